From an optimization exercise on the open Yosys and OpenROAD flow, aimed at small area, a short achievable clock period and few clock cycles per item; shortcuts taken in it are not production practice. Where RTL was checked, it was by simulation tests only, not by an equivalence proof against the original. Order is by start time. A run may have started before the one above it ended, and the first run may already hold edits. Not every run is shown, and edits may drop behaviour that the tests do not exercise. Only the layout flow was run in runs 1 to 4; the RTL was not checked for function there.

===== flow/design.v =====
`timescale 1ns / 1ps
module PE_seq_flat #(
    parameter VECTOR_LENGTH = 16,
    parameter W = 8,
    parameter ACC_WIDTH = W+7
)(
    input clk,
    input reset,
    input start,
    input signed [W*VECTOR_LENGTH-1:0] in_vector_flat,
    input signed [W*VECTOR_LENGTH-1:0] weight_row_flat,
    input signed [W-1:0] bias,
    output reg signed [ACC_WIDTH-1:0] result,
    output reg done
);
    reg [$clog2(VECTOR_LENGTH)-1:0] index;
    reg signed [ACC_WIDTH-1:0] acc;
    reg signed [ACC_WIDTH-1:0] in_val;
    reg signed [ACC_WIDTH-1:0] w_val;
    function automatic signed [ACC_WIDTH-1:0] sign_extend;
        input signed [W-1:0] value;
        begin
            sign_extend = {{(ACC_WIDTH-W){value[W-1]}}, value};
        end
    endfunction
    always @(posedge clk) begin
    if (reset) begin
        index <= 0;
        acc <= 0;
        result <= 0;
        done <= 0;
    end else if (start) begin
        index <= 0;
        acc <= 0;
        done <= 0;
    end else if (!done) begin
        in_val = sign_extend(in_vector_flat[index*W +: W]);
        w_val = sign_extend(weight_row_flat[index*W +: W]);
        if (index == VECTOR_LENGTH-1) begin
            result <= (acc + in_val*w_val) + bias;
            done <= 1;
            acc <= acc+in_val*w_val;
        end else begin
            acc <= acc + in_val * w_val;
            index <= index + 1;
        end
    end
end
endmodule
`timescale 1ns / 1ps
module fc_layer1_flattened #(
    parameter IN_SIZE  = 16,
    parameter OUT_SIZE = 8,
    parameter W = 8,
    parameter ACC_WIDTH = W+7
)(
    input clk,
    input reset,
    input start,
    input signed [W*IN_SIZE-1:0] in_vector_flat,
    input signed [W*(OUT_SIZE*IN_SIZE)-1:0] weights_flat,
    input signed [W*OUT_SIZE-1:0] biases_flat,
    output reg signed [W*OUT_SIZE-1:0] out_vector_flat,
    output reg done
);
    localparam MAX_POS = (2 ** (W-1)) - 1;
    wire signed [W-1:0] biases [0:OUT_SIZE-1];
    genvar i;
    generate
        for (i = 0; i < OUT_SIZE; i = i + 1) begin : UNPACK_BIASES
            assign biases[i] = biases_flat[i*W +: W];
        end
    endgenerate
    wire signed [W*IN_SIZE-1:0] weight_rows [0:OUT_SIZE-1];
    genvar n;
    generate
        for (n = 0; n < OUT_SIZE; n = n + 1) begin : UNPACK_WEIGHTS
            assign weight_rows[n] = weights_flat[n*IN_SIZE*W +: IN_SIZE*W];
        end
    endgenerate
    wire signed [ACC_WIDTH-1:0] pe_result [0:OUT_SIZE-1];
    wire [OUT_SIZE-1:0] pe_done;
    genvar p;
    generate
        for (p = 0; p < OUT_SIZE; p = p + 1) begin : PE_INSTANCES
            PE_seq_flat #(IN_SIZE, W, ACC_WIDTH) pe_inst (
                .clk(clk),
                .reset(reset),
                .start(start),
                .in_vector_flat(in_vector_flat),
                .weight_row_flat(weight_rows[p]),
                .bias(biases[p]),
                .result(pe_result[p]),
                .done(pe_done[p])
            );
        end
    endgenerate
    integer j;
    always @(posedge clk) begin
    if (reset) begin
        out_vector_flat <= 0;
        done <= 0;
    end else if (start) begin
        done <= 0;
    end else if (&pe_done) begin
        for (j = 0; j < OUT_SIZE; j = j + 1) begin
            if ($signed(pe_result[j]) > 0) begin
                if (pe_result[j] > MAX_POS)
                    out_vector_flat[j*W +: W] <= MAX_POS;
                else
                    out_vector_flat[j*W +: W] <= pe_result[j][W-1:0];
            end else begin
                out_vector_flat[j*W +: W] <= 0;
            end
        end
        done <= 1;
    end
end
endmodule

===== flow/run.sh =====
#!/bin/bash
# synth_recipe.tcl (not shown) runs the flow's synth.tcl, then flattens the netlist and writes it again
# the make line also repeats each setting of config.mk as NAME=value (left out here)
make -C /OpenROAD-flow-scripts/flow DESIGN_CONFIG=/design/flow/config.mk WORK_HOME=/design/flow/orfs CLKGATE_MAP_FILE= SYNTH_SCRIPT=/design/flow/synth_recipe.tcl finish

===== flow/config.mk =====
export PLATFORM = sky130hd
export DESIGN_NAME = fc_layer1_flattened
export DESIGN_NICKNAME = fc_layer1_flattened
export VERILOG_FILES = /design/flow/design.v
export SDC_FILE = /design/flow/constraint.sdc
export NUM_CORES = 4
export LEC_CHECK = 0
export CAP_MARGIN = 20
export CORE_AREA = 5 5 445 445
export DIE_AREA = 0 0 450 450
export PLACE_DENSITY = 0.6
export SLEW_MARGIN = 20

===== flow/constraint.sdc =====
create_clock -name core_clock -period 10.0 [get_ports {clk}]
set_input_delay 2.0000 -clock core_clock [delete_from_list [all_inputs] [get_ports {clk}]]
set_output_delay 2.0000 -clock core_clock [all_outputs]
set_load 0.01 [all_outputs]

==> flow_summary.json, run 1 <==
{
  "outcome": "finished clean",
  "chipHeight_um": 450,
  "ff2ff_path_depth": 27,
  "setup_viol": 0,
  "seq_area_mm2": 0.00699,
  "tightest_slew_ns": 1.02,
  "reg2reg_from": "PE_INSTANCES[3].pe_inst.index[0]",
  "cts_max_path_buffers": 3,
  "syn_inst": 5050,
  "track_usage_pct": 23.3,
  "critPathBufInv": 4,
  "hpwl_um": 207000,
  "grt_pass1_wl_um": 345000,
  "min_period_ns": 9.06,
  "drc": 0,
  "timing_worst_setup_path_type": "input port to register",
  "path_clk_slew_ns": 0.05,
  "port_buffers": 1283,
  "slew_headroom_pct": 31.9,
  "numCtsBuffers": 49,
  "vias": 45927,
  "hold_viol_final": 0,
  "highest_layer": "met5",
  "grt_antenna_before_repair": 63,
  "pre_cts_ws_ns": 0.329,
  "synth_top_area_cell": "mux4_2",
  "gp_congestion": 0.948,
  "grt_max_degree": 79,
  "clock_sinks": 345,
  "rrSetupSlack_ns": 1.67,
  "multi_input_area_mm2": 0.0435,
  "grt_overflow_total": 0,
  "async_flop_share_pct": 0,
  "fp.dieW_um": 450,
  "start_util_pct": 27.8,
  "cp-startpoint": "in_vector_flat[87]",
  "yosysTopAreaCellShare_pct": 26.0,
  "rsz0062_at_grt": "false",
  "wl_um": 243000,
  "ctsRootBufferMaster": "clkbuf_16",
  "path_common_cell": "fa_1",
  "grt_pass1_vias": 48222,
  "final_cell_area_mm2": 0.0712,
  "utilization_pct": 37.0,
  "ant_nets": 0,
  "wl_met3_um": 15300,
  "clk_latency_ns": 0.64,
  "drive_above_1_share_pct": 13.8,
  "synth_cell_types": 65,
  "cts_setup_buffers": 0,
  "fin_ws_ns": 0.939,
  "post_cts_resized": 0,
  "syn-cell-area_mm2": 0.0535,
  "synth_edf_count": 0,
  "wl_met1_um": 91400,
  "crit_path_end_kind": "register",
  "hp-class": "register to register",
  "max_cap_violations": 0,
  "maxSlewViolCount": 0,
  "fin_worst_skew_ns": 0.0392,
  "required_ns": 10.45,
  "nets": 8374,
  "dieArea_mm2": 0.203,
  "ys_ff_latch": 345,
  "cp_max_fo": 8,
  "finalCritPeriodShare_pct": 90.6,
  "crit_path_end": "PE_INSTANCES[3].pe_inst.result[14]",
  "area_delta_synth_final_pct": 33.1,
  "drt_iter0_drc": 3419,
  "hold_buffers": 0,
  "met2_length_um": 127000,
  "cp.depth": 27,
  "fillers": 18889,
  "design.portCount": 1284,
  "slowest_delay_ns": 0.68,
  "yosys_warnings": 2,
  "coreArea_mm2": 0.193,
  "routedWlPerCell_um": 27.6,
  "crit_arrival_ns": 9.51,
  "tritoncts": "built",
  "fp-row-count": 161,
  "synth-seq-area-share_pct": 12.9,
  "hold_path_depth": 2,
  "syn_avg_cell_area_um2": 10.6,
  "crit_family": "adder cells",
  "synthFlopType": "dfxtp_1",
  "htree_levels": 2,
  "startpoint_type": "input port",
  "finalSetupTns_ns": 0,
  "drt_first_pass_iters": 5,
  "fmax_mhz": 110,
  "crit-reg2reg-capture": "PE_INSTANCES[3].pe_inst.result[14]",
  "crit_path_top_delay_cell": "mux4_2",
  "via_per_inst": 5.20,
  "place_area_mm2": 0.0693,
  "netlist_top_cells_area": "mux4_2 (26%), fa_1 (20%), dfxtp_1 (13%)"
}
-- worst min-delay path by stage --
stage / from / end / slack (ns)
after CTS: out_vector_flat[60] / out_vector_flat[60] / 0.45
final: out_vector_flat[60] / out_vector_flat[60] / 0.45
after global routing: PE_INSTANCES[5].pe_inst.result[11] / PE_INSTANCES[5].pe_inst.result[11] / 0.46
after global placement: PE_INSTANCES[3].pe_inst.result[8] / PE_INSTANCES[3].pe_inst.result[8] / 0.44
after detailed placement: PE_INSTANCES[7].pe_inst.result[8] / PE_INSTANCES[7].pe_inst.result[8] / 0.44
after floorplan: PE_INSTANCES[0].pe_inst.result[9] / PE_INSTANCES[0].pe_inst.result[9] / 0.43
-- synthesized netlist by cell type (8+ instances only) --
library cell and instances:
a211o_1 10, a211oi_1 26, a21o_1 41, a21oi_1 256, a31oi_1 22, and2_1 254
and3_1 8, buf_1 77, buf_2 10, buf_6 10, clkbuf_1 142, dfxtp_1 345
fa_1 536, ha_1 399, inv_1 555, inv_2 8, mux2i_1 118, mux4_1 12
mux4_2 617, nand2_1 436, nand2b_1 13, nand3_1 30, nand4_1 11, nor2_1 429
nor2b_1 47, nor3_1 85, nor4_1 15, o211ai_1 8, o21a_1 22, o21ai_0 47
o21ai_1 17, o21bai_1 27, o41ai_1 8, or2_1 12, or2_2 8, or3_1 19
xnor2_1 223, xor2_1 61
-- stage by stage --
stage	hold slack [ns]	std cells
after floorplan	0.432	5050
after global placement	0.438	8695
after detailed placement	0.443	8695
after CTS	0.451	8786
after global routing	0.462	8818
final	0.449	8830
-- layer usage --
layer	GRT usage [%]	up-vias
li1	-	20241
met1	27.2	23512
met2	42.6	1796
met3	4.67	366
met4	8.01	12
met5	0	-
-- layout by cell type, fill, tap and decap left out, types with 15 or more instances in the layout --
master              n
or3_1              18
inv_1             555
xnor2_1           223
xor2_1             61
buf_4              67
o21ai_1            17
nor3_1             83
diode_2            44
dfxtp_4            16
nand3_1            30
ha_1              399
o21bai_1           27
nor4_1             15
a211oi_1           26
mux2i_1           118
and2_1            254
nor2b_1            47
o21a_1             22
dfxtp_1           314
mux4_2            617
o21ai_0            47
clkdlybuf4s50_1  1281
a31oi_1            22
nand2_1           436
clkbuf_16          51
a21o_1             41
a21oi_1           256
nor2_1            428
dfxtp_2            15
fa_1              536
-- state kept, by name, summed over array words and instances (netlist names) --
register and count:
PE_INSTANCES.pe_inst.index 32, PE_INSTANCES.pe_inst.done 8, PE_INSTANCES.pe_inst.acc 120, PE_INSTANCES.pe_inst.result 120
out_vector_flat 64, done 1
-- kinds of logic (layout without fill, tap and decap cells) --
| logic type | count (synthesis) | in the layout | share of synthesized area [%] |
|---|---|---|---|
| AO/OA/AOI/OAI | 539 | 539 | 6.22 |
| multiplexers | 754 | 754 | 28.9 |
| adder cells (fa/ha/maj) | 935 | 935 | 29.4 |
| buffers and inverters | 803 | 2013 | 5.81 |
| flip-flops | 345 | 345 | 12.9 |
| AND/OR/NAND/NOR | 1388 | 1388 | 12.0 |
| XOR/XNOR | 286 | 286 | 4.73 |
| other | 0 | 44 | 0 |
-- worst min-delay path: stages, from the launching register on --
cell and delay [ns]:
dfxtp_1 0.30, nand2_1 0.05, a21oi_1 0.05
-- area by class of cell --
| cell class | count | share of cell area [%] |
|---|---|---|
| well taps | 2526 | 4.44 |
| clock inverters | 27 | 0.515 |
| flip-flops and latches | 345 | 9.81 |
| inverters | 563 | 2.97 |
| multi-input cells | 3902 | 61.1 |
| diodes | 44 | 0.155 |
| clock buffers | 64 | 2.04 |
| repair buffers | 1359 | 19.0 |
Power of run 1 is not shown: the default activity estimate is doubtful for this run.
==> run 2, diff against run 1 <==
==> flow/design.v (replaced) <==
`timescale 1ns / 1ps
module PE_seq_flat (
    input clk,
    input en,                       
    input fb_en,                    
    input last,                     
    input [127:0] weight_row_flat,
    input [31:0] b_one,      
    input [31:0] b_two,
    input [31:0] b_neg,
    input [7:0] bias,
    input [14:0] negk,
    output [7:0] result
);
    reg [14:0] acc_s, acc_c;
    wire [7:0] w0 = weight_row_flat[7:0];
    wire [7:0] w1 = weight_row_flat[15:8];
    wire [7:0] w2 = weight_row_flat[23:16];
    wire [7:0] w3 = weight_row_flat[31:24];
    wire [7:0] w4 = weight_row_flat[39:32];
    wire [7:0] w5 = weight_row_flat[47:40];
    wire [7:0] w6 = weight_row_flat[55:48];
    wire [7:0] w7 = weight_row_flat[63:56];
    wire [7:0] w8 = weight_row_flat[71:64];
    wire [7:0] w9 = weight_row_flat[79:72];
    wire [7:0] w10 = weight_row_flat[87:80];
    wire [7:0] w11 = weight_row_flat[95:88];
    wire [7:0] w12 = weight_row_flat[103:96];
    wire [7:0] w13 = weight_row_flat[111:104];
    wire [7:0] w14 = weight_row_flat[119:112];
    wire [7:0] w15 = weight_row_flat[127:120];
    wire [8:0] pp0_0 = ({9{b_one[0]}} & {w0[7], w0} | {9{b_two[0]}} & {w0, 1'b0}) ^ {9{b_neg[0]}};
    wire [8:0] pp0_1 = ({9{b_one[1]}} & {w1[7], w1} | {9{b_two[1]}} & {w1, 1'b0}) ^ {9{b_neg[1]}};
    wire [8:0] pp0_2 = ({9{b_one[2]}} & {w2[7], w2} | {9{b_two[2]}} & {w2, 1'b0}) ^ {9{b_neg[2]}};
    wire [8:0] pp0_3 = ({9{b_one[3]}} & {w3[7], w3} | {9{b_two[3]}} & {w3, 1'b0}) ^ {9{b_neg[3]}};
    wire [8:0] pp0_4 = ({9{b_one[4]}} & {w4[7], w4} | {9{b_two[4]}} & {w4, 1'b0}) ^ {9{b_neg[4]}};
    wire [8:0] pp0_5 = ({9{b_one[5]}} & {w5[7], w5} | {9{b_two[5]}} & {w5, 1'b0}) ^ {9{b_neg[5]}};
    wire [8:0] pp0_6 = ({9{b_one[6]}} & {w6[7], w6} | {9{b_two[6]}} & {w6, 1'b0}) ^ {9{b_neg[6]}};
    wire [8:0] pp0_7 = ({9{b_one[7]}} & {w7[7], w7} | {9{b_two[7]}} & {w7, 1'b0}) ^ {9{b_neg[7]}};
    wire [8:0] pp0_8 = ({9{b_one[8]}} & {w8[7], w8} | {9{b_two[8]}} & {w8, 1'b0}) ^ {9{b_neg[8]}};
    wire [8:0] pp0_9 = ({9{b_one[9]}} & {w9[7], w9} | {9{b_two[9]}} & {w9, 1'b0}) ^ {9{b_neg[9]}};
    wire [8:0] pp0_10 = ({9{b_one[10]}} & {w10[7], w10} | {9{b_two[10]}} & {w10, 1'b0}) ^ {9{b_neg[10]}};
    wire [8:0] pp0_11 = ({9{b_one[11]}} & {w11[7], w11} | {9{b_two[11]}} & {w11, 1'b0}) ^ {9{b_neg[11]}};
    wire [8:0] pp0_12 = ({9{b_one[12]}} & {w12[7], w12} | {9{b_two[12]}} & {w12, 1'b0}) ^ {9{b_neg[12]}};
    wire [8:0] pp0_13 = ({9{b_one[13]}} & {w13[7], w13} | {9{b_two[13]}} & {w13, 1'b0}) ^ {9{b_neg[13]}};
    wire [8:0] pp0_14 = ({9{b_one[14]}} & {w14[7], w14} | {9{b_two[14]}} & {w14, 1'b0}) ^ {9{b_neg[14]}};
    wire [8:0] pp0_15 = ({9{b_one[15]}} & {w15[7], w15} | {9{b_two[15]}} & {w15, 1'b0}) ^ {9{b_neg[15]}};
    wire [8:0] pp1_0 = ({9{b_one[16]}} & {w0[7], w0} | {9{b_two[16]}} & {w0, 1'b0}) ^ {9{b_neg[16]}};
    wire [8:0] pp1_1 = ({9{b_one[17]}} & {w1[7], w1} | {9{b_two[17]}} & {w1, 1'b0}) ^ {9{b_neg[17]}};
    wire [8:0] pp1_2 = ({9{b_one[18]}} & {w2[7], w2} | {9{b_two[18]}} & {w2, 1'b0}) ^ {9{b_neg[18]}};
    wire [8:0] pp1_3 = ({9{b_one[19]}} & {w3[7], w3} | {9{b_two[19]}} & {w3, 1'b0}) ^ {9{b_neg[19]}};
    wire [8:0] pp1_4 = ({9{b_one[20]}} & {w4[7], w4} | {9{b_two[20]}} & {w4, 1'b0}) ^ {9{b_neg[20]}};
    wire [8:0] pp1_5 = ({9{b_one[21]}} & {w5[7], w5} | {9{b_two[21]}} & {w5, 1'b0}) ^ {9{b_neg[21]}};
    wire [8:0] pp1_6 = ({9{b_one[22]}} & {w6[7], w6} | {9{b_two[22]}} & {w6, 1'b0}) ^ {9{b_neg[22]}};
    wire [8:0] pp1_7 = ({9{b_one[23]}} & {w7[7], w7} | {9{b_two[23]}} & {w7, 1'b0}) ^ {9{b_neg[23]}};
    wire [8:0] pp1_8 = ({9{b_one[24]}} & {w8[7], w8} | {9{b_two[24]}} & {w8, 1'b0}) ^ {9{b_neg[24]}};
    wire [8:0] pp1_9 = ({9{b_one[25]}} & {w9[7], w9} | {9{b_two[25]}} & {w9, 1'b0}) ^ {9{b_neg[25]}};
    wire [8:0] pp1_10 = ({9{b_one[26]}} & {w10[7], w10} | {9{b_two[26]}} & {w10, 1'b0}) ^ {9{b_neg[26]}};
    wire [8:0] pp1_11 = ({9{b_one[27]}} & {w11[7], w11} | {9{b_two[27]}} & {w11, 1'b0}) ^ {9{b_neg[27]}};
    wire [8:0] pp1_12 = ({9{b_one[28]}} & {w12[7], w12} | {9{b_two[28]}} & {w12, 1'b0}) ^ {9{b_neg[28]}};
    wire [8:0] pp1_13 = ({9{b_one[29]}} & {w13[7], w13} | {9{b_two[29]}} & {w13, 1'b0}) ^ {9{b_neg[29]}};
    wire [8:0] pp1_14 = ({9{b_one[30]}} & {w14[7], w14} | {9{b_two[30]}} & {w14, 1'b0}) ^ {9{b_neg[30]}};
    wire [8:0] pp1_15 = ({9{b_one[31]}} & {w15[7], w15} | {9{b_two[31]}} & {w15, 1'b0}) ^ {9{b_neg[31]}};
    wire [7:0] bg = {~bias[7] & last, bias[6:0] & {7{last}}};
    wire [10:0] fbs = acc_s[10:0] & {11{fb_en}};
    wire [10:0] fbc = acc_c[10:0] & {11{fb_en}};
    wire fs0 = negk[0] ^ bg[0] ^ pp0_0[0];
    wire fc0 = (negk[0] & bg[0]) | (negk[0] & pp0_0[0]) | (bg[0] & pp0_0[0]);
    wire fs1 = pp0_10[0] ^ pp0_11[0] ^ pp0_12[0];
    wire fc1 = (pp0_10[0] & pp0_11[0]) | (pp0_10[0] & pp0_12[0]) | (pp0_11[0] & pp0_12[0]);
    wire fs2 = pp0_13[0] ^ pp0_14[0] ^ pp0_15[0];
    wire fc2 = (pp0_13[0] & pp0_14[0]) | (pp0_13[0] & pp0_15[0]) | (pp0_14[0] & pp0_15[0]);
    wire fs3 = pp0_1[0] ^ pp0_2[0] ^ pp0_3[0];
    wire fc3 = (pp0_1[0] & pp0_2[0]) | (pp0_1[0] & pp0_3[0]) | (pp0_2[0] & pp0_3[0]);
    wire fs4 = pp0_4[0] ^ pp0_5[0] ^ pp0_6[0];
    wire fc4 = (pp0_4[0] & pp0_5[0]) | (pp0_4[0] & pp0_6[0]) | (pp0_5[0] & pp0_6[0]);
    wire fs5 = pp0_7[0] ^ pp0_8[0] ^ pp0_9[0];
    wire fc5 = (pp0_7[0] & pp0_8[0]) | (pp0_7[0] & pp0_9[0]) | (pp0_8[0] & pp0_9[0]);
    wire fs6 = fs0 ^ fs1 ^ fs2;
    wire fc6 = (fs0 & fs1) | (fs0 & fs2) | (fs1 & fs2);
    wire fs7 = fs3 ^ fs4 ^ fs5;
    wire fc7 = (fs3 & fs4) | (fs3 & fs5) | (fs4 & fs5);
    wire fs8 = negk[1] ^ bg[1] ^ pp0_0[1];
    wire fc8 = (negk[1] & bg[1]) | (negk[1] & pp0_0[1]) | (bg[1] & pp0_0[1]);
    wire fs9 = pp0_10[1] ^ pp0_11[1] ^ pp0_12[1];
    wire fc9 = (pp0_10[1] & pp0_11[1]) | (pp0_10[1] & pp0_12[1]) | (pp0_11[1] & pp0_12[1]);
    wire fs10 = pp0_13[1] ^ pp0_14[1] ^ pp0_15[1];
    wire fc10 = (pp0_13[1] & pp0_14[1]) | (pp0_13[1] & pp0_15[1]) | (pp0_14[1] & pp0_15[1]);
    wire fs11 = pp0_1[1] ^ pp0_2[1] ^ pp0_3[1];
    wire fc11 = (pp0_1[1] & pp0_2[1]) | (pp0_1[1] & pp0_3[1]) | (pp0_2[1] & pp0_3[1]);
    wire fs12 = pp0_4[1] ^ pp0_5[1] ^ pp0_6[1];
    wire fc12 = (pp0_4[1] & pp0_5[1]) | (pp0_4[1] & pp0_6[1]) | (pp0_5[1] & pp0_6[1]);
    wire fs13 = pp0_7[1] ^ pp0_8[1] ^ pp0_9[1];
    wire fc13 = (pp0_7[1] & pp0_8[1]) | (pp0_7[1] & pp0_9[1]) | (pp0_8[1] & pp0_9[1]);
    wire fs14 = fc0 ^ fc1 ^ fc2;
    wire fc14 = (fc0 & fc1) | (fc0 & fc2) | (fc1 & fc2);
    wire fs15 = fc3 ^ fc4 ^ fc5;
    wire fc15 = (fc3 & fc4) | (fc3 & fc5) | (fc4 & fc5);
    wire fs16 = fs10 ^ fs11 ^ fs12;
    wire fc16 = (fs10 & fs11) | (fs10 & fs12) | (fs11 & fs12);
    wire fs17 = fs13 ^ fs8 ^ fs9;
    wire fc17 = (fs13 & fs8) | (fs13 & fs9) | (fs8 & fs9);
    wire fs18 = fs14 ^ fs15 ^ fc6;
    wire fc18 = (fs14 & fs15) | (fs14 & fc6) | (fs15 & fc6);
    wire fs19 = fc7 ^ fs16 ^ fs17;
    wire fc19 = (fc7 & fs16) | (fc7 & fs17) | (fs16 & fs17);
    wire fs20 = negk[2] ^ bg[2] ^ pp0_0[2];
    wire fc20 = (negk[2] & bg[2]) | (negk[2] & pp0_0[2]) | (bg[2] & pp0_0[2]);
    wire fs21 = pp0_10[2] ^ pp0_11[2] ^ pp0_12[2];
    wire fc21 = (pp0_10[2] & pp0_11[2]) | (pp0_10[2] & pp0_12[2]) | (pp0_11[2] & pp0_12[2]);
    wire fs22 = pp0_13[2] ^ pp0_14[2] ^ pp0_15[2];
    wire fc22 = (pp0_13[2] & pp0_14[2]) | (pp0_13[2] & pp0_15[2]) | (pp0_14[2] & pp0_15[2]);
    wire fs23 = pp0_1[2] ^ pp0_2[2] ^ pp0_3[2];
    wire fc23 = (pp0_1[2] & pp0_2[2]) | (pp0_1[2] & pp0_3[2]) | (pp0_2[2] & pp0_3[2]);
    wire fs24 = pp0_4[2] ^ pp0_5[2] ^ pp0_6[2];
    wire fc24 = (pp0_4[2] & pp0_5[2]) | (pp0_4[2] & pp0_6[2]) | (pp0_5[2] & pp0_6[2]);
    wire fs25 = pp0_7[2] ^ pp0_8[2] ^ pp0_9[2];
    wire fc25 = (pp0_7[2] & pp0_8[2]) | (pp0_7[2] & pp0_9[2]) | (pp0_8[2] & pp0_9[2]);
    wire fs26 = pp1_0[0] ^ pp1_10[0] ^ pp1_11[0];
    wire fc26 = (pp1_0[0] & pp1_10[0]) | (pp1_0[0] & pp1_11[0]) | (pp1_10[0] & pp1_11[0]);
    wire fs27 = pp1_12[0] ^ pp1_13[0] ^ pp1_14[0];
    wire fc27 = (pp1_12[0] & pp1_13[0]) | (pp1_12[0] & pp1_14[0]) | (pp1_13[0] & pp1_14[0]);
    wire fs28 = pp1_15[0] ^ pp1_1[0] ^ pp1_2[0];
    wire fc28 = (pp1_15[0] & pp1_1[0]) | (pp1_15[0] & pp1_2[0]) | (pp1_1[0] & pp1_2[0]);
    wire fs29 = pp1_3[0] ^ pp1_4[0] ^ pp1_5[0];
    wire fc29 = (pp1_3[0] & pp1_4[0]) | (pp1_3[0] & pp1_5[0]) | (pp1_4[0] & pp1_5[0]);
    wire fs30 = pp1_6[0] ^ pp1_7[0] ^ pp1_8[0];
    wire fc30 = (pp1_6[0] & pp1_7[0]) | (pp1_6[0] & pp1_8[0]) | (pp1_7[0] & pp1_8[0]);
    wire fs31 = pp1_9[0] ^ fc10 ^ fc11;
    wire fc31 = (pp1_9[0] & fc10) | (pp1_9[0] & fc11) | (fc10 & fc11);
    wire fs32 = fc12 ^ fc13 ^ fc8;
    wire fc32 = (fc12 & fc13) | (fc12 & fc8) | (fc13 & fc8);
    wire fs33 = fc9 ^ fs20 ^ fs21;
    wire fc33 = (fc9 & fs20) | (fc9 & fs21) | (fs20 & fs21);
    wire fs34 = fs22 ^ fs23 ^ fs24;
    wire fc34 = (fs22 & fs23) | (fs22 & fs24) | (fs23 & fs24);
    wire fs35 = fs25 ^ fs26 ^ fs27;
    wire fc35 = (fs25 & fs26) | (fs25 & fs27) | (fs26 & fs27);
    wire fs36 = fs28 ^ fs29 ^ fs30;
    wire fc36 = (fs28 & fs29) | (fs28 & fs30) | (fs29 & fs30);
    wire fs37 = fc14 ^ fc15 ^ fs31;
    wire fc37 = (fc14 & fc15) | (fc14 & fs31) | (fc15 & fs31);
    wire fs38 = fs32 ^ fc16 ^ fc17;
    wire fc38 = (fs32 & fc16) | (fs32 & fc17) | (fc16 & fc17);
    wire fs39 = fs33 ^ fs34 ^ fs35;
    wire fc39 = (fs33 & fs34) | (fs33 & fs35) | (fs34 & fs35);
    wire fs40 = fs36 ^ fc18 ^ fs37;
    wire fc40 = (fs36 & fc18) | (fs36 & fs37) | (fc18 & fs37);
    wire fs41 = fc19 ^ fs38 ^ fs39;
    wire fc41 = (fc19 & fs38) | (fc19 & fs39) | (fs38 & fs39);
    wire fs42 = negk[3] ^ bg[3] ^ pp0_0[3];
    wire fc42 = (negk[3] & bg[3]) | (negk[3] & pp0_0[3]) | (bg[3] & pp0_0[3]);
    wire fs43 = pp0_10[3] ^ pp0_11[3] ^ pp0_12[3];
    wire fc43 = (pp0_10[3] & pp0_11[3]) | (pp0_10[3] & pp0_12[3]) | (pp0_11[3] & pp0_12[3]);
    wire fs44 = pp0_13[3] ^ pp0_14[3] ^ pp0_15[3];
    wire fc44 = (pp0_13[3] & pp0_14[3]) | (pp0_13[3] & pp0_15[3]) | (pp0_14[3] & pp0_15[3]);
    wire fs45 = pp0_1[3] ^ pp0_2[3] ^ pp0_3[3];
    wire fc45 = (pp0_1[3] & pp0_2[3]) | (pp0_1[3] & pp0_3[3]) | (pp0_2[3] & pp0_3[3]);
    wire fs46 = pp0_4[3] ^ pp0_5[3] ^ pp0_6[3];
    wire fc46 = (pp0_4[3] & pp0_5[3]) | (pp0_4[3] & pp0_6[3]) | (pp0_5[3] & pp0_6[3]);
    wire fs47 = pp0_7[3] ^ pp0_8[3] ^ pp0_9[3];
    wire fc47 = (pp0_7[3] & pp0_8[3]) | (pp0_7[3] & pp0_9[3]) | (pp0_8[3] & pp0_9[3]);
    wire fs48 = pp1_0[1] ^ pp1_10[1] ^ pp1_11[1];
    wire fc48 = (pp1_0[1] & pp1_10[1]) | (pp1_0[1] & pp1_11[1]) | (pp1_10[1] & pp1_11[1]);
    wire fs49 = pp1_12[1] ^ pp1_13[1] ^ pp1_14[1];
    wire fc49 = (pp1_12[1] & pp1_13[1]) | (pp1_12[1] & pp1_14[1]) | (pp1_13[1] & pp1_14[1]);
    wire fs50 = pp1_15[1] ^ pp1_1[1] ^ pp1_2[1];
    wire fc50 = (pp1_15[1] & pp1_1[1]) | (pp1_15[1] & pp1_2[1]) | (pp1_1[1] & pp1_2[1]);
    wire fs51 = pp1_3[1] ^ pp1_4[1] ^ pp1_5[1];
    wire fc51 = (pp1_3[1] & pp1_4[1]) | (pp1_3[1] & pp1_5[1]) | (pp1_4[1] & pp1_5[1]);
    wire fs52 = pp1_6[1] ^ pp1_7[1] ^ pp1_8[1];
    wire fc52 = (pp1_6[1] & pp1_7[1]) | (pp1_6[1] & pp1_8[1]) | (pp1_7[1] & pp1_8[1]);
    wire fs53 = pp1_9[1] ^ fc20 ^ fc21;
    wire fc53 = (pp1_9[1] & fc20) | (pp1_9[1] & fc21) | (fc20 & fc21);
    wire fs54 = fc22 ^ fc23 ^ fc24;
    wire fc54 = (fc22 & fc23) | (fc22 & fc24) | (fc23 & fc24);
    wire fs55 = fc25 ^ fc26 ^ fc27;
    wire fc55 = (fc25 & fc26) | (fc25 & fc27) | (fc26 & fc27);
    wire fs56 = fc28 ^ fc29 ^ fc30;
    wire fc56 = (fc28 & fc29) | (fc28 & fc30) | (fc29 & fc30);
    wire fs57 = fs42 ^ fs43 ^ fs44;
    wire fc57 = (fs42 & fs43) | (fs42 & fs44) | (fs43 & fs44);
    wire fs58 = fs45 ^ fs46 ^ fs47;
    wire fc58 = (fs45 & fs46) | (fs45 & fs47) | (fs46 & fs47);
    wire fs59 = fs48 ^ fs49 ^ fs50;
    wire fc59 = (fs48 & fs49) | (fs48 & fs50) | (fs49 & fs50);
    wire fs60 = fs51 ^ fs52 ^ fc31;
    wire fc60 = (fs51 & fs52) | (fs51 & fc31) | (fs52 & fc31);
    wire fs61 = fc32 ^ fs53 ^ fs54;
    wire fc61 = (fc32 & fs53) | (fc32 & fs54) | (fs53 & fs54);
    wire fs62 = fs55 ^ fs56 ^ fc33;
    wire fc62 = (fs55 & fs56) | (fs55 & fc33) | (fs56 & fc33);
    wire fs63 = fc34 ^ fc35 ^ fc36;
    wire fc63 = (fc34 & fc35) | (fc34 & fc36) | (fc35 & fc36);
    wire fs64 = fs57 ^ fs58 ^ fs59;
    wire fc64 = (fs57 & fs58) | (fs57 & fs59) | (fs58 & fs59);
    wire fs65 = fc37 ^ fs60 ^ fc38;
    wire fc65 = (fc37 & fs60) | (fc37 & fc38) | (fs60 & fc38);
    wire fs66 = fs61 ^ fc39 ^ fs62;
    wire fc66 = (fs61 & fc39) | (fs61 & fs62) | (fc39 & fs62);
    wire fs67 = fs63 ^ fs64 ^ fc40;
    wire fc67 = (fs63 & fs64) | (fs63 & fc40) | (fs64 & fc40);
    wire fs68 = fs65 ^ fc41 ^ fs66;
    wire fc68 = (fs65 & fc41) | (fs65 & fs66) | (fc41 & fs66);
    wire fs69 = negk[4] ^ fbc[0] ^ fbs[0];
    wire fc69 = (negk[4] & fbc[0]) | (negk[4] & fbs[0]) | (fbc[0] & fbs[0]);
    wire fs70 = fs69 ^ bg[4] ^ pp0_0[4];
    wire fc70 = (fs69 & bg[4]) | (fs69 & pp0_0[4]) | (bg[4] & pp0_0[4]);
    wire fs71 = pp0_10[4] ^ pp0_11[4] ^ pp0_12[4];
    wire fc71 = (pp0_10[4] & pp0_11[4]) | (pp0_10[4] & pp0_12[4]) | (pp0_11[4] & pp0_12[4]);
    wire fs72 = pp0_13[4] ^ pp0_14[4] ^ pp0_15[4];
    wire fc72 = (pp0_13[4] & pp0_14[4]) | (pp0_13[4] & pp0_15[4]) | (pp0_14[4] & pp0_15[4]);
    wire fs73 = pp0_1[4] ^ pp0_2[4] ^ pp0_3[4];
    wire fc73 = (pp0_1[4] & pp0_2[4]) | (pp0_1[4] & pp0_3[4]) | (pp0_2[4] & pp0_3[4]);
    wire fs74 = pp0_4[4] ^ pp0_5[4] ^ pp0_6[4];
    wire fc74 = (pp0_4[4] & pp0_5[4]) | (pp0_4[4] & pp0_6[4]) | (pp0_5[4] & pp0_6[4]);
    wire fs75 = pp0_7[4] ^ pp0_8[4] ^ pp0_9[4];
    wire fc75 = (pp0_7[4] & pp0_8[4]) | (pp0_7[4] & pp0_9[4]) | (pp0_8[4] & pp0_9[4]);
    wire fs76 = pp1_0[2] ^ pp1_10[2] ^ pp1_11[2];
    wire fc76 = (pp1_0[2] & pp1_10[2]) | (pp1_0[2] & pp1_11[2]) | (pp1_10[2] & pp1_11[2]);
    wire fs77 = pp1_12[2] ^ pp1_13[2] ^ pp1_14[2];
    wire fc77 = (pp1_12[2] & pp1_13[2]) | (pp1_12[2] & pp1_14[2]) | (pp1_13[2] & pp1_14[2]);
    wire fs78 = pp1_15[2] ^ pp1_1[2] ^ pp1_2[2];
    wire fc78 = (pp1_15[2] & pp1_1[2]) | (pp1_15[2] & pp1_2[2]) | (pp1_1[2] & pp1_2[2]);
    wire fs79 = pp1_3[2] ^ pp1_4[2] ^ pp1_5[2];
    wire fc79 = (pp1_3[2] & pp1_4[2]) | (pp1_3[2] & pp1_5[2]) | (pp1_4[2] & pp1_5[2]);
    wire fs80 = pp1_6[2] ^ pp1_7[2] ^ pp1_8[2];
    wire fc80 = (pp1_6[2] & pp1_7[2]) | (pp1_6[2] & pp1_8[2]) | (pp1_7[2] & pp1_8[2]);
    wire fs81 = pp1_9[2] ^ fc42 ^ fc43;
    wire fc81 = (pp1_9[2] & fc42) | (pp1_9[2] & fc43) | (fc42 & fc43);
    wire fs82 = fc44 ^ fc45 ^ fc46;
    wire fc82 = (fc44 & fc45) | (fc44 & fc46) | (fc45 & fc46);
    wire fs83 = fc47 ^ fc48 ^ fc49;
    wire fc83 = (fc47 & fc48) | (fc47 & fc49) | (fc48 & fc49);
    wire fs84 = fc50 ^ fc51 ^ fc52;
    wire fc84 = (fc50 & fc51) | (fc50 & fc52) | (fc51 & fc52);
    wire fs85 = fs70 ^ fs71 ^ fs72;
    wire fc85 = (fs70 & fs71) | (fs70 & fs72) | (fs71 & fs72);
    wire fs86 = fs73 ^ fs74 ^ fs75;
    wire fc86 = (fs73 & fs74) | (fs73 & fs75) | (fs74 & fs75);
    wire fs87 = fs76 ^ fs77 ^ fs78;
    wire fc87 = (fs76 & fs77) | (fs76 & fs78) | (fs77 & fs78);
    wire fs88 = fs79 ^ fs80 ^ fc53;
    wire fc88 = (fs79 & fs80) | (fs79 & fc53) | (fs80 & fc53);
    wire fs89 = fc54 ^ fc55 ^ fc56;
    wire fc89 = (fc54 & fc55) | (fc54 & fc56) | (fc55 & fc56);
    wire fs90 = fs81 ^ fs82 ^ fs83;
    wire fc90 = (fs81 & fs82) | (fs81 & fs83) | (fs82 & fs83);
    wire fs91 = fs84 ^ fc57 ^ fc58;
    wire fc91 = (fs84 & fc57) | (fs84 & fc58) | (fc57 & fc58);
    wire fs92 = fc59 ^ fs85 ^ fs86;
    wire fc92 = (fc59 & fs85) | (fc59 & fs86) | (fs85 & fs86);
    wire fs93 = fs87 ^ fc60 ^ fc61;
    wire fc93 = (fs87 & fc60) | (fs87 & fc61) | (fc60 & fc61);
    wire fs94 = fs88 ^ fs89 ^ fc62;
    wire fc94 = (fs88 & fs89) | (fs88 & fc62) | (fs89 & fc62);
    wire fs95 = fc63 ^ fs90 ^ fc64;
    wire fc95 = (fc63 & fs90) | (fc63 & fc64) | (fs90 & fc64);
    wire fs96 = fs91 ^ fs92 ^ fc65;
    wire fc96 = (fs91 & fs92) | (fs91 & fc65) | (fs92 & fc65);
    wire fs97 = fs93 ^ fc66 ^ fs94;
    wire fc97 = (fs93 & fc66) | (fs93 & fs94) | (fc66 & fs94);
    wire fs98 = fs95 ^ fc67 ^ fs96;
    wire fc98 = (fs95 & fc67) | (fs95 & fs96) | (fc67 & fs96);
    wire fs99 = fc68 ^ fs97 ^ fs98;
    wire fc99 = (fc68 & fs97) | (fc68 & fs98) | (fs97 & fs98);
    wire fs100 = negk[5] ^ fbc[1] ^ fbs[1];
    wire fc100 = (negk[5] & fbc[1]) | (negk[5] & fbs[1]) | (fbc[1] & fbs[1]);
    wire fs101 = fc69 ^ fs100 ^ bg[5];
    wire fc101 = (fc69 & fs100) | (fc69 & bg[5]) | (fs100 & bg[5]);
    wire fs102 = fs101 ^ pp0_0[5] ^ pp0_10[5];
    wire fc102 = (fs101 & pp0_0[5]) | (fs101 & pp0_10[5]) | (pp0_0[5] & pp0_10[5]);
    wire fs103 = pp0_11[5] ^ pp0_12[5] ^ pp0_13[5];
    wire fc103 = (pp0_11[5] & pp0_12[5]) | (pp0_11[5] & pp0_13[5]) | (pp0_12[5] & pp0_13[5]);
    wire fs104 = pp0_14[5] ^ pp0_15[5] ^ pp0_1[5];
    wire fc104 = (pp0_14[5] & pp0_15[5]) | (pp0_14[5] & pp0_1[5]) | (pp0_15[5] & pp0_1[5]);
    wire fs105 = pp0_2[5] ^ pp0_3[5] ^ pp0_4[5];
    wire fc105 = (pp0_2[5] & pp0_3[5]) | (pp0_2[5] & pp0_4[5]) | (pp0_3[5] & pp0_4[5]);
    wire fs106 = pp0_5[5] ^ pp0_6[5] ^ pp0_7[5];
    wire fc106 = (pp0_5[5] & pp0_6[5]) | (pp0_5[5] & pp0_7[5]) | (pp0_6[5] & pp0_7[5]);
    wire fs107 = pp0_8[5] ^ pp0_9[5] ^ pp1_0[3];
    wire fc107 = (pp0_8[5] & pp0_9[5]) | (pp0_8[5] & pp1_0[3]) | (pp0_9[5] & pp1_0[3]);
    wire fs108 = pp1_10[3] ^ pp1_11[3] ^ pp1_12[3];
    wire fc108 = (pp1_10[3] & pp1_11[3]) | (pp1_10[3] & pp1_12[3]) | (pp1_11[3] & pp1_12[3]);
    wire fs109 = pp1_13[3] ^ pp1_14[3] ^ pp1_15[3];
    wire fc109 = (pp1_13[3] & pp1_14[3]) | (pp1_13[3] & pp1_15[3]) | (pp1_14[3] & pp1_15[3]);
    wire fs110 = pp1_1[3] ^ pp1_2[3] ^ pp1_3[3];
    wire fc110 = (pp1_1[3] & pp1_2[3]) | (pp1_1[3] & pp1_3[3]) | (pp1_2[3] & pp1_3[3]);
    wire fs111 = pp1_4[3] ^ pp1_5[3] ^ pp1_6[3];
    wire fc111 = (pp1_4[3] & pp1_5[3]) | (pp1_4[3] & pp1_6[3]) | (pp1_5[3] & pp1_6[3]);
    wire fs112 = pp1_7[3] ^ pp1_8[3] ^ pp1_9[3];
    wire fc112 = (pp1_7[3] & pp1_8[3]) | (pp1_7[3] & pp1_9[3]) | (pp1_8[3] & pp1_9[3]);
    wire fs113 = fc70 ^ fc71 ^ fc72;
    wire fc113 = (fc70 & fc71) | (fc70 & fc72) | (fc71 & fc72);
    wire fs114 = fc73 ^ fc74 ^ fc75;
    wire fc114 = (fc73 & fc74) | (fc73 & fc75) | (fc74 & fc75);
    wire fs115 = fc76 ^ fc77 ^ fc78;
    wire fc115 = (fc76 & fc77) | (fc76 & fc78) | (fc77 & fc78);
    wire fs116 = fc79 ^ fc80 ^ fs102;
    wire fc116 = (fc79 & fc80) | (fc79 & fs102) | (fc80 & fs102);
    wire fs117 = fs103 ^ fs104 ^ fs105;
    wire fc117 = (fs103 & fs104) | (fs103 & fs105) | (fs104 & fs105);
    wire fs118 = fs106 ^ fs107 ^ fs108;
    wire fc118 = (fs106 & fs107) | (fs106 & fs108) | (fs107 & fs108);
    wire fs119 = fs109 ^ fs110 ^ fs111;
    wire fc119 = (fs109 & fs110) | (fs109 & fs111) | (fs110 & fs111);
    wire fs120 = fs112 ^ fc81 ^ fc82;
    wire fc120 = (fs112 & fc81) | (fs112 & fc82) | (fc81 & fc82);
    wire fs121 = fc83 ^ fc84 ^ fs113;
    wire fc121 = (fc83 & fc84) | (fc83 & fs113) | (fc84 & fs113);
    wire fs122 = fs114 ^ fs115 ^ fc85;
    wire fc122 = (fs114 & fs115) | (fs114 & fc85) | (fs115 & fc85);
    wire fs123 = fc86 ^ fc87 ^ fs116;
    wire fc123 = (fc86 & fc87) | (fc86 & fs116) | (fc87 & fs116);
    wire fs124 = fs117 ^ fs118 ^ fs119;
    wire fc124 = (fs117 & fs118) | (fs117 & fs119) | (fs118 & fs119);
    wire fs125 = fc88 ^ fc89 ^ fc90;
    wire fc125 = (fc88 & fc89) | (fc88 & fc90) | (fc89 & fc90);
    wire fs126 = fs120 ^ fc91 ^ fs121;
    wire fc126 = (fs120 & fc91) | (fs120 & fs121) | (fc91 & fs121);
    wire fs127 = fc92 ^ fs122 ^ fs123;
    wire fc127 = (fc92 & fs122) | (fc92 & fs123) | (fs122 & fs123);
    wire fs128 = fs124 ^ fc93 ^ fc94;
    wire fc128 = (fs124 & fc93) | (fs124 & fc94) | (fc93 & fc94);
    wire fs129 = fs125 ^ fc95 ^ fs126;
    wire fc129 = (fs125 & fc95) | (fs125 & fs126) | (fc95 & fs126);
    wire fs130 = fs127 ^ fc96 ^ fc97;
    wire fc130 = (fs127 & fc96) | (fs127 & fc97) | (fc96 & fc97);
    wire fs131 = fs128 ^ fs129 ^ fc98;
    wire fc131 = (fs128 & fs129) | (fs128 & fc98) | (fs129 & fc98);
    wire fs132 = fs130 ^ fc99 ^ fs131;
    wire fc132 = (fs130 & fc99) | (fs130 & fs131) | (fc99 & fs131);
    wire fs133 = negk[6] ^ fbc[2] ^ fbs[2];
    wire fc133 = (negk[6] & fbc[2]) | (negk[6] & fbs[2]) | (fbc[2] & fbs[2]);
    wire fs134 = fc100 ^ fs133 ^ bg[6];
    wire fc134 = (fc100 & fs133) | (fc100 & bg[6]) | (fs133 & bg[6]);
    wire fs135 = fc101 ^ fs134 ^ pp0_0[6];
    wire fc135 = (fc101 & fs134) | (fc101 & pp0_0[6]) | (fs134 & pp0_0[6]);
    wire fs136 = pp0_10[6] ^ pp0_11[6] ^ pp0_12[6];
    wire fc136 = (pp0_10[6] & pp0_11[6]) | (pp0_10[6] & pp0_12[6]) | (pp0_11[6] & pp0_12[6]);
    wire fs137 = pp0_13[6] ^ pp0_14[6] ^ pp0_15[6];
    wire fc137 = (pp0_13[6] & pp0_14[6]) | (pp0_13[6] & pp0_15[6]) | (pp0_14[6] & pp0_15[6]);
    wire fs138 = pp0_1[6] ^ pp0_2[6] ^ pp0_3[6];
    wire fc138 = (pp0_1[6] & pp0_2[6]) | (pp0_1[6] & pp0_3[6]) | (pp0_2[6] & pp0_3[6]);
    wire fs139 = pp0_4[6] ^ pp0_5[6] ^ pp0_6[6];
    wire fc139 = (pp0_4[6] & pp0_5[6]) | (pp0_4[6] & pp0_6[6]) | (pp0_5[6] & pp0_6[6]);
    wire fs140 = pp0_7[6] ^ pp0_8[6] ^ pp0_9[6];
    wire fc140 = (pp0_7[6] & pp0_8[6]) | (pp0_7[6] & pp0_9[6]) | (pp0_8[6] & pp0_9[6]);
    wire fs141 = pp1_0[4] ^ pp1_10[4] ^ pp1_11[4];
    wire fc141 = (pp1_0[4] & pp1_10[4]) | (pp1_0[4] & pp1_11[4]) | (pp1_10[4] & pp1_11[4]);
    wire fs142 = pp1_12[4] ^ pp1_13[4] ^ pp1_14[4];
    wire fc142 = (pp1_12[4] & pp1_13[4]) | (pp1_12[4] & pp1_14[4]) | (pp1_13[4] & pp1_14[4]);
    wire fs143 = pp1_15[4] ^ pp1_1[4] ^ pp1_2[4];
    wire fc143 = (pp1_15[4] & pp1_1[4]) | (pp1_15[4] & pp1_2[4]) | (pp1_1[4] & pp1_2[4]);
    wire fs144 = pp1_3[4] ^ pp1_4[4] ^ pp1_5[4];
    wire fc144 = (pp1_3[4] & pp1_4[4]) | (pp1_3[4] & pp1_5[4]) | (pp1_4[4] & pp1_5[4]);
    wire fs145 = pp1_6[4] ^ pp1_7[4] ^ pp1_8[4];
    wire fc145 = (pp1_6[4] & pp1_7[4]) | (pp1_6[4] & pp1_8[4]) | (pp1_7[4] & pp1_8[4]);
    wire fs146 = pp1_9[4] ^ fc102 ^ fc103;
    wire fc146 = (pp1_9[4] & fc102) | (pp1_9[4] & fc103) | (fc102 & fc103);
    wire fs147 = fc104 ^ fc105 ^ fc106;
    wire fc147 = (fc104 & fc105) | (fc104 & fc106) | (fc105 & fc106);
    wire fs148 = fc107 ^ fc108 ^ fc109;
    wire fc148 = (fc107 & fc108) | (fc107 & fc109) | (fc108 & fc109);
    wire fs149 = fc110 ^ fc111 ^ fc112;
    wire fc149 = (fc110 & fc111) | (fc110 & fc112) | (fc111 & fc112);
    wire fs150 = fs135 ^ fs136 ^ fs137;
    wire fc150 = (fs135 & fs136) | (fs135 & fs137) | (fs136 & fs137);
    wire fs151 = fs138 ^ fs139 ^ fs140;
    wire fc151 = (fs138 & fs139) | (fs138 & fs140) | (fs139 & fs140);
    wire fs152 = fs141 ^ fs142 ^ fs143;
    wire fc152 = (fs141 & fs142) | (fs141 & fs143) | (fs142 & fs143);
    wire fs153 = fs144 ^ fs145 ^ fc113;
    wire fc153 = (fs144 & fs145) | (fs144 & fc113) | (fs145 & fc113);
    wire fs154 = fc114 ^ fc115 ^ fs146;
    wire fc154 = (fc114 & fc115) | (fc114 & fs146) | (fc115 & fs146);
    wire fs155 = fs147 ^ fs148 ^ fs149;
    wire fc155 = (fs147 & fs148) | (fs147 & fs149) | (fs148 & fs149);
    wire fs156 = fc116 ^ fc117 ^ fc118;
    wire fc156 = (fc116 & fc117) | (fc116 & fc118) | (fc117 & fc118);
    wire fs157 = fc119 ^ fs150 ^ fs151;
    wire fc157 = (fc119 & fs150) | (fc119 & fs151) | (fs150 & fs151);
    wire fs158 = fs152 ^ fc120 ^ fc121;
    wire fc158 = (fs152 & fc120) | (fs152 & fc121) | (fc120 & fc121);
    wire fs159 = fs153 ^ fc122 ^ fs154;
    wire fc159 = (fs153 & fc122) | (fs153 & fs154) | (fc122 & fs154);
    wire fs160 = fs155 ^ fc123 ^ fc124;
    wire fc160 = (fs155 & fc123) | (fs155 & fc124) | (fc123 & fc124);
    wire fs161 = fs156 ^ fs157 ^ fc125;
    wire fc161 = (fs156 & fs157) | (fs156 & fc125) | (fs157 & fc125);
    wire fs162 = fc126 ^ fs158 ^ fs159;
    wire fc162 = (fc126 & fs158) | (fc126 & fs159) | (fs158 & fs159);
    wire fs163 = fc127 ^ fs160 ^ fc128;
    wire fc163 = (fc127 & fs160) | (fc127 & fc128) | (fs160 & fc128);
    wire fs164 = fs161 ^ fc129 ^ fs162;
    wire fc164 = (fs161 & fc129) | (fs161 & fs162) | (fc129 & fs162);
    wire fs165 = fc130 ^ fs163 ^ fs164;
    wire fc165 = (fc130 & fs163) | (fc130 & fs164) | (fs163 & fs164);
    wire fs166 = fc131 ^ fs165 ^ fc132;
    wire fc166 = (fc131 & fs165) | (fc131 & fc132) | (fs165 & fc132);
    wire fs167 = negk[7] ^ fbc[3] ^ fbs[3];
    wire fc167 = (negk[7] & fbc[3]) | (negk[7] & fbs[3]) | (fbc[3] & fbs[3]);
    wire fs168 = fc133 ^ fs167 ^ bg[7];
    wire fc168 = (fc133 & fs167) | (fc133 & bg[7]) | (fs167 & bg[7]);
    wire fs169 = fc134 ^ fs168 ^ pp0_0[7];
    wire fc169 = (fc134 & fs168) | (fc134 & pp0_0[7]) | (fs168 & pp0_0[7]);
    wire fs170 = pp0_10[7] ^ pp0_11[7] ^ pp0_12[7];
    wire fc170 = (pp0_10[7] & pp0_11[7]) | (pp0_10[7] & pp0_12[7]) | (pp0_11[7] & pp0_12[7]);
    wire fs171 = pp0_13[7] ^ pp0_14[7] ^ pp0_15[7];
    wire fc171 = (pp0_13[7] & pp0_14[7]) | (pp0_13[7] & pp0_15[7]) | (pp0_14[7] & pp0_15[7]);
    wire fs172 = pp0_1[7] ^ pp0_2[7] ^ pp0_3[7];
    wire fc172 = (pp0_1[7] & pp0_2[7]) | (pp0_1[7] & pp0_3[7]) | (pp0_2[7] & pp0_3[7]);
    wire fs173 = pp0_4[7] ^ pp0_5[7] ^ pp0_6[7];
    wire fc173 = (pp0_4[7] & pp0_5[7]) | (pp0_4[7] & pp0_6[7]) | (pp0_5[7] & pp0_6[7]);
    wire fs174 = pp0_7[7] ^ pp0_8[7] ^ pp0_9[7];
    wire fc174 = (pp0_7[7] & pp0_8[7]) | (pp0_7[7] & pp0_9[7]) | (pp0_8[7] & pp0_9[7]);
    wire fs175 = pp1_0[5] ^ pp1_10[5] ^ pp1_11[5];
    wire fc175 = (pp1_0[5] & pp1_10[5]) | (pp1_0[5] & pp1_11[5]) | (pp1_10[5] & pp1_11[5]);
    wire fs176 = pp1_12[5] ^ pp1_13[5] ^ pp1_14[5];
    wire fc176 = (pp1_12[5] & pp1_13[5]) | (pp1_12[5] & pp1_14[5]) | (pp1_13[5] & pp1_14[5]);
    wire fs177 = pp1_15[5] ^ pp1_1[5] ^ pp1_2[5];
    wire fc177 = (pp1_15[5] & pp1_1[5]) | (pp1_15[5] & pp1_2[5]) | (pp1_1[5] & pp1_2[5]);
    wire fs178 = pp1_3[5] ^ pp1_4[5] ^ pp1_5[5];
    wire fc178 = (pp1_3[5] & pp1_4[5]) | (pp1_3[5] & pp1_5[5]) | (pp1_4[5] & pp1_5[5]);
    wire fs179 = pp1_6[5] ^ pp1_7[5] ^ pp1_8[5];
    wire fc179 = (pp1_6[5] & pp1_7[5]) | (pp1_6[5] & pp1_8[5]) | (pp1_7[5] & pp1_8[5]);
    wire fs180 = pp1_9[5] ^ fc135 ^ fc136;
    wire fc180 = (pp1_9[5] & fc135) | (pp1_9[5] & fc136) | (fc135 & fc136);
    wire fs181 = fc137 ^ fc138 ^ fc139;
    wire fc181 = (fc137 & fc138) | (fc137 & fc139) | (fc138 & fc139);
    wire fs182 = fc140 ^ fc141 ^ fc142;
    wire fc182 = (fc140 & fc141) | (fc140 & fc142) | (fc141 & fc142);
    wire fs183 = fc143 ^ fc144 ^ fc145;
    wire fc183 = (fc143 & fc144) | (fc143 & fc145) | (fc144 & fc145);
    wire fs184 = fs169 ^ fs170 ^ fs171;
    wire fc184 = (fs169 & fs170) | (fs169 & fs171) | (fs170 & fs171);
    wire fs185 = fs172 ^ fs173 ^ fs174;
    wire fc185 = (fs172 & fs173) | (fs172 & fs174) | (fs173 & fs174);
    wire fs186 = fs175 ^ fs176 ^ fs177;
    wire fc186 = (fs175 & fs176) | (fs175 & fs177) | (fs176 & fs177);
    wire fs187 = fs178 ^ fs179 ^ fc146;
    wire fc187 = (fs178 & fs179) | (fs178 & fc146) | (fs179 & fc146);
    wire fs188 = fc147 ^ fc148 ^ fc149;
    wire fc188 = (fc147 & fc148) | (fc147 & fc149) | (fc148 & fc149);
    wire fs189 = fs180 ^ fs181 ^ fs182;
    wire fc189 = (fs180 & fs181) | (fs180 & fs182) | (fs181 & fs182);
    wire fs190 = fs183 ^ fc150 ^ fc151;
    wire fc190 = (fs183 & fc150) | (fs183 & fc151) | (fc150 & fc151);
    wire fs191 = fc152 ^ fs184 ^ fs185;
    wire fc191 = (fc152 & fs184) | (fc152 & fs185) | (fs184 & fs185);
    wire fs192 = fs186 ^ fc153 ^ fc154;
    wire fc192 = (fs186 & fc153) | (fs186 & fc154) | (fc153 & fc154);
    wire fs193 = fc155 ^ fs187 ^ fs188;
    wire fc193 = (fc155 & fs187) | (fc155 & fs188) | (fs187 & fs188);
    wire fs194 = fc156 ^ fs189 ^ fc157;
    wire fc194 = (fc156 & fs189) | (fc156 & fc157) | (fs189 & fc157);
    wire fs195 = fs190 ^ fs191 ^ fc158;
    wire fc195 = (fs190 & fs191) | (fs190 & fc158) | (fs191 & fc158);
    wire fs196 = fc159 ^ fs192 ^ fs193;
    wire fc196 = (fc159 & fs192) | (fc159 & fs193) | (fs192 & fs193);
    wire fs197 = fc160 ^ fs194 ^ fc161;
    wire fc197 = (fc160 & fs194) | (fc160 & fc161) | (fs194 & fc161);
    wire fs198 = fs195 ^ fc162 ^ fs196;
    wire fc198 = (fs195 & fc162) | (fs195 & fs196) | (fc162 & fs196);
    wire fs199 = fc163 ^ fs197 ^ fc164;
    wire fc199 = (fc163 & fs197) | (fc163 & fc164) | (fs197 & fc164);
    wire fs200 = fs198 ^ fc165 ^ fs199;
    wire fc200 = (fs198 & fc165) | (fs198 & fs199) | (fc165 & fs199);
    wire fs201 = negk[8] ^ fbc[4] ^ fbs[4];
    wire fc201 = (negk[8] & fbc[4]) | (negk[8] & fbs[4]) | (fbc[4] & fbs[4]);
    wire fs202 = fc167 ^ fs201 ^ fc168;
    wire fc202 = (fc167 & fs201) | (fc167 & fc168) | (fs201 & fc168);
    wire fs203 = fs202 ^ pp1_0[6] ^ pp1_10[6];
    wire fc203 = (fs202 & pp1_0[6]) | (fs202 & pp1_10[6]) | (pp1_0[6] & pp1_10[6]);
    wire fs204 = pp1_11[6] ^ pp1_12[6] ^ pp1_13[6];
    wire fc204 = (pp1_11[6] & pp1_12[6]) | (pp1_11[6] & pp1_13[6]) | (pp1_12[6] & pp1_13[6]);
    wire fs205 = pp1_14[6] ^ pp1_15[6] ^ pp1_1[6];
    wire fc205 = (pp1_14[6] & pp1_15[6]) | (pp1_14[6] & pp1_1[6]) | (pp1_15[6] & pp1_1[6]);
    wire fs206 = pp1_2[6] ^ pp1_3[6] ^ pp1_4[6];
    wire fc206 = (pp1_2[6] & pp1_3[6]) | (pp1_2[6] & pp1_4[6]) | (pp1_3[6] & pp1_4[6]);
    wire fs207 = pp1_5[6] ^ pp1_6[6] ^ pp1_7[6];
    wire fc207 = (pp1_5[6] & pp1_6[6]) | (pp1_5[6] & pp1_7[6]) | (pp1_6[6] & pp1_7[6]);
    wire fs208 = pp1_8[6] ^ pp1_9[6] ^ ~pp0_0[8];
    wire fc208 = (pp1_8[6] & pp1_9[6]) | (pp1_8[6] & ~pp0_0[8]) | (pp1_9[6] & ~pp0_0[8]);
    wire fs209 = ~pp0_10[8] ^ ~pp0_11[8] ^ ~pp0_12[8];
    wire fc209 = (~pp0_10[8] & ~pp0_11[8]) | (~pp0_10[8] & ~pp0_12[8]) | (~pp0_11[8] & ~pp0_12[8]);
    wire fs210 = ~pp0_13[8] ^ ~pp0_14[8] ^ ~pp0_15[8];
    wire fc210 = (~pp0_13[8] & ~pp0_14[8]) | (~pp0_13[8] & ~pp0_15[8]) | (~pp0_14[8] & ~pp0_15[8]);
    wire fs211 = ~pp0_1[8] ^ ~pp0_2[8] ^ ~pp0_3[8];
    wire fc211 = (~pp0_1[8] & ~pp0_2[8]) | (~pp0_1[8] & ~pp0_3[8]) | (~pp0_2[8] & ~pp0_3[8]);
    wire fs212 = ~pp0_4[8] ^ ~pp0_5[8] ^ ~pp0_6[8];
    wire fc212 = (~pp0_4[8] & ~pp0_5[8]) | (~pp0_4[8] & ~pp0_6[8]) | (~pp0_5[8] & ~pp0_6[8]);
    wire fs213 = ~pp0_7[8] ^ ~pp0_8[8] ^ ~pp0_9[8];
    wire fc213 = (~pp0_7[8] & ~pp0_8[8]) | (~pp0_7[8] & ~pp0_9[8]) | (~pp0_8[8] & ~pp0_9[8]);
    wire fs214 = fc169 ^ fc170 ^ fc171;
    wire fc214 = (fc169 & fc170) | (fc169 & fc171) | (fc170 & fc171);
    wire fs215 = fc172 ^ fc173 ^ fc174;
    wire fc215 = (fc172 & fc173) | (fc172 & fc174) | (fc173 & fc174);
    wire fs216 = fc175 ^ fc176 ^ fc177;
    wire fc216 = (fc175 & fc176) | (fc175 & fc177) | (fc176 & fc177);
    wire fs217 = fc178 ^ fc179 ^ fs203;
    wire fc217 = (fc178 & fc179) | (fc178 & fs203) | (fc179 & fs203);
    wire fs218 = fs204 ^ fs205 ^ fs206;
    wire fc218 = (fs204 & fs205) | (fs204 & fs206) | (fs205 & fs206);
    wire fs219 = fs207 ^ fs208 ^ fs209;
    wire fc219 = (fs207 & fs208) | (fs207 & fs209) | (fs208 & fs209);
    wire fs220 = fs210 ^ fs211 ^ fs212;
    wire fc220 = (fs210 & fs211) | (fs210 & fs212) | (fs211 & fs212);
    wire fs221 = fs213 ^ fc180 ^ fc181;
    wire fc221 = (fs213 & fc180) | (fs213 & fc181) | (fc180 & fc181);
    wire fs222 = fc182 ^ fc183 ^ fs214;
    wire fc222 = (fc182 & fc183) | (fc182 & fs214) | (fc183 & fs214);
    wire fs223 = fs215 ^ fs216 ^ fc184;
    wire fc223 = (fs215 & fs216) | (fs215 & fc184) | (fs216 & fc184);
    wire fs224 = fc185 ^ fc186 ^ fs217;
    wire fc224 = (fc185 & fc186) | (fc185 & fs217) | (fc186 & fs217);
    wire fs225 = fs218 ^ fs219 ^ fs220;
    wire fc225 = (fs218 & fs219) | (fs218 & fs220) | (fs219 & fs220);
    wire fs226 = fc187 ^ fc188 ^ fc189;
    wire fc226 = (fc187 & fc188) | (fc187 & fc189) | (fc188 & fc189);
    wire fs227 = fs221 ^ fc190 ^ fs222;
    wire fc227 = (fs221 & fc190) | (fs221 & fs222) | (fc190 & fs222);
    wire fs228 = fc191 ^ fs223 ^ fs224;
    wire fc228 = (fc191 & fs223) | (fc191 & fs224) | (fs223 & fs224);
    wire fs229 = fs225 ^ fc192 ^ fc193;
    wire fc229 = (fs225 & fc192) | (fs225 & fc193) | (fc192 & fc193);
    wire fs230 = fs226 ^ fc194 ^ fs227;
    wire fc230 = (fs226 & fc194) | (fs226 & fs227) | (fc194 & fs227);
    wire fs231 = fs228 ^ fc195 ^ fc196;
    wire fc231 = (fs228 & fc195) | (fs228 & fc196) | (fc195 & fc196);
    wire fs232 = fs229 ^ fs230 ^ fc197;
    wire fc232 = (fs229 & fs230) | (fs229 & fc197) | (fs230 & fc197);
    wire fs233 = fc198 ^ fs231 ^ fs232;
    wire fc233 = (fc198 & fs231) | (fc198 & fs232) | (fs231 & fs232);
    wire fs234 = fc199 ^ fs233 ^ fc200;
    wire fc234 = (fc199 & fs233) | (fc199 & fc200) | (fs233 & fc200);
    wire fs235 = negk[9] ^ fbc[5] ^ fbs[5];
    wire fc235 = (negk[9] & fbc[5]) | (negk[9] & fbs[5]) | (fbc[5] & fbs[5]);
    wire fs236 = fc201 ^ fs235 ^ fc202;
    wire fc236 = (fc201 & fs235) | (fc201 & fc202) | (fs235 & fc202);
    wire fs237 = fs236 ^ pp1_0[7] ^ pp1_10[7];
    wire fc237 = (fs236 & pp1_0[7]) | (fs236 & pp1_10[7]) | (pp1_0[7] & pp1_10[7]);
    wire fs238 = pp1_11[7] ^ pp1_12[7] ^ pp1_13[7];
    wire fc238 = (pp1_11[7] & pp1_12[7]) | (pp1_11[7] & pp1_13[7]) | (pp1_12[7] & pp1_13[7]);
    wire fs239 = pp1_14[7] ^ pp1_15[7] ^ pp1_1[7];
    wire fc239 = (pp1_14[7] & pp1_15[7]) | (pp1_14[7] & pp1_1[7]) | (pp1_15[7] & pp1_1[7]);
    wire fs240 = pp1_2[7] ^ pp1_3[7] ^ pp1_4[7];
    wire fc240 = (pp1_2[7] & pp1_3[7]) | (pp1_2[7] & pp1_4[7]) | (pp1_3[7] & pp1_4[7]);
    wire fs241 = pp1_5[7] ^ pp1_6[7] ^ pp1_7[7];
    wire fc241 = (pp1_5[7] & pp1_6[7]) | (pp1_5[7] & pp1_7[7]) | (pp1_6[7] & pp1_7[7]);
    wire fs242 = pp1_8[7] ^ pp1_9[7] ^ fc203;
    wire fc242 = (pp1_8[7] & pp1_9[7]) | (pp1_8[7] & fc203) | (pp1_9[7] & fc203);
    wire fs243 = fc204 ^ fc205 ^ fc206;
    wire fc243 = (fc204 & fc205) | (fc204 & fc206) | (fc205 & fc206);
    wire fs244 = fc207 ^ fs237 ^ fs238;
    wire fc244 = (fc207 & fs237) | (fc207 & fs238) | (fs237 & fs238);
    wire fs245 = fs239 ^ fs240 ^ fs241;
    wire fc245 = (fs239 & fs240) | (fs239 & fs241) | (fs240 & fs241);
    wire fs246 = fc208 ^ fc209 ^ fc210;
    wire fc246 = (fc208 & fc209) | (fc208 & fc210) | (fc209 & fc210);
    wire fs247 = fc211 ^ fc212 ^ fc213;
    wire fc247 = (fc211 & fc212) | (fc211 & fc213) | (fc212 & fc213);
    wire fs248 = fc214 ^ fc215 ^ fc216;
    wire fc248 = (fc214 & fc215) | (fc214 & fc216) | (fc215 & fc216);
    wire fs249 = fs242 ^ fs243 ^ fc217;
    wire fc249 = (fs242 & fs243) | (fs242 & fc217) | (fs243 & fc217);
    wire fs250 = fc218 ^ fs244 ^ fs245;
    wire fc250 = (fc218 & fs244) | (fc218 & fs245) | (fs244 & fs245);
    wire fs251 = fc219 ^ fc220 ^ fs246;
    wire fc251 = (fc219 & fc220) | (fc219 & fs246) | (fc220 & fs246);
    wire fs252 = fs247 ^ fc221 ^ fc222;
    wire fc252 = (fs247 & fc221) | (fs247 & fc222) | (fc221 & fc222);
    wire fs253 = fs248 ^ fc223 ^ fc224;
    wire fc253 = (fs248 & fc223) | (fs248 & fc224) | (fc223 & fc224);
    wire fs254 = fs249 ^ fs250 ^ fc225;
    wire fc254 = (fs249 & fs250) | (fs249 & fc225) | (fs250 & fc225);
    wire fs255 = fs251 ^ fc226 ^ fc227;
    wire fc255 = (fs251 & fc226) | (fs251 & fc227) | (fc226 & fc227);
    wire fs256 = fs252 ^ fc228 ^ fs253;
    wire fc256 = (fs252 & fc228) | (fs252 & fs253) | (fc228 & fs253);
    wire fs257 = fs254 ^ fc229 ^ fc230;
    wire fc257 = (fs254 & fc229) | (fs254 & fc230) | (fc229 & fc230);
    wire fs258 = fs255 ^ fs256 ^ fc231;
    wire fc258 = (fs255 & fs256) | (fs255 & fc231) | (fs256 & fc231);
    wire fs259 = fs257 ^ fc232 ^ fs258;
    wire fc259 = (fs257 & fc232) | (fs257 & fs258) | (fc232 & fs258);
    wire fs260 = fc233 ^ fs259 ^ fc234;
    wire fc260 = (fc233 & fs259) | (fc233 & fc234) | (fs259 & fc234);
    wire fs261 = negk[10] ^ fbc[6] ^ fbs[6];
    wire fc261 = (negk[10] & fbc[6]) | (negk[10] & fbs[6]) | (fbc[6] & fbs[6]);
    wire fs262 = fc235 ^ fs261 ^ fc236;
    wire fc262 = (fc235 & fs261) | (fc235 & fc236) | (fs261 & fc236);
    wire fs263 = ~pp1_0[8] ^ ~pp1_10[8] ^ ~pp1_11[8];
    wire fc263 = (~pp1_0[8] & ~pp1_10[8]) | (~pp1_0[8] & ~pp1_11[8]) | (~pp1_10[8] & ~pp1_11[8]);
    wire fs264 = ~pp1_12[8] ^ ~pp1_13[8] ^ ~pp1_14[8];
    wire fc264 = (~pp1_12[8] & ~pp1_13[8]) | (~pp1_12[8] & ~pp1_14[8]) | (~pp1_13[8] & ~pp1_14[8]);
    wire fs265 = ~pp1_15[8] ^ ~pp1_1[8] ^ ~pp1_2[8];
    wire fc265 = (~pp1_15[8] & ~pp1_1[8]) | (~pp1_15[8] & ~pp1_2[8]) | (~pp1_1[8] & ~pp1_2[8]);
    wire fs266 = ~pp1_3[8] ^ ~pp1_4[8] ^ ~pp1_5[8];
    wire fc266 = (~pp1_3[8] & ~pp1_4[8]) | (~pp1_3[8] & ~pp1_5[8]) | (~pp1_4[8] & ~pp1_5[8]);
    wire fs267 = ~pp1_6[8] ^ ~pp1_7[8] ^ ~pp1_8[8];
    wire fc267 = (~pp1_6[8] & ~pp1_7[8]) | (~pp1_6[8] & ~pp1_8[8]) | (~pp1_7[8] & ~pp1_8[8]);
    wire fs268 = ~pp1_9[8] ^ fs262 ^ fc237;
    wire fc268 = (~pp1_9[8] & fs262) | (~pp1_9[8] & fc237) | (fs262 & fc237);
    wire fs269 = fc238 ^ fc239 ^ fc240;
    wire fc269 = (fc238 & fc239) | (fc238 & fc240) | (fc239 & fc240);
    wire fs270 = fc241 ^ fs263 ^ fs264;
    wire fc270 = (fc241 & fs263) | (fc241 & fs264) | (fs263 & fs264);
    wire fs271 = fs265 ^ fs266 ^ fs267;
    wire fc271 = (fs265 & fs266) | (fs265 & fs267) | (fs266 & fs267);
    wire fs272 = fc242 ^ fc243 ^ fs268;
    wire fc272 = (fc242 & fc243) | (fc242 & fs268) | (fc243 & fs268);
    wire fs273 = fs269 ^ fc244 ^ fc245;
    wire fc273 = (fs269 & fc244) | (fs269 & fc245) | (fc244 & fc245);
    wire fs274 = fc246 ^ fc247 ^ fs270;
    wire fc274 = (fc246 & fc247) | (fc246 & fs270) | (fc247 & fs270);
    wire fs275 = fs271 ^ fc248 ^ fc249;
    wire fc275 = (fs271 & fc248) | (fs271 & fc249) | (fc248 & fc249);
    wire fs276 = fs272 ^ fc250 ^ fs273;
    wire fc276 = (fs272 & fc250) | (fs272 & fs273) | (fc250 & fs273);
    wire fs277 = fc251 ^ fs274 ^ fc252;
    wire fc277 = (fc251 & fs274) | (fc251 & fc252) | (fs274 & fc252);
    wire fs278 = fc253 ^ fs275 ^ fs276;
    wire fc278 = (fc253 & fs275) | (fc253 & fs276) | (fs275 & fs276);
    wire fs279 = fc254 ^ fc255 ^ fs277;
    wire fc279 = (fc254 & fc255) | (fc254 & fs277) | (fc255 & fs277);
    wire fs280 = fc256 ^ fs278 ^ fc257;
    wire fc280 = (fc256 & fs278) | (fc256 & fc257) | (fs278 & fc257);
    wire fs281 = fs279 ^ fc258 ^ fs280;
    wire fc281 = (fs279 & fc258) | (fs279 & fs280) | (fc258 & fs280);
    wire fs282 = fc259 ^ fs281 ^ fc260;
    wire fc282 = (fc259 & fs281) | (fc259 & fc260) | (fs281 & fc260);
    wire fs283 = negk[11] ^ fbc[7] ^ fbs[7];
    wire fc283 = (negk[11] & fbc[7]) | (negk[11] & fbs[7]) | (fbc[7] & fbs[7]);
    wire fs284 = fc261 ^ fs283 ^ fc262;
    wire fc284 = (fc261 & fs283) | (fc261 & fc262) | (fs283 & fc262);
    wire fs285 = fc263 ^ fc264 ^ fc265;
    wire fc285 = (fc263 & fc264) | (fc263 & fc265) | (fc264 & fc265);
    wire fs286 = fc266 ^ fc267 ^ fs284;
    wire fc286 = (fc266 & fc267) | (fc266 & fs284) | (fc267 & fs284);
    wire fs287 = fc268 ^ fc269 ^ fc270;
    wire fc287 = (fc268 & fc269) | (fc268 & fc270) | (fc269 & fc270);
    wire fs288 = fc271 ^ fs285 ^ fs286;
    wire fc288 = (fc271 & fs285) | (fc271 & fs286) | (fs285 & fs286);
    wire fs289 = fc272 ^ fc273 ^ fc274;
    wire fc289 = (fc272 & fc273) | (fc272 & fc274) | (fc273 & fc274);
    wire fs290 = fs287 ^ fs288 ^ fc275;
    wire fc290 = (fs287 & fs288) | (fs287 & fc275) | (fs288 & fc275);
    wire fs291 = fc276 ^ fs289 ^ fc277;
    wire fc291 = (fc276 & fs289) | (fc276 & fc277) | (fs289 & fc277);
    wire fs292 = fs290 ^ fc278 ^ fc279;
    wire fc292 = (fs290 & fc278) | (fs290 & fc279) | (fc278 & fc279);
    wire fs293 = fs291 ^ fc280 ^ fs292;
    wire fc293 = (fs291 & fc280) | (fs291 & fs292) | (fc280 & fs292);
    wire fs294 = fc281 ^ fs293 ^ fc282;
    wire fc294 = (fc281 & fs293) | (fc281 & fc282) | (fs293 & fc282);
    wire fs295 = negk[12] ^ fbc[8] ^ fbs[8];
    wire fc295 = (negk[12] & fbc[8]) | (negk[12] & fbs[8]) | (fbc[8] & fbs[8]);
    wire fs296 = fc283 ^ fs295 ^ fc284;
    wire fc296 = (fc283 & fs295) | (fc283 & fc284) | (fs295 & fc284);
    wire fs297 = fc285 ^ fc286 ^ fs296;
    wire fc297 = (fc285 & fc286) | (fc285 & fs296) | (fc286 & fs296);
    wire fs298 = fc287 ^ fc288 ^ fs297;
    wire fc298 = (fc287 & fc288) | (fc287 & fs297) | (fc288 & fs297);
    wire fs299 = fc289 ^ fs298 ^ fc290;
    wire fc299 = (fc289 & fs298) | (fc289 & fc290) | (fs298 & fc290);
    wire fs300 = fc291 ^ fs299 ^ fc292;
    wire fc300 = (fc291 & fs299) | (fc291 & fc292) | (fs299 & fc292);
    wire fs301 = fc293 ^ fs300 ^ fc294;
    wire fc301 = (fc293 & fs300) | (fc293 & fc294) | (fs300 & fc294);
    wire fs302 = negk[13] ^ fbc[9] ^ fbs[9];
    wire fc302 = (negk[13] & fbc[9]) | (negk[13] & fbs[9]) | (fbc[9] & fbs[9]);
    wire fs303 = fc295 ^ fs302 ^ fc296;
    wire fc303 = (fc295 & fs302) | (fc295 & fc296) | (fs302 & fc296);
    wire fs304 = fc297 ^ fs303 ^ fc298;
    wire fc304 = (fc297 & fs303) | (fc297 & fc298) | (fs303 & fc298);
    wire fs305 = fs304 ^ fc299 ^ fc300;
    wire fc305 = (fs304 & fc299) | (fs304 & fc300) | (fc299 & fc300);
    wire fs306 = negk[14] ^ fbc[10] ^ fbs[10];
    wire fc306 = (negk[14] & fbc[10]) | (negk[14] & fbs[10]) | (fbc[10] & fbs[10]);
    wire fs307 = fc302 ^ fs306 ^ fc303;
    wire fc307 = (fc302 & fs306) | (fc302 & fc303) | (fs306 & fc303);
    wire fs308 = fs307 ^ fc304 ^ fc305;
    wire fc308 = (fs307 & fc304) | (fs307 & fc305) | (fc304 & fc305);
    wire [14:0] ts = {fs308, fs305, fs301, fs294, fs282, fs260, fs234, fs200, fs166, fs132, fs99, fs67, fs40, fs18, fs6};
    wire [14:0] tc = {1'b0, fc301, 1'b0, 1'b0, 1'b0, 1'b0, 1'b0, fc166, 1'b0, 1'b0, 1'b0, fs68, fs41, fs19, fs7};
    always @(posedge clk) begin
        if (en) begin
            acc_s <= ts;
            acc_c <= tc;
        end
    end
    wire [14:0] r = acc_s + acc_c;
    assign result = r[14] ? 8'd0 : (|r[13:7]) ? 8'd127 : {1'b0, r[6:0]};
endmodule
`timescale 1ns / 1ps
module fc_layer1_flattened #(
    parameter IN_SIZE  = 16,
    parameter OUT_SIZE = 8,
    parameter W = 8,
    parameter ACC_WIDTH = W+7
)(
    input clk,
    input reset,
    input start,
    input signed [W*IN_SIZE-1:0] in_vector_flat,
    input signed [W*(OUT_SIZE*IN_SIZE)-1:0] weights_flat,
    input signed [W*OUT_SIZE-1:0] biases_flat,
    output reg signed [W*OUT_SIZE-1:0] out_vector_flat,
    output reg done
);
    reg [0:0] cnt;      
    reg run;                
    reg [14:0] negk;        
    wire first = (cnt == 0);
    wire lastc = (cnt == 1);
    wire en = start | run;
    wire [0:0] cnt_n = reset ? 1'd0 : start ? (first ? 1'd1 : 1'd0) :
                        (run ? (lastc ? 1'd0 : cnt + 1'd1) : cnt);
    wire [31:0] b_one, b_two, b_neg;
    wire [15:0] nsum [0:3];
    genvar gi;
    generate
        for (gi = 0; gi < 16; gi = gi + 1) begin : ENC
            wire [7:0] x = in_vector_flat[gi*8 +: 8];
            wire [8:0] xe = {x, 1'b0};
            wire [2:0] t0 = (cnt == 1'd0) ? xe[6:4] : xe[2:0];
            assign b_one[0+gi] = t0[1] ^ t0[0];
            assign b_two[0+gi] = (t0[2] & ~t0[1] & ~t0[0]) | (~t0[2] & t0[1] & t0[0]);
            assign b_neg[0+gi] = t0[2];
            wire [2:0] t1 = (cnt == 1'd0) ? xe[8:6] : xe[4:2];
            assign b_one[16+gi] = t1[1] ^ t1[0];
            assign b_two[16+gi] = (t1[2] & ~t1[1] & ~t1[0]) | (~t1[2] & t1[1] & t1[0]);
            assign b_neg[16+gi] = t1[2];
            assign nsum[0][gi] = x[1];
            assign nsum[1][gi] = x[3];
            assign nsum[2][gi] = x[5];
            assign nsum[3][gi] = x[7];
        end
    endgenerate
    function automatic [14:0] popw;
        input [15:0] v;
        integer q;
        begin
            popw = 15'd0;
            for (q = 0; q < 16; q = q + 1) popw = popw + {14'd0, v[q]};
        end
    endfunction
    wire [14:0] negk_x = popw(nsum[0]) + (popw(nsum[1]) << 2) + (popw(nsum[2]) << 4) +
                         (popw(nsum[3]) << 6) + 15'd12160;
    always @(posedge clk) begin
        if (reset) begin
            run <= 1'b0;
            done <= 1'b0;
        end else if (start) begin
            run <= 1'b1;
            done <= 1'b0;
        end else if (run) begin
            if (lastc) begin
                run <= 1'b0;
                done <= 1'b1;
            end
        end
        cnt <= cnt_n;
        negk <= (cnt_n == 1'd1) ? negk_x : 15'd0;
    end
    wire [7:0] res [0:7];
    genvar gn;
    generate
        for (gn = 0; gn < 8; gn = gn + 1) begin : PE_INSTANCES
            PE_seq_flat pe_inst (
                .clk(clk),
                .en(en),
                .fb_en(~first),
                .last(lastc),
                .weight_row_flat(weights_flat[gn*128 +: 128]),
                .b_one(b_one),
                .b_two(b_two),
                .b_neg(b_neg),
                .bias(biases_flat[gn*8 +: 8]),
                .negk(negk),
                .result(res[gn])
            );
        end
    endgenerate
    integer j;
    always @(*) begin
        for (j = 0; j < 8; j = j + 1)
            out_vector_flat[j*8 +: 8] = res[j];
    end
endmodule
==> run 2 against run 1 <==
- the flow now stops in global routing
- area after synthesis rose by 130%
- synthesized cell count rose to 2.9 times the previous value
==> flow_summary.json, run 2 <==
{
  "async_flop_share_pct": 0,
  "htree_levels": 4,
  "grt_overflow_total": 2,
  "yosys_warnings": 2,
  "yosysTopAreaCellShare_pct": 40.6,
  "synth_top_area_cell": "fa_1",
  "design.portCount": 1284,
  "numCtsBuffers": 17,
  "gp_congestion": 1.48,
  "ys_ff_latch": 186,
  "syn-cell-area_mm2": 0.121,
  "synthXorXnorAreaFrac_pct": 10.4,
  "grt_pass1_vias": 143202,
  "hold_buffers": 0,
  "port_buffers": 1275,
  "synthFlopType": "edfxtp_1",
  "ctsRootBufferMaster": "clkbuf_16",
  "syn_avg_cell_area_um2": 8.23,
  "synth-simple-area-share_pct": 11.3,
  "grt_pass1_wl_um": 1060000,
  "tool.error": "[ERROR GRT-0116] Global routing finished with congestion. Check the congestion regions in the DRC Viewer.",
  "synth.most_common_cell": "inv_1",
  "cts_max_path_buffers": 2,
  "fp-row-count": 161,
  "grt_max_degree": 63,
  "outcome": "aborted with a tool error",
  "syn_inst": 14742,
  "synth_edf_count": 168,
  "start_util_pct": 63.0,
  "pre_cts_ws_ns": -0.946,
  "place_inst": 19636,
  "synth_adder_area_share_pct": 42.0,
  "synth-compound-area-share_pct": 19.1,
  "chipHeight_um": 450,
  "netlist_top_cells_area": "fa_1 (41%), a22oi_1 (8.7%), inv_1 (8.1%)",
  "muxShareOfSynthArea_pct": 0.640,
  "fp.dieW_um": 450,
  "synth-seq-area-share_pct": 4.46,
  "synth_top_family_by_area": "adder cells",
  "synth_cell_types": 78,
  "haltStage": "global routing",
  "synth_common_cells": "inv_1 (2,626), fa_1 (2,460), nand2_1 (1,600), a22oi_1 (1,410), nor2_1 (1,288)",
  "hpwl_um": 661000,
  "track_usage_pct": 75.8,
  "clock_sinks": 186
}
-- run 2: cell types whose count changed after synthesis, moves of 751 or more --
cell | previous run | this run
a22oi_1 | 4 | 1410
fa_1 | 536 | 2460
o21ai_0 | 47 | 798
inv_1 | 555 | 2626
nor2_1 | 429 | 1288
nand2_1 | 436 | 1600
-- run 2: through the flow --
step / hold WS [ns] / area (µm²)
floorplan: 0.508 / 121000
global placement: 0.486 / 151000
detailed placement: 0.511 / 151000
CTS: 0.531 / 152000
-- run 2: cells by family after synthesis --
group           after synthesis
xor+xnor                   1425
other cells                   1
mux                          52
fa+ha+maj                  2597
buf+inv                    3627
compound gates             3465
simple gates               3389
flops                       186
-- run 2: timing repair --
item                       in CTS
resized for setup              26
setup endpoints to repair       7
pin swaps                       3
buffers inserted                4
-- run 2: worst max path at each step --
stage / start / slack (ns) / endpoint
after global placement: in_vector_flat[121] / -0.88 / PE_INSTANCES[3].pe_inst.acc_s[12]
after CTS: in_vector_flat[3] / 0.001 / PE_INSTANCES[6].pe_inst.acc_s[12]
after floorplan: in_vector_flat[105] / 0.32 / PE_INSTANCES[1].pe_inst.acc_s[12]
after detailed placement: in_vector_flat[121] / -0.95 / PE_INSTANCES[3].pe_inst.acc_s[12]
-- run 2: layer usage --
layer,GRT usage [%],overflow
met4,68.3,0
met1,77.2,0
met3,67.1,0
met2,86.5,2
met5,55.7,0
==> run 3, diff against run 2 <==
==> flow/design.v (replaced) <==
`timescale 1ns / 1ps
module PE_seq_flat (
    input clk,
    input en,                       
    input fb_en,                    
    input last,                     
    input [127:0] weight_row_flat,
    input [15:0] b_one,      
    input [15:0] b_two,
    input [15:0] b_neg,
    input [7:0] bias,
    input [14:0] negk,
    output [7:0] result
);
    reg [14:0] acc_s, acc_c;
    wire [7:0] w0 = weight_row_flat[7:0];
    wire [7:0] w1 = weight_row_flat[15:8];
    wire [7:0] w2 = weight_row_flat[23:16];
    wire [7:0] w3 = weight_row_flat[31:24];
    wire [7:0] w4 = weight_row_flat[39:32];
    wire [7:0] w5 = weight_row_flat[47:40];
    wire [7:0] w6 = weight_row_flat[55:48];
    wire [7:0] w7 = weight_row_flat[63:56];
    wire [7:0] w8 = weight_row_flat[71:64];
    wire [7:0] w9 = weight_row_flat[79:72];
    wire [7:0] w10 = weight_row_flat[87:80];
    wire [7:0] w11 = weight_row_flat[95:88];
    wire [7:0] w12 = weight_row_flat[103:96];
    wire [7:0] w13 = weight_row_flat[111:104];
    wire [7:0] w14 = weight_row_flat[119:112];
    wire [7:0] w15 = weight_row_flat[127:120];
    wire [8:0] pp0_0 = ({9{b_one[0]}} & {w0[7], w0} | {9{b_two[0]}} & {w0, 1'b0}) ^ {9{b_neg[0]}};
    wire [8:0] pp0_1 = ({9{b_one[1]}} & {w1[7], w1} | {9{b_two[1]}} & {w1, 1'b0}) ^ {9{b_neg[1]}};
    wire [8:0] pp0_2 = ({9{b_one[2]}} & {w2[7], w2} | {9{b_two[2]}} & {w2, 1'b0}) ^ {9{b_neg[2]}};
    wire [8:0] pp0_3 = ({9{b_one[3]}} & {w3[7], w3} | {9{b_two[3]}} & {w3, 1'b0}) ^ {9{b_neg[3]}};
    wire [8:0] pp0_4 = ({9{b_one[4]}} & {w4[7], w4} | {9{b_two[4]}} & {w4, 1'b0}) ^ {9{b_neg[4]}};
    wire [8:0] pp0_5 = ({9{b_one[5]}} & {w5[7], w5} | {9{b_two[5]}} & {w5, 1'b0}) ^ {9{b_neg[5]}};
    wire [8:0] pp0_6 = ({9{b_one[6]}} & {w6[7], w6} | {9{b_two[6]}} & {w6, 1'b0}) ^ {9{b_neg[6]}};
    wire [8:0] pp0_7 = ({9{b_one[7]}} & {w7[7], w7} | {9{b_two[7]}} & {w7, 1'b0}) ^ {9{b_neg[7]}};
    wire [8:0] pp0_8 = ({9{b_one[8]}} & {w8[7], w8} | {9{b_two[8]}} & {w8, 1'b0}) ^ {9{b_neg[8]}};
    wire [8:0] pp0_9 = ({9{b_one[9]}} & {w9[7], w9} | {9{b_two[9]}} & {w9, 1'b0}) ^ {9{b_neg[9]}};
    wire [8:0] pp0_10 = ({9{b_one[10]}} & {w10[7], w10} | {9{b_two[10]}} & {w10, 1'b0}) ^ {9{b_neg[10]}};
    wire [8:0] pp0_11 = ({9{b_one[11]}} & {w11[7], w11} | {9{b_two[11]}} & {w11, 1'b0}) ^ {9{b_neg[11]}};
    wire [8:0] pp0_12 = ({9{b_one[12]}} & {w12[7], w12} | {9{b_two[12]}} & {w12, 1'b0}) ^ {9{b_neg[12]}};
    wire [8:0] pp0_13 = ({9{b_one[13]}} & {w13[7], w13} | {9{b_two[13]}} & {w13, 1'b0}) ^ {9{b_neg[13]}};
    wire [8:0] pp0_14 = ({9{b_one[14]}} & {w14[7], w14} | {9{b_two[14]}} & {w14, 1'b0}) ^ {9{b_neg[14]}};
    wire [8:0] pp0_15 = ({9{b_one[15]}} & {w15[7], w15} | {9{b_two[15]}} & {w15, 1'b0}) ^ {9{b_neg[15]}};
    wire [7:0] bg = {~bias[7] & last, bias[6:0] & {7{last}}};
    wire [12:0] fbs = acc_s[12:0] & {13{fb_en}};
    wire [12:0] fbc = acc_c[12:0] & {13{fb_en}};
    wire fs0 = negk[0] ^ bg[0] ^ pp0_0[0];
    wire fc0 = (negk[0] & bg[0]) | (negk[0] & pp0_0[0]) | (bg[0] & pp0_0[0]);
    wire fs1 = pp0_10[0] ^ pp0_11[0] ^ pp0_12[0];
    wire fc1 = (pp0_10[0] & pp0_11[0]) | (pp0_10[0] & pp0_12[0]) | (pp0_11[0] & pp0_12[0]);
    wire fs2 = pp0_13[0] ^ pp0_14[0] ^ pp0_15[0];
    wire fc2 = (pp0_13[0] & pp0_14[0]) | (pp0_13[0] & pp0_15[0]) | (pp0_14[0] & pp0_15[0]);
    wire fs3 = pp0_1[0] ^ pp0_2[0] ^ pp0_3[0];
    wire fc3 = (pp0_1[0] & pp0_2[0]) | (pp0_1[0] & pp0_3[0]) | (pp0_2[0] & pp0_3[0]);
    wire fs4 = pp0_4[0] ^ pp0_5[0] ^ pp0_6[0];
    wire fc4 = (pp0_4[0] & pp0_5[0]) | (pp0_4[0] & pp0_6[0]) | (pp0_5[0] & pp0_6[0]);
    wire fs5 = pp0_7[0] ^ pp0_8[0] ^ pp0_9[0];
    wire fc5 = (pp0_7[0] & pp0_8[0]) | (pp0_7[0] & pp0_9[0]) | (pp0_8[0] & pp0_9[0]);
    wire fs6 = fs0 ^ fs1 ^ fs2;
    wire fc6 = (fs0 & fs1) | (fs0 & fs2) | (fs1 & fs2);
    wire fs7 = fs3 ^ fs4 ^ fs5;
    wire fc7 = (fs3 & fs4) | (fs3 & fs5) | (fs4 & fs5);
    wire fs8 = negk[1] ^ bg[1] ^ pp0_0[1];
    wire fc8 = (negk[1] & bg[1]) | (negk[1] & pp0_0[1]) | (bg[1] & pp0_0[1]);
    wire fs9 = pp0_10[1] ^ pp0_11[1] ^ pp0_12[1];
    wire fc9 = (pp0_10[1] & pp0_11[1]) | (pp0_10[1] & pp0_12[1]) | (pp0_11[1] & pp0_12[1]);
    wire fs10 = pp0_13[1] ^ pp0_14[1] ^ pp0_15[1];
    wire fc10 = (pp0_13[1] & pp0_14[1]) | (pp0_13[1] & pp0_15[1]) | (pp0_14[1] & pp0_15[1]);
    wire fs11 = pp0_1[1] ^ pp0_2[1] ^ pp0_3[1];
    wire fc11 = (pp0_1[1] & pp0_2[1]) | (pp0_1[1] & pp0_3[1]) | (pp0_2[1] & pp0_3[1]);
    wire fs12 = pp0_4[1] ^ pp0_5[1] ^ pp0_6[1];
    wire fc12 = (pp0_4[1] & pp0_5[1]) | (pp0_4[1] & pp0_6[1]) | (pp0_5[1] & pp0_6[1]);
    wire fs13 = pp0_7[1] ^ pp0_8[1] ^ pp0_9[1];
    wire fc13 = (pp0_7[1] & pp0_8[1]) | (pp0_7[1] & pp0_9[1]) | (pp0_8[1] & pp0_9[1]);
    wire fs14 = fc0 ^ fc1 ^ fc2;
    wire fc14 = (fc0 & fc1) | (fc0 & fc2) | (fc1 & fc2);
    wire fs15 = fc3 ^ fc4 ^ fc5;
    wire fc15 = (fc3 & fc4) | (fc3 & fc5) | (fc4 & fc5);
    wire fs16 = fs10 ^ fs11 ^ fs12;
    wire fc16 = (fs10 & fs11) | (fs10 & fs12) | (fs11 & fs12);
    wire fs17 = fs13 ^ fs8 ^ fs9;
    wire fc17 = (fs13 & fs8) | (fs13 & fs9) | (fs8 & fs9);
    wire fs18 = fs14 ^ fs15 ^ fc6;
    wire fc18 = (fs14 & fs15) | (fs14 & fc6) | (fs15 & fc6);
    wire fs19 = fc7 ^ fs16 ^ fs17;
    wire fc19 = (fc7 & fs16) | (fc7 & fs17) | (fs16 & fs17);
    wire fs20 = negk[2] ^ fbc[0] ^ fbs[0];
    wire fc20 = (negk[2] & fbc[0]) | (negk[2] & fbs[0]) | (fbc[0] & fbs[0]);
    wire fs21 = fs20 ^ bg[2] ^ pp0_0[2];
    wire fc21 = (fs20 & bg[2]) | (fs20 & pp0_0[2]) | (bg[2] & pp0_0[2]);
    wire fs22 = pp0_10[2] ^ pp0_11[2] ^ pp0_12[2];
    wire fc22 = (pp0_10[2] & pp0_11[2]) | (pp0_10[2] & pp0_12[2]) | (pp0_11[2] & pp0_12[2]);
    wire fs23 = pp0_13[2] ^ pp0_14[2] ^ pp0_15[2];
    wire fc23 = (pp0_13[2] & pp0_14[2]) | (pp0_13[2] & pp0_15[2]) | (pp0_14[2] & pp0_15[2]);
    wire fs24 = pp0_1[2] ^ pp0_2[2] ^ pp0_3[2];
    wire fc24 = (pp0_1[2] & pp0_2[2]) | (pp0_1[2] & pp0_3[2]) | (pp0_2[2] & pp0_3[2]);
    wire fs25 = pp0_4[2] ^ pp0_5[2] ^ pp0_6[2];
    wire fc25 = (pp0_4[2] & pp0_5[2]) | (pp0_4[2] & pp0_6[2]) | (pp0_5[2] & pp0_6[2]);
    wire fs26 = pp0_7[2] ^ pp0_8[2] ^ pp0_9[2];
    wire fc26 = (pp0_7[2] & pp0_8[2]) | (pp0_7[2] & pp0_9[2]) | (pp0_8[2] & pp0_9[2]);
    wire fs27 = fc10 ^ fc11 ^ fc12;
    wire fc27 = (fc10 & fc11) | (fc10 & fc12) | (fc11 & fc12);
    wire fs28 = fc13 ^ fc8 ^ fc9;
    wire fc28 = (fc13 & fc8) | (fc13 & fc9) | (fc8 & fc9);
    wire fs29 = fs21 ^ fs22 ^ fs23;
    wire fc29 = (fs21 & fs22) | (fs21 & fs23) | (fs22 & fs23);
    wire fs30 = fs24 ^ fs25 ^ fs26;
    wire fc30 = (fs24 & fs25) | (fs24 & fs26) | (fs25 & fs26);
    wire fs31 = fc14 ^ fc15 ^ fs27;
    wire fc31 = (fc14 & fc15) | (fc14 & fs27) | (fc15 & fs27);
    wire fs32 = fs28 ^ fc16 ^ fc17;
    wire fc32 = (fs28 & fc16) | (fs28 & fc17) | (fc16 & fc17);
    wire fs33 = fs29 ^ fs30 ^ fc18;
    wire fc33 = (fs29 & fs30) | (fs29 & fc18) | (fs30 & fc18);
    wire fs34 = fs31 ^ fc19 ^ fs32;
    wire fc34 = (fs31 & fc19) | (fs31 & fs32) | (fc19 & fs32);
    wire fs35 = negk[3] ^ fbc[1] ^ fbs[1];
    wire fc35 = (negk[3] & fbc[1]) | (negk[3] & fbs[1]) | (fbc[1] & fbs[1]);
    wire fs36 = fc20 ^ fs35 ^ bg[3];
    wire fc36 = (fc20 & fs35) | (fc20 & bg[3]) | (fs35 & bg[3]);
    wire fs37 = fs36 ^ pp0_0[3] ^ pp0_10[3];
    wire fc37 = (fs36 & pp0_0[3]) | (fs36 & pp0_10[3]) | (pp0_0[3] & pp0_10[3]);
    wire fs38 = pp0_11[3] ^ pp0_12[3] ^ pp0_13[3];
    wire fc38 = (pp0_11[3] & pp0_12[3]) | (pp0_11[3] & pp0_13[3]) | (pp0_12[3] & pp0_13[3]);
    wire fs39 = pp0_14[3] ^ pp0_15[3] ^ pp0_1[3];
    wire fc39 = (pp0_14[3] & pp0_15[3]) | (pp0_14[3] & pp0_1[3]) | (pp0_15[3] & pp0_1[3]);
    wire fs40 = pp0_2[3] ^ pp0_3[3] ^ pp0_4[3];
    wire fc40 = (pp0_2[3] & pp0_3[3]) | (pp0_2[3] & pp0_4[3]) | (pp0_3[3] & pp0_4[3]);
    wire fs41 = pp0_5[3] ^ pp0_6[3] ^ pp0_7[3];
    wire fc41 = (pp0_5[3] & pp0_6[3]) | (pp0_5[3] & pp0_7[3]) | (pp0_6[3] & pp0_7[3]);
    wire fs42 = pp0_8[3] ^ pp0_9[3] ^ fc21;
    wire fc42 = (pp0_8[3] & pp0_9[3]) | (pp0_8[3] & fc21) | (pp0_9[3] & fc21);
    wire fs43 = fc22 ^ fc23 ^ fc24;
    wire fc43 = (fc22 & fc23) | (fc22 & fc24) | (fc23 & fc24);
    wire fs44 = fc25 ^ fc26 ^ fs37;
    wire fc44 = (fc25 & fc26) | (fc25 & fs37) | (fc26 & fs37);
    wire fs45 = fs38 ^ fs39 ^ fs40;
    wire fc45 = (fs38 & fs39) | (fs38 & fs40) | (fs39 & fs40);
    wire fs46 = fs41 ^ fc27 ^ fc28;
    wire fc46 = (fs41 & fc27) | (fs41 & fc28) | (fc27 & fc28);
    wire fs47 = fs42 ^ fs43 ^ fc29;
    wire fc47 = (fs42 & fs43) | (fs42 & fc29) | (fs43 & fc29);
    wire fs48 = fc30 ^ fs44 ^ fs45;
    wire fc48 = (fc30 & fs44) | (fc30 & fs45) | (fs44 & fs45);
    wire fs49 = fc31 ^ fs46 ^ fc32;
    wire fc49 = (fc31 & fs46) | (fc31 & fc32) | (fs46 & fc32);
    wire fs50 = fs47 ^ fs48 ^ fc33;
    wire fc50 = (fs47 & fs48) | (fs47 & fc33) | (fs48 & fc33);
    wire fs51 = fc34 ^ fs49 ^ fs50;
    wire fc51 = (fc34 & fs49) | (fc34 & fs50) | (fs49 & fs50);
    wire fs52 = negk[4] ^ fbc[2] ^ fbs[2];
    wire fc52 = (negk[4] & fbc[2]) | (negk[4] & fbs[2]) | (fbc[2] & fbs[2]);
    wire fs53 = fc35 ^ fs52 ^ bg[4];
    wire fc53 = (fc35 & fs52) | (fc35 & bg[4]) | (fs52 & bg[4]);
    wire fs54 = fc36 ^ fs53 ^ pp0_0[4];
    wire fc54 = (fc36 & fs53) | (fc36 & pp0_0[4]) | (fs53 & pp0_0[4]);
    wire fs55 = pp0_10[4] ^ pp0_11[4] ^ pp0_12[4];
    wire fc55 = (pp0_10[4] & pp0_11[4]) | (pp0_10[4] & pp0_12[4]) | (pp0_11[4] & pp0_12[4]);
    wire fs56 = pp0_13[4] ^ pp0_14[4] ^ pp0_15[4];
    wire fc56 = (pp0_13[4] & pp0_14[4]) | (pp0_13[4] & pp0_15[4]) | (pp0_14[4] & pp0_15[4]);
    wire fs57 = pp0_1[4] ^ pp0_2[4] ^ pp0_3[4];
    wire fc57 = (pp0_1[4] & pp0_2[4]) | (pp0_1[4] & pp0_3[4]) | (pp0_2[4] & pp0_3[4]);
    wire fs58 = pp0_4[4] ^ pp0_5[4] ^ pp0_6[4];
    wire fc58 = (pp0_4[4] & pp0_5[4]) | (pp0_4[4] & pp0_6[4]) | (pp0_5[4] & pp0_6[4]);
    wire fs59 = pp0_7[4] ^ pp0_8[4] ^ pp0_9[4];
    wire fc59 = (pp0_7[4] & pp0_8[4]) | (pp0_7[4] & pp0_9[4]) | (pp0_8[4] & pp0_9[4]);
    wire fs60 = fc37 ^ fc38 ^ fc39;
    wire fc60 = (fc37 & fc38) | (fc37 & fc39) | (fc38 & fc39);
    wire fs61 = fc40 ^ fc41 ^ fs54;
    wire fc61 = (fc40 & fc41) | (fc40 & fs54) | (fc41 & fs54);
    wire fs62 = fs55 ^ fs56 ^ fs57;
    wire fc62 = (fs55 & fs56) | (fs55 & fs57) | (fs56 & fs57);
    wire fs63 = fs58 ^ fs59 ^ fc42;
    wire fc63 = (fs58 & fs59) | (fs58 & fc42) | (fs59 & fc42);
    wire fs64 = fc43 ^ fs60 ^ fc44;
    wire fc64 = (fc43 & fs60) | (fc43 & fc44) | (fs60 & fc44);
    wire fs65 = fc45 ^ fs61 ^ fs62;
    wire fc65 = (fc45 & fs61) | (fc45 & fs62) | (fs61 & fs62);
    wire fs66 = fc46 ^ fs63 ^ fc47;
    wire fc66 = (fc46 & fs63) | (fc46 & fc47) | (fs63 & fc47);
    wire fs67 = fc48 ^ fs64 ^ fs65;
    wire fc67 = (fc48 & fs64) | (fc48 & fs65) | (fs64 & fs65);
    wire fs68 = fc49 ^ fs66 ^ fs67;
    wire fc68 = (fc49 & fs66) | (fc49 & fs67) | (fs66 & fs67);
    wire fs69 = fc50 ^ fs68 ^ fc51;
    wire fc69 = (fc50 & fs68) | (fc50 & fc51) | (fs68 & fc51);
    wire fs70 = negk[5] ^ fbc[3] ^ fbs[3];
    wire fc70 = (negk[5] & fbc[3]) | (negk[5] & fbs[3]) | (fbc[3] & fbs[3]);
    wire fs71 = fc52 ^ fs70 ^ bg[5];
    wire fc71 = (fc52 & fs70) | (fc52 & bg[5]) | (fs70 & bg[5]);
    wire fs72 = fc53 ^ fs71 ^ pp0_0[5];
    wire fc72 = (fc53 & fs71) | (fc53 & pp0_0[5]) | (fs71 & pp0_0[5]);
    wire fs73 = pp0_10[5] ^ pp0_11[5] ^ pp0_12[5];
    wire fc73 = (pp0_10[5] & pp0_11[5]) | (pp0_10[5] & pp0_12[5]) | (pp0_11[5] & pp0_12[5]);
    wire fs74 = pp0_13[5] ^ pp0_14[5] ^ pp0_15[5];
    wire fc74 = (pp0_13[5] & pp0_14[5]) | (pp0_13[5] & pp0_15[5]) | (pp0_14[5] & pp0_15[5]);
    wire fs75 = pp0_1[5] ^ pp0_2[5] ^ pp0_3[5];
    wire fc75 = (pp0_1[5] & pp0_2[5]) | (pp0_1[5] & pp0_3[5]) | (pp0_2[5] & pp0_3[5]);
    wire fs76 = pp0_4[5] ^ pp0_5[5] ^ pp0_6[5];
    wire fc76 = (pp0_4[5] & pp0_5[5]) | (pp0_4[5] & pp0_6[5]) | (pp0_5[5] & pp0_6[5]);
    wire fs77 = pp0_7[5] ^ pp0_8[5] ^ pp0_9[5];
    wire fc77 = (pp0_7[5] & pp0_8[5]) | (pp0_7[5] & pp0_9[5]) | (pp0_8[5] & pp0_9[5]);
    wire fs78 = fc54 ^ fc55 ^ fc56;
    wire fc78 = (fc54 & fc55) | (fc54 & fc56) | (fc55 & fc56);
    wire fs79 = fc57 ^ fc58 ^ fc59;
    wire fc79 = (fc57 & fc58) | (fc57 & fc59) | (fc58 & fc59);
    wire fs80 = fs72 ^ fs73 ^ fs74;
    wire fc80 = (fs72 & fs73) | (fs72 & fs74) | (fs73 & fs74);
    wire fs81 = fs75 ^ fs76 ^ fs77;
    wire fc81 = (fs75 & fs76) | (fs75 & fs77) | (fs76 & fs77);
    wire fs82 = fc60 ^ fs78 ^ fs79;
    wire fc82 = (fc60 & fs78) | (fc60 & fs79) | (fs78 & fs79);
    wire fs83 = fc61 ^ fc62 ^ fs80;
    wire fc83 = (fc61 & fc62) | (fc61 & fs80) | (fc62 & fs80);
    wire fs84 = fs81 ^ fc63 ^ fc64;
    wire fc84 = (fs81 & fc63) | (fs81 & fc64) | (fc63 & fc64);
    wire fs85 = fs82 ^ fc65 ^ fs83;
    wire fc85 = (fs82 & fc65) | (fs82 & fs83) | (fc65 & fs83);
    wire fs86 = fc66 ^ fs84 ^ fc67;
    wire fc86 = (fc66 & fs84) | (fc66 & fc67) | (fs84 & fc67);
    wire fs87 = fs85 ^ fc68 ^ fs86;
    wire fc87 = (fs85 & fc68) | (fs85 & fs86) | (fc68 & fs86);
    wire fs88 = negk[6] ^ fbc[4] ^ fbs[4];
    wire fc88 = (negk[6] & fbc[4]) | (negk[6] & fbs[4]) | (fbc[4] & fbs[4]);
    wire fs89 = fc70 ^ fs88 ^ bg[6];
    wire fc89 = (fc70 & fs88) | (fc70 & bg[6]) | (fs88 & bg[6]);
    wire fs90 = fc71 ^ fs89 ^ pp0_0[6];
    wire fc90 = (fc71 & fs89) | (fc71 & pp0_0[6]) | (fs89 & pp0_0[6]);
    wire fs91 = pp0_10[6] ^ pp0_11[6] ^ pp0_12[6];
    wire fc91 = (pp0_10[6] & pp0_11[6]) | (pp0_10[6] & pp0_12[6]) | (pp0_11[6] & pp0_12[6]);
    wire fs92 = pp0_13[6] ^ pp0_14[6] ^ pp0_15[6];
    wire fc92 = (pp0_13[6] & pp0_14[6]) | (pp0_13[6] & pp0_15[6]) | (pp0_14[6] & pp0_15[6]);
    wire fs93 = pp0_1[6] ^ pp0_2[6] ^ pp0_3[6];
    wire fc93 = (pp0_1[6] & pp0_2[6]) | (pp0_1[6] & pp0_3[6]) | (pp0_2[6] & pp0_3[6]);
    wire fs94 = pp0_4[6] ^ pp0_5[6] ^ pp0_6[6];
    wire fc94 = (pp0_4[6] & pp0_5[6]) | (pp0_4[6] & pp0_6[6]) | (pp0_5[6] & pp0_6[6]);
    wire fs95 = pp0_7[6] ^ pp0_8[6] ^ pp0_9[6];
    wire fc95 = (pp0_7[6] & pp0_8[6]) | (pp0_7[6] & pp0_9[6]) | (pp0_8[6] & pp0_9[6]);
    wire fs96 = fc72 ^ fc73 ^ fc74;
    wire fc96 = (fc72 & fc73) | (fc72 & fc74) | (fc73 & fc74);
    wire fs97 = fc75 ^ fc76 ^ fc77;
    wire fc97 = (fc75 & fc76) | (fc75 & fc77) | (fc76 & fc77);
    wire fs98 = fs90 ^ fs91 ^ fs92;
    wire fc98 = (fs90 & fs91) | (fs90 & fs92) | (fs91 & fs92);
    wire fs99 = fs93 ^ fs94 ^ fs95;
    wire fc99 = (fs93 & fs94) | (fs93 & fs95) | (fs94 & fs95);
    wire fs100 = fc78 ^ fc79 ^ fs96;
    wire fc100 = (fc78 & fc79) | (fc78 & fs96) | (fc79 & fs96);
    wire fs101 = fs97 ^ fc80 ^ fc81;
    wire fc101 = (fs97 & fc80) | (fs97 & fc81) | (fc80 & fc81);
    wire fs102 = fs98 ^ fs99 ^ fc82;
    wire fc102 = (fs98 & fs99) | (fs98 & fc82) | (fs99 & fc82);
    wire fs103 = fs100 ^ fc83 ^ fs101;
    wire fc103 = (fs100 & fc83) | (fs100 & fs101) | (fc83 & fs101);
    wire fs104 = fc84 ^ fs102 ^ fc85;
    wire fc104 = (fc84 & fs102) | (fc84 & fc85) | (fs102 & fc85);
    wire fs105 = fs103 ^ fc86 ^ fs104;
    wire fc105 = (fs103 & fc86) | (fs103 & fs104) | (fc86 & fs104);
    wire fs106 = negk[7] ^ fbc[5] ^ fbs[5];
    wire fc106 = (negk[7] & fbc[5]) | (negk[7] & fbs[5]) | (fbc[5] & fbs[5]);
    wire fs107 = fc88 ^ fs106 ^ bg[7];
    wire fc107 = (fc88 & fs106) | (fc88 & bg[7]) | (fs106 & bg[7]);
    wire fs108 = fc89 ^ fs107 ^ pp0_0[7];
    wire fc108 = (fc89 & fs107) | (fc89 & pp0_0[7]) | (fs107 & pp0_0[7]);
    wire fs109 = pp0_10[7] ^ pp0_11[7] ^ pp0_12[7];
    wire fc109 = (pp0_10[7] & pp0_11[7]) | (pp0_10[7] & pp0_12[7]) | (pp0_11[7] & pp0_12[7]);
    wire fs110 = pp0_13[7] ^ pp0_14[7] ^ pp0_15[7];
    wire fc110 = (pp0_13[7] & pp0_14[7]) | (pp0_13[7] & pp0_15[7]) | (pp0_14[7] & pp0_15[7]);
    wire fs111 = pp0_1[7] ^ pp0_2[7] ^ pp0_3[7];
    wire fc111 = (pp0_1[7] & pp0_2[7]) | (pp0_1[7] & pp0_3[7]) | (pp0_2[7] & pp0_3[7]);
    wire fs112 = pp0_4[7] ^ pp0_5[7] ^ pp0_6[7];
    wire fc112 = (pp0_4[7] & pp0_5[7]) | (pp0_4[7] & pp0_6[7]) | (pp0_5[7] & pp0_6[7]);
    wire fs113 = pp0_7[7] ^ pp0_8[7] ^ pp0_9[7];
    wire fc113 = (pp0_7[7] & pp0_8[7]) | (pp0_7[7] & pp0_9[7]) | (pp0_8[7] & pp0_9[7]);
    wire fs114 = fc90 ^ fc91 ^ fc92;
    wire fc114 = (fc90 & fc91) | (fc90 & fc92) | (fc91 & fc92);
    wire fs115 = fc93 ^ fc94 ^ fc95;
    wire fc115 = (fc93 & fc94) | (fc93 & fc95) | (fc94 & fc95);
    wire fs116 = fs108 ^ fs109 ^ fs110;
    wire fc116 = (fs108 & fs109) | (fs108 & fs110) | (fs109 & fs110);
    wire fs117 = fs111 ^ fs112 ^ fs113;
    wire fc117 = (fs111 & fs112) | (fs111 & fs113) | (fs112 & fs113);
    wire fs118 = fc96 ^ fc97 ^ fs114;
    wire fc118 = (fc96 & fc97) | (fc96 & fs114) | (fc97 & fs114);
    wire fs119 = fs115 ^ fc98 ^ fc99;
    wire fc119 = (fs115 & fc98) | (fs115 & fc99) | (fc98 & fc99);
    wire fs120 = fs116 ^ fs117 ^ fc100;
    wire fc120 = (fs116 & fs117) | (fs116 & fc100) | (fs117 & fc100);
    wire fs121 = fc101 ^ fs118 ^ fs119;
    wire fc121 = (fc101 & fs118) | (fc101 & fs119) | (fs118 & fs119);
    wire fs122 = fc102 ^ fs120 ^ fc103;
    wire fc122 = (fc102 & fs120) | (fc102 & fc103) | (fs120 & fc103);
    wire fs123 = fs121 ^ fc104 ^ fs122;
    wire fc123 = (fs121 & fc104) | (fs121 & fs122) | (fc104 & fs122);
    wire fs124 = negk[8] ^ fbc[6] ^ fbs[6];
    wire fc124 = (negk[8] & fbc[6]) | (negk[8] & fbs[6]) | (fbc[6] & fbs[6]);
    wire fs125 = fc106 ^ fs124 ^ fc107;
    wire fc125 = (fc106 & fs124) | (fc106 & fc107) | (fs124 & fc107);
    wire fs126 = fs125 ^ ~pp0_0[8] ^ ~pp0_10[8];
    wire fc126 = (fs125 & ~pp0_0[8]) | (fs125 & ~pp0_10[8]) | (~pp0_0[8] & ~pp0_10[8]);
    wire fs127 = ~pp0_11[8] ^ ~pp0_12[8] ^ ~pp0_13[8];
    wire fc127 = (~pp0_11[8] & ~pp0_12[8]) | (~pp0_11[8] & ~pp0_13[8]) | (~pp0_12[8] & ~pp0_13[8]);
    wire fs128 = ~pp0_14[8] ^ ~pp0_15[8] ^ ~pp0_1[8];
    wire fc128 = (~pp0_14[8] & ~pp0_15[8]) | (~pp0_14[8] & ~pp0_1[8]) | (~pp0_15[8] & ~pp0_1[8]);
    wire fs129 = ~pp0_2[8] ^ ~pp0_3[8] ^ ~pp0_4[8];
    wire fc129 = (~pp0_2[8] & ~pp0_3[8]) | (~pp0_2[8] & ~pp0_4[8]) | (~pp0_3[8] & ~pp0_4[8]);
    wire fs130 = ~pp0_5[8] ^ ~pp0_6[8] ^ ~pp0_7[8];
    wire fc130 = (~pp0_5[8] & ~pp0_6[8]) | (~pp0_5[8] & ~pp0_7[8]) | (~pp0_6[8] & ~pp0_7[8]);
    wire fs131 = ~pp0_8[8] ^ ~pp0_9[8] ^ fc108;
    wire fc131 = (~pp0_8[8] & ~pp0_9[8]) | (~pp0_8[8] & fc108) | (~pp0_9[8] & fc108);
    wire fs132 = fc109 ^ fc110 ^ fc111;
    wire fc132 = (fc109 & fc110) | (fc109 & fc111) | (fc110 & fc111);
    wire fs133 = fc112 ^ fc113 ^ fs126;
    wire fc133 = (fc112 & fc113) | (fc112 & fs126) | (fc113 & fs126);
    wire fs134 = fs127 ^ fs128 ^ fs129;
    wire fc134 = (fs127 & fs128) | (fs127 & fs129) | (fs128 & fs129);
    wire fs135 = fs130 ^ fc114 ^ fc115;
    wire fc135 = (fs130 & fc114) | (fs130 & fc115) | (fc114 & fc115);
    wire fs136 = fs131 ^ fs132 ^ fc116;
    wire fc136 = (fs131 & fs132) | (fs131 & fc116) | (fs132 & fc116);
    wire fs137 = fc117 ^ fs133 ^ fs134;
    wire fc137 = (fc117 & fs133) | (fc117 & fs134) | (fs133 & fs134);
    wire fs138 = fc118 ^ fs135 ^ fc119;
    wire fc138 = (fc118 & fs135) | (fc118 & fc119) | (fs135 & fc119);
    wire fs139 = fs136 ^ fs137 ^ fc120;
    wire fc139 = (fs136 & fs137) | (fs136 & fc120) | (fs137 & fc120);
    wire fs140 = fc121 ^ fs138 ^ fs139;
    wire fc140 = (fc121 & fs138) | (fc121 & fs139) | (fs138 & fs139);
    wire fs141 = fc122 ^ fs140 ^ fc123;
    wire fc141 = (fc122 & fs140) | (fc122 & fc123) | (fs140 & fc123);
    wire fs142 = negk[9] ^ fbc[7] ^ fbs[7];
    wire fc142 = (negk[9] & fbc[7]) | (negk[9] & fbs[7]) | (fbc[7] & fbs[7]);
    wire fs143 = fc124 ^ fs142 ^ fc125;
    wire fc143 = (fc124 & fs142) | (fc124 & fc125) | (fs142 & fc125);
    wire fs144 = fs143 ^ fc126 ^ fc127;
    wire fc144 = (fs143 & fc126) | (fs143 & fc127) | (fc126 & fc127);
    wire fs145 = fc128 ^ fc129 ^ fc130;
    wire fc145 = (fc128 & fc129) | (fc128 & fc130) | (fc129 & fc130);
    wire fs146 = fc131 ^ fc132 ^ fc133;
    wire fc146 = (fc131 & fc132) | (fc131 & fc133) | (fc132 & fc133);
    wire fs147 = fc134 ^ fs144 ^ fs145;
    wire fc147 = (fc134 & fs144) | (fc134 & fs145) | (fs144 & fs145);
    wire fs148 = fc135 ^ fc136 ^ fc137;
    wire fc148 = (fc135 & fc136) | (fc135 & fc137) | (fc136 & fc137);
    wire fs149 = fs146 ^ fs147 ^ fc138;
    wire fc149 = (fs146 & fs147) | (fs146 & fc138) | (fs147 & fc138);
    wire fs150 = fs148 ^ fc139 ^ fs149;
    wire fc150 = (fs148 & fc139) | (fs148 & fs149) | (fc139 & fs149);
    wire fs151 = fc140 ^ fs150 ^ fc141;
    wire fc151 = (fc140 & fs150) | (fc140 & fc141) | (fs150 & fc141);
    wire fs152 = negk[10] ^ fbc[8] ^ fbs[8];
    wire fc152 = (negk[10] & fbc[8]) | (negk[10] & fbs[8]) | (fbc[8] & fbs[8]);
    wire fs153 = fc142 ^ fs152 ^ fc143;
    wire fc153 = (fc142 & fs152) | (fc142 & fc143) | (fs152 & fc143);
    wire fs154 = fs153 ^ fc144 ^ fc145;
    wire fc154 = (fs153 & fc144) | (fs153 & fc145) | (fc144 & fc145);
    wire fs155 = fc146 ^ fc147 ^ fs154;
    wire fc155 = (fc146 & fc147) | (fc146 & fs154) | (fc147 & fs154);
    wire fs156 = fc148 ^ fs155 ^ fc149;
    wire fc156 = (fc148 & fs155) | (fc148 & fc149) | (fs155 & fc149);
    wire fs157 = fc150 ^ fs156 ^ fc151;
    wire fc157 = (fc150 & fs156) | (fc150 & fc151) | (fs156 & fc151);
    wire fs158 = negk[11] ^ fbc[9] ^ fbs[9];
    wire fc158 = (negk[11] & fbc[9]) | (negk[11] & fbs[9]) | (fbc[9] & fbs[9]);
    wire fs159 = fc152 ^ fs158 ^ fc153;
    wire fc159 = (fc152 & fs158) | (fc152 & fc153) | (fs158 & fc153);
    wire fs160 = fs159 ^ fc154 ^ fc155;
    wire fc160 = (fs159 & fc154) | (fs159 & fc155) | (fc154 & fc155);
    wire fs161 = fs160 ^ fc156 ^ fc157;
    wire fc161 = (fs160 & fc156) | (fs160 & fc157) | (fc156 & fc157);
    wire fs162 = negk[12] ^ fbc[10] ^ fbs[10];
    wire fc162 = (negk[12] & fbc[10]) | (negk[12] & fbs[10]) | (fbc[10] & fbs[10]);
    wire fs163 = fc158 ^ fs162 ^ fc159;
    wire fc163 = (fc158 & fs162) | (fc158 & fc159) | (fs162 & fc159);
    wire fs164 = fs163 ^ fc160 ^ fc161;
    wire fc164 = (fs163 & fc160) | (fs163 & fc161) | (fc160 & fc161);
    wire fs165 = negk[13] ^ fbc[11] ^ fbs[11];
    wire fc165 = (negk[13] & fbc[11]) | (negk[13] & fbs[11]) | (fbc[11] & fbs[11]);
    wire fs166 = fc162 ^ fs165 ^ fc163;
    wire fc166 = (fc162 & fs165) | (fc162 & fc163) | (fs165 & fc163);
    wire fs167 = negk[14] ^ fbc[12] ^ fbs[12];
    wire fc167 = (negk[14] & fbc[12]) | (negk[14] & fbs[12]) | (fbc[12] & fbs[12]);
    wire fs168 = fc165 ^ fs167 ^ fc166;
    wire fc168 = (fc165 & fs167) | (fc165 & fc166) | (fs167 & fc166);
    wire [14:0] ts = {fs168, fs166, fs164, fs161, fs157, fs151, fs141, fc105, fc87, fs87, fs69, fs51, fs33, fs18, fs6};
    wire [14:0] tc = {1'b0, fc164, 1'b0, 1'b0, 1'b0, 1'b0, 1'b0, fs123, fs105, fc69, 1'b0, 1'b0, fs34, fs19, fs7};
    always @(posedge clk) begin
        if (en) begin
            acc_s <= ts;
            acc_c <= tc;
        end
    end
    wire [14:0] r = acc_s + acc_c;
    assign result = r[14] ? 8'd0 : (|r[13:7]) ? 8'd127 : {1'b0, r[6:0]};
endmodule
`timescale 1ns / 1ps
module fc_layer1_flattened #(
    parameter IN_SIZE  = 16,
    parameter OUT_SIZE = 8,
    parameter W = 8,
    parameter ACC_WIDTH = W+7
)(
    input clk,
    input reset,
    input start,
    input signed [W*IN_SIZE-1:0] in_vector_flat,
    input signed [W*(OUT_SIZE*IN_SIZE)-1:0] weights_flat,
    input signed [W*OUT_SIZE-1:0] biases_flat,
    output reg signed [W*OUT_SIZE-1:0] out_vector_flat,
    output reg done
);
    reg [1:0] cnt;      
    reg run;                
    reg [14:0] negk;        
    wire first = (cnt == 0);
    wire lastc = (cnt == 3);
    wire en = start | run;
    wire [1:0] cnt_n = reset ? 2'd0 : start ? (first ? 2'd1 : 2'd0) :
                        (run ? (lastc ? 2'd0 : cnt + 2'd1) : cnt);
    wire [15:0] b_one, b_two, b_neg;
    wire [15:0] nsum [0:3];
    genvar gi;
    generate
        for (gi = 0; gi < 16; gi = gi + 1) begin : ENC
            wire [7:0] x = in_vector_flat[gi*8 +: 8];
            wire [8:0] xe = {x, 1'b0};
            wire [2:0] t0 = (cnt == 2'd0) ? xe[8:6] : (cnt == 2'd1) ? xe[6:4] : (cnt == 2'd2) ? xe[4:2] : xe[2:0];
            assign b_one[0+gi] = t0[1] ^ t0[0];
            assign b_two[0+gi] = (t0[2] & ~t0[1] & ~t0[0]) | (~t0[2] & t0[1] & t0[0]);
            assign b_neg[0+gi] = t0[2];
            assign nsum[0][gi] = x[1];
            assign nsum[1][gi] = x[3];
            assign nsum[2][gi] = x[5];
            assign nsum[3][gi] = x[7];
        end
    endgenerate
    function automatic [14:0] popw;
        input [15:0] v;
        integer q;
        begin
            popw = 15'd0;
            for (q = 0; q < 16; q = q + 1) popw = popw + {14'd0, v[q]};
        end
    endfunction
    wire [14:0] negk_x = popw(nsum[0]) + (popw(nsum[1]) << 2) + (popw(nsum[2]) << 4) +
                         (popw(nsum[3]) << 6) + 15'd12160;
    always @(posedge clk) begin
        if (reset) begin
            run <= 1'b0;
            done <= 1'b0;
        end else if (start) begin
            run <= 1'b1;
            done <= 1'b0;
        end else if (run) begin
            if (lastc) begin
                run <= 1'b0;
                done <= 1'b1;
            end
        end
        cnt <= cnt_n;
        negk <= (cnt_n == 2'd3) ? negk_x : 15'd0;
    end
    wire [7:0] res [0:7];
    genvar gn;
    generate
        for (gn = 0; gn < 8; gn = gn + 1) begin : PE_INSTANCES
            PE_seq_flat pe_inst (
                .clk(clk),
                .en(en),
                .fb_en(~first),
                .last(lastc),
                .weight_row_flat(weights_flat[gn*128 +: 128]),
                .b_one(b_one),
                .b_two(b_two),
                .b_neg(b_neg),
                .bias(biases_flat[gn*8 +: 8]),
                .negk(negk),
                .result(res[gn])
            );
        end
    endgenerate
    integer j;
    always @(*) begin
        for (j = 0; j < 8; j = j + 1)
            out_vector_flat[j*8 +: 8] = res[j];
    end
endmodule
==> run 3 against run 2 <==
- the run now finishes clean
- synthesized cell count fell by 39%
- area after synthesis fell by 37%
==> flow_summary.json, run 3 <==
{
  "outcome": "finished clean",
  "fmax_mhz": 102,
  "startpoint_type": "input port",
  "rrSetupSlack_ns": 0.54,
  "final_cell_mix": "inv_1 (1,536), fa_1 (1,340), clkdlybuf4s50_1 (1,275), nor2_1 (675), nand2_1 (656)",
  "syn-cell-area_mm2": 0.0760,
  "finalCritPeriodShare_pct": 97.8,
  "maxSlewViolCount": 0,
  "cp-startpoint": "in_vector_flat[52]",
  "hold_viol_final": 0,
  "syn_inst": 9042,
  "slowest_delay_ns": 0.77,
  "drive_above_1_share_pct": 9.11,
  "crit_family": "adder cells",
  "synth_top_area_cell": "fa_1",
  "synth_edf_count": 176,
  "critPathBufInv": 9,
  "hpwl_um": 490000,
  "fp-row-count": 161,
  "grt_antenna_before_repair": 114,
  "pre_cts_ws_ns": -0.227,
  "timing_worst_setup_path_type": "input port to register",
  "crit-reg2reg-capture": "PE_INSTANCES[3].pe_inst.acc_s[12]",
  "start_util_pct": 39.5,
  "clock_sinks": 195,
  "crit_arrival_ns": 10.09,
  "path_common_cell": "fa_1",
  "crit_path_top_delay_cell": "a211oi_4",
  "top_register": "PE_INSTANCES.pe_inst.acc_s",
  "rsz0062_at_grt": "false",
  "largest_register_ffs": 120,
  "final_common_cell": "inv_1",
  "required_ns": 10.31,
  "yosys_warnings": 2,
  "vias": 86130,
  "setup_viol": 0,
  "grt_pass1_wl_um": 726000,
  "finalSetupTns_ns": 0,
  "async_flop_share_pct": 0,
  "path_clk_slew_ns": 0.10,
  "grt_overflow_total": 0,
  "synthFlopType": "edfxtp_1",
  "hp-class": "register to register",
  "whs_ns": 0.520,
  "met3_usage_pct": 21.3,
  "crit_path_end_kind": "register",
  "coreArea_mm2": 0.193,
  "netlist_top_cells_area": "fa_1 (35%), inv_1 (7.6%), edfxtp_1 (7.0%)",
  "hp-start": "done",
  "yosysTopAreaCellShare_pct": 35.3,
  "design.portCount": 1284,
  "grt_busiest_layer": "met2",
  "clk_latency_ns": 0.57,
  "grt_pass1_vias": 80748,
  "synth.most_common_cell": "inv_1",
  "gp_congestion": 1.15,
  "min_period_ns": 9.78,
  "chipHeight_um": 450,
  "via_per_inst": 6.63,
  "numCtsBuffers": 17,
  "port_buffers": 1275,
  "max_cap_violations": 0,
  "ant_nets": 0,
  "use_met2_pct": 73.7,
  "synth-seq-area-share_pct": 7.46,
  "ff2ff_path_depth": 27,
  "reg2reg_from": "cnt[0]",
  "cp_max_fo": 22,
  "drt_first_pass_iters": 10,
  "synth_common_cells": "inv_1 (1,539), fa_1 (1,340), nor2_1 (675), nand2_1 (657), or3_1 (618)",
  "fin_worst_skew_ns": 0.0287,
  "drt_iter0_drc": 14870,
  "dieArea_mm2": 0.203,
  "hold_buffers": 0,
  "tritoncts": "built",
  "grt_max_degree": 121,
  "htree_levels": 4,
  "tightest_slew_ns": 1.14,
  "cts_max_path_buffers": 2,
  "syn_avg_cell_area_um2": 8.40,
  "drc": 0,
  "fillers": 18320,
  "post_cts_resized": 0,
  "hold_path_depth": 2,
  "nets": 13081,
  "reg.largest.list": "PE_INSTANCES.pe_inst.acc_s x120, PE_INSTANCES.pe_inst.acc_c x56, negk x15",
  "ys_ff_latch": 195,
  "use_met1_pct": 62.1,
  "synth_cell_types": 95,
  "ctsRootBufferMaster": "clkbuf_16",
  "wl_um": 558000,
  "utilization_pct": 50.6,
  "area_delta_synth_final_pct": 28.2,
  "track_usage_pct": 53.1,
  "fp.dieW_um": 450,
  "fin_ws_ns": 0.219,
  "cts_setup_buffers": 0,
  "whs_endpoint": "done",
  "routedWlPerCell_um": 42.9,
  "slew_headroom_pct": 24.1
}
## run 3: cell types whose count changed after synthesis, moves of 370 or more
cell,change
o311ai_0,+543
a221o_1,+370
fa_1,-1120
nor2_1,-613
inv_1,-1087
a21oi_1,-416
xnor2_1,-769
or3_1,+615
xor2_1,-417
a22oi_1,-1402
nand2_1,-943
## run 3: cells by family after synthesis
group	share of synthesized area, %
simple gates	15.9
buf+inv	12.1
compound gates	22.9
fa+ha+maj	37.8
xor+xnor	2.58
flops	7.46
mux	1.38
other cells	0.00494
## run 3: worst reg2reg max path, cell delays in order (launching register included)
cell	delay, ns
dfxtp_1	0.51
inv_1	0.17
ha_4	0.30
inv_6	0.57
o211ai_1	0.37
a211oi_4	0.77
buf_12	0.26
or3_1	0.13
o311ai_0	0.11
a221oi_1	0.55
buf_4	0.23
fa_1	0.16
inv_1	0.08
fa_1	0.66
fa_1	0.53
fa_1	0.46
fa_1	0.55
inv_1	0.06
fa_1	0.54
inv_1	0.06
fa_1	0.42
inv_1	0.11
fa_1	0.19
inv_1	0.06
fa_1	0.45
fa_1	0.43
inv_1	0.09
fa_1	0.40
## run 3: cell type report
cell class | count | area (µm²) | share of cell area (%)
multi-input cells | 6581 | 61500 | 63.1
repair buffers | 2038 | 20500 | 21.0
diodes | 84 | 210 | 0.216
well taps | 2526 | 3160 | 3.24
clock inverters | 15 | 221 | 0.227
clock buffers | 17 | 425 | 0.437
flip-flops and latches | 195 | 5670 | 5.83
inverters | 1540 | 5790 | 5.94
## run 3: worst max-delay path by stage
stage,end,cells after the start,slack (ns)
2_1_floorplan,PE_INSTANCES[0].pe_inst.acc_s[12],24,1.29
3_3_place_gp,PE_INSTANCES[4].pe_inst.acc_s[12],27,-0.23
3_5_place_dp,PE_INSTANCES[3].pe_inst.acc_s[12],28,-0.23
4_1_cts,PE_INSTANCES[4].pe_inst.acc_s[12],27,0.40
5_1_grt,PE_INSTANCES[3].pe_inst.acc_s[12],28,0.003
6_report,PE_INSTANCES[3].pe_inst.acc_s[12],26,0.22
## run 3: routing by layer
metal / part of all wire, % / vias up
met5: 0.10 / -
met4: 12 / 56
met3: 14 / 1979
met2: 39 / 7694
met1: 34 / 42215
li1: - / 34186
## run 3: stage by stage
stage	cells	cell area (µm²)
finish	12996	97400
global route	12962	97300
CTS	12911	97200
detailed placement	12879	96500
global placement	12878	96500
floorplan	9049	76000
Power of run 3 is left out: the tool's default activity adds up to more than one toggle a clock period on the data nets, which glitch-free logic cannot reach.
==> run 4, diff against run 3 <==
==> flow/design.v (replaced) <==
`timescale 1ns / 1ps
module PE_seq_flat (
    input clk,
    input en,                       
    input [127:0] weight_row_flat,
    input [63:0] b_one,      
    input [63:0] b_two,      
    input [63:0] b_neg,      
    input [7:0] bias,
    input [14:0] neg_s,
    input [14:0] neg_c,
    output [7:0] result
);
    reg [14:0] acc_s, acc_c;
    wire [7:0] w0 = weight_row_flat[7:0];
    wire [7:0] w1 = weight_row_flat[15:8];
    wire [7:0] w2 = weight_row_flat[23:16];
    wire [7:0] w3 = weight_row_flat[31:24];
    wire [7:0] w4 = weight_row_flat[39:32];
    wire [7:0] w5 = weight_row_flat[47:40];
    wire [7:0] w6 = weight_row_flat[55:48];
    wire [7:0] w7 = weight_row_flat[63:56];
    wire [7:0] w8 = weight_row_flat[71:64];
    wire [7:0] w9 = weight_row_flat[79:72];
    wire [7:0] w10 = weight_row_flat[87:80];
    wire [7:0] w11 = weight_row_flat[95:88];
    wire [7:0] w12 = weight_row_flat[103:96];
    wire [7:0] w13 = weight_row_flat[111:104];
    wire [7:0] w14 = weight_row_flat[119:112];
    wire [7:0] w15 = weight_row_flat[127:120];
    wire [8:0] pp0_0 = ({9{b_one[0]}} & {w0[7], w0} | {9{b_two[0]}} & {w0, 1'b0}) ^ {9{b_neg[0]}};
    wire [8:0] pp0_1 = ({9{b_one[1]}} & {w1[7], w1} | {9{b_two[1]}} & {w1, 1'b0}) ^ {9{b_neg[1]}};
    wire [8:0] pp0_2 = ({9{b_one[2]}} & {w2[7], w2} | {9{b_two[2]}} & {w2, 1'b0}) ^ {9{b_neg[2]}};
    wire [8:0] pp0_3 = ({9{b_one[3]}} & {w3[7], w3} | {9{b_two[3]}} & {w3, 1'b0}) ^ {9{b_neg[3]}};
    wire [8:0] pp0_4 = ({9{b_one[4]}} & {w4[7], w4} | {9{b_two[4]}} & {w4, 1'b0}) ^ {9{b_neg[4]}};
    wire [8:0] pp0_5 = ({9{b_one[5]}} & {w5[7], w5} | {9{b_two[5]}} & {w5, 1'b0}) ^ {9{b_neg[5]}};
    wire [8:0] pp0_6 = ({9{b_one[6]}} & {w6[7], w6} | {9{b_two[6]}} & {w6, 1'b0}) ^ {9{b_neg[6]}};
    wire [8:0] pp0_7 = ({9{b_one[7]}} & {w7[7], w7} | {9{b_two[7]}} & {w7, 1'b0}) ^ {9{b_neg[7]}};
    wire [8:0] pp0_8 = ({9{b_one[8]}} & {w8[7], w8} | {9{b_two[8]}} & {w8, 1'b0}) ^ {9{b_neg[8]}};
    wire [8:0] pp0_9 = ({9{b_one[9]}} & {w9[7], w9} | {9{b_two[9]}} & {w9, 1'b0}) ^ {9{b_neg[9]}};
    wire [8:0] pp0_10 = ({9{b_one[10]}} & {w10[7], w10} | {9{b_two[10]}} & {w10, 1'b0}) ^ {9{b_neg[10]}};
    wire [8:0] pp0_11 = ({9{b_one[11]}} & {w11[7], w11} | {9{b_two[11]}} & {w11, 1'b0}) ^ {9{b_neg[11]}};
    wire [8:0] pp0_12 = ({9{b_one[12]}} & {w12[7], w12} | {9{b_two[12]}} & {w12, 1'b0}) ^ {9{b_neg[12]}};
    wire [8:0] pp0_13 = ({9{b_one[13]}} & {w13[7], w13} | {9{b_two[13]}} & {w13, 1'b0}) ^ {9{b_neg[13]}};
    wire [8:0] pp0_14 = ({9{b_one[14]}} & {w14[7], w14} | {9{b_two[14]}} & {w14, 1'b0}) ^ {9{b_neg[14]}};
    wire [8:0] pp0_15 = ({9{b_one[15]}} & {w15[7], w15} | {9{b_two[15]}} & {w15, 1'b0}) ^ {9{b_neg[15]}};
    wire [8:0] pp1_0 = ({9{b_one[16]}} & {w0[7], w0} | {9{b_two[16]}} & {w0, 1'b0}) ^ {9{b_neg[16]}};
    wire [8:0] pp1_1 = ({9{b_one[17]}} & {w1[7], w1} | {9{b_two[17]}} & {w1, 1'b0}) ^ {9{b_neg[17]}};
    wire [8:0] pp1_2 = ({9{b_one[18]}} & {w2[7], w2} | {9{b_two[18]}} & {w2, 1'b0}) ^ {9{b_neg[18]}};
    wire [8:0] pp1_3 = ({9{b_one[19]}} & {w3[7], w3} | {9{b_two[19]}} & {w3, 1'b0}) ^ {9{b_neg[19]}};
    wire [8:0] pp1_4 = ({9{b_one[20]}} & {w4[7], w4} | {9{b_two[20]}} & {w4, 1'b0}) ^ {9{b_neg[20]}};
    wire [8:0] pp1_5 = ({9{b_one[21]}} & {w5[7], w5} | {9{b_two[21]}} & {w5, 1'b0}) ^ {9{b_neg[21]}};
    wire [8:0] pp1_6 = ({9{b_one[22]}} & {w6[7], w6} | {9{b_two[22]}} & {w6, 1'b0}) ^ {9{b_neg[22]}};
    wire [8:0] pp1_7 = ({9{b_one[23]}} & {w7[7], w7} | {9{b_two[23]}} & {w7, 1'b0}) ^ {9{b_neg[23]}};
    wire [8:0] pp1_8 = ({9{b_one[24]}} & {w8[7], w8} | {9{b_two[24]}} & {w8, 1'b0}) ^ {9{b_neg[24]}};
    wire [8:0] pp1_9 = ({9{b_one[25]}} & {w9[7], w9} | {9{b_two[25]}} & {w9, 1'b0}) ^ {9{b_neg[25]}};
    wire [8:0] pp1_10 = ({9{b_one[26]}} & {w10[7], w10} | {9{b_two[26]}} & {w10, 1'b0}) ^ {9{b_neg[26]}};
    wire [8:0] pp1_11 = ({9{b_one[27]}} & {w11[7], w11} | {9{b_two[27]}} & {w11, 1'b0}) ^ {9{b_neg[27]}};
    wire [8:0] pp1_12 = ({9{b_one[28]}} & {w12[7], w12} | {9{b_two[28]}} & {w12, 1'b0}) ^ {9{b_neg[28]}};
    wire [8:0] pp1_13 = ({9{b_one[29]}} & {w13[7], w13} | {9{b_two[29]}} & {w13, 1'b0}) ^ {9{b_neg[29]}};
    wire [8:0] pp1_14 = ({9{b_one[30]}} & {w14[7], w14} | {9{b_two[30]}} & {w14, 1'b0}) ^ {9{b_neg[30]}};
    wire [8:0] pp1_15 = ({9{b_one[31]}} & {w15[7], w15} | {9{b_two[31]}} & {w15, 1'b0}) ^ {9{b_neg[31]}};
    wire [8:0] pp2_0 = ({9{b_one[32]}} & {w0[7], w0} | {9{b_two[32]}} & {w0, 1'b0}) ^ {9{b_neg[32]}};
    wire [8:0] pp2_1 = ({9{b_one[33]}} & {w1[7], w1} | {9{b_two[33]}} & {w1, 1'b0}) ^ {9{b_neg[33]}};
    wire [8:0] pp2_2 = ({9{b_one[34]}} & {w2[7], w2} | {9{b_two[34]}} & {w2, 1'b0}) ^ {9{b_neg[34]}};
    wire [8:0] pp2_3 = ({9{b_one[35]}} & {w3[7], w3} | {9{b_two[35]}} & {w3, 1'b0}) ^ {9{b_neg[35]}};
    wire [8:0] pp2_4 = ({9{b_one[36]}} & {w4[7], w4} | {9{b_two[36]}} & {w4, 1'b0}) ^ {9{b_neg[36]}};
    wire [8:0] pp2_5 = ({9{b_one[37]}} & {w5[7], w5} | {9{b_two[37]}} & {w5, 1'b0}) ^ {9{b_neg[37]}};
    wire [8:0] pp2_6 = ({9{b_one[38]}} & {w6[7], w6} | {9{b_two[38]}} & {w6, 1'b0}) ^ {9{b_neg[38]}};
    wire [8:0] pp2_7 = ({9{b_one[39]}} & {w7[7], w7} | {9{b_two[39]}} & {w7, 1'b0}) ^ {9{b_neg[39]}};
    wire [8:0] pp2_8 = ({9{b_one[40]}} & {w8[7], w8} | {9{b_two[40]}} & {w8, 1'b0}) ^ {9{b_neg[40]}};
    wire [8:0] pp2_9 = ({9{b_one[41]}} & {w9[7], w9} | {9{b_two[41]}} & {w9, 1'b0}) ^ {9{b_neg[41]}};
    wire [8:0] pp2_10 = ({9{b_one[42]}} & {w10[7], w10} | {9{b_two[42]}} & {w10, 1'b0}) ^ {9{b_neg[42]}};
    wire [8:0] pp2_11 = ({9{b_one[43]}} & {w11[7], w11} | {9{b_two[43]}} & {w11, 1'b0}) ^ {9{b_neg[43]}};
    wire [8:0] pp2_12 = ({9{b_one[44]}} & {w12[7], w12} | {9{b_two[44]}} & {w12, 1'b0}) ^ {9{b_neg[44]}};
    wire [8:0] pp2_13 = ({9{b_one[45]}} & {w13[7], w13} | {9{b_two[45]}} & {w13, 1'b0}) ^ {9{b_neg[45]}};
    wire [8:0] pp2_14 = ({9{b_one[46]}} & {w14[7], w14} | {9{b_two[46]}} & {w14, 1'b0}) ^ {9{b_neg[46]}};
    wire [8:0] pp2_15 = ({9{b_one[47]}} & {w15[7], w15} | {9{b_two[47]}} & {w15, 1'b0}) ^ {9{b_neg[47]}};
    wire [8:0] pp3_0 = ({9{b_one[48]}} & {w0[7], w0} | {9{b_two[48]}} & {w0, 1'b0}) ^ {9{b_neg[48]}};
    wire [8:0] pp3_1 = ({9{b_one[49]}} & {w1[7], w1} | {9{b_two[49]}} & {w1, 1'b0}) ^ {9{b_neg[49]}};
    wire [8:0] pp3_2 = ({9{b_one[50]}} & {w2[7], w2} | {9{b_two[50]}} & {w2, 1'b0}) ^ {9{b_neg[50]}};
    wire [8:0] pp3_3 = ({9{b_one[51]}} & {w3[7], w3} | {9{b_two[51]}} & {w3, 1'b0}) ^ {9{b_neg[51]}};
    wire [8:0] pp3_4 = ({9{b_one[52]}} & {w4[7], w4} | {9{b_two[52]}} & {w4, 1'b0}) ^ {9{b_neg[52]}};
    wire [8:0] pp3_5 = ({9{b_one[53]}} & {w5[7], w5} | {9{b_two[53]}} & {w5, 1'b0}) ^ {9{b_neg[53]}};
    wire [8:0] pp3_6 = ({9{b_one[54]}} & {w6[7], w6} | {9{b_two[54]}} & {w6, 1'b0}) ^ {9{b_neg[54]}};
    wire [8:0] pp3_7 = ({9{b_one[55]}} & {w7[7], w7} | {9{b_two[55]}} & {w7, 1'b0}) ^ {9{b_neg[55]}};
    wire [8:0] pp3_8 = ({9{b_one[56]}} & {w8[7], w8} | {9{b_two[56]}} & {w8, 1'b0}) ^ {9{b_neg[56]}};
    wire [8:0] pp3_9 = ({9{b_one[57]}} & {w9[7], w9} | {9{b_two[57]}} & {w9, 1'b0}) ^ {9{b_neg[57]}};
    wire [8:0] pp3_10 = ({9{b_one[58]}} & {w10[7], w10} | {9{b_two[58]}} & {w10, 1'b0}) ^ {9{b_neg[58]}};
    wire [8:0] pp3_11 = ({9{b_one[59]}} & {w11[7], w11} | {9{b_two[59]}} & {w11, 1'b0}) ^ {9{b_neg[59]}};
    wire [8:0] pp3_12 = ({9{b_one[60]}} & {w12[7], w12} | {9{b_two[60]}} & {w12, 1'b0}) ^ {9{b_neg[60]}};
    wire [8:0] pp3_13 = ({9{b_one[61]}} & {w13[7], w13} | {9{b_two[61]}} & {w13, 1'b0}) ^ {9{b_neg[61]}};
    wire [8:0] pp3_14 = ({9{b_one[62]}} & {w14[7], w14} | {9{b_two[62]}} & {w14, 1'b0}) ^ {9{b_neg[62]}};
    wire [8:0] pp3_15 = ({9{b_one[63]}} & {w15[7], w15} | {9{b_two[63]}} & {w15, 1'b0}) ^ {9{b_neg[63]}};
    wire fs0, fc0;
    fa3 u_f0 (.a(bias[0]), .b(pp0_0[0]), .c(pp0_10[0]), .s(fs0), .co(fc0));
    wire fs1, fc1;
    fa3 u_f1 (.a(pp0_11[0]), .b(pp0_12[0]), .c(pp0_13[0]), .s(fs1), .co(fc1));
    wire fs2, fc2;
    fa3 u_f2 (.a(pp0_14[0]), .b(pp0_15[0]), .c(pp0_1[0]), .s(fs2), .co(fc2));
    wire fs3, fc3;
    fa3 u_f3 (.a(pp0_2[0]), .b(pp0_3[0]), .c(pp0_4[0]), .s(fs3), .co(fc3));
    wire fs4, fc4;
    fa3 u_f4 (.a(pp0_5[0]), .b(pp0_6[0]), .c(pp0_7[0]), .s(fs4), .co(fc4));
    wire fs5, fc5;
    fa3 u_f5 (.a(pp0_8[0]), .b(pp0_9[0]), .c(fs0), .s(fs5), .co(fc5));
    wire fs6, fc6;
    fa3 u_f6 (.a(fs1), .b(fs2), .c(fs3), .s(fs6), .co(fc6));
    wire fs7, fc7;
    fa3 u_f7 (.a(fs4), .b(fs5), .c(fs6), .s(fs7), .co(fc7));
    wire fs8, fc8;
    fa3 u_f8 (.a(fs7), .b(neg_c[0]), .c(neg_s[0]), .s(fs8), .co(fc8));
    wire fs9, fc9;
    fa3 u_f9 (.a(bias[1]), .b(pp0_0[1]), .c(pp0_10[1]), .s(fs9), .co(fc9));
    wire fs10, fc10;
    fa3 u_f10 (.a(pp0_11[1]), .b(pp0_12[1]), .c(pp0_13[1]), .s(fs10), .co(fc10));
    wire fs11, fc11;
    fa3 u_f11 (.a(pp0_14[1]), .b(pp0_15[1]), .c(pp0_1[1]), .s(fs11), .co(fc11));
    wire fs12, fc12;
    fa3 u_f12 (.a(pp0_2[1]), .b(pp0_3[1]), .c(pp0_4[1]), .s(fs12), .co(fc12));
    wire fs13, fc13;
    fa3 u_f13 (.a(pp0_5[1]), .b(pp0_6[1]), .c(pp0_7[1]), .s(fs13), .co(fc13));
    wire fs14, fc14;
    fa3 u_f14 (.a(pp0_8[1]), .b(pp0_9[1]), .c(fc0), .s(fs14), .co(fc14));
    wire fs15, fc15;
    fa3 u_f15 (.a(fc1), .b(fc2), .c(fc3), .s(fs15), .co(fc15));
    wire fs16, fc16;
    fa3 u_f16 (.a(fc4), .b(fs10), .c(fs11), .s(fs16), .co(fc16));
    wire fs17, fc17;
    fa3 u_f17 (.a(fs12), .b(fs13), .c(fs9), .s(fs17), .co(fc17));
    wire fs18, fc18;
    fa3 u_f18 (.a(fc5), .b(fc6), .c(fs14), .s(fs18), .co(fc18));
    wire fs19, fc19;
    fa3 u_f19 (.a(fs15), .b(fs16), .c(fs17), .s(fs19), .co(fc19));
    wire fs20, fc20;
    fa3 u_f20 (.a(fc7), .b(fs18), .c(fs19), .s(fs20), .co(fc20));
    wire fs21, fc21;
    fa3 u_f21 (.a(neg_c[1]), .b(neg_s[1]), .c(fs20), .s(fs21), .co(fc21));
    wire fs22, fc22;
    fa3 u_f22 (.a(bias[2]), .b(pp0_0[2]), .c(pp0_10[2]), .s(fs22), .co(fc22));
    wire fs23, fc23;
    fa3 u_f23 (.a(pp0_11[2]), .b(pp0_12[2]), .c(pp0_13[2]), .s(fs23), .co(fc23));
    wire fs24, fc24;
    fa3 u_f24 (.a(pp0_14[2]), .b(pp0_15[2]), .c(pp0_1[2]), .s(fs24), .co(fc24));
    wire fs25, fc25;
    fa3 u_f25 (.a(pp0_2[2]), .b(pp0_3[2]), .c(pp0_4[2]), .s(fs25), .co(fc25));
    wire fs26, fc26;
    fa3 u_f26 (.a(pp0_5[2]), .b(pp0_6[2]), .c(pp0_7[2]), .s(fs26), .co(fc26));
    wire fs27, fc27;
    fa3 u_f27 (.a(pp0_8[2]), .b(pp0_9[2]), .c(pp1_0[0]), .s(fs27), .co(fc27));
    wire fs28, fc28;
    fa3 u_f28 (.a(pp1_10[0]), .b(pp1_11[0]), .c(pp1_12[0]), .s(fs28), .co(fc28));
    wire fs29, fc29;
    fa3 u_f29 (.a(pp1_13[0]), .b(pp1_14[0]), .c(pp1_15[0]), .s(fs29), .co(fc29));
    wire fs30, fc30;
    fa3 u_f30 (.a(pp1_1[0]), .b(pp1_2[0]), .c(pp1_3[0]), .s(fs30), .co(fc30));
    wire fs31, fc31;
    fa3 u_f31 (.a(pp1_4[0]), .b(pp1_5[0]), .c(pp1_6[0]), .s(fs31), .co(fc31));
    wire fs32, fc32;
    fa3 u_f32 (.a(pp1_7[0]), .b(pp1_8[0]), .c(pp1_9[0]), .s(fs32), .co(fc32));
    wire fs33, fc33;
    fa3 u_f33 (.a(fc10), .b(fc11), .c(fc12), .s(fs33), .co(fc33));
    wire fs34, fc34;
    fa3 u_f34 (.a(fc13), .b(fc9), .c(fs22), .s(fs34), .co(fc34));
    wire fs35, fc35;
    fa3 u_f35 (.a(fs23), .b(fs24), .c(fs25), .s(fs35), .co(fc35));
    wire fs36, fc36;
    fa3 u_f36 (.a(fs26), .b(fs27), .c(fs28), .s(fs36), .co(fc36));
    wire fs37, fc37;
    fa3 u_f37 (.a(fs29), .b(fs30), .c(fs31), .s(fs37), .co(fc37));
    wire fs38, fc38;
    fa3 u_f38 (.a(fs32), .b(fc14), .c(fc15), .s(fs38), .co(fc38));
    wire fs39, fc39;
    fa3 u_f39 (.a(fc16), .b(fc17), .c(fs33), .s(fs39), .co(fc39));
    wire fs40, fc40;
    fa3 u_f40 (.a(fs34), .b(fs35), .c(fs36), .s(fs40), .co(fc40));
    wire fs41, fc41;
    fa3 u_f41 (.a(fs37), .b(fc18), .c(fs38), .s(fs41), .co(fc41));
    wire fs42, fc42;
    fa3 u_f42 (.a(fc19), .b(fs39), .c(fs40), .s(fs42), .co(fc42));
    wire fs43, fc43;
    fa3 u_f43 (.a(fs41), .b(fc20), .c(neg_c[2]), .s(fs43), .co(fc43));
    wire fs44, fc44;
    fa3 u_f44 (.a(neg_s[2]), .b(fs42), .c(fc21), .s(fs44), .co(fc44));
    wire fs45, fc45;
    fa3 u_f45 (.a(bias[3]), .b(pp0_0[3]), .c(pp0_10[3]), .s(fs45), .co(fc45));
    wire fs46, fc46;
    fa3 u_f46 (.a(pp0_11[3]), .b(pp0_12[3]), .c(pp0_13[3]), .s(fs46), .co(fc46));
    wire fs47, fc47;
    fa3 u_f47 (.a(pp0_14[3]), .b(pp0_15[3]), .c(pp0_1[3]), .s(fs47), .co(fc47));
    wire fs48, fc48;
    fa3 u_f48 (.a(pp0_2[3]), .b(pp0_3[3]), .c(pp0_4[3]), .s(fs48), .co(fc48));
    wire fs49, fc49;
    fa3 u_f49 (.a(pp0_5[3]), .b(pp0_6[3]), .c(pp0_7[3]), .s(fs49), .co(fc49));
    wire fs50, fc50;
    fa3 u_f50 (.a(pp0_8[3]), .b(pp0_9[3]), .c(pp1_0[1]), .s(fs50), .co(fc50));
    wire fs51, fc51;
    fa3 u_f51 (.a(pp1_10[1]), .b(pp1_11[1]), .c(pp1_12[1]), .s(fs51), .co(fc51));
    wire fs52, fc52;
    fa3 u_f52 (.a(pp1_13[1]), .b(pp1_14[1]), .c(pp1_15[1]), .s(fs52), .co(fc52));
    wire fs53, fc53;
    fa3 u_f53 (.a(pp1_1[1]), .b(pp1_2[1]), .c(pp1_3[1]), .s(fs53), .co(fc53));
    wire fs54, fc54;
    fa3 u_f54 (.a(pp1_4[1]), .b(pp1_5[1]), .c(pp1_6[1]), .s(fs54), .co(fc54));
    wire fs55, fc55;
    fa3 u_f55 (.a(pp1_7[1]), .b(pp1_8[1]), .c(pp1_9[1]), .s(fs55), .co(fc55));
    wire fs56, fc56;
    fa3 u_f56 (.a(fc22), .b(fc23), .c(fc24), .s(fs56), .co(fc56));
    wire fs57, fc57;
    fa3 u_f57 (.a(fc25), .b(fc26), .c(fc27), .s(fs57), .co(fc57));
    wire fs58, fc58;
    fa3 u_f58 (.a(fc28), .b(fc29), .c(fc30), .s(fs58), .co(fc58));
    wire fs59, fc59;
    fa3 u_f59 (.a(fc31), .b(fc32), .c(fs45), .s(fs59), .co(fc59));
    wire fs60, fc60;
    fa3 u_f60 (.a(fs46), .b(fs47), .c(fs48), .s(fs60), .co(fc60));
    wire fs61, fc61;
    fa3 u_f61 (.a(fs49), .b(fs50), .c(fs51), .s(fs61), .co(fc61));
    wire fs62, fc62;
    fa3 u_f62 (.a(fs52), .b(fs53), .c(fs54), .s(fs62), .co(fc62));
    wire fs63, fc63;
    fa3 u_f63 (.a(fs55), .b(fc33), .c(fc34), .s(fs63), .co(fc63));
    wire fs64, fc64;
    fa3 u_f64 (.a(fc35), .b(fc36), .c(fc37), .s(fs64), .co(fc64));
    wire fs65, fc65;
    fa3 u_f65 (.a(fs56), .b(fs57), .c(fs58), .s(fs65), .co(fc65));
    wire fs66, fc66;
    fa3 u_f66 (.a(fs59), .b(fs60), .c(fs61), .s(fs66), .co(fc66));
    wire fs67, fc67;
    fa3 u_f67 (.a(fs62), .b(fc38), .c(fc39), .s(fs67), .co(fc67));
    wire fs68, fc68;
    fa3 u_f68 (.a(fc40), .b(fs63), .c(fs64), .s(fs68), .co(fc68));
    wire fs69, fc69;
    fa3 u_f69 (.a(fs65), .b(fs66), .c(fc41), .s(fs69), .co(fc69));
    wire fs70, fc70;
    fa3 u_f70 (.a(fs67), .b(fc42), .c(fs68), .s(fs70), .co(fc70));
    wire fs71, fc71;
    fa3 u_f71 (.a(neg_c[3]), .b(neg_s[3]), .c(fs69), .s(fs71), .co(fc71));
    wire fs72, fc72;
    fa3 u_f72 (.a(fc43), .b(fs70), .c(fs71), .s(fs72), .co(fc72));
    wire fs73, fc73;
    fa3 u_f73 (.a(bias[4]), .b(pp0_0[4]), .c(pp0_10[4]), .s(fs73), .co(fc73));
    wire fs74, fc74;
    fa3 u_f74 (.a(pp0_11[4]), .b(pp0_12[4]), .c(pp0_13[4]), .s(fs74), .co(fc74));
    wire fs75, fc75;
    fa3 u_f75 (.a(pp0_14[4]), .b(pp0_15[4]), .c(pp0_1[4]), .s(fs75), .co(fc75));
    wire fs76, fc76;
    fa3 u_f76 (.a(pp0_2[4]), .b(pp0_3[4]), .c(pp0_4[4]), .s(fs76), .co(fc76));
    wire fs77, fc77;
    fa3 u_f77 (.a(pp0_5[4]), .b(pp0_6[4]), .c(pp0_7[4]), .s(fs77), .co(fc77));
    wire fs78, fc78;
    fa3 u_f78 (.a(pp0_8[4]), .b(pp0_9[4]), .c(pp1_0[2]), .s(fs78), .co(fc78));
    wire fs79, fc79;
    fa3 u_f79 (.a(pp1_10[2]), .b(pp1_11[2]), .c(pp1_12[2]), .s(fs79), .co(fc79));
    wire fs80, fc80;
    fa3 u_f80 (.a(pp1_13[2]), .b(pp1_14[2]), .c(pp1_15[2]), .s(fs80), .co(fc80));
    wire fs81, fc81;
    fa3 u_f81 (.a(pp1_1[2]), .b(pp1_2[2]), .c(pp1_3[2]), .s(fs81), .co(fc81));
    wire fs82, fc82;
    fa3 u_f82 (.a(pp1_4[2]), .b(pp1_5[2]), .c(pp1_6[2]), .s(fs82), .co(fc82));
    wire fs83, fc83;
    fa3 u_f83 (.a(pp1_7[2]), .b(pp1_8[2]), .c(pp1_9[2]), .s(fs83), .co(fc83));
    wire fs84, fc84;
    fa3 u_f84 (.a(pp2_0[0]), .b(pp2_10[0]), .c(pp2_11[0]), .s(fs84), .co(fc84));
    wire fs85, fc85;
    fa3 u_f85 (.a(pp2_12[0]), .b(pp2_13[0]), .c(pp2_14[0]), .s(fs85), .co(fc85));
    wire fs86, fc86;
    fa3 u_f86 (.a(pp2_15[0]), .b(pp2_1[0]), .c(pp2_2[0]), .s(fs86), .co(fc86));
    wire fs87, fc87;
    fa3 u_f87 (.a(pp2_3[0]), .b(pp2_4[0]), .c(pp2_5[0]), .s(fs87), .co(fc87));
    wire fs88, fc88;
    fa3 u_f88 (.a(pp2_6[0]), .b(pp2_7[0]), .c(pp2_8[0]), .s(fs88), .co(fc88));
    wire fs89, fc89;
    fa3 u_f89 (.a(pp2_9[0]), .b(fc45), .c(fc46), .s(fs89), .co(fc89));
    wire fs90, fc90;
    fa3 u_f90 (.a(fc47), .b(fc48), .c(fc49), .s(fs90), .co(fc90));
    wire fs91, fc91;
    fa3 u_f91 (.a(fc50), .b(fc51), .c(fc52), .s(fs91), .co(fc91));
    wire fs92, fc92;
    fa3 u_f92 (.a(fc53), .b(fc54), .c(fc55), .s(fs92), .co(fc92));
    wire fs93, fc93;
    fa3 u_f93 (.a(fs73), .b(fs74), .c(fs75), .s(fs93), .co(fc93));
    wire fs94, fc94;
    fa3 u_f94 (.a(fs76), .b(fs77), .c(fs78), .s(fs94), .co(fc94));
    wire fs95, fc95;
    fa3 u_f95 (.a(fs79), .b(fs80), .c(fs81), .s(fs95), .co(fc95));
    wire fs96, fc96;
    fa3 u_f96 (.a(fs82), .b(fs83), .c(fs84), .s(fs96), .co(fc96));
    wire fs97, fc97;
    fa3 u_f97 (.a(fs85), .b(fs86), .c(fs87), .s(fs97), .co(fc97));
    wire fs98, fc98;
    fa3 u_f98 (.a(fs88), .b(fc56), .c(fc57), .s(fs98), .co(fc98));
    wire fs99, fc99;
    fa3 u_f99 (.a(fc58), .b(fc59), .c(fc60), .s(fs99), .co(fc99));
    wire fs100, fc100;
    fa3 u_f100 (.a(fc61), .b(fc62), .c(fs89), .s(fs100), .co(fc100));
    wire fs101, fc101;
    fa3 u_f101 (.a(fs90), .b(fs91), .c(fs92), .s(fs101), .co(fc101));
    wire fs102, fc102;
    fa3 u_f102 (.a(fs93), .b(fs94), .c(fs95), .s(fs102), .co(fc102));
    wire fs103, fc103;
    fa3 u_f103 (.a(fs96), .b(fs97), .c(fc63), .s(fs103), .co(fc103));
    wire fs104, fc104;
    fa3 u_f104 (.a(fc64), .b(fc65), .c(fs98), .s(fs104), .co(fc104));
    wire fs105, fc105;
    fa3 u_f105 (.a(fc66), .b(fs100), .c(fs101), .s(fs105), .co(fc105));
    wire fs106, fc106;
    fa3 u_f106 (.a(fs99), .b(fs102), .c(fc67), .s(fs106), .co(fc106));
    wire fs107, fc107;
    fa3 u_f107 (.a(fc68), .b(fs103), .c(fs104), .s(fs107), .co(fc107));
    wire fs108, fc108;
    fa3 u_f108 (.a(fs105), .b(neg_c[4]), .c(neg_s[4]), .s(fs108), .co(fc108));
    wire fs109, fc109;
    fa3 u_f109 (.a(fc69), .b(fs106), .c(fc70), .s(fs109), .co(fc109));
    wire fs110, fc110;
    fa3 u_f110 (.a(fs107), .b(fs108), .c(fc71), .s(fs110), .co(fc110));
    wire fs111, fc111;
    fa3 u_f111 (.a(fs109), .b(fc72), .c(fs110), .s(fs111), .co(fc111));
    wire fs112, fc112;
    fa3 u_f112 (.a(bias[5]), .b(pp0_0[5]), .c(pp0_10[5]), .s(fs112), .co(fc112));
    wire fs113, fc113;
    fa3 u_f113 (.a(pp0_11[5]), .b(pp0_12[5]), .c(pp0_13[5]), .s(fs113), .co(fc113));
    wire fs114, fc114;
    fa3 u_f114 (.a(pp0_14[5]), .b(pp0_15[5]), .c(pp0_1[5]), .s(fs114), .co(fc114));
    wire fs115, fc115;
    fa3 u_f115 (.a(pp0_2[5]), .b(pp0_3[5]), .c(pp0_4[5]), .s(fs115), .co(fc115));
    wire fs116, fc116;
    fa3 u_f116 (.a(pp0_5[5]), .b(pp0_6[5]), .c(pp0_7[5]), .s(fs116), .co(fc116));
    wire fs117, fc117;
    fa3 u_f117 (.a(pp0_8[5]), .b(pp0_9[5]), .c(pp1_0[3]), .s(fs117), .co(fc117));
    wire fs118, fc118;
    fa3 u_f118 (.a(pp1_10[3]), .b(pp1_11[3]), .c(pp1_12[3]), .s(fs118), .co(fc118));
    wire fs119, fc119;
    fa3 u_f119 (.a(pp1_13[3]), .b(pp1_14[3]), .c(pp1_15[3]), .s(fs119), .co(fc119));
    wire fs120, fc120;
    fa3 u_f120 (.a(pp1_1[3]), .b(pp1_2[3]), .c(pp1_3[3]), .s(fs120), .co(fc120));
    wire fs121, fc121;
    fa3 u_f121 (.a(pp1_4[3]), .b(pp1_5[3]), .c(pp1_6[3]), .s(fs121), .co(fc121));
    wire fs122, fc122;
    fa3 u_f122 (.a(pp1_7[3]), .b(pp1_8[3]), .c(pp1_9[3]), .s(fs122), .co(fc122));
    wire fs123, fc123;
    fa3 u_f123 (.a(pp2_0[1]), .b(pp2_10[1]), .c(pp2_11[1]), .s(fs123), .co(fc123));
    wire fs124, fc124;
    fa3 u_f124 (.a(pp2_12[1]), .b(pp2_13[1]), .c(pp2_14[1]), .s(fs124), .co(fc124));
    wire fs125, fc125;
    fa3 u_f125 (.a(pp2_15[1]), .b(pp2_1[1]), .c(pp2_2[1]), .s(fs125), .co(fc125));
    wire fs126, fc126;
    fa3 u_f126 (.a(pp2_3[1]), .b(pp2_4[1]), .c(pp2_5[1]), .s(fs126), .co(fc126));
    wire fs127, fc127;
    fa3 u_f127 (.a(pp2_6[1]), .b(pp2_7[1]), .c(pp2_8[1]), .s(fs127), .co(fc127));
    wire fs128, fc128;
    fa3 u_f128 (.a(pp2_9[1]), .b(fc73), .c(fc74), .s(fs128), .co(fc128));
    wire fs129, fc129;
    fa3 u_f129 (.a(fc75), .b(fc76), .c(fc77), .s(fs129), .co(fc129));
    wire fs130, fc130;
    fa3 u_f130 (.a(fc78), .b(fc79), .c(fc80), .s(fs130), .co(fc130));
    wire fs131, fc131;
    fa3 u_f131 (.a(fc81), .b(fc82), .c(fc83), .s(fs131), .co(fc131));
    wire fs132, fc132;
    fa3 u_f132 (.a(fc84), .b(fc85), .c(fc86), .s(fs132), .co(fc132));
    wire fs133, fc133;
    fa3 u_f133 (.a(fc87), .b(fc88), .c(fs112), .s(fs133), .co(fc133));
    wire fs134, fc134;
    fa3 u_f134 (.a(fs113), .b(fs114), .c(fs115), .s(fs134), .co(fc134));
    wire fs135, fc135;
    fa3 u_f135 (.a(fs116), .b(fs117), .c(fs118), .s(fs135), .co(fc135));
    wire fs136, fc136;
    fa3 u_f136 (.a(fs119), .b(fs120), .c(fs121), .s(fs136), .co(fc136));
    wire fs137, fc137;
    fa3 u_f137 (.a(fs122), .b(fs123), .c(fs124), .s(fs137), .co(fc137));
    wire fs138, fc138;
    fa3 u_f138 (.a(fs125), .b(fs126), .c(fs127), .s(fs138), .co(fc138));
    wire fs139, fc139;
    fa3 u_f139 (.a(fc89), .b(fc90), .c(fc91), .s(fs139), .co(fc139));
    wire fs140, fc140;
    fa3 u_f140 (.a(fc92), .b(fc93), .c(fc94), .s(fs140), .co(fc140));
    wire fs141, fc141;
    fa3 u_f141 (.a(fc95), .b(fc96), .c(fc97), .s(fs141), .co(fc141));
    wire fs142, fc142;
    fa3 u_f142 (.a(fs128), .b(fs129), .c(fs130), .s(fs142), .co(fc142));
    wire fs143, fc143;
    fa3 u_f143 (.a(fs131), .b(fs132), .c(fs133), .s(fs143), .co(fc143));
    wire fs144, fc144;
    fa3 u_f144 (.a(fs134), .b(fs135), .c(fs136), .s(fs144), .co(fc144));
    wire fs145, fc145;
    fa3 u_f145 (.a(fs137), .b(fs138), .c(fc98), .s(fs145), .co(fc145));
    wire fs146, fc146;
    fa3 u_f146 (.a(fc100), .b(fc101), .c(fc99), .s(fs146), .co(fc146));
    wire fs147, fc147;
    fa3 u_f147 (.a(fs139), .b(fc102), .c(fs140), .s(fs147), .co(fc147));
    wire fs148, fc148;
    fa3 u_f148 (.a(fs141), .b(fs142), .c(fs143), .s(fs148), .co(fc148));
    wire fs149, fc149;
    fa3 u_f149 (.a(fs144), .b(fc103), .c(fc104), .s(fs149), .co(fc149));
    wire fs150, fc150;
    fa3 u_f150 (.a(fs145), .b(fc105), .c(fs146), .s(fs150), .co(fc150));
    wire fs151, fc151;
    fa3 u_f151 (.a(fs147), .b(neg_c[5]), .c(neg_s[5]), .s(fs151), .co(fc151));
    wire fs152, fc152;
    fa3 u_f152 (.a(fs148), .b(fc106), .c(fc107), .s(fs152), .co(fc152));
    wire fs153, fc153;
    fa3 u_f153 (.a(fs149), .b(fc108), .c(fs150), .s(fs153), .co(fc153));
    wire fs154, fc154;
    fa3 u_f154 (.a(fs151), .b(fc109), .c(fs152), .s(fs154), .co(fc154));
    wire fs155, fc155;
    fa3 u_f155 (.a(fs153), .b(fc110), .c(fs154), .s(fs155), .co(fc155));
    wire fs156, fc156;
    fa3 u_f156 (.a(bias[6]), .b(pp0_0[6]), .c(pp0_10[6]), .s(fs156), .co(fc156));
    wire fs157, fc157;
    fa3 u_f157 (.a(pp0_11[6]), .b(pp0_12[6]), .c(pp0_13[6]), .s(fs157), .co(fc157));
    wire fs158, fc158;
    fa3 u_f158 (.a(pp0_14[6]), .b(pp0_15[6]), .c(pp0_1[6]), .s(fs158), .co(fc158));
    wire fs159, fc159;
    fa3 u_f159 (.a(pp0_2[6]), .b(pp0_3[6]), .c(pp0_4[6]), .s(fs159), .co(fc159));
    wire fs160, fc160;
    fa3 u_f160 (.a(pp0_5[6]), .b(pp0_6[6]), .c(pp0_7[6]), .s(fs160), .co(fc160));
    wire fs161, fc161;
    fa3 u_f161 (.a(pp0_8[6]), .b(pp0_9[6]), .c(pp1_0[4]), .s(fs161), .co(fc161));
    wire fs162, fc162;
    fa3 u_f162 (.a(pp1_10[4]), .b(pp1_11[4]), .c(pp1_12[4]), .s(fs162), .co(fc162));
    wire fs163, fc163;
    fa3 u_f163 (.a(pp1_13[4]), .b(pp1_14[4]), .c(pp1_15[4]), .s(fs163), .co(fc163));
    wire fs164, fc164;
    fa3 u_f164 (.a(pp1_1[4]), .b(pp1_2[4]), .c(pp1_3[4]), .s(fs164), .co(fc164));
    wire fs165, fc165;
    fa3 u_f165 (.a(pp1_4[4]), .b(pp1_5[4]), .c(pp1_6[4]), .s(fs165), .co(fc165));
    wire fs166, fc166;
    fa3 u_f166 (.a(pp1_7[4]), .b(pp1_8[4]), .c(pp1_9[4]), .s(fs166), .co(fc166));
    wire fs167, fc167;
    fa3 u_f167 (.a(pp2_0[2]), .b(pp2_10[2]), .c(pp2_11[2]), .s(fs167), .co(fc167));
    wire fs168, fc168;
    fa3 u_f168 (.a(pp2_12[2]), .b(pp2_13[2]), .c(pp2_14[2]), .s(fs168), .co(fc168));
    wire fs169, fc169;
    fa3 u_f169 (.a(pp2_15[2]), .b(pp2_1[2]), .c(pp2_2[2]), .s(fs169), .co(fc169));
    wire fs170, fc170;
    fa3 u_f170 (.a(pp2_3[2]), .b(pp2_4[2]), .c(pp2_5[2]), .s(fs170), .co(fc170));
    wire fs171, fc171;
    fa3 u_f171 (.a(pp2_6[2]), .b(pp2_7[2]), .c(pp2_8[2]), .s(fs171), .co(fc171));
    wire fs172, fc172;
    fa3 u_f172 (.a(pp2_9[2]), .b(pp3_0[0]), .c(pp3_10[0]), .s(fs172), .co(fc172));
    wire fs173, fc173;
    fa3 u_f173 (.a(pp3_11[0]), .b(pp3_12[0]), .c(pp3_13[0]), .s(fs173), .co(fc173));
    wire fs174, fc174;
    fa3 u_f174 (.a(pp3_14[0]), .b(pp3_15[0]), .c(pp3_1[0]), .s(fs174), .co(fc174));
    wire fs175, fc175;
    fa3 u_f175 (.a(pp3_2[0]), .b(pp3_3[0]), .c(pp3_4[0]), .s(fs175), .co(fc175));
    wire fs176, fc176;
    fa3 u_f176 (.a(pp3_5[0]), .b(pp3_6[0]), .c(pp3_7[0]), .s(fs176), .co(fc176));
    wire fs177, fc177;
    fa3 u_f177 (.a(pp3_8[0]), .b(pp3_9[0]), .c(fc112), .s(fs177), .co(fc177));
    wire fs178, fc178;
    fa3 u_f178 (.a(fc113), .b(fc114), .c(fc115), .s(fs178), .co(fc178));
    wire fs179, fc179;
    fa3 u_f179 (.a(fc116), .b(fc117), .c(fc118), .s(fs179), .co(fc179));
    wire fs180, fc180;
    fa3 u_f180 (.a(fc119), .b(fc120), .c(fc121), .s(fs180), .co(fc180));
    wire fs181, fc181;
    fa3 u_f181 (.a(fc122), .b(fc123), .c(fc124), .s(fs181), .co(fc181));
    wire fs182, fc182;
    fa3 u_f182 (.a(fc125), .b(fc126), .c(fc127), .s(fs182), .co(fc182));
    wire fs183, fc183;
    fa3 u_f183 (.a(fs156), .b(fs157), .c(fs158), .s(fs183), .co(fc183));
    wire fs184, fc184;
    fa3 u_f184 (.a(fs159), .b(fs160), .c(fs161), .s(fs184), .co(fc184));
    wire fs185, fc185;
    fa3 u_f185 (.a(fs162), .b(fs163), .c(fs164), .s(fs185), .co(fc185));
    wire fs186, fc186;
    fa3 u_f186 (.a(fs165), .b(fs166), .c(fs167), .s(fs186), .co(fc186));
    wire fs187, fc187;
    fa3 u_f187 (.a(fs168), .b(fs169), .c(fs170), .s(fs187), .co(fc187));
    wire fs188, fc188;
    fa3 u_f188 (.a(fs171), .b(fs172), .c(fs173), .s(fs188), .co(fc188));
    wire fs189, fc189;
    fa3 u_f189 (.a(fs174), .b(fs175), .c(fs176), .s(fs189), .co(fc189));
    wire fs190, fc190;
    fa3 u_f190 (.a(fc128), .b(fc129), .c(fc130), .s(fs190), .co(fc190));
    wire fs191, fc191;
    fa3 u_f191 (.a(fc131), .b(fc132), .c(fc133), .s(fs191), .co(fc191));
    wire fs192, fc192;
    fa3 u_f192 (.a(fc134), .b(fc135), .c(fc136), .s(fs192), .co(fc192));
    wire fs193, fc193;
    fa3 u_f193 (.a(fc137), .b(fc138), .c(fs177), .s(fs193), .co(fc193));
    wire fs194, fc194;
    fa3 u_f194 (.a(fs178), .b(fs179), .c(fs180), .s(fs194), .co(fc194));
    wire fs195, fc195;
    fa3 u_f195 (.a(fs181), .b(fs182), .c(fs183), .s(fs195), .co(fc195));
    wire fs196, fc196;
    fa3 u_f196 (.a(fs184), .b(fs185), .c(fs186), .s(fs196), .co(fc196));
    wire fs197, fc197;
    fa3 u_f197 (.a(fs187), .b(fs188), .c(fs189), .s(fs197), .co(fc197));
    wire fs198, fc198;
    fa3 u_f198 (.a(fc139), .b(fc140), .c(fc141), .s(fs198), .co(fc198));
    wire fs199, fc199;
    fa3 u_f199 (.a(fc142), .b(fs190), .c(fc143), .s(fs199), .co(fc199));
    wire fs200, fc200;
    fa3 u_f200 (.a(fc144), .b(fs191), .c(fs192), .s(fs200), .co(fc200));
    wire fs201, fc201;
    fa3 u_f201 (.a(fs193), .b(fs194), .c(fs195), .s(fs201), .co(fc201));
    wire fs202, fc202;
    fa3 u_f202 (.a(fs196), .b(fs197), .c(fc145), .s(fs202), .co(fc202));
    wire fs203, fc203;
    fa3 u_f203 (.a(fc146), .b(fc147), .c(fs198), .s(fs203), .co(fc203));
    wire fs204, fc204;
    fa3 u_f204 (.a(fc148), .b(fs199), .c(fs200), .s(fs204), .co(fc204));
    wire fs205, fc205;
    fa3 u_f205 (.a(neg_c[6]), .b(neg_s[6]), .c(fs201), .s(fs205), .co(fc205));
    wire fs206, fc206;
    fa3 u_f206 (.a(fc149), .b(fs202), .c(fc150), .s(fs206), .co(fc206));
    wire fs207, fc207;
    fa3 u_f207 (.a(fc151), .b(fs203), .c(fs204), .s(fs207), .co(fc207));
    wire fs208, fc208;
    fa3 u_f208 (.a(fs205), .b(fc152), .c(fc153), .s(fs208), .co(fc208));
    wire fs209, fc209;
    fa3 u_f209 (.a(fs206), .b(fs207), .c(fc154), .s(fs209), .co(fc209));
    wire fs210, fc210;
    fa3 u_f210 (.a(fs208), .b(fc155), .c(fs209), .s(fs210), .co(fc210));
    wire fs211, fc211;
    fa3 u_f211 (.a(~bias[7]), .b(pp0_0[7]), .c(pp0_10[7]), .s(fs211), .co(fc211));
    wire fs212, fc212;
    fa3 u_f212 (.a(pp0_11[7]), .b(pp0_12[7]), .c(pp0_13[7]), .s(fs212), .co(fc212));
    wire fs213, fc213;
    fa3 u_f213 (.a(pp0_14[7]), .b(pp0_15[7]), .c(pp0_1[7]), .s(fs213), .co(fc213));
    wire fs214, fc214;
    fa3 u_f214 (.a(pp0_2[7]), .b(pp0_3[7]), .c(pp0_4[7]), .s(fs214), .co(fc214));
    wire fs215, fc215;
    fa3 u_f215 (.a(pp0_5[7]), .b(pp0_6[7]), .c(pp0_7[7]), .s(fs215), .co(fc215));
    wire fs216, fc216;
    fa3 u_f216 (.a(pp0_8[7]), .b(pp0_9[7]), .c(pp1_0[5]), .s(fs216), .co(fc216));
    wire fs217, fc217;
    fa3 u_f217 (.a(pp1_10[5]), .b(pp1_11[5]), .c(pp1_12[5]), .s(fs217), .co(fc217));
    wire fs218, fc218;
    fa3 u_f218 (.a(pp1_13[5]), .b(pp1_14[5]), .c(pp1_15[5]), .s(fs218), .co(fc218));
    wire fs219, fc219;
    fa3 u_f219 (.a(pp1_1[5]), .b(pp1_2[5]), .c(pp1_3[5]), .s(fs219), .co(fc219));
    wire fs220, fc220;
    fa3 u_f220 (.a(pp1_4[5]), .b(pp1_5[5]), .c(pp1_6[5]), .s(fs220), .co(fc220));
    wire fs221, fc221;
    fa3 u_f221 (.a(pp1_7[5]), .b(pp1_8[5]), .c(pp1_9[5]), .s(fs221), .co(fc221));
    wire fs222, fc222;
    fa3 u_f222 (.a(pp2_0[3]), .b(pp2_10[3]), .c(pp2_11[3]), .s(fs222), .co(fc222));
    wire fs223, fc223;
    fa3 u_f223 (.a(pp2_12[3]), .b(pp2_13[3]), .c(pp2_14[3]), .s(fs223), .co(fc223));
    wire fs224, fc224;
    fa3 u_f224 (.a(pp2_15[3]), .b(pp2_1[3]), .c(pp2_2[3]), .s(fs224), .co(fc224));
    wire fs225, fc225;
    fa3 u_f225 (.a(pp2_3[3]), .b(pp2_4[3]), .c(pp2_5[3]), .s(fs225), .co(fc225));
    wire fs226, fc226;
    fa3 u_f226 (.a(pp2_6[3]), .b(pp2_7[3]), .c(pp2_8[3]), .s(fs226), .co(fc226));
    wire fs227, fc227;
    fa3 u_f227 (.a(pp2_9[3]), .b(pp3_0[1]), .c(pp3_10[1]), .s(fs227), .co(fc227));
    wire fs228, fc228;
    fa3 u_f228 (.a(pp3_11[1]), .b(pp3_12[1]), .c(pp3_13[1]), .s(fs228), .co(fc228));
    wire fs229, fc229;
    fa3 u_f229 (.a(pp3_14[1]), .b(pp3_15[1]), .c(pp3_1[1]), .s(fs229), .co(fc229));
    wire fs230, fc230;
    fa3 u_f230 (.a(pp3_2[1]), .b(pp3_3[1]), .c(pp3_4[1]), .s(fs230), .co(fc230));
    wire fs231, fc231;
    fa3 u_f231 (.a(pp3_5[1]), .b(pp3_6[1]), .c(pp3_7[1]), .s(fs231), .co(fc231));
    wire fs232, fc232;
    fa3 u_f232 (.a(pp3_8[1]), .b(pp3_9[1]), .c(fc156), .s(fs232), .co(fc232));
    wire fs233, fc233;
    fa3 u_f233 (.a(fc157), .b(fc158), .c(fc159), .s(fs233), .co(fc233));
    wire fs234, fc234;
    fa3 u_f234 (.a(fc160), .b(fc161), .c(fc162), .s(fs234), .co(fc234));
    wire fs235, fc235;
    fa3 u_f235 (.a(fc163), .b(fc164), .c(fc165), .s(fs235), .co(fc235));
    wire fs236, fc236;
    fa3 u_f236 (.a(fc166), .b(fc167), .c(fc168), .s(fs236), .co(fc236));
    wire fs237, fc237;
    fa3 u_f237 (.a(fc169), .b(fc170), .c(fc171), .s(fs237), .co(fc237));
    wire fs238, fc238;
    fa3 u_f238 (.a(fc172), .b(fc173), .c(fc174), .s(fs238), .co(fc238));
    wire fs239, fc239;
    fa3 u_f239 (.a(fc175), .b(fc176), .c(fs211), .s(fs239), .co(fc239));
    wire fs240, fc240;
    fa3 u_f240 (.a(fs212), .b(fs213), .c(fs214), .s(fs240), .co(fc240));
    wire fs241, fc241;
    fa3 u_f241 (.a(fs215), .b(fs216), .c(fs217), .s(fs241), .co(fc241));
    wire fs242, fc242;
    fa3 u_f242 (.a(fs218), .b(fs219), .c(fs220), .s(fs242), .co(fc242));
    wire fs243, fc243;
    fa3 u_f243 (.a(fs221), .b(fs222), .c(fs223), .s(fs243), .co(fc243));
    wire fs244, fc244;
    fa3 u_f244 (.a(fs224), .b(fs225), .c(fs226), .s(fs244), .co(fc244));
    wire fs245, fc245;
    fa3 u_f245 (.a(fs227), .b(fs228), .c(fs229), .s(fs245), .co(fc245));
    wire fs246, fc246;
    fa3 u_f246 (.a(fs230), .b(fs231), .c(fc177), .s(fs246), .co(fc246));
    wire fs247, fc247;
    fa3 u_f247 (.a(fc178), .b(fc179), .c(fc180), .s(fs247), .co(fc247));
    wire fs248, fc248;
    fa3 u_f248 (.a(fc181), .b(fc182), .c(fc183), .s(fs248), .co(fc248));
    wire fs249, fc249;
    fa3 u_f249 (.a(fc184), .b(fc185), .c(fc186), .s(fs249), .co(fc249));
    wire fs250, fc250;
    fa3 u_f250 (.a(fc187), .b(fc188), .c(fc189), .s(fs250), .co(fc250));
    wire fs251, fc251;
    fa3 u_f251 (.a(fs232), .b(fs233), .c(fs234), .s(fs251), .co(fc251));
    wire fs252, fc252;
    fa3 u_f252 (.a(fs235), .b(fs236), .c(fs237), .s(fs252), .co(fc252));
    wire fs253, fc253;
    fa3 u_f253 (.a(fs238), .b(fs239), .c(fs240), .s(fs253), .co(fc253));
    wire fs254, fc254;
    fa3 u_f254 (.a(fs241), .b(fs242), .c(fs243), .s(fs254), .co(fc254));
    wire fs255, fc255;
    fa3 u_f255 (.a(fs244), .b(fs245), .c(fc190), .s(fs255), .co(fc255));
    wire fs256, fc256;
    fa3 u_f256 (.a(fc191), .b(fc192), .c(fc193), .s(fs256), .co(fc256));
    wire fs257, fc257;
    fa3 u_f257 (.a(fc194), .b(fs246), .c(fs247), .s(fs257), .co(fc257));
    wire fs258, fc258;
    fa3 u_f258 (.a(fc195), .b(fc196), .c(fc197), .s(fs258), .co(fc258));
    wire fs259, fc259;
    fa3 u_f259 (.a(fs248), .b(fs249), .c(fs250), .s(fs259), .co(fc259));
    wire fs260, fc260;
    fa3 u_f260 (.a(fs251), .b(fs252), .c(fs253), .s(fs260), .co(fc260));
    wire fs261, fc261;
    fa3 u_f261 (.a(fs254), .b(fc198), .c(fs255), .s(fs261), .co(fc261));
    wire fs262, fc262;
    fa3 u_f262 (.a(fc199), .b(fc200), .c(fs256), .s(fs262), .co(fc262));
    wire fs263, fc263;
    fa3 u_f263 (.a(fs257), .b(fc201), .c(fs258), .s(fs263), .co(fc263));
    wire fs264, fc264;
    fa3 u_f264 (.a(fs259), .b(neg_c[7]), .c(neg_s[7]), .s(fs264), .co(fc264));
    wire fs265, fc265;
    fa3 u_f265 (.a(fs260), .b(fc202), .c(fc203), .s(fs265), .co(fc265));
    wire fs266, fc266;
    fa3 u_f266 (.a(fs261), .b(fc204), .c(fs262), .s(fs266), .co(fc266));
    wire fs267, fc267;
    fa3 u_f267 (.a(fc205), .b(fs263), .c(fs264), .s(fs267), .co(fc267));
    wire fs268, fc268;
    fa3 u_f268 (.a(fc206), .b(fs265), .c(fc207), .s(fs268), .co(fc268));
    wire fs269, fc269;
    fa3 u_f269 (.a(fs266), .b(fs267), .c(fc208), .s(fs269), .co(fc269));
    wire fs270, fc270;
    fa3 u_f270 (.a(fs268), .b(fc209), .c(fs269), .s(fs270), .co(fc270));
    wire fs271, fc271;
    fa3 u_f271 (.a(pp1_0[6]), .b(pp1_10[6]), .c(pp1_11[6]), .s(fs271), .co(fc271));
    wire fs272, fc272;
    fa3 u_f272 (.a(pp1_12[6]), .b(pp1_13[6]), .c(pp1_14[6]), .s(fs272), .co(fc272));
    wire fs273, fc273;
    fa3 u_f273 (.a(pp1_15[6]), .b(pp1_1[6]), .c(pp1_2[6]), .s(fs273), .co(fc273));
    wire fs274, fc274;
    fa3 u_f274 (.a(pp1_3[6]), .b(pp1_4[6]), .c(pp1_5[6]), .s(fs274), .co(fc274));
    wire fs275, fc275;
    fa3 u_f275 (.a(pp1_6[6]), .b(pp1_7[6]), .c(pp1_8[6]), .s(fs275), .co(fc275));
    wire fs276, fc276;
    fa3 u_f276 (.a(pp1_9[6]), .b(pp2_0[4]), .c(pp2_10[4]), .s(fs276), .co(fc276));
    wire fs277, fc277;
    fa3 u_f277 (.a(pp2_11[4]), .b(pp2_12[4]), .c(pp2_13[4]), .s(fs277), .co(fc277));
    wire fs278, fc278;
    fa3 u_f278 (.a(pp2_14[4]), .b(pp2_15[4]), .c(pp2_1[4]), .s(fs278), .co(fc278));
    wire fs279, fc279;
    fa3 u_f279 (.a(pp2_2[4]), .b(pp2_3[4]), .c(pp2_4[4]), .s(fs279), .co(fc279));
    wire fs280, fc280;
    fa3 u_f280 (.a(pp2_5[4]), .b(pp2_6[4]), .c(pp2_7[4]), .s(fs280), .co(fc280));
    wire fs281, fc281;
    fa3 u_f281 (.a(pp2_8[4]), .b(pp2_9[4]), .c(pp3_0[2]), .s(fs281), .co(fc281));
    wire fs282, fc282;
    fa3 u_f282 (.a(pp3_10[2]), .b(pp3_11[2]), .c(pp3_12[2]), .s(fs282), .co(fc282));
    wire fs283, fc283;
    fa3 u_f283 (.a(pp3_13[2]), .b(pp3_14[2]), .c(pp3_15[2]), .s(fs283), .co(fc283));
    wire fs284, fc284;
    fa3 u_f284 (.a(pp3_1[2]), .b(pp3_2[2]), .c(pp3_3[2]), .s(fs284), .co(fc284));
    wire fs285, fc285;
    fa3 u_f285 (.a(pp3_4[2]), .b(pp3_5[2]), .c(pp3_6[2]), .s(fs285), .co(fc285));
    wire fs286, fc286;
    fa3 u_f286 (.a(pp3_7[2]), .b(pp3_8[2]), .c(pp3_9[2]), .s(fs286), .co(fc286));
    wire fs287, fc287;
    fa3 u_f287 (.a(~pp0_0[8]), .b(~pp0_10[8]), .c(~pp0_11[8]), .s(fs287), .co(fc287));
    wire fs288, fc288;
    fa3 u_f288 (.a(~pp0_12[8]), .b(~pp0_13[8]), .c(~pp0_14[8]), .s(fs288), .co(fc288));
    wire fs289, fc289;
    fa3 u_f289 (.a(~pp0_15[8]), .b(~pp0_1[8]), .c(~pp0_2[8]), .s(fs289), .co(fc289));
    wire fs290, fc290;
    fa3 u_f290 (.a(~pp0_3[8]), .b(~pp0_4[8]), .c(~pp0_5[8]), .s(fs290), .co(fc290));
    wire fs291, fc291;
    fa3 u_f291 (.a(~pp0_6[8]), .b(~pp0_7[8]), .c(~pp0_8[8]), .s(fs291), .co(fc291));
    wire fs292, fc292;
    fa3 u_f292 (.a(~pp0_9[8]), .b(fc211), .c(fc212), .s(fs292), .co(fc292));
    wire fs293, fc293;
    fa3 u_f293 (.a(fc213), .b(fc214), .c(fc215), .s(fs293), .co(fc293));
    wire fs294, fc294;
    fa3 u_f294 (.a(fc216), .b(fc217), .c(fc218), .s(fs294), .co(fc294));
    wire fs295, fc295;
    fa3 u_f295 (.a(fc219), .b(fc220), .c(fc221), .s(fs295), .co(fc295));
    wire fs296, fc296;
    fa3 u_f296 (.a(fc222), .b(fc223), .c(fc224), .s(fs296), .co(fc296));
    wire fs297, fc297;
    fa3 u_f297 (.a(fc225), .b(fc226), .c(fc227), .s(fs297), .co(fc297));
    wire fs298, fc298;
    fa3 u_f298 (.a(fc228), .b(fc229), .c(fc230), .s(fs298), .co(fc298));
    wire fs299, fc299;
    fa3 u_f299 (.a(fc231), .b(fs271), .c(fs272), .s(fs299), .co(fc299));
    wire fs300, fc300;
    fa3 u_f300 (.a(fs273), .b(fs274), .c(fs275), .s(fs300), .co(fc300));
    wire fs301, fc301;
    fa3 u_f301 (.a(fs276), .b(fs277), .c(fs278), .s(fs301), .co(fc301));
    wire fs302, fc302;
    fa3 u_f302 (.a(fs279), .b(fs280), .c(fs281), .s(fs302), .co(fc302));
    wire fs303, fc303;
    fa3 u_f303 (.a(fs282), .b(fs283), .c(fs284), .s(fs303), .co(fc303));
    wire fs304, fc304;
    fa3 u_f304 (.a(fs285), .b(fs286), .c(fs287), .s(fs304), .co(fc304));
    wire fs305, fc305;
    fa3 u_f305 (.a(fs288), .b(fs289), .c(fs290), .s(fs305), .co(fc305));
    wire fs306, fc306;
    fa3 u_f306 (.a(fs291), .b(fc232), .c(fc233), .s(fs306), .co(fc306));
    wire fs307, fc307;
    fa3 u_f307 (.a(fc234), .b(fc235), .c(fc236), .s(fs307), .co(fc307));
    wire fs308, fc308;
    fa3 u_f308 (.a(fc237), .b(fc238), .c(fc239), .s(fs308), .co(fc308));
    wire fs309, fc309;
    fa3 u_f309 (.a(fc240), .b(fc241), .c(fc242), .s(fs309), .co(fc309));
    wire fs310, fc310;
    fa3 u_f310 (.a(fc243), .b(fc244), .c(fc245), .s(fs310), .co(fc310));
    wire fs311, fc311;
    fa3 u_f311 (.a(fs292), .b(fs293), .c(fs294), .s(fs311), .co(fc311));
    wire fs312, fc312;
    fa3 u_f312 (.a(fs295), .b(fs296), .c(fs297), .s(fs312), .co(fc312));
    wire fs313, fc313;
    fa3 u_f313 (.a(fs298), .b(fs299), .c(fs300), .s(fs313), .co(fc313));
    wire fs314, fc314;
    fa3 u_f314 (.a(fs301), .b(fs302), .c(fs303), .s(fs314), .co(fc314));
    wire fs315, fc315;
    fa3 u_f315 (.a(fs304), .b(fs305), .c(fc246), .s(fs315), .co(fc315));
    wire fs316, fc316;
    fa3 u_f316 (.a(fc247), .b(fc248), .c(fc249), .s(fs316), .co(fc316));
    wire fs317, fc317;
    fa3 u_f317 (.a(fc250), .b(fc251), .c(fc252), .s(fs317), .co(fc317));
    wire fs318, fc318;
    fa3 u_f318 (.a(fs306), .b(fs307), .c(fc253), .s(fs318), .co(fc318));
    wire fs319, fc319;
    fa3 u_f319 (.a(fc254), .b(fs308), .c(fs309), .s(fs319), .co(fc319));
    wire fs320, fc320;
    fa3 u_f320 (.a(fs310), .b(fs311), .c(fs312), .s(fs320), .co(fc320));
    wire fs321, fc321;
    fa3 u_f321 (.a(fs313), .b(fs314), .c(fc255), .s(fs321), .co(fc321));
    wire fs322, fc322;
    fa3 u_f322 (.a(fc256), .b(fc257), .c(fs315), .s(fs322), .co(fc322));
    wire fs323, fc323;
    fa3 u_f323 (.a(fc258), .b(fc259), .c(fs316), .s(fs323), .co(fc323));
    wire fs324, fc324;
    fa3 u_f324 (.a(fs317), .b(fc260), .c(fs318), .s(fs324), .co(fc324));
    wire fs325, fc325;
    fa3 u_f325 (.a(fs319), .b(fs320), .c(neg_c[8]), .s(fs325), .co(fc325));
    wire fs326, fc326;
    fa3 u_f326 (.a(neg_s[8]), .b(fc261), .c(fs321), .s(fs326), .co(fc326));
    wire fs327, fc327;
    fa3 u_f327 (.a(fc262), .b(fs322), .c(fc263), .s(fs327), .co(fc327));
    wire fs328, fc328;
    fa3 u_f328 (.a(fc264), .b(fs323), .c(fs324), .s(fs328), .co(fc328));
    wire fs329, fc329;
    fa3 u_f329 (.a(fs325), .b(fc265), .c(fs326), .s(fs329), .co(fc329));
    wire fs330, fc330;
    fa3 u_f330 (.a(fc266), .b(fc267), .c(fs327), .s(fs330), .co(fc330));
    wire fs331, fc331;
    fa3 u_f331 (.a(fs328), .b(fs329), .c(fc268), .s(fs331), .co(fc331));
    wire fs332, fc332;
    fa3 u_f332 (.a(fs330), .b(fc269), .c(fs331), .s(fs332), .co(fc332));
    wire fs333, fc333;
    fa3 u_f333 (.a(pp1_0[7]), .b(pp1_10[7]), .c(pp1_11[7]), .s(fs333), .co(fc333));
    wire fs334, fc334;
    fa3 u_f334 (.a(pp1_12[7]), .b(pp1_13[7]), .c(pp1_14[7]), .s(fs334), .co(fc334));
    wire fs335, fc335;
    fa3 u_f335 (.a(pp1_15[7]), .b(pp1_1[7]), .c(pp1_2[7]), .s(fs335), .co(fc335));
    wire fs336, fc336;
    fa3 u_f336 (.a(pp1_3[7]), .b(pp1_4[7]), .c(pp1_5[7]), .s(fs336), .co(fc336));
    wire fs337, fc337;
    fa3 u_f337 (.a(pp1_6[7]), .b(pp1_7[7]), .c(pp1_8[7]), .s(fs337), .co(fc337));
    wire fs338, fc338;
    fa3 u_f338 (.a(pp1_9[7]), .b(pp2_0[5]), .c(pp2_10[5]), .s(fs338), .co(fc338));
    wire fs339, fc339;
    fa3 u_f339 (.a(pp2_11[5]), .b(pp2_12[5]), .c(pp2_13[5]), .s(fs339), .co(fc339));
    wire fs340, fc340;
    fa3 u_f340 (.a(pp2_14[5]), .b(pp2_15[5]), .c(pp2_1[5]), .s(fs340), .co(fc340));
    wire fs341, fc341;
    fa3 u_f341 (.a(pp2_2[5]), .b(pp2_3[5]), .c(pp2_4[5]), .s(fs341), .co(fc341));
    wire fs342, fc342;
    fa3 u_f342 (.a(pp2_5[5]), .b(pp2_6[5]), .c(pp2_7[5]), .s(fs342), .co(fc342));
    wire fs343, fc343;
    fa3 u_f343 (.a(pp2_8[5]), .b(pp2_9[5]), .c(pp3_0[3]), .s(fs343), .co(fc343));
    wire fs344, fc344;
    fa3 u_f344 (.a(pp3_10[3]), .b(pp3_11[3]), .c(pp3_12[3]), .s(fs344), .co(fc344));
    wire fs345, fc345;
    fa3 u_f345 (.a(pp3_13[3]), .b(pp3_14[3]), .c(pp3_15[3]), .s(fs345), .co(fc345));
    wire fs346, fc346;
    fa3 u_f346 (.a(pp3_1[3]), .b(pp3_2[3]), .c(pp3_3[3]), .s(fs346), .co(fc346));
    wire fs347, fc347;
    fa3 u_f347 (.a(pp3_4[3]), .b(pp3_5[3]), .c(pp3_6[3]), .s(fs347), .co(fc347));
    wire fs348, fc348;
    fa3 u_f348 (.a(pp3_7[3]), .b(pp3_8[3]), .c(pp3_9[3]), .s(fs348), .co(fc348));
    wire fs349, fc349;
    fa3 u_f349 (.a(fc271), .b(fc272), .c(fc273), .s(fs349), .co(fc349));
    wire fs350, fc350;
    fa3 u_f350 (.a(fc274), .b(fc275), .c(fc276), .s(fs350), .co(fc350));
    wire fs351, fc351;
    fa3 u_f351 (.a(fc277), .b(fc278), .c(fc279), .s(fs351), .co(fc351));
    wire fs352, fc352;
    fa3 u_f352 (.a(fc280), .b(fc281), .c(fc282), .s(fs352), .co(fc352));
    wire fs353, fc353;
    fa3 u_f353 (.a(fc283), .b(fc284), .c(fc285), .s(fs353), .co(fc353));
    wire fs354, fc354;
    fa3 u_f354 (.a(fc286), .b(fc287), .c(fc288), .s(fs354), .co(fc354));
    wire fs355, fc355;
    fa3 u_f355 (.a(fc289), .b(fc290), .c(fc291), .s(fs355), .co(fc355));
    wire fs356, fc356;
    fa3 u_f356 (.a(fs333), .b(fs334), .c(fs335), .s(fs356), .co(fc356));
    wire fs357, fc357;
    fa3 u_f357 (.a(fs336), .b(fs337), .c(fs338), .s(fs357), .co(fc357));
    wire fs358, fc358;
    fa3 u_f358 (.a(fs339), .b(fs340), .c(fs341), .s(fs358), .co(fc358));
    wire fs359, fc359;
    fa3 u_f359 (.a(fs342), .b(fs343), .c(fs344), .s(fs359), .co(fc359));
    wire fs360, fc360;
    fa3 u_f360 (.a(fs345), .b(fs346), .c(fs347), .s(fs360), .co(fc360));
    wire fs361, fc361;
    fa3 u_f361 (.a(fs348), .b(fc292), .c(fc293), .s(fs361), .co(fc361));
    wire fs362, fc362;
    fa3 u_f362 (.a(fc294), .b(fc295), .c(fc296), .s(fs362), .co(fc362));
    wire fs363, fc363;
    fa3 u_f363 (.a(fc297), .b(fc298), .c(fc299), .s(fs363), .co(fc363));
    wire fs364, fc364;
    fa3 u_f364 (.a(fc300), .b(fc301), .c(fc302), .s(fs364), .co(fc364));
    wire fs365, fc365;
    fa3 u_f365 (.a(fc303), .b(fs349), .c(fs350), .s(fs365), .co(fc365));
    wire fs366, fc366;
    fa3 u_f366 (.a(fs351), .b(fs352), .c(fs353), .s(fs366), .co(fc366));
    wire fs367, fc367;
    fa3 u_f367 (.a(fc304), .b(fc305), .c(fs354), .s(fs367), .co(fc367));
    wire fs368, fc368;
    fa3 u_f368 (.a(fs355), .b(fs356), .c(fs357), .s(fs368), .co(fc368));
    wire fs369, fc369;
    fa3 u_f369 (.a(fs358), .b(fs359), .c(fs360), .s(fs369), .co(fc369));
    wire fs370, fc370;
    fa3 u_f370 (.a(fc306), .b(fc307), .c(fc308), .s(fs370), .co(fc370));
    wire fs371, fc371;
    fa3 u_f371 (.a(fc309), .b(fc310), .c(fc311), .s(fs371), .co(fc371));
    wire fs372, fc372;
    fa3 u_f372 (.a(fc312), .b(fs361), .c(fs362), .s(fs372), .co(fc372));
    wire fs373, fc373;
    fa3 u_f373 (.a(fc313), .b(fc314), .c(fs363), .s(fs373), .co(fc373));
    wire fs374, fc374;
    fa3 u_f374 (.a(fs364), .b(fs365), .c(fs366), .s(fs374), .co(fc374));
    wire fs375, fc375;
    fa3 u_f375 (.a(fs367), .b(fs368), .c(fs369), .s(fs375), .co(fc375));
    wire fs376, fc376;
    fa3 u_f376 (.a(fc315), .b(fc316), .c(fc317), .s(fs376), .co(fc376));
    wire fs377, fc377;
    fa3 u_f377 (.a(fc318), .b(fc319), .c(fc320), .s(fs377), .co(fc377));
    wire fs378, fc378;
    fa3 u_f378 (.a(fs370), .b(fs371), .c(fs372), .s(fs378), .co(fc378));
    wire fs379, fc379;
    fa3 u_f379 (.a(fs373), .b(fs374), .c(neg_c[9]), .s(fs379), .co(fc379));
    wire fs380, fc380;
    fa3 u_f380 (.a(neg_s[9]), .b(fs375), .c(fc321), .s(fs380), .co(fc380));
    wire fs381, fc381;
    fa3 u_f381 (.a(fc322), .b(fc323), .c(fs376), .s(fs381), .co(fc381));
    wire fs382, fc382;
    fa3 u_f382 (.a(fc324), .b(fc325), .c(fs377), .s(fs382), .co(fc382));
    wire fs383, fc383;
    fa3 u_f383 (.a(fs378), .b(fs379), .c(fc326), .s(fs383), .co(fc383));
    wire fs384, fc384;
    fa3 u_f384 (.a(fs380), .b(fc327), .c(fs381), .s(fs384), .co(fc384));
    wire fs385, fc385;
    fa3 u_f385 (.a(fc328), .b(fs382), .c(fc329), .s(fs385), .co(fc385));
    wire fs386, fc386;
    fa3 u_f386 (.a(fs383), .b(fc330), .c(fs384), .s(fs386), .co(fc386));
    wire fs387, fc387;
    fa3 u_f387 (.a(fs385), .b(fc331), .c(fs386), .s(fs387), .co(fc387));
    wire fs388, fc388;
    fa3 u_f388 (.a(pp2_0[6]), .b(pp2_10[6]), .c(pp2_11[6]), .s(fs388), .co(fc388));
    wire fs389, fc389;
    fa3 u_f389 (.a(pp2_12[6]), .b(pp2_13[6]), .c(pp2_14[6]), .s(fs389), .co(fc389));
    wire fs390, fc390;
    fa3 u_f390 (.a(pp2_15[6]), .b(pp2_1[6]), .c(pp2_2[6]), .s(fs390), .co(fc390));
    wire fs391, fc391;
    fa3 u_f391 (.a(pp2_3[6]), .b(pp2_4[6]), .c(pp2_5[6]), .s(fs391), .co(fc391));
    wire fs392, fc392;
    fa3 u_f392 (.a(pp2_6[6]), .b(pp2_7[6]), .c(pp2_8[6]), .s(fs392), .co(fc392));
    wire fs393, fc393;
    fa3 u_f393 (.a(pp2_9[6]), .b(pp3_0[4]), .c(pp3_10[4]), .s(fs393), .co(fc393));
    wire fs394, fc394;
    fa3 u_f394 (.a(pp3_11[4]), .b(pp3_12[4]), .c(pp3_13[4]), .s(fs394), .co(fc394));
    wire fs395, fc395;
    fa3 u_f395 (.a(pp3_14[4]), .b(pp3_15[4]), .c(pp3_1[4]), .s(fs395), .co(fc395));
    wire fs396, fc396;
    fa3 u_f396 (.a(pp3_2[4]), .b(pp3_3[4]), .c(pp3_4[4]), .s(fs396), .co(fc396));
    wire fs397, fc397;
    fa3 u_f397 (.a(pp3_5[4]), .b(pp3_6[4]), .c(pp3_7[4]), .s(fs397), .co(fc397));
    wire fs398, fc398;
    fa3 u_f398 (.a(pp3_8[4]), .b(pp3_9[4]), .c(~pp1_0[8]), .s(fs398), .co(fc398));
    wire fs399, fc399;
    fa3 u_f399 (.a(~pp1_10[8]), .b(~pp1_11[8]), .c(~pp1_12[8]), .s(fs399), .co(fc399));
    wire fs400, fc400;
    fa3 u_f400 (.a(~pp1_13[8]), .b(~pp1_14[8]), .c(~pp1_15[8]), .s(fs400), .co(fc400));
    wire fs401, fc401;
    fa3 u_f401 (.a(~pp1_1[8]), .b(~pp1_2[8]), .c(~pp1_3[8]), .s(fs401), .co(fc401));
    wire fs402, fc402;
    fa3 u_f402 (.a(~pp1_4[8]), .b(~pp1_5[8]), .c(~pp1_6[8]), .s(fs402), .co(fc402));
    wire fs403, fc403;
    fa3 u_f403 (.a(~pp1_7[8]), .b(~pp1_8[8]), .c(~pp1_9[8]), .s(fs403), .co(fc403));
    wire fs404, fc404;
    fa3 u_f404 (.a(fc333), .b(fc334), .c(fc335), .s(fs404), .co(fc404));
    wire fs405, fc405;
    fa3 u_f405 (.a(fc336), .b(fc337), .c(fc338), .s(fs405), .co(fc405));
    wire fs406, fc406;
    fa3 u_f406 (.a(fc339), .b(fc340), .c(fc341), .s(fs406), .co(fc406));
    wire fs407, fc407;
    fa3 u_f407 (.a(fc342), .b(fc343), .c(fc344), .s(fs407), .co(fc407));
    wire fs408, fc408;
    fa3 u_f408 (.a(fc345), .b(fc346), .c(fc347), .s(fs408), .co(fc408));
    wire fs409, fc409;
    fa3 u_f409 (.a(fc348), .b(fs388), .c(fs389), .s(fs409), .co(fc409));
    wire fs410, fc410;
    fa3 u_f410 (.a(fs390), .b(fs391), .c(fs392), .s(fs410), .co(fc410));
    wire fs411, fc411;
    fa3 u_f411 (.a(fs393), .b(fs394), .c(fs395), .s(fs411), .co(fc411));
    wire fs412, fc412;
    fa3 u_f412 (.a(fs396), .b(fs397), .c(fs398), .s(fs412), .co(fc412));
    wire fs413, fc413;
    fa3 u_f413 (.a(fs399), .b(fs400), .c(fs401), .s(fs413), .co(fc413));
    wire fs414, fc414;
    fa3 u_f414 (.a(fs402), .b(fs403), .c(fc349), .s(fs414), .co(fc414));
    wire fs415, fc415;
    fa3 u_f415 (.a(fc350), .b(fc351), .c(fc352), .s(fs415), .co(fc415));
    wire fs416, fc416;
    fa3 u_f416 (.a(fc353), .b(fc354), .c(fc355), .s(fs416), .co(fc416));
    wire fs417, fc417;
    fa3 u_f417 (.a(fc356), .b(fc357), .c(fc358), .s(fs417), .co(fc417));
    wire fs418, fc418;
    fa3 u_f418 (.a(fc359), .b(fc360), .c(fs404), .s(fs418), .co(fc418));
    wire fs419, fc419;
    fa3 u_f419 (.a(fs405), .b(fs406), .c(fs407), .s(fs419), .co(fc419));
    wire fs420, fc420;
    fa3 u_f420 (.a(fs408), .b(fs409), .c(fs410), .s(fs420), .co(fc420));
    wire fs421, fc421;
    fa3 u_f421 (.a(fs411), .b(fs412), .c(fs413), .s(fs421), .co(fc421));
    wire fs422, fc422;
    fa3 u_f422 (.a(fc361), .b(fc362), .c(fc363), .s(fs422), .co(fc422));
    wire fs423, fc423;
    fa3 u_f423 (.a(fc364), .b(fc365), .c(fc366), .s(fs423), .co(fc423));
    wire fs424, fc424;
    fa3 u_f424 (.a(fs414), .b(fs415), .c(fc367), .s(fs424), .co(fc424));
    wire fs425, fc425;
    fa3 u_f425 (.a(fc368), .b(fc369), .c(fs416), .s(fs425), .co(fc425));
    wire fs426, fc426;
    fa3 u_f426 (.a(fs417), .b(fs418), .c(fs419), .s(fs426), .co(fc426));
    wire fs427, fc427;
    fa3 u_f427 (.a(fs420), .b(fs421), .c(fc370), .s(fs427), .co(fc427));
    wire fs428, fc428;
    fa3 u_f428 (.a(fc371), .b(fc372), .c(fc373), .s(fs428), .co(fc428));
    wire fs429, fc429;
    fa3 u_f429 (.a(fc374), .b(fs422), .c(fs423), .s(fs429), .co(fc429));
    wire fs430, fc430;
    fa3 u_f430 (.a(fc375), .b(fs424), .c(fs425), .s(fs430), .co(fc430));
    wire fs431, fc431;
    fa3 u_f431 (.a(fs426), .b(neg_c[10]), .c(neg_s[10]), .s(fs431), .co(fc431));
    wire fs432, fc432;
    fa3 u_f432 (.a(fc376), .b(fc377), .c(fc378), .s(fs432), .co(fc432));
    wire fs433, fc433;
    fa3 u_f433 (.a(fs427), .b(fc379), .c(fs428), .s(fs433), .co(fc433));
    wire fs434, fc434;
    fa3 u_f434 (.a(fs429), .b(fs430), .c(fs431), .s(fs434), .co(fc434));
    wire fs435, fc435;
    fa3 u_f435 (.a(fc380), .b(fc381), .c(fc382), .s(fs435), .co(fc435));
    wire fs436, fc436;
    fa3 u_f436 (.a(fs432), .b(fs433), .c(fs434), .s(fs436), .co(fc436));
    wire fs437, fc437;
    fa3 u_f437 (.a(fc383), .b(fc384), .c(fs435), .s(fs437), .co(fc437));
    wire fs438, fc438;
    fa3 u_f438 (.a(fs436), .b(fc385), .c(fc386), .s(fs438), .co(fc438));
    wire fs439, fc439;
    fa3 u_f439 (.a(fs437), .b(fc387), .c(fs438), .s(fs439), .co(fc439));
    wire fs440, fc440;
    fa3 u_f440 (.a(pp2_0[7]), .b(pp2_10[7]), .c(pp2_11[7]), .s(fs440), .co(fc440));
    wire fs441, fc441;
    fa3 u_f441 (.a(pp2_12[7]), .b(pp2_13[7]), .c(pp2_14[7]), .s(fs441), .co(fc441));
    wire fs442, fc442;
    fa3 u_f442 (.a(pp2_15[7]), .b(pp2_1[7]), .c(pp2_2[7]), .s(fs442), .co(fc442));
    wire fs443, fc443;
    fa3 u_f443 (.a(pp2_3[7]), .b(pp2_4[7]), .c(pp2_5[7]), .s(fs443), .co(fc443));
    wire fs444, fc444;
    fa3 u_f444 (.a(pp2_6[7]), .b(pp2_7[7]), .c(pp2_8[7]), .s(fs444), .co(fc444));
    wire fs445, fc445;
    fa3 u_f445 (.a(pp2_9[7]), .b(pp3_0[5]), .c(pp3_10[5]), .s(fs445), .co(fc445));
    wire fs446, fc446;
    fa3 u_f446 (.a(pp3_11[5]), .b(pp3_12[5]), .c(pp3_13[5]), .s(fs446), .co(fc446));
    wire fs447, fc447;
    fa3 u_f447 (.a(pp3_14[5]), .b(pp3_15[5]), .c(pp3_1[5]), .s(fs447), .co(fc447));
    wire fs448, fc448;
    fa3 u_f448 (.a(pp3_2[5]), .b(pp3_3[5]), .c(pp3_4[5]), .s(fs448), .co(fc448));
    wire fs449, fc449;
    fa3 u_f449 (.a(pp3_5[5]), .b(pp3_6[5]), .c(pp3_7[5]), .s(fs449), .co(fc449));
    wire fs450, fc450;
    fa3 u_f450 (.a(pp3_8[5]), .b(pp3_9[5]), .c(fc388), .s(fs450), .co(fc450));
    wire fs451, fc451;
    fa3 u_f451 (.a(fc389), .b(fc390), .c(fc391), .s(fs451), .co(fc451));
    wire fs452, fc452;
    fa3 u_f452 (.a(fc392), .b(fc393), .c(fc394), .s(fs452), .co(fc452));
    wire fs453, fc453;
    fa3 u_f453 (.a(fc395), .b(fc396), .c(fc397), .s(fs453), .co(fc453));
    wire fs454, fc454;
    fa3 u_f454 (.a(fc398), .b(fc399), .c(fc400), .s(fs454), .co(fc454));
    wire fs455, fc455;
    fa3 u_f455 (.a(fc401), .b(fc402), .c(fc403), .s(fs455), .co(fc455));
    wire fs456, fc456;
    fa3 u_f456 (.a(fs440), .b(fs441), .c(fs442), .s(fs456), .co(fc456));
    wire fs457, fc457;
    fa3 u_f457 (.a(fs443), .b(fs444), .c(fs445), .s(fs457), .co(fc457));
    wire fs458, fc458;
    fa3 u_f458 (.a(fs446), .b(fs447), .c(fs448), .s(fs458), .co(fc458));
    wire fs459, fc459;
    fa3 u_f459 (.a(fs449), .b(fc404), .c(fc405), .s(fs459), .co(fc459));
    wire fs460, fc460;
    fa3 u_f460 (.a(fc406), .b(fc407), .c(fc408), .s(fs460), .co(fc460));
    wire fs461, fc461;
    fa3 u_f461 (.a(fc409), .b(fc410), .c(fc411), .s(fs461), .co(fc461));
    wire fs462, fc462;
    fa3 u_f462 (.a(fs450), .b(fs451), .c(fs452), .s(fs462), .co(fc462));
    wire fs463, fc463;
    fa3 u_f463 (.a(fs453), .b(fc412), .c(fc413), .s(fs463), .co(fc463));
    wire fs464, fc464;
    fa3 u_f464 (.a(fs454), .b(fs455), .c(fs456), .s(fs464), .co(fc464));
    wire fs465, fc465;
    fa3 u_f465 (.a(fs457), .b(fs458), .c(fc414), .s(fs465), .co(fc465));
    wire fs466, fc466;
    fa3 u_f466 (.a(fc415), .b(fc416), .c(fc417), .s(fs466), .co(fc466));
    wire fs467, fc467;
    fa3 u_f467 (.a(fc418), .b(fc419), .c(fs459), .s(fs467), .co(fc467));
    wire fs468, fc468;
    fa3 u_f468 (.a(fs460), .b(fc420), .c(fs461), .s(fs468), .co(fc468));
    wire fs469, fc469;
    fa3 u_f469 (.a(fs462), .b(fc421), .c(fs463), .s(fs469), .co(fc469));
    wire fs470, fc470;
    fa3 u_f470 (.a(fs464), .b(fc422), .c(fc423), .s(fs470), .co(fc470));
    wire fs471, fc471;
    fa3 u_f471 (.a(fs465), .b(fc424), .c(fc425), .s(fs471), .co(fc471));
    wire fs472, fc472;
    fa3 u_f472 (.a(fc426), .b(fs466), .c(fs467), .s(fs472), .co(fc472));
    wire fs473, fc473;
    fa3 u_f473 (.a(fs468), .b(neg_c[11]), .c(neg_s[11]), .s(fs473), .co(fc473));
    wire fs474, fc474;
    fa3 u_f474 (.a(fs469), .b(fc427), .c(fc428), .s(fs474), .co(fc474));
    wire fs475, fc475;
    fa3 u_f475 (.a(fc429), .b(fs470), .c(fc430), .s(fs475), .co(fc475));
    wire fs476, fc476;
    fa3 u_f476 (.a(fc431), .b(fs471), .c(fs472), .s(fs476), .co(fc476));
    wire fs477, fc477;
    fa3 u_f477 (.a(fs473), .b(fc432), .c(fc433), .s(fs477), .co(fc477));
    wire fs478, fc478;
    fa3 u_f478 (.a(fs474), .b(fc434), .c(fs475), .s(fs478), .co(fc478));
    wire fs479, fc479;
    fa3 u_f479 (.a(fs476), .b(fc435), .c(fs477), .s(fs479), .co(fc479));
    wire fs480, fc480;
    fa3 u_f480 (.a(fc436), .b(fs478), .c(fc437), .s(fs480), .co(fc480));
    wire fs481, fc481;
    fa3 u_f481 (.a(fs479), .b(fc438), .c(fs480), .s(fs481), .co(fc481));
    wire fs482, fc482;
    fa3 u_f482 (.a(pp3_0[6]), .b(pp3_10[6]), .c(pp3_11[6]), .s(fs482), .co(fc482));
    wire fs483, fc483;
    fa3 u_f483 (.a(pp3_12[6]), .b(pp3_13[6]), .c(pp3_14[6]), .s(fs483), .co(fc483));
    wire fs484, fc484;
    fa3 u_f484 (.a(pp3_15[6]), .b(pp3_1[6]), .c(pp3_2[6]), .s(fs484), .co(fc484));
    wire fs485, fc485;
    fa3 u_f485 (.a(pp3_3[6]), .b(pp3_4[6]), .c(pp3_5[6]), .s(fs485), .co(fc485));
    wire fs486, fc486;
    fa3 u_f486 (.a(pp3_6[6]), .b(pp3_7[6]), .c(pp3_8[6]), .s(fs486), .co(fc486));
    wire fs487, fc487;
    fa3 u_f487 (.a(pp3_9[6]), .b(~pp2_0[8]), .c(~pp2_10[8]), .s(fs487), .co(fc487));
    wire fs488, fc488;
    fa3 u_f488 (.a(~pp2_11[8]), .b(~pp2_12[8]), .c(~pp2_13[8]), .s(fs488), .co(fc488));
    wire fs489, fc489;
    fa3 u_f489 (.a(~pp2_14[8]), .b(~pp2_15[8]), .c(~pp2_1[8]), .s(fs489), .co(fc489));
    wire fs490, fc490;
    fa3 u_f490 (.a(~pp2_2[8]), .b(~pp2_3[8]), .c(~pp2_4[8]), .s(fs490), .co(fc490));
    wire fs491, fc491;
    fa3 u_f491 (.a(~pp2_5[8]), .b(~pp2_6[8]), .c(~pp2_7[8]), .s(fs491), .co(fc491));
    wire fs492, fc492;
    fa3 u_f492 (.a(~pp2_8[8]), .b(~pp2_9[8]), .c(fc440), .s(fs492), .co(fc492));
    wire fs493, fc493;
    fa3 u_f493 (.a(fc441), .b(fc442), .c(fc443), .s(fs493), .co(fc493));
    wire fs494, fc494;
    fa3 u_f494 (.a(fc444), .b(fc445), .c(fc446), .s(fs494), .co(fc494));
    wire fs495, fc495;
    fa3 u_f495 (.a(fc447), .b(fc448), .c(fc449), .s(fs495), .co(fc495));
    wire fs496, fc496;
    fa3 u_f496 (.a(fs482), .b(fs483), .c(fs484), .s(fs496), .co(fc496));
    wire fs497, fc497;
    fa3 u_f497 (.a(fs485), .b(fs486), .c(fs487), .s(fs497), .co(fc497));
    wire fs498, fc498;
    fa3 u_f498 (.a(fs488), .b(fs489), .c(fs490), .s(fs498), .co(fc498));
    wire fs499, fc499;
    fa3 u_f499 (.a(fs491), .b(fc450), .c(fc451), .s(fs499), .co(fc499));
    wire fs500, fc500;
    fa3 u_f500 (.a(fc452), .b(fc453), .c(fc454), .s(fs500), .co(fc500));
    wire fs501, fc501;
    fa3 u_f501 (.a(fc455), .b(fc456), .c(fc457), .s(fs501), .co(fc501));
    wire fs502, fc502;
    fa3 u_f502 (.a(fc458), .b(fs492), .c(fs493), .s(fs502), .co(fc502));
    wire fs503, fc503;
    fa3 u_f503 (.a(fs494), .b(fs495), .c(fs496), .s(fs503), .co(fc503));
    wire fs504, fc504;
    fa3 u_f504 (.a(fs497), .b(fs498), .c(fc459), .s(fs504), .co(fc504));
    wire fs505, fc505;
    fa3 u_f505 (.a(fc460), .b(fc461), .c(fc462), .s(fs505), .co(fc505));
    wire fs506, fc506;
    fa3 u_f506 (.a(fs499), .b(fc463), .c(fc464), .s(fs506), .co(fc506));
    wire fs507, fc507;
    fa3 u_f507 (.a(fs500), .b(fs501), .c(fs502), .s(fs507), .co(fc507));
    wire fs508, fc508;
    fa3 u_f508 (.a(fs503), .b(fc465), .c(fc466), .s(fs508), .co(fc508));
    wire fs509, fc509;
    fa3 u_f509 (.a(fc467), .b(fs504), .c(fc468), .s(fs509), .co(fc509));
    wire fs510, fc510;
    fa3 u_f510 (.a(fs505), .b(fc469), .c(fs506), .s(fs510), .co(fc510));
    wire fs511, fc511;
    fa3 u_f511 (.a(fs507), .b(neg_c[12]), .c(neg_s[12]), .s(fs511), .co(fc511));
    wire fs512, fc512;
    fa3 u_f512 (.a(fc470), .b(fc471), .c(fc472), .s(fs512), .co(fc512));
    wire fs513, fc513;
    fa3 u_f513 (.a(fs508), .b(fc473), .c(fs509), .s(fs513), .co(fc513));
    wire fs514, fc514;
    fa3 u_f514 (.a(fs510), .b(fs511), .c(fc474), .s(fs514), .co(fc514));
    wire fs515, fc515;
    fa3 u_f515 (.a(fc475), .b(fc476), .c(fs512), .s(fs515), .co(fc515));
    wire fs516, fc516;
    fa3 u_f516 (.a(fs513), .b(fc477), .c(fs514), .s(fs516), .co(fc516));
    wire fs517, fc517;
    fa3 u_f517 (.a(fc478), .b(fs515), .c(fc479), .s(fs517), .co(fc517));
    wire fs518, fc518;
    fa3 u_f518 (.a(fs516), .b(fc480), .c(fs517), .s(fs518), .co(fc518));
    wire fs519, fc519;
    fa3 u_f519 (.a(pp3_0[7]), .b(pp3_10[7]), .c(pp3_11[7]), .s(fs519), .co(fc519));
    wire fs520, fc520;
    fa3 u_f520 (.a(pp3_12[7]), .b(pp3_13[7]), .c(pp3_14[7]), .s(fs520), .co(fc520));
    wire fs521, fc521;
    fa3 u_f521 (.a(pp3_15[7]), .b(pp3_1[7]), .c(pp3_2[7]), .s(fs521), .co(fc521));
    wire fs522, fc522;
    fa3 u_f522 (.a(pp3_3[7]), .b(pp3_4[7]), .c(pp3_5[7]), .s(fs522), .co(fc522));
    wire fs523, fc523;
    fa3 u_f523 (.a(pp3_6[7]), .b(pp3_7[7]), .c(pp3_8[7]), .s(fs523), .co(fc523));
    wire fs524, fc524;
    fa3 u_f524 (.a(pp3_9[7]), .b(fc482), .c(fc483), .s(fs524), .co(fc524));
    wire fs525, fc525;
    fa3 u_f525 (.a(fc484), .b(fc485), .c(fc486), .s(fs525), .co(fc525));
    wire fs526, fc526;
    fa3 u_f526 (.a(fc487), .b(fc488), .c(fc489), .s(fs526), .co(fc526));
    wire fs527, fc527;
    fa3 u_f527 (.a(fc490), .b(fc491), .c(fs519), .s(fs527), .co(fc527));
    wire fs528, fc528;
    fa3 u_f528 (.a(fs520), .b(fs521), .c(fs522), .s(fs528), .co(fc528));
    wire fs529, fc529;
    fa3 u_f529 (.a(fs523), .b(fc492), .c(fc493), .s(fs529), .co(fc529));
    wire fs530, fc530;
    fa3 u_f530 (.a(fc494), .b(fc495), .c(fc496), .s(fs530), .co(fc530));
    wire fs531, fc531;
    fa3 u_f531 (.a(fs524), .b(fs525), .c(fc497), .s(fs531), .co(fc531));
    wire fs532, fc532;
    fa3 u_f532 (.a(fc498), .b(fs526), .c(fs527), .s(fs532), .co(fc532));
    wire fs533, fc533;
    fa3 u_f533 (.a(fs528), .b(fc499), .c(fc500), .s(fs533), .co(fc533));
    wire fs534, fc534;
    fa3 u_f534 (.a(fc501), .b(fc502), .c(fs529), .s(fs534), .co(fc534));
    wire fs535, fc535;
    fa3 u_f535 (.a(fc503), .b(fs530), .c(fs531), .s(fs535), .co(fc535));
    wire fs536, fc536;
    fa3 u_f536 (.a(fs532), .b(fc504), .c(fc505), .s(fs536), .co(fc536));
    wire fs537, fc537;
    fa3 u_f537 (.a(fc506), .b(fc507), .c(fs533), .s(fs537), .co(fc537));
    wire fs538, fc538;
    fa3 u_f538 (.a(fs534), .b(neg_c[13]), .c(neg_s[13]), .s(fs538), .co(fc538));
    wire fs539, fc539;
    fa3 u_f539 (.a(fs535), .b(fc508), .c(fc509), .s(fs539), .co(fc539));
    wire fs540, fc540;
    fa3 u_f540 (.a(fs536), .b(fc510), .c(fc511), .s(fs540), .co(fc540));
    wire fs541, fc541;
    fa3 u_f541 (.a(fs537), .b(fs538), .c(fc512), .s(fs541), .co(fc541));
    wire fs542, fc542;
    fa3 u_f542 (.a(fc513), .b(fs539), .c(fs540), .s(fs542), .co(fc542));
    wire fs543, fc543;
    fa3 u_f543 (.a(fc514), .b(fc515), .c(fs541), .s(fs543), .co(fc543));
    wire fs544, fc544;
    fa3 u_f544 (.a(fs542), .b(fc516), .c(fs543), .s(fs544), .co(fc544));
    wire fs545, fc545;
    fa3 u_f545 (.a(fc517), .b(fs544), .c(fc518), .s(fs545), .co(fc545));
    wire fs546, fc546;
    fa3 u_f546 (.a(~pp3_0[8]), .b(~pp3_10[8]), .c(~pp3_11[8]), .s(fs546), .co(fc546));
    wire fs547, fc547;
    fa3 u_f547 (.a(~pp3_12[8]), .b(~pp3_13[8]), .c(~pp3_14[8]), .s(fs547), .co(fc547));
    wire fs548, fc548;
    fa3 u_f548 (.a(~pp3_15[8]), .b(~pp3_1[8]), .c(~pp3_2[8]), .s(fs548), .co(fc548));
    wire fs549, fc549;
    fa3 u_f549 (.a(~pp3_3[8]), .b(~pp3_4[8]), .c(~pp3_5[8]), .s(fs549), .co(fc549));
    wire fs550, fc550;
    fa3 u_f550 (.a(~pp3_6[8]), .b(~pp3_7[8]), .c(~pp3_8[8]), .s(fs550), .co(fc550));
    wire fs551, fc551;
    fa3 u_f551 (.a(~pp3_9[8]), .b(fc519), .c(fc520), .s(fs551), .co(fc551));
    wire fs552, fc552;
    fa3 u_f552 (.a(fc521), .b(fc522), .c(fc523), .s(fs552), .co(fc552));
    wire fs553, fc553;
    fa3 u_f553 (.a(fs546), .b(fs547), .c(fs548), .s(fs553), .co(fc553));
    wire fs554, fc554;
    fa3 u_f554 (.a(fs549), .b(fs550), .c(fc524), .s(fs554), .co(fc554));
    wire fs555, fc555;
    fa3 u_f555 (.a(fc525), .b(fc526), .c(fc527), .s(fs555), .co(fc555));
    wire fs556, fc556;
    fa3 u_f556 (.a(fc528), .b(fs551), .c(fs552), .s(fs556), .co(fc556));
    wire fs557, fc557;
    fa3 u_f557 (.a(fs553), .b(fc529), .c(fc530), .s(fs557), .co(fc557));
    wire fs558, fc558;
    fa3 u_f558 (.a(fs554), .b(fc531), .c(fc532), .s(fs558), .co(fc558));
    wire fs559, fc559;
    fa3 u_f559 (.a(fs555), .b(fs556), .c(fc533), .s(fs559), .co(fc559));
    wire fs560, fc560;
    fa3 u_f560 (.a(fc534), .b(fs557), .c(fc535), .s(fs560), .co(fc560));
    wire fs561, fc561;
    fa3 u_f561 (.a(fs558), .b(neg_c[14]), .c(neg_s[14]), .s(fs561), .co(fc561));
    wire fs562, fc562;
    fa3 u_f562 (.a(fc536), .b(fc537), .c(fs559), .s(fs562), .co(fc562));
    wire fs563, fc563;
    fa3 u_f563 (.a(fc538), .b(fs560), .c(fs561), .s(fs563), .co(fc563));
    wire fs564, fc564;
    fa3 u_f564 (.a(fc539), .b(fc540), .c(fs562), .s(fs564), .co(fc564));
    wire fs565, fc565;
    fa3 u_f565 (.a(fs563), .b(fc541), .c(fc542), .s(fs565), .co(fc565));
    wire fs566, fc566;
    fa3 u_f566 (.a(fs564), .b(fc543), .c(fs565), .s(fs566), .co(fc566));
    wire fs567, fc567;
    fa3 u_f567 (.a(fc544), .b(fs566), .c(fc545), .s(fs567), .co(fc567));
    wire [14:0] ts = {fs567, fs545, fc481, fc439, fs439, fc332, fc270, fc210, fs210, fc111, fs111, fc44, fs43, fc8, fs8};
    wire [14:0] tc = {1'b0, 1'b0, fs518, fs481, 1'b0, fs387, fs332, fs270, 1'b0, fs155, 1'b0, fs72, fs44, fs21, 1'b0};
    always @(posedge clk) begin
        if (en) begin
            acc_s <= ts;
            acc_c <= tc;
        end
    end
    wire [14:0] r = acc_s + acc_c;
    assign result = r[14] ? 8'd0 : (|r[13:7]) ? 8'd127 : {1'b0, r[6:0]};
endmodule
module fa3 (input a, input b, input c, output s, output co);
    assign s = a ^ b ^ c;
    assign co = (a & b) | (a & c) | (b & c);
endmodule
`timescale 1ns / 1ps
module fc_layer1_flattened #(
    parameter IN_SIZE  = 16,
    parameter OUT_SIZE = 8,
    parameter W = 8,
    parameter ACC_WIDTH = W+7
)(
    input clk,
    input reset,
    input start,
    input signed [W*IN_SIZE-1:0] in_vector_flat,
    input signed [W*(OUT_SIZE*IN_SIZE)-1:0] weights_flat,
    input signed [W*OUT_SIZE-1:0] biases_flat,
    output reg signed [W*OUT_SIZE-1:0] out_vector_flat,
    output reg done
);
    wire [63:0] b_one, b_two, b_neg;
    genvar gi, gk;
    generate
        for (gi = 0; gi < 16; gi = gi + 1) begin : ENC
            wire [8:0] xe = {in_vector_flat[gi*8 +: 8], 1'b0};
            for (gk = 0; gk < 4; gk = gk + 1) begin : DIG
                wire [2:0] t = xe[2*gk +: 3];
                assign b_one[gk*16+gi] = t[1] ^ t[0];
                assign b_two[gk*16+gi] = (t[2] & ~t[1] & ~t[0]) | (~t[2] & t[1] & t[0]);
                assign b_neg[gk*16+gi] = t[2];
            end
        end
    endgenerate
    wire ns0, nc0;
    fa3 u_n0 (.a(in_vector_flat[105]), .b(in_vector_flat[113]), .c(in_vector_flat[121]), .s(ns0), .co(nc0));
    wire ns1, nc1;
    fa3 u_n1 (.a(in_vector_flat[17]), .b(in_vector_flat[1]), .c(in_vector_flat[25]), .s(ns1), .co(nc1));
    wire ns2, nc2;
    fa3 u_n2 (.a(in_vector_flat[33]), .b(in_vector_flat[41]), .c(in_vector_flat[49]), .s(ns2), .co(nc2));
    wire ns3, nc3;
    fa3 u_n3 (.a(in_vector_flat[57]), .b(in_vector_flat[65]), .c(in_vector_flat[73]), .s(ns3), .co(nc3));
    wire ns4, nc4;
    fa3 u_n4 (.a(in_vector_flat[81]), .b(in_vector_flat[89]), .c(in_vector_flat[97]), .s(ns4), .co(nc4));
    wire ns5, nc5;
    fa3 u_n5 (.a(in_vector_flat[9]), .b(ns0), .c(ns1), .s(ns5), .co(nc5));
    wire ns6, nc6;
    fa3 u_n6 (.a(ns2), .b(ns3), .c(ns4), .s(ns6), .co(nc6));
    wire ns7, nc7;
    fa3 u_n7 (.a(nc0), .b(nc1), .c(nc2), .s(ns7), .co(nc7));
    wire ns8, nc8;
    fa3 u_n8 (.a(nc3), .b(nc4), .c(nc5), .s(ns8), .co(nc8));
    wire ns9, nc9;
    fa3 u_n9 (.a(nc6), .b(ns7), .c(ns8), .s(ns9), .co(nc9));
    wire ns10, nc10;
    fa3 u_n10 (.a(in_vector_flat[107]), .b(in_vector_flat[115]), .c(in_vector_flat[11]), .s(ns10), .co(nc10));
    wire ns11, nc11;
    fa3 u_n11 (.a(in_vector_flat[123]), .b(in_vector_flat[19]), .c(in_vector_flat[27]), .s(ns11), .co(nc11));
    wire ns12, nc12;
    fa3 u_n12 (.a(in_vector_flat[35]), .b(in_vector_flat[3]), .c(in_vector_flat[43]), .s(ns12), .co(nc12));
    wire ns13, nc13;
    fa3 u_n13 (.a(in_vector_flat[51]), .b(in_vector_flat[59]), .c(in_vector_flat[67]), .s(ns13), .co(nc13));
    wire ns14, nc14;
    fa3 u_n14 (.a(in_vector_flat[75]), .b(in_vector_flat[83]), .c(in_vector_flat[91]), .s(ns14), .co(nc14));
    wire ns15, nc15;
    fa3 u_n15 (.a(in_vector_flat[99]), .b(ns10), .c(ns11), .s(ns15), .co(nc15));
    wire ns16, nc16;
    fa3 u_n16 (.a(ns12), .b(ns13), .c(ns14), .s(ns16), .co(nc16));
    wire ns17, nc17;
    fa3 u_n17 (.a(nc7), .b(ns15), .c(ns16), .s(ns17), .co(nc17));
    wire ns18, nc18;
    fa3 u_n18 (.a(nc8), .b(ns17), .c(nc9), .s(ns18), .co(nc18));
    wire ns19, nc19;
    fa3 u_n19 (.a(nc10), .b(nc11), .c(nc12), .s(ns19), .co(nc19));
    wire ns20, nc20;
    fa3 u_n20 (.a(nc13), .b(nc14), .c(nc15), .s(ns20), .co(nc20));
    wire ns21, nc21;
    fa3 u_n21 (.a(nc16), .b(ns19), .c(nc17), .s(ns21), .co(nc21));
    wire ns22, nc22;
    fa3 u_n22 (.a(ns20), .b(ns21), .c(nc18), .s(ns22), .co(nc22));
    wire ns23, nc23;
    fa3 u_n23 (.a(in_vector_flat[101]), .b(in_vector_flat[109]), .c(in_vector_flat[117]), .s(ns23), .co(nc23));
    wire ns24, nc24;
    fa3 u_n24 (.a(in_vector_flat[125]), .b(in_vector_flat[13]), .c(in_vector_flat[21]), .s(ns24), .co(nc24));
    wire ns25, nc25;
    fa3 u_n25 (.a(in_vector_flat[29]), .b(in_vector_flat[37]), .c(in_vector_flat[45]), .s(ns25), .co(nc25));
    wire ns26, nc26;
    fa3 u_n26 (.a(in_vector_flat[53]), .b(in_vector_flat[5]), .c(in_vector_flat[61]), .s(ns26), .co(nc26));
    wire ns27, nc27;
    fa3 u_n27 (.a(in_vector_flat[69]), .b(in_vector_flat[77]), .c(in_vector_flat[85]), .s(ns27), .co(nc27));
    wire ns28, nc28;
    fa3 u_n28 (.a(in_vector_flat[93]), .b(ns23), .c(ns24), .s(ns28), .co(nc28));
    wire ns29, nc29;
    fa3 u_n29 (.a(ns25), .b(ns26), .c(ns27), .s(ns29), .co(nc29));
    wire ns30, nc30;
    fa3 u_n30 (.a(nc19), .b(ns28), .c(ns29), .s(ns30), .co(nc30));
    wire ns31, nc31;
    fa3 u_n31 (.a(nc20), .b(ns30), .c(nc21), .s(ns31), .co(nc31));
    wire ns32, nc32;
    fa3 u_n32 (.a(nc23), .b(nc24), .c(nc25), .s(ns32), .co(nc32));
    wire ns33, nc33;
    fa3 u_n33 (.a(nc26), .b(nc27), .c(nc28), .s(ns33), .co(nc33));
    wire ns34, nc34;
    fa3 u_n34 (.a(nc29), .b(ns32), .c(nc30), .s(ns34), .co(nc34));
    wire ns35, nc35;
    fa3 u_n35 (.a(ns33), .b(ns34), .c(nc31), .s(ns35), .co(nc35));
    wire ns36, nc36;
    fa3 u_n36 (.a(in_vector_flat[103]), .b(in_vector_flat[111]), .c(in_vector_flat[119]), .s(ns36), .co(nc36));
    wire ns37, nc37;
    fa3 u_n37 (.a(in_vector_flat[127]), .b(in_vector_flat[15]), .c(in_vector_flat[23]), .s(ns37), .co(nc37));
    wire ns38, nc38;
    fa3 u_n38 (.a(in_vector_flat[31]), .b(in_vector_flat[39]), .c(in_vector_flat[47]), .s(ns38), .co(nc38));
    wire ns39, nc39;
    fa3 u_n39 (.a(in_vector_flat[55]), .b(in_vector_flat[63]), .c(in_vector_flat[71]), .s(ns39), .co(nc39));
    wire ns40, nc40;
    fa3 u_n40 (.a(in_vector_flat[79]), .b(in_vector_flat[7]), .c(in_vector_flat[87]), .s(ns40), .co(nc40));
    wire ns41, nc41;
    fa3 u_n41 (.a(in_vector_flat[95]), .b(ns36), .c(ns37), .s(ns41), .co(nc41));
    wire ns42, nc42;
    fa3 u_n42 (.a(ns38), .b(ns39), .c(ns40), .s(ns42), .co(nc42));
    wire ns43, nc43;
    fa3 u_n43 (.a(nc32), .b(ns41), .c(ns42), .s(ns43), .co(nc43));
    wire ns44, nc44;
    fa3 u_n44 (.a(nc33), .b(ns43), .c(nc34), .s(ns44), .co(nc44));
    wire ns45, nc45;
    fa3 u_n45 (.a(nc36), .b(nc37), .c(nc38), .s(ns45), .co(nc45));
    wire ns46, nc46;
    fa3 u_n46 (.a(nc39), .b(nc40), .c(nc41), .s(ns46), .co(nc46));
    wire ns47, nc47;
    fa3 u_n47 (.a(nc42), .b(ns45), .c(nc43), .s(ns47), .co(nc47));
    wire ns48, nc48;
    fa3 u_n48 (.a(ns46), .b(ns47), .c(nc44), .s(ns48), .co(nc48));
    wire ns49, nc49;
    fa3 u_n49 (.a(nc45), .b(nc46), .c(nc47), .s(ns49), .co(nc49));
    wire [14:0] nts = {1'b0, 1'b0, 1'b0, 1'b0, 1'b0, nc49, ns49, ns48, ns44, ns35, ns31, ns22, ns18, ns9, ns5};
    wire [14:0] ntc = {1'b0, 1'b0, 1'b0, 1'b0, 1'b0, 1'b0, nc48, 1'b0, nc35, 1'b0, nc22, 1'b0, 1'b0, 1'b0, ns6};
    wire [14:0] neg_s = nts ^ ntc ^ 15'd12160;
    wire [14:0] neg_c = {(nts[13:0] & ntc[13:0]) | (nts[13:0] & 14'd12160) | (ntc[13:0] & 14'd12160), 1'b0};
    always @(posedge clk) begin
        if (reset)
            done <= 1'b0;
        else if (start)
            done <= 1'b1;
    end
    wire [7:0] res [0:7];
    genvar gn;
    generate
        for (gn = 0; gn < 8; gn = gn + 1) begin : PE_INSTANCES
            PE_seq_flat pe_inst (
                .clk(clk),
                .en(start),
                .weight_row_flat(weights_flat[gn*128 +: 128]),
                .b_one(b_one),
                .b_two(b_two),
                .b_neg(b_neg),
                .bias(biases_flat[gn*8 +: 8]),
                .neg_s(neg_s),
                .neg_c(neg_c),
                .result(res[gn])
            );
        end
    endgenerate
    integer j;
    always @(*) begin
        for (j = 0; j < 8; j = j + 1)
            out_vector_flat[j*8 +: 8] = res[j];
    end
endmodule
==> flow/flow/run.sh (new file) <==
#!/bin/bash
# Standard layout, with plain buffers (not delay cells) on the ports.
set -e
cp standard.sh standard_sh_copy.log
echo "export BUFFER_PORTS_ARGS = -buffer_cell sky130_fd_sc_hd__buf_2" >> config.mk
bash standard.sh > standard_flow.log 2>&1
==> flow/standard.sh (new file) <==
#!/bin/bash
# synth_recipe.tcl (not shown) runs the flow's synth.tcl, then flattens the netlist and writes it again
# the make line also repeats each setting of config.mk as NAME=value (left out here)
make -C /OpenROAD-flow-scripts/flow DESIGN_CONFIG=/design/flow/config.mk WORK_HOME=/design/flow/orfs CLKGATE_MAP_FILE= SYNTH_SCRIPT=/design/flow/synth_recipe.tcl "${@:-finish}"
--- a/flow/config.mk
+++ b/flow/config.mk
@@ -7,6 +7,10 @@
 export LEC_CHECK = 0
 export CAP_MARGIN = 20
-export CORE_AREA = 5 5 445 445
-export DIE_AREA = 0 0 450 450
-export PLACE_DENSITY = 0.6
+export CORE_AREA = 5 5 615 615
+export DIE_AREA = 0 0 620 620
+export PLACE_DENSITY = 0.62
+export SETUP_SLACK_MARGIN = 1.5
 export SLEW_MARGIN = 20
+export SYNTH_HIERARCHICAL = 1
+export SYNTH_MINIMUM_KEEP_SIZE = 0
+export BUFFER_PORTS_ARGS = -buffer_cell sky130_fd_sc_hd__buf_2
removed: flow/run.sh
==> run 4 against run 3 <==
- the flow now stops in global routing
- synthesized cell count grew 92%
- area after synthesis is 140% higher
==> flow_summary.json, run 4 <==
{
  "outcome": "aborted with a tool error",
  "haltStage": "global routing",
  "tool.error": "[ERROR GRT-0232] Routing congestion too high. Check the congestion heatmap in the GUI.",
  "syn-cell-area_mm2": 0.186,
  "synth_cell_types": 44,
  "fp-row-count": 224,
  "grt_overflow_total": 1,
  "async_flop_share_pct": 0,
  "netlist_top_cells_area": "fa_1 (50%), xnor2_1 (20%), a22oi_1 (15%)",
  "syn_avg_cell_area_um2": 10.7,
  "start_util_pct": 50.0,
  "numCtsBuffers": 21,
  "ys_ff_latch": 193,
  "syn_inst": 17377,
  "synth.most_common_cell": "fa_1",
  "ctsRootBufferMaster": "clkbuf_16",
  "hpwl_um": 1050000,
  "synth_top_area_cell": "fa_1",
  "synth_edf_count": 192,
  "gp_congestion": 1.20,
  "chipHeight_um": 620,
  "synthFlopType": "edfxtp_1",
  "cts_max_path_buffers": 3,
  "synth_common_cells": "fa_1 (4,602), xnor2_1 (4,136), a22oi_1 (3,584), clkbuf_1 (1,680), buf_1 (768)",
  "track_usage_pct": 77.4,
  "hold_buffers": 0,
  "yosys_warnings": 8,
  "place_inst": 22080,
  "fp.dieW_um": 620,
  "htree_levels": 4,
  "grt_max_degree": 64,
  "synth-seq-area-share_pct": 3.12,
  "clock_sinks": 193,
  "design.portCount": 1284,
  "yosysTopAreaCellShare_pct": 49.7,
  "port_buffers": 1275
}
==> run 4: cell count changes after synthesis, moves of 545 or more <==
cell,before,now
xnor2_1,186,4136
a22oi_1,8,3584
fa_1,1340,4602
inv_1,1539,38
clkbuf_1,409,1680
buf_1,16,768
nor2_1,675,58
or3_1,618,24
xor2_1,38,592
o311ai_0,545,0
==> run 4: worst min path at each step <==
| stage | to | slack (ns) |
|---|---|---|
| 3_3_place_gp | done | 0.46 |
| 4_1_cts | done | 0.49 |
| 3_5_place_dp | done | 0.47 |
| 2_1_floorplan | done | 0.50 |
==> run 4: through the flow <==
stage / hold slack, ns / worst slack (ns) / area, µm²
after floorplan: 0.503 / 1.50 / 186000
after global placement: 0.459 / 0.118 / 201000
after detailed placement: 0.473 / 0.0962 / 201000
after CTS: 0.494 / 1.39 / 206000
==> run 4: what timing repair did <==
item | CTS
setup buffers | 147
resized for setup | 216
pin swaps | 76
endpoints found under the setup margin | 51
gates cloned | 36
==> run 4: modules after synthesis (local to each module, per instance) <==
module / cell area [µm²] / flip-flops and latches / cells inside
PE_seq_flat: 11500 / 24 / 1570
fc_layer1_flattened: 1530 / 1 / 223
fa3: 20.0 / 0 / 1
==> run 4: kinds of logic after synthesis <==
| kind of cell | after synthesis | share of synthesized area, % |
|---|---|---|
| buffers and inverters | 2494 | 5.06 |
| XOR/XNOR | 4728 | 22.3 |
| other | 10 | 0.0202 |
| multiplexers | 16 | 0.0971 |
| flip-flops | 193 | 3.12 |
| adder cells (fa/ha/maj) | 4678 | 50.2 |
| AO/OA/AOI/OAI | 4384 | 17.0 |
| AND/OR/NAND/NOR | 874 | 2.23 |
==> run 4: layer usage <==
| layer | GRT overflow | track usage, % |
|---|---|---|
| met3 | 1 | 65.0 |
| met4 | 0 | 79.3 |
| met1 | 0 | 77.4 |
| met5 | 0 | 44.0 |
| met2 | 0 | 89.2 |
## Run 5: large edit since run 4, in outline
flow/design.v: 1408 -> 1450 lines; modules unchanged: 1
  PE_seq_flat: edited, 1240 -> 1266 lines, shown in part
  ha2: new, 4 lines
  fc_layer1_flattened: edited, 162 -> 174 lines
==> module PE_seq_flat, changes in run 5, first 31 of 1757 lines <==
@@ -93,1141 +93,1167 @@
     wire [8:0] pp3_15 = ({9{b_one[63]}} & {w15[7], w15} | {9{b_two[63]}} & {w15, 1'b0}) ^ {9{b_neg[63]}};
     wire fs0, fc0;
-    fa3 u_f0 (.a(bias[0]), .b(pp0_0[0]), .c(pp0_10[0]), .s(fs0), .co(fc0));
+    fa3 u_f0 (.a(bias[6]), .b(pp0_0[6]), .c(pp0_10[6]), .s(fs0), .co(fc0));
     wire fs1, fc1;
-    fa3 u_f1 (.a(pp0_11[0]), .b(pp0_12[0]), .c(pp0_13[0]), .s(fs1), .co(fc1));
+    fa3 u_f1 (.a(pp0_11[6]), .b(pp0_12[6]), .c(pp0_13[6]), .s(fs1), .co(fc1));
     wire fs2, fc2;
-    fa3 u_f2 (.a(pp0_14[0]), .b(pp0_15[0]), .c(pp0_1[0]), .s(fs2), .co(fc2));
+    fa3 u_f2 (.a(~bias[7]), .b(pp0_0[7]), .c(pp0_10[7]), .s(fs2), .co(fc2));
     wire fs3, fc3;
-    fa3 u_f3 (.a(pp0_2[0]), .b(pp0_3[0]), .c(pp0_4[0]), .s(fs3), .co(fc3));
+    fa3 u_f3 (.a(pp0_11[7]), .b(pp0_12[7]), .c(pp0_13[7]), .s(fs3), .co(fc3));
     wire fs4, fc4;
-    fa3 u_f4 (.a(pp0_5[0]), .b(pp0_6[0]), .c(pp0_7[0]), .s(fs4), .co(fc4));
+    fa3 u_f4 (.a(pp0_14[7]), .b(pp0_15[7]), .c(pp0_1[7]), .s(fs4), .co(fc4));
     wire fs5, fc5;
-    fa3 u_f5 (.a(pp0_8[0]), .b(pp0_9[0]), .c(fs0), .s(fs5), .co(fc5));
+    fa3 u_f5 (.a(pp1_0[6]), .b(pp1_10[6]), .c(pp1_11[6]), .s(fs5), .co(fc5));
     wire fs6, fc6;
-    fa3 u_f6 (.a(fs1), .b(fs2), .c(fs3), .s(fs6), .co(fc6));
+    fa3 u_f6 (.a(pp1_12[6]), .b(pp1_13[6]), .c(pp1_14[6]), .s(fs6), .co(fc6));
     wire fs7, fc7;
-    fa3 u_f7 (.a(fs4), .b(fs5), .c(fs6), .s(fs7), .co(fc7));
+    fa3 u_f7 (.a(pp1_15[6]), .b(pp1_1[6]), .c(pp1_2[6]), .s(fs7), .co(fc7));
     wire fs8, fc8;
-    fa3 u_f8 (.a(fs7), .b(neg_c[0]), .c(neg_s[0]), .s(fs8), .co(fc8));
+    fa3 u_f8 (.a(bias[4]), .b(pp0_0[4]), .c(pp0_10[4]), .s(fs8), .co(fc8));
     wire fs9, fc9;
-    fa3 u_f9 (.a(bias[1]), .b(pp0_0[1]), .c(pp0_10[1]), .s(fs9), .co(fc9));
==> module ha2 as of run 5 <==
module ha2 (input a, input b, output s, output co);
    assign s = a ^ b;
    assign co = a & b;
endmodule
==> module fc_layer1_flattened as of run 5 <==
module fc_layer1_flattened #(
    parameter IN_SIZE  = 16,
    parameter OUT_SIZE = 8,
    parameter W = 8,
    parameter ACC_WIDTH = W+7
)(
    input clk,
    input reset,
    input start,
    input signed [W*IN_SIZE-1:0] in_vector_flat,
    input signed [W*(OUT_SIZE*IN_SIZE)-1:0] weights_flat,
    input signed [W*OUT_SIZE-1:0] biases_flat,
    output reg signed [W*OUT_SIZE-1:0] out_vector_flat,
    output reg done
);
    wire [63:0] b_one, b_two, b_neg;
    genvar gi, gk;
    generate
        for (gi = 0; gi < 16; gi = gi + 1) begin : ENC
            wire [8:0] xe = {in_vector_flat[gi*8 +: 8], 1'b0};
            for (gk = 0; gk < 4; gk = gk + 1) begin : DIG
                wire [2:0] t = xe[2*gk +: 3];
                assign b_one[gk*16+gi] = t[1] ^ t[0];
                assign b_two[gk*16+gi] = (t[2] & ~t[1] & ~t[0]) | (~t[2] & t[1] & t[0]);
                assign b_neg[gk*16+gi] = t[2];
            end
        end
    endgenerate
    wire ns0, nc0;
    fa3 u_n0 (.a(in_vector_flat[105]), .b(in_vector_flat[113]), .c(in_vector_flat[121]), .s(ns0), .co(nc0));
    wire nhs1, nhc1;
    ha2 u_nh1 (.a(in_vector_flat[17]), .b(in_vector_flat[1]), .s(nhs1), .co(nhc1));
    wire ns2, nc2;
    fa3 u_n2 (.a(in_vector_flat[107]), .b(in_vector_flat[115]), .c(in_vector_flat[11]), .s(ns2), .co(nc2));
    wire nhs3, nhc3;
    ha2 u_nh3 (.a(in_vector_flat[123]), .b(in_vector_flat[19]), .s(nhs3), .co(nhc3));
    wire ns4, nc4;
    fa3 u_n4 (.a(in_vector_flat[101]), .b(in_vector_flat[109]), .c(in_vector_flat[117]), .s(ns4), .co(nc4));
    wire nhs5, nhc5;
    ha2 u_nh5 (.a(in_vector_flat[125]), .b(in_vector_flat[13]), .s(nhs5), .co(nhc5));
    wire ns6, nc6;
    fa3 u_n6 (.a(in_vector_flat[103]), .b(in_vector_flat[111]), .c(in_vector_flat[119]), .s(ns6), .co(nc6));
    wire nhs7, nhc7;
    ha2 u_nh7 (.a(in_vector_flat[127]), .b(in_vector_flat[15]), .s(nhs7), .co(nhc7));
    wire ns8, nc8;
    fa3 u_n8 (.a(in_vector_flat[25]), .b(in_vector_flat[33]), .c(in_vector_flat[41]), .s(ns8), .co(nc8));
    wire ns9, nc9;
    fa3 u_n9 (.a(in_vector_flat[49]), .b(in_vector_flat[57]), .c(in_vector_flat[65]), .s(ns9), .co(nc9));
    wire ns10, nc10;
    fa3 u_n10 (.a(in_vector_flat[27]), .b(in_vector_flat[35]), .c(in_vector_flat[3]), .s(ns10), .co(nc10));
    wire ns11, nc11;
    fa3 u_n11 (.a(in_vector_flat[43]), .b(in_vector_flat[51]), .c(in_vector_flat[59]), .s(ns11), .co(nc11));
    wire ns12, nc12;
    fa3 u_n12 (.a(in_vector_flat[21]), .b(in_vector_flat[29]), .c(in_vector_flat[37]), .s(ns12), .co(nc12));
    wire ns13, nc13;
    fa3 u_n13 (.a(in_vector_flat[45]), .b(in_vector_flat[53]), .c(in_vector_flat[5]), .s(ns13), .co(nc13));
    wire ns14, nc14;
    fa3 u_n14 (.a(in_vector_flat[23]), .b(in_vector_flat[31]), .c(in_vector_flat[39]), .s(ns14), .co(nc14));
    wire ns15, nc15;
    fa3 u_n15 (.a(in_vector_flat[47]), .b(in_vector_flat[55]), .c(in_vector_flat[63]), .s(ns15), .co(nc15));
    wire ns16, nc16;
    fa3 u_n16 (.a(in_vector_flat[73]), .b(in_vector_flat[81]), .c(in_vector_flat[89]), .s(ns16), .co(nc16));
    wire nhs17, nhc17;
    ha2 u_nh17 (.a(in_vector_flat[97]), .b(in_vector_flat[9]), .s(nhs17), .co(nhc17));
    wire ns18, nc18;
    fa3 u_n18 (.a(in_vector_flat[67]), .b(in_vector_flat[75]), .c(in_vector_flat[83]), .s(ns18), .co(nc18));
    wire nhs19, nhc19;
    ha2 u_nh19 (.a(in_vector_flat[91]), .b(in_vector_flat[99]), .s(nhs19), .co(nhc19));
    wire ns20, nc20;
    fa3 u_n20 (.a(in_vector_flat[61]), .b(in_vector_flat[69]), .c(in_vector_flat[77]), .s(ns20), .co(nc20));
    wire nhs21, nhc21;
    ha2 u_nh21 (.a(in_vector_flat[85]), .b(in_vector_flat[93]), .s(nhs21), .co(nhc21));
    wire ns22, nc22;
    fa3 u_n22 (.a(in_vector_flat[71]), .b(in_vector_flat[79]), .c(in_vector_flat[7]), .s(ns22), .co(nc22));
    wire nhs23, nhc23;
    ha2 u_nh23 (.a(in_vector_flat[87]), .b(in_vector_flat[95]), .s(nhs23), .co(nhc23));
    wire ns24, nc24;
    fa3 u_n24 (.a(nhs1), .b(nhs17), .c(ns0), .s(ns24), .co(nc24));
    wire ns25, nc25;
    fa3 u_n25 (.a(nhc1), .b(nhc17), .c(nc0), .s(ns25), .co(nc25));
    wire nhs26, nhc26;
    ha2 u_nh26 (.a(nc16), .b(nc8), .s(nhs26), .co(nhc26));
    wire ns27, nc27;
    fa3 u_n27 (.a(nhs19), .b(nhs3), .c(ns10), .s(ns27), .co(nc27));
    wire ns28, nc28;
    fa3 u_n28 (.a(ns11), .b(ns18), .c(ns2), .s(ns28), .co(nc28));
    wire ns29, nc29;
    fa3 u_n29 (.a(nhc19), .b(nhc3), .c(nc10), .s(ns29), .co(nc29));
    wire ns30, nc30;
    fa3 u_n30 (.a(nc11), .b(nc18), .c(nc2), .s(ns30), .co(nc30));
    wire ns31, nc31;
    fa3 u_n31 (.a(nhs21), .b(nhs5), .c(ns12), .s(ns31), .co(nc31));
    wire ns32, nc32;
    fa3 u_n32 (.a(ns13), .b(ns20), .c(ns4), .s(ns32), .co(nc32));
    wire ns33, nc33;
    fa3 u_n33 (.a(nhc21), .b(nhc5), .c(nc12), .s(ns33), .co(nc33));
    wire ns34, nc34;
    fa3 u_n34 (.a(nc13), .b(nc20), .c(nc4), .s(ns34), .co(nc34));
    wire ns35, nc35;
    fa3 u_n35 (.a(nhs23), .b(nhs7), .c(ns14), .s(ns35), .co(nc35));
    wire ns36, nc36;
    fa3 u_n36 (.a(ns15), .b(ns22), .c(ns6), .s(ns36), .co(nc36));
    wire ns37, nc37;
    fa3 u_n37 (.a(nhc23), .b(nhc7), .c(nc14), .s(ns37), .co(nc37));
    wire ns38, nc38;
    fa3 u_n38 (.a(nc15), .b(nc22), .c(nc6), .s(ns38), .co(nc38));
    wire nhs39, nhc39;
    ha2 u_nh39 (.a(ns16), .b(ns8), .s(nhs39), .co(nhc39));
    wire ns40, nc40;
    fa3 u_n40 (.a(nc9), .b(nhs26), .c(nc24), .s(ns40), .co(nc40));
    wire ns41, nc41;
    fa3 u_n41 (.a(nhc26), .b(nc25), .c(ns27), .s(ns41), .co(nc41));
    wire ns42, nc42;
    fa3 u_n42 (.a(nc27), .b(nc28), .c(ns29), .s(ns42), .co(nc42));
    wire ns43, nc43;
    fa3 u_n43 (.a(nc29), .b(nc30), .c(ns31), .s(ns43), .co(nc43));
    wire ns44, nc44;
    fa3 u_n44 (.a(nc31), .b(nc32), .c(ns33), .s(ns44), .co(nc44));
    wire ns45, nc45;
    fa3 u_n45 (.a(nc33), .b(nc34), .c(ns35), .s(ns45), .co(nc45));
    wire ns46, nc46;
    fa3 u_n46 (.a(nc35), .b(nc36), .c(ns37), .s(ns46), .co(nc46));
    wire nhs47, nhc47;
    ha2 u_nh47 (.a(ns9), .b(nhs39), .s(nhs47), .co(nhc47));
    wire ns48, nc48;
    fa3 u_n48 (.a(nhc39), .b(ns25), .c(ns40), .s(ns48), .co(nc48));
    wire ns49, nc49;
    fa3 u_n49 (.a(ns28), .b(nc40), .c(ns41), .s(ns49), .co(nc49));
    wire ns50, nc50;
    fa3 u_n50 (.a(ns30), .b(nc41), .c(ns42), .s(ns50), .co(nc50));
    wire ns51, nc51;
    fa3 u_n51 (.a(ns32), .b(nc42), .c(ns43), .s(ns51), .co(nc51));
    wire ns52, nc52;
    fa3 u_n52 (.a(ns34), .b(nc43), .c(ns44), .s(ns52), .co(nc52));
    wire ns53, nc53;
    fa3 u_n53 (.a(ns36), .b(nc44), .c(ns45), .s(ns53), .co(nc53));
    wire ns54, nc54;
    fa3 u_n54 (.a(ns38), .b(nc45), .c(ns46), .s(ns54), .co(nc54));
    wire ns55, nc55;
    fa3 u_n55 (.a(nc37), .b(nc38), .c(nc46), .s(ns55), .co(nc55));
    wire [14:0] nts = {1'b0, 1'b0, 1'b0, 1'b0, 1'b0, nc55, nc54, nc53, nc52, nc51, nc50, nc49, nc48, nhc47, ns24};
    wire [14:0] ntc = {1'b0, 1'b0, 1'b0, 1'b0, 1'b0, 1'b0, ns55, ns54, ns53, ns52, ns51, ns50, ns49, ns48, nhs47};
    wire [14:0] neg_s = nts ^ ntc ^ 15'd12160;
    wire [14:0] neg_c = {(nts[13:0] & ntc[13:0]) | (nts[13:0] & 14'd12160) | (ntc[13:0] & 14'd12160), 1'b0};
    always @(posedge clk) begin
        if (reset)
            done <= 1'b0;
        else if (start)
            done <= 1'b1;
    end
    wire [7:0] res [0:7];
    genvar gn;
    generate
        for (gn = 0; gn < 8; gn = gn + 1) begin : PE_INSTANCES
            PE_seq_flat pe_inst (
                .clk(clk),
                .en(start),
                .weight_row_flat(weights_flat[gn*128 +: 128]),
                .b_one(b_one),
                .b_two(b_two),
                .b_neg(b_neg),
                .bias(biases_flat[gn*8 +: 8]),
                .neg_s(neg_s),
                .neg_c(neg_c),
                .result(res[gn])
            );
        end
    endgenerate
    integer j;
    always @(*) begin
        for (j = 0; j < 8; j = j + 1)
            out_vector_flat[j*8 +: 8] = res[j];
    end
endmodule
==> flow/flow/run.sh (replaced) <==
#!/bin/bash
# Standard layout, with plain buffers (not delay cells) on the ports.
set -e
cp standard.sh standard_sh_copy.log
echo "export BUFFER_PORTS_ARGS = -buffer_cell sky130_fd_sc_hd__buf_1" >> config.mk
bash standard.sh > standard_flow.log 2>&1
==> flow/config.mk (replaced) <==
export PLATFORM = sky130hd
export DESIGN_NAME = fc_layer1_flattened
export DESIGN_NICKNAME = fc_layer1_flattened
export VERILOG_FILES = /design/flow/design.v
export SDC_FILE = /design/flow/constraint.sdc
export NUM_CORES = 4
export LEC_CHECK = 0
export CAP_MARGIN = 20
export CELL_PAD_IN_SITES_GLOBAL_PLACEMENT = 1
export CORE_AREA = 5 5 795 795
export CTS_CLUSTER_DIAMETER = 50
export CTS_CLUSTER_SIZE = 20
export DIE_AREA = 0 0 800 800
export PLACE_DENSITY = 0.36
export SETUP_SLACK_MARGIN = 2.2
export SLEW_MARGIN = 20
export SYNTH_HIERARCHICAL = 1
export SYNTH_MINIMUM_KEEP_SIZE = 0
export BUFFER_PORTS_ARGS = -buffer_cell sky130_fd_sc_hd__buf_1
==> run 5 against run 4 <==
- the run now finishes clean
- area after synthesis up 1.7%
- synthesized cell count is 1.5% higher
==> flow_summary.json, run 5 <==
{
  "via_per_inst": 6.71,
  "grt_max_degree": 51,
  "clock_sinks": 241,
  "finalSetupTns_ns": 0,
  "hp-class": "register to register",
  "fp.dieW_um": 800,
  "nets": 23904,
  "cts_max_path_buffers": 3,
  "syn-cell-area_mm2": 0.189,
  "chipHeight_um": 800,
  "hold_path_depth": 2,
  "rrSetupSlack_ns": 9.44,
  "maxSlewViolCount": 0,
  "crit_arrival_ns": 8.67,
  "fillers": 63615,
  "crit_path_top_delay_cell": "a22oi_1",
  "crit-reg2reg-capture": "done",
  "gp_congestion": 1.05,
  "htree_levels": 2,
  "tritoncts": "built",
  "synth.most_common_cell": "fa_1",
  "fp-row-count": 290,
  "drt_first_pass_iters": 7,
  "slowest_delay_ns": 0.75,
  "drc": 0,
  "path_clk_slew_ns": 0.06,
  "final_cells": 26616,
  "synth_cell_types": 40,
  "wl_um": 1680000,
  "area_delta_synth_final_pct": 14.4,
  "timing_worst_setup_path_type": "input port to register",
  "cp_cell_sequence": "buf_1 > buf_4 > nand2b_1 > o21ai_4 > buf_12 > a22oi_1 > xnor2_1 > fa_1 > fa_1 > fa_1 > fa_1 > fa_1 > fa_1 > fa_1 > fa_1 > fa_1",
  "drive_above_1_share_pct": 10.1,
  "finalCritPeriodShare_pct": 80.1,
  "synth_top_area_cell": "fa_1",
  "hpwl_um": 1300000,
  "netlist_top_cells_area": "fa_1 (48%), xnor2_1 (19%), a22oi_1 (14%)",
  "ant_nets": 0,
  "vias": 178658,
  "seq_area_mm2": 0.00723,
  "reg2reg_from": "done",
  "dieArea_mm2": 0.640,
  "crit_path_end_kind": "register",
  "rsz0062_at_grt": "true",
  "max_cap_violations": 0,
  "ctsRootBufferMaster": "clkbuf_16",
  "startpoint_type": "input port",
  "min_period_ns": 8.01,
  "grt_overflow_total": 0,
  "required_ns": 10.66,
  "final_common_cell": "fa_1",
  "drt_iter0_drc": 30605,
  "reg.largest.list": "PE_INSTANCES.pe_inst.acc_c x120, PE_INSTANCES.pe_inst.acc_s x120, done x1",
  "final_cell_mix": "fa_1 (4,456), xnor2_1 (4,076), a22oi_1 (3,581), buf_1 (1,155), buf_4 (777)",
  "tightest_slew_ns": 1.36,
  "grt_pass1_vias": 173774,
  "place_inst": 25912,
  "yosys_warnings": 8,
  "hold_viol_final": 0,
  "numCtsBuffers": 61,
  "routedWlPerCell_um": 63.0,
  "whs_endpoint": "done",
  "synth-seq-area-share_pct": 3.83,
  "coreArea_mm2": 0.623,
  "grt_pass1_wl_um": 2050000,
  "slew_headroom_pct": 9.54,
  "setup_viol": 0,
  "start_util_pct": 30.3,
  "yosysTopAreaCellShare_pct": 48.3,
  "multi_input_area_mm2": 0.175,
  "ys_ff_latch": 241,
  "async_flop_share_pct": 0,
  "port_buffers": 1275,
  "fmax_mhz": 125,
  "clk_latency_ns": 0.88,
  "hp-start": "done",
  "design.portCount": 1284,
  "track_usage_pct": 50.3,
  "synth_common_cells": "fa_1 (4,549), xnor2_1 (4,128), a22oi_1 (3,584), clkbuf_1 (1,664), buf_1 (768)",
  "syn_avg_cell_area_um2": 10.7,
  "synth_edf_count": 240,
  "path_common_cell": "fa_1",
  "synthFlopType": "edfxtp_1",
  "cp_max_fo": 39,
  "outcome": "finished clean",
  "fin_worst_skew_ns": 0,
  "grt_antenna_before_repair": 493,
  "ff2ff_path_depth": 2,
  "syn_inst": 17631
}
run 5: cell families after synthesis:
logic type / share of synthesized area, %
AOI/OAI and AO/OA: 16.9
xor gates and xnor gates: 21.9
adders and majority gates: 50.1
buffers and inverters: 4.98
DFF: 3.83
muxes: 0.0955
other: 0.0199
and+or+nand+nor: 2.12
run 5: layer usage:
layer | share of wire, % | vias up | GRT usage [%] | wire, µm
li1 | - | 60106 | - | -
met1 | 37 | 96334 | 61.3 | 616000
met2 | 41 | 17139 | 70.7 | 683000
met3 | 13 | 4955 | 20.0 | 218000
met4 | 9.5 | 124 | 38.9 | 159000
met5 | 0.079 | - | 0 | 1330
run 5: cell type report:
class | instances | area share (%)
multi-input cells | 14971 | 80.9
clock inverters | 51 | 0.261
flip-flops and latches | 241 | 3.35
diodes | 389 | 0.451
repair buffers | 2520 | 9.39
inverters | 57 | 0.108
well taps | 8322 | 4.82
clock buffers | 65 | 0.714
run 5: what timing repair did:
item,CTS,global route
pin swaps,48,39
endpoints found under the hold margin,0,0
hold buffers,0,0
buffers inserted,104,70
gates resized for setup,170,237
setup endpoints to repair,140,106
cloned,3,20
run 5: Yosys stat by module (local to each module, per instance):
module	area (µm²)	flip-flops and latches
fc_layer1_flattened	1600	1
ha2	12.5	0
fa3	20.0	0
PE_seq_flat	11800	30
run 5: per-stage QoR:
step                worst slack [ns]  utilization (%)  hold WS (ns)  area, µm²
floorplan                       2.12                -         0.503     189000
global placement               0.411             33.5         0.458     209000
detailed placement             0.634             33.5         0.472     209000
CTS                             2.12             34.2         0.487     213000
global route                    2.08             34.6         0.526     215000
finish                          1.99             34.7         0.478     216000
run 5: critical path, delay by kind of cell:
kind                       cells  cell delay [ns]
adders and majority gates      9             4.49
AOI/OAI and AO/OA              2             0.83
and+or+nand+nor                1             0.20
xor gates and xnor gates       1             0.18
buffers and inverters          3             0.60
run 5: worst max-delay path by stage:
stage                             start                                end  cells past startpoint
floorplan           in_vector_flat[119]  PE_INSTANCES[0].pe_inst.acc_c[12]                     15
global placement     in_vector_flat[98]  PE_INSTANCES[2].pe_inst.acc_c[10]                     16
detailed placement   in_vector_flat[99]  PE_INSTANCES[3].pe_inst.acc_c[13]                     16
CTS                 in_vector_flat[103]  PE_INSTANCES[4].pe_inst.acc_c[12]                     18
global route          in_vector_flat[7]  PE_INSTANCES[4].pe_inst.acc_c[12]                     17
finish               in_vector_flat[18]   PE_INSTANCES[0].pe_inst.acc_c[8]                     16
Testbench counts for the RTL of run 5, summed over its fixed seeds: cycles 960, items 960.
Power of run 5 is left out for the same reason.
==> run 6, diff against run 5 <==
--- a/flow/design.v
+++ b/flow/design.v
@@ -1290,15 +1290,12 @@
     output reg done
 );
-    wire [63:0] b_one, b_two, b_neg;
-    genvar gi, gk;
+    wire [63:0] b_one [0:3];
+    wire [63:0] b_two [0:3];
+    wire [63:0] b_neg [0:3];
+    genvar gb;
     generate
-        for (gi = 0; gi < 16; gi = gi + 1) begin : ENC
-            wire [8:0] xe = {in_vector_flat[gi*8 +: 8], 1'b0};
-            for (gk = 0; gk < 4; gk = gk + 1) begin : DIG
-                wire [2:0] t = xe[2*gk +: 3];
-                assign b_one[gk*16+gi] = t[1] ^ t[0];
-                assign b_two[gk*16+gi] = (t[2] & ~t[1] & ~t[0]) | (~t[2] & t[1] & t[0]);
-                assign b_neg[gk*16+gi] = t[2];
-            end
+        for (gb = 0; gb < 4; gb = gb + 1) begin : ENC_BANK
+            booth_enc u_enc (.in_vector_flat(in_vector_flat), .b_one(b_one[gb]),
+                             .b_two(b_two[gb]), .b_neg(b_neg[gb]));
         end
     endgenerate
@@ -1433,7 +1430,7 @@
                 .en(start),
                 .weight_row_flat(weights_flat[gn*128 +: 128]),
-                .b_one(b_one),
-                .b_two(b_two),
-                .b_neg(b_neg),
+                .b_one(b_one[gn / 2]),
+                .b_two(b_two[gn / 2]),
+                .b_neg(b_neg[gn / 2]),
                 .bias(biases_flat[gn*8 +: 8]),
                 .neg_s(neg_s),
@@ -1449,2 +1446,21 @@
     end
 endmodule
+module booth_enc (
+    input [127:0] in_vector_flat,
+    output [63:0] b_one,      
+    output [63:0] b_two,      
+    output [63:0] b_neg       
+);
+    genvar gi, gk;
+    generate
+        for (gi = 0; gi < 16; gi = gi + 1) begin : ENC
+            wire [8:0] xe = {in_vector_flat[gi*8 +: 8], 1'b0};
+            for (gk = 0; gk < 4; gk = gk + 1) begin : DIG
+                wire [2:0] t = xe[2*gk +: 3];
+                assign b_one[gk*16+gi] = t[1] ^ t[0];
+                assign b_two[gk*16+gi] = (t[2] & ~t[1] & ~t[0]) | (~t[2] & t[1] & t[0]);
+                assign b_neg[gk*16+gi] = t[2];
+            end
+        end
+    endgenerate
+endmodule
==> run 6 against run 5 <==
- still clean
- die area is the same
- register-to-register slack worse by 0.02 ns
- count of clock-buffer cells in the layout grew 18
- hold slack lost 0.012 ns
- sequential cell count unchanged
- via count down 5.1%
- non-clock buffer count grew 113
- first-iteration DRC count decreased by 19%
- clock skew unchanged
- critical path type unchanged
- largest cell class unchanged
==> flow_summary.json, run 6 <==
{
  "reg.largest.list": "PE_INSTANCES.pe_inst.acc_c x120, PE_INSTANCES.pe_inst.acc_s x120, done x1",
  "syn-cell-area_mm2": 0.195,
  "min_period_ns": 7.90,
  "async_flop_share_pct": 0,
  "synth_edf_count": 240,
  "synth_cell_types": 42,
  "whs_endpoint": "done",
  "synth.most_common_cell": "fa_1",
  "grt_overflow_total": 0,
  "clock_sinks": 241,
  "wl_um": 1480000,
  "fin_worst_skew_ns": 0,
  "ctsRootBufferMaster": "clkbuf_16",
  "drive_above_1_share_pct": 11.8,
  "required_ns": 10.59,
  "tightest_slew_ns": 1.29,
  "cts_max_path_buffers": 4,
  "routedWlPerCell_um": 54.4,
  "multi_input_area_mm2": 0.181,
  "crit_path_end_kind": "register",
  "path_clk_slew_ns": 0.05,
  "drt_first_pass_iters": 8,
  "ff2ff_path_depth": 1,
  "syn_avg_cell_area_um2": 10.5,
  "startpoint_type": "input port",
  "max_cap_violations": 0,
  "area_delta_synth_final_pct": 12.6,
  "chipHeight_um": 800,
  "design.portCount": 1284,
  "grt_pass1_vias": 167581,
  "maxSlewViolCount": 0,
  "rrSetupSlack_ns": 9.42,
  "coreArea_mm2": 0.623,
  "outcome": "finished clean",
  "vias": 169471,
  "yosys_warnings": 8,
  "synthFlopType": "edfxtp_1",
  "syn_inst": 18574,
  "netlist_top_cells_area": "fa_1 (47%), xnor2_1 (19%), a22oi_1 (14%)",
  "hold_path_depth": 1,
  "start_util_pct": 31.4,
  "synth-seq-area-share_pct": 3.70,
  "port_buffers": 1275,
  "finalCritPeriodShare_pct": 79.0,
  "grt_antenna_before_repair": 258,
  "finalSetupTns_ns": 0,
  "numCtsBuffers": 78,
  "clk_latency_ns": 0.87,
  "rsz0062_at_grt": "true",
  "synth_common_cells": "fa_1 (4,549), xnor2_1 (4,128), a22oi_1 (3,584), clkbuf_1 (1,664), buf_1 (768)",
  "seq_area_mm2": 0.00723,
  "ant_nets": 0,
  "hp-start": "done",
  "ys_ff_latch": 241,
  "via_per_inst": 6.24,
  "setup_viol": 0,
  "fp-row-count": 290,
  "dieArea_mm2": 0.640,
  "fillers": 63344,
  "final_cell_mix": "fa_1 (4,472), xnor2_1 (4,073), a22oi_1 (3,579), buf_1 (1,138), buf_4 (1,128)",
  "hpwl_um": 1260000,
  "yosysTopAreaCellShare_pct": 46.6,
  "crit-reg2reg-capture": "done",
  "fp.dieW_um": 800,
  "crit_arrival_ns": 8.49,
  "reg2reg_from": "done",
  "timing_worst_setup_path_type": "input port to register",
  "slew_headroom_pct": 13.7,
  "hold_viol_final": 0,
  "fmax_mhz": 127,
  "track_usage_pct": 45.1,
  "cp_max_fo": 18,
  "synth_top_area_cell": "fa_1",
  "htree_levels": 3,
  "hold_buffers": 0,
  "drt_iter0_drc": 24872,
  "drc": 0,
  "hp-class": "register to register",
  "final_common_cell": "fa_1",
  "nets": 24657,
  "grt_pass1_wl_um": 1860000,
  "gp_congestion": 1.03,
  "grt_max_degree": 68,
  "tritoncts": "built"
}
## run 6: changes by cell type in the layout (fill, tap and decap cells not counted), sizes merged, moves of 11 or more
cell | before | now
xor2 | 600 | 744
inv | 68 | 57
diode | 389 | 190
o21ai | 624 | 764
nand3b | 64 | 204
clkbuf | 149 | 162
nor2b | 24 | 72
buf | 2431 | 2553
nand2b | 48 | 192
## run 6: repair_timing
action / 4_1_cts / 5_1_grt
setup endpoints to repair: 138 / 110
cloned: 1 / 9
pin swaps: 26 / 27
buffers inserted: 37 / 47
gates resized for setup: 276 / 312
## run 6: worst max-delay path by stage
stage / from / endpoint / slack, ns / cells past startpoint
after floorplan: in_vector_flat[119] / PE_INSTANCES[0].pe_inst.acc_c[12] / 2.12 / 15
after CTS: in_vector_flat[119] / PE_INSTANCES[5].pe_inst.acc_c[11] / 2.14 / 16
final: in_vector_flat[122] / PE_INSTANCES[2].pe_inst.acc_c[10] / 2.10 / 15
after detailed placement: in_vector_flat[61] / PE_INSTANCES[5].pe_inst.acc_c[11] / 0.63 / 15
after global placement: in_vector_flat[27] / PE_INSTANCES[7].pe_inst.acc_c[10] / 0.23 / 16
after global routing: in_vector_flat[122] / PE_INSTANCES[2].pe_inst.acc_c[10] / 2.12 / 15
## run 6: kinds of logic (layout without fill, tap and decap cells)
logic type | Yosys count | count (layout) | synth area share [%]
adders and majority gates | 4833 | 4833 | 48.4
xor gates and xnor gates | 4872 | 4872 | 21.8
other | 10 | 278 | 0.0192
buffers and inverters | 2817 | 2825 | 6.04
AOI/OAI and AO/OA | 4617 | 4617 | 16.7
muxes | 8 | 8 | 0.0922
and+or+nand+nor | 1176 | 1176 | 3.20
DFF | 241 | 241 | 3.70
## run 6: worst max-delay path, cell delays in order
cell and delay [ns]:
clkbuf_4 0.51, buf_4 0.25, xor2_2 0.13, buf_4 0.39, a22oi_1 0.18, xnor2_1 0.20
fa_1 0.68, fa_1 0.47, fa_1 0.58, fa_1 0.47, fa_1 0.59, fa_1 0.47
fa_1 0.41, fa_1 0.59, fa_1 0.44
## run 6: final cells by class
class / instances / area share, %
clock inverters: 52 / 0.273
repair buffers: 2633 / 8.36
well taps: 8322 / 4.73
diodes: 190 / 0.216
flip-flops and latches: 241 / 3.28
multi-input cells: 15594 / 82.1
clock buffers: 83 / 0.896
inverters: 57 / 0.0995
## run 6: per-module statistics from Yosys (local to each module, per instance)
module	flops+latches	copies in the design	cell area, µm²	cells inside
ha2	0	163	12.5	1
booth_enc	0	4	2020	288
fa3	0	4541	20.0	1
fc_layer1_flattened	1	1	184	22
PE_seq_flat	30	8	11800	1587
## run 6: metal layers
metal / vias to the layer above / GRT usage (%) / wire length, µm
met3: 2652 / 14.2 / 161000
met2: 12035 / 65.8 / 626000
met4: 112 / 29.4 / 120000
met1: 92463 / 57.5 / 571000
met5: - / 0 / 715
li1: 62209 / - / -
## run 6: through the flow
step / hold slack [ns] / std cells / area (µm²) / utilization [%] / worst slack [ns]
after floorplan: 0.516 / 18652 / 196000 / - / 2.12
after global placement: 0.453 / 26750 / 213000 / 34.1 / 0.228
after detailed placement: 0.460 / 26753 / 213000 / 34.1 / 0.629
after CTS: 0.471 / 26926 / 217000 / 34.9 / 2.14
after global routing: 0.519 / 27056 / 220000 / 35.3 / 2.12
final: 0.465 / 27172 / 220000 / 35.3 / 2.10
Testbench counts for the RTL of run 6, summed over its fixed seeds: cycles 960, items 960.
Power of run 6 is left out for the same reason.
==> run 7, diff against run 6 <==
--- a/flow/config.mk
+++ b/flow/config.mk
@@ -8,9 +8,9 @@
 export CAP_MARGIN = 20
 export CELL_PAD_IN_SITES_GLOBAL_PLACEMENT = 1
-export CORE_AREA = 5 5 795 795
+export CORE_AREA = 5 5 735 735
 export CTS_CLUSTER_DIAMETER = 50
 export CTS_CLUSTER_SIZE = 20
-export DIE_AREA = 0 0 800 800
-export PLACE_DENSITY = 0.36
+export DIE_AREA = 0 0 740 740
+export PLACE_DENSITY = 0.42
 export SETUP_SLACK_MARGIN = 2.2
 export SLEW_MARGIN = 20
==> run 7 against run 6 <==
- non-clock buffer count shrank 132
- area after synthesis unchanged
- via count is 0.73% higher
- hold slack better by 0.0063 ns
- setup slack lost 0.23 ns
- die area shrank 14%
- highest routed layer unchanged
- count of clock-buffer cells in the layout decreased by 16
- critical path type unchanged
- global-route usage increased by 4.8 points
- sequential share of layout area hardly changed
==> flow_summary.json, run 7 <==
{
  "max_cap_violations": 0,
  "ys_ff_latch": 241,
  "syn_avg_cell_area_um2": 10.5,
  "vias": 170716,
  "netlist_top_cells_area": "fa_1 (47%), xnor2_1 (19%), a22oi_1 (14%)",
  "synthFlopType": "edfxtp_1",
  "fillers": 52541,
  "nets": 24506,
  "grt_overflow_total": 0,
  "path_clk_slew_ns": 0.06,
  "startpoint_type": "input port",
  "synth-compound-area-share_pct": 16.7,
  "rrSetupSlack_ns": 9.42,
  "drt_first_pass_iters": 7,
  "synth_common_cells": "fa_1 (4,549), xnor2_1 (4,128), a22oi_1 (3,584), clkbuf_1 (1,664), buf_1 (768)",
  "min_period_ns": 8.13,
  "area_delta_synth_final_pct": 11.0,
  "ctsRootBufferMaster": "clkbuf_16",
  "wl_um": 1410000,
  "hold_path_depth": 1,
  "grt_pass1_wl_um": 1780000,
  "yosys_warnings": 8,
  "final_cell_mix": "fa_1 (4,406), xnor2_1 (4,053), a22oi_1 (3,583), buf_1 (1,145), buf_4 (1,003)",
  "reg.largest.list": "PE_INSTANCES.pe_inst.acc_c x120, PE_INSTANCES.pe_inst.acc_s x120, done x1",
  "whs_ns": 0.472,
  "clk_latency_ns": 0.81,
  "crit_path_top_delay_cell": "fa_4",
  "slew_headroom_pct": 14.8,
  "tightest_slew_ns": 1.28,
  "grt_max_degree": 52,
  "grt_pass1_vias": 166932,
  "hpwl_um": 1170000,
  "synth_cell_types": 42,
  "hold_buffers": 0,
  "async_flop_share_pct": 0,
  "finalCritPeriodShare_pct": 81.3,
  "slowest_delay_ns": 0.78,
  "port_buffers": 1275,
  "fin_worst_skew_ns": 0,
  "final_cell_area_mm2": 0.217,
  "maxSlewViolCount": 0,
  "tritoncts": "built",
  "track_usage_pct": 49.9,
  "outcome": "finished clean",
  "use_met1_pct": 61.8,
  "grt_busiest_layer": "met2",
  "ant_nets": 0,
  "fp.dieW_um": 740,
  "grt_antenna_before_repair": 306,
  "via_per_inst": 6.62,
  "syn_inst": 18574,
  "rsz0062_at_grt": "true",
  "crit-reg2reg-capture": "done",
  "numCtsBuffers": 59,
  "synthXorXnorAreaFrac_pct": 21.8,
  "reg2reg_from": "done",
  "chipHeight_um": 740,
  "drive_above_1_share_pct": 11.1,
  "hold_viol_final": 0,
  "syn-cell-area_mm2": 0.195,
  "synth.most_common_cell": "fa_1",
  "critPathBufInv": 4,
  "synth_edf_count": 240,
  "routedWlPerCell_um": 54.6,
  "finalSetupTns_ns": 0,
  "drc": 0,
  "clock_sinks": 241,
  "dieArea_mm2": 0.548,
  "synth-simple-area-share_pct": 3.20,
  "cp_max_fo": 4,
  "start_util_pct": 36.7,
  "fp-row-count": 268,
  "synth_top_family_by_area": "adder cells",
  "place_area_mm2": 0.209,
  "ff2ff_path_depth": 1,
  "timing_worst_setup_path_type": "input port to register",
  "synth-seq-area-share_pct": 3.70,
  "muxShareOfSynthArea_pct": 0.0922,
  "crit_family": "adder cells",
  "crit_arrival_ns": 8.69,
  "cts_max_path_buffers": 3,
  "required_ns": 10.57,
  "path_common_cell": "fa_2",
  "synth_top_area_cell": "fa_1",
  "design.portCount": 1284,
  "setup_viol": 0,
  "final_common_cell": "fa_1",
  "cp_cell_sequence": "buf_4 > fa_2 > fa_2 > fa_2 > fa_4 > inv_4 > ha_4 > inv_12 > buf_6 > fa_2 > fa_2 > fa_2 > fa_2 > fa_2 > fa_2 > fa_2 > fa_1",
  "fmax_mhz": 123,
  "synth_adder_area_share_pct": 48.4,
  "use_met2_pct": 68.6,
  "coreArea_mm2": 0.532,
  "hp-start": "done",
  "crit_path_end_kind": "register",
  "drt_iter0_drc": 26555,
  "yosysTopAreaCellShare_pct": 46.6,
  "htree_levels": 2,
  "hp-class": "register to register",
  "whs_endpoint": "done",
  "met3_usage_pct": 20.7,
  "gp_congestion": 1.07
}
-- run 7: final cells by class --
class	count	area [µm²]	share of cell area [%]
Tap cell	7020	8780	4.05
Clock buffer	67	1550	0.713
Antenna cell	276	691	0.318
Multi-Input combinational cell	15594	181000	83.3
Timing Repair Buffer	2501	17300	7.98
Sequential cell	241	7230	3.33
Inverter	57	245	0.113
Clock inverter	45	483	0.223
-- run 7: timing repair --
action                     CTS  global route
gates resized for setup    331           361
pin swaps                   37            46
buffers inserted            46            63
setup endpoints to repair  143           117
gates cloned                 6            11
-- run 7: cells by family (layout without fill, tap and decap cells) --
| family | Yosys count | after routing |
|---|---|---|
| compound gates | 4617 | 4617 |
| xor+xnor | 4872 | 4872 |
| fa+ha+maj | 4833 | 4833 |
| buf+inv | 2817 | 2670 |
| flops | 241 | 241 |
| mux | 8 | 8 |
| other cells | 10 | 364 |
| simple gates | 1176 | 1176 |
-- run 7: worst max-delay path by stage --
stage	from	end	slack [ns]	cells after the start
after global routing	in_vector_flat[47]	PE_INSTANCES[0].pe_inst.acc_c[12]	1.89	17
after global placement	in_vector_flat[47]	PE_INSTANCES[4].pe_inst.acc_c[10]	0.47	16
final	in_vector_flat[103]	PE_INSTANCES[0].pe_inst.acc_c[12]	1.87	17
after detailed placement	in_vector_flat[47]	PE_INSTANCES[3].pe_inst.acc_c[10]	0.51	16
after floorplan	in_vector_flat[119]	PE_INSTANCES[0].pe_inst.acc_c[12]	2.12	15
after CTS	in_vector_flat[47]	PE_INSTANCES[7].pe_inst.acc_c[12]	1.96	17
-- run 7: stage by stage --
stage | setup slack, ns | std cells | utilization, %
6_report | 1.87 | 25801 | 40.8
5_1_grt | 1.89 | 25625 | 40.7
4_1_cts | 1.96 | 25451 | 40.2
3_5_place_dp | 0.505 | 25287 | 39.3
3_3_place_gp | 0.466 | 25287 | 39.3
2_1_floorplan | 2.12 | 18652 | -
-- run 7: modules after synthesis (local to each module, per instance) --
module	cell area, µm²	times used
ha2	12.5	163
fa3	20.0	4541
booth_enc	2020	4
PE_seq_flat	11800	8
fc_layer1_flattened	184	1
-- run 7: routing by layer --
layer | vias up | routed length, µm
met5 | - | 1390
met4 | 162 | 135000
met3 | 3215 | 193000
met2 | 14077 | 567000
met1 | 91284 | 513000
li1 | 61978 | -
Power of run 7 is left out for the same reason.

## port drivers added, routing unchanged
No port has a modelled driver above. Below, the same layouts with a new extraction and two added sets of constraints.
Step 1: set_driving_cell puts a clkbuf_16 on clk and a buf_2 on each other input, an assumption about the parent block.
Step 2, shift: input delay + t, output delay - t, t = (earliest + latest rising clock arrival at the registers) / 2. This alone moves slack from input paths to output paths.
Slacks: ideal ports / drivers / drivers and shift; pairs: ideal ports / drivers.
| run | t, ns | setup WS [ns] | worst setup path at the end | latest minus earliest clock arrival (ns) | pins driven straight from the clock port |
|---|---|---|---|---|---|
| run 1 | 0.718 | 0.939 / 0.959 / 0.241 | input to register | 0.040 / 0.040 | 1 |
| run 3 | 0.646 | 0.219 / 0.273 / -0.373 | input to register | 0.030 / 0.030 | 1 |
| run 5 | 1.046 | 1.991 / 2.092 / 1.046 | input to register | 0.060 / 0.061 | 1 |
| run 6 | 1.019 | 2.101 / 2.220 / 1.201 | input to register | 0.100 / 0.100 | 1 |
| run 7 | 0.976 | 1.872 / 1.934 / 0.958 | input to register | 0.112 / 0.112 | 1 |
Met with ideal ports but missed after step 2: setup timing in run 3. For run 5, which loses most, drivers alone change the setup slack by +0.101 ns; drivers and shift together by -0.945 ns.
